This is an optimization exercise on Yosys and OpenROAD, whose aim is small area, not a production implementation. At most, simulation tests tie the RTL to the original design; equivalence was not proved. Order is by start time. A run may have started before the one above it ended, and the first run may already hold edits. Some runs may be left out. An edit can pass the tests and still lose a function that they never use. No functional check of the RTL was part of runs 18 and 20 to 22. The flow treats the clock pin as an ideal source. Dropping or thinning the clock tree relies on that and would not hold on a real chip. Power and IR drop assume default switching activity.

==> design.v <==
`timescale 1ps/1ps
module full_adder (
    input A,
    input B,
    input c_in,
    output sum,
    output g,
    output p
);
    assign sum = A ^ B ^ c_in;
    assign g = A & B;
    assign p = A ^ B;
endmodule
`timescale 1ps/1ps
module cla_unit_4bit (
    input [3:0] g,
    input [3:0] p,
    input c_in,
    output [3:0] c_out
);
    assign c_out[0] = g[0] | (p[0] & c_in);  
    assign c_out[1] = g[1] | (p[1] & c_out[0]); 
    assign c_out[2] = g[2] | (p[2] & c_out[1]); 
    assign c_out[3] = g[3] | (p[3] & c_out[2]); 
endmodule
`timescale 1ps/1ps
module cla_4bit (
    input [3:0] A,
    input [3:0] B,
    input c_in,
    output [3:0] sum,
    output c_out
);
    wire [3:0] g;
    wire [3:0] p;
    wire [3:0] c;
    cla_unit_4bit CLA(.g(g), .p(p), .c_in(c_in), .c_out(c));
    full_adder f00(.A(A[0]), .B(B[0]), .c_in(c_in), .g(g[0]), .p(p[0]), .sum(sum[0]));
    full_adder f01(.A(A[1]), .B(B[1]), .c_in(c[0]), .g(g[1]), .p(p[1]), .sum(sum[1]));
    full_adder f02(.A(A[2]), .B(B[2]), .c_in(c[1]), .g(g[2]), .p(p[2]), .sum(sum[2]));
    full_adder f03(.A(A[3]), .B(B[3]), .c_in(c[2]), .g(g[3]), .p(p[3]), .sum(sum[3]));
    assign c_out = c[3];
endmodule
`timescale 1ps/1ps
module cla_8bit (
    input [7:0] A,
    input [7:0] B,
    input c_in,
    output [7:0] sum,
    output c_out
);
    wire c;  
    cla_4bit CLA00(.A(A[3:0]), .B(B[3:0]), .c_in(c_in), .sum(sum[3:0]), .c_out(c));
    cla_4bit CLA01(.A(A[7:4]), .B(B[7:4]), .c_in(c), .sum(sum[7:4]), .c_out(c_out));
endmodule
`timescale 1ps/1ps
module cla_16bit (
    input [15:0] A,
    input [15:0] B,
    input c_in,
    output [15:0] sum,
    output c_out
);
    wire c;  
    cla_8bit CLA00(.A(A[7:0]), .B(B[7:0]), .c_in(c_in), .sum(sum[7:0]), .c_out(c));
    cla_8bit CLA01(.A(A[15:8]), .B(B[15:8]), .c_in(c), .sum(sum[15:8]), .c_out(c_out));
endmodule
`timescale 1ps/1ps
module cla_32bit (
    input [31:0] A,
    input [31:0] B,
    input c_in,
    output [31:0] sum,
    output c_out
);
    wire c;  
    cla_16bit CLA00(.A(A[15:0]), .B(B[15:0]), .c_in(c_in), .sum(sum[15:0]), .c_out(c));
    cla_16bit CLA01(.A(A[31:16]), .B(B[31:16]), .c_in(c), .sum(sum[31:16]), .c_out(c_out));
endmodule
`timescale 1ns/1ps
module delay(
    clk,
    n_rst,
    din,
    dout
);
input clk, n_rst, din;
output dout;
parameter N = 2;
localparam S_ZERO  = 1'b0;
localparam S_ONE   = 1'b1;
reg state, next_state;
reg [N-1:0] cnt, next_cnt;
always @(posedge clk or negedge n_rst)
    if(!n_rst) begin
        state <= S_ZERO;
        cnt <= 1'b0;
    end
    else begin
        state <= next_state;
        cnt <= next_cnt;
    end
reg led_delay;
always @(state or din or cnt or next_cnt)
    case (state)
		S_ZERO : begin
			next_state = (din == 1'b1)? S_ONE : state;
			next_cnt = {N{1'b1}};
			led_delay = 1'b0;
		end
		S_ONE   : begin
			next_state = (next_cnt == {N{1'b0}})? S_ZERO : state;
			next_cnt   = cnt - {{(N-1){1'b0}},1'b1};
			led_delay = 1'b1;
		end
		default  : begin
			next_state = S_ZERO;
			next_cnt = cnt;
			led_delay = 1'b0;
		end
	endcase
assign dout = led_delay;
endmodule
`timescale 1ps/1ps
module divider_u (
    input clk,
    input n_rst,
    input [15:0] M,
    input [15:0] Q,
    input start,
    output [15:0] remain,
    output [15:0] quotient,
    output done
);
    localparam IDLE = 1'h0;
    localparam CHECK = 1'h1; 
    reg [16:0] A;
    reg [4:0] count;  
    reg [15:0] q;
    reg [15:0] result;
    wire [16:0] M_sign;
    assign M_sign = {1'b0,M};  
    wire [16:0] M_sign_not;
    assign M_sign_not = ~M_sign + 17'h01;  
    wire [16:0] A_shift;
    assign A_shift = {A[15:0],q[15]};
    wire [15:0] q_shift;
    assign q_shift = {q[14:0],1'b0};
    wire [16:0] A_a_M;
    assign A_a_M = A + M_sign;
    reg state, n_state;
    always @(posedge clk or negedge n_rst) begin
        if (!n_rst) begin
            state <= IDLE;
        end
        else begin
            state <= n_state;
        end
    end
    always @(*)
        case(state)
            IDLE : n_state = (start == 1'b1) ? CHECK : state;
            CHECK : n_state = (count == 5'h00) ? IDLE : state;  
            default : n_state = IDLE;
        endcase
    always @(posedge clk or negedge n_rst) begin
        if (!n_rst) begin
            A <= 17'h00000;
        end
        else begin
            if (state == IDLE) begin
                A <= 17'h00000;
            end
            else  begin
                A <= (A[16] == 1'b1) ? A_shift + M_sign : A_shift + M_sign_not;
            end
        end
    end
    always @(posedge clk or negedge n_rst) begin
        if (!n_rst) begin
            count <= 5'h10;
        end
        else begin
            if (state == IDLE) begin
                count <= 5'h10;
            end
            else begin
                count <= count - 5'h01;
            end
        end
    end
    always @(posedge clk or negedge n_rst) begin
        if (!n_rst) begin
            q <= 16'h0000;
        end
        else begin
            if ((state == IDLE) && (start == 1'b1)) begin
                q <= Q;
            end
            else if (state == CHECK) begin
                q <= (A[16] == 1'b0) ? {q_shift[15:1],1'b1} : {q_shift[15:1],1'b0};
            end
            else begin
                q <= q;
            end
        end
    end
    always @(posedge clk or negedge n_rst) begin
        if (!n_rst) begin
            result <= 16'h0000;
        end
        else begin
            if (state == CHECK) begin
                result <= ((count == 5'h00) && (A[16] == 1'b0)) ? {A[15:0]} : {A_a_M[15:0]};
            end
            else begin
                result <= result;
            end
        end
    end
    assign remain = result;
    assign quotient = q;
    wire done_sig;
    assign done_sig = (count == 5'h1f) ? 1'b1 : 1'b0;
    reg done_edge;
    always @(posedge clk or negedge n_rst) begin
        if (!n_rst) begin
            done_edge <= 1'b0;
        end
        else begin
            done_edge <= done_sig;
        end
    end
    assign done = ((done_sig == 1'b1) && (done_edge == 1'b0)) ? 1'b1 : 1'b0;
endmodule
`timescale 1ps/1ps
module divider_s (
    input clk,
    input n_rst,
    input [15:0] M,
    input [15:0] Q,
    input start,
    input different,
    output [15:0] remain,
    output [15:0] quotient,
    output done
);
    localparam IDLE = 1'h0;
    localparam CHECK = 1'h1; 
    reg [16:0] A;
    reg [4:0] count;  
    reg [15:0] q;
    reg [15:0] result;
    wire [16:0] M_sign;
    assign M_sign = {1'b0,M};  
    wire [16:0] M_sign_not;
    assign M_sign_not = ~M_sign + 17'h01;  
    wire [16:0] A_shift;
    assign A_shift = {A[15:0],q[15]};
    wire [15:0] q_shift;
    assign q_shift = {q[14:0],1'b0};
    wire [16:0] A_a_M;
    assign A_a_M = A + M_sign;
    reg state, n_state;
    always @(posedge clk or negedge n_rst) begin
        if (!n_rst) begin
            state <= IDLE;
        end
        else begin
            state <= n_state;
        end
    end
    always @(*)
        case(state)
            IDLE : n_state = (start == 1'b1) ? CHECK : state;
            CHECK : n_state = (count == 5'h00) ? IDLE : state;  
            default : n_state = IDLE;
        endcase
    always @(posedge clk or negedge n_rst) begin
        if (!n_rst) begin
            A <= 17'h00000;
        end
        else begin
            if (state == IDLE) begin
                A <= 17'h00000;
            end
            else  begin
                A <= (A[16] == 1'b1) ? A_shift + M_sign : A_shift + M_sign_not;
            end
        end
    end
    always @(posedge clk or negedge n_rst) begin
        if (!n_rst) begin
            count <= 5'h10;
        end
        else begin
            if (state == IDLE) begin
                count <= 5'h10;
            end
            else begin
                count <= count - 5'h01;
            end
        end
    end
    always @(posedge clk or negedge n_rst) begin
        if (!n_rst) begin
            q <= 16'h0000;
        end
        else begin
            if ((state == IDLE) && (start == 1'b1)) begin
                q <= Q;
            end
            else if (state == CHECK) begin
                q <= (A[16] == 1'b0) ? {q_shift[15:1],1'b1} : {q_shift[15:1],1'b0};
            end
            else begin
                q <= q;
            end
        end
    end
    always @(posedge clk or negedge n_rst) begin
        if (!n_rst) begin
            result <= 16'h0000;
        end
        else begin
            if (state == CHECK) begin
                result <= ((count == 5'h00) && (A[16] == 1'b0)) ? {A[15:0]} : {A_a_M[15:0]};
            end
            else begin
                result <= result;
            end
        end
    end
    assign remain = result;
    assign quotient = ((different == 1'b1) && (count == 5'h1f)) ? ~q + 16'h1 : q;  
    wire done_sig;
    assign done_sig = (count == 5'h1f) ? 1'b1 : 1'b0;
    reg done_edge;
    always @(posedge clk or negedge n_rst) begin
        if (!n_rst) begin
            done_edge <= 1'b0;
        end
        else begin
            done_edge <= done_sig;
        end
    end
    assign done = ((done_sig == 1'b1) && (done_edge == 1'b0)) ? 1'b1 : 1'b0;
endmodule
`timescale 1ps/1ps
module mul_s (
    input clk,
    input n_rst,
    input [15:0] M,
    input [15:0] Q,
    input start,
    input [3:0] dtype,
    output reg [31:0] result,
    output done
);
    localparam IDLE = 1'h0;
    localparam CHECK = 1'h1;  
    reg [16:0] A;  
    reg [4:0] count;  
    reg [15:0] q;
    reg q0;
    wire [16:0] A_m_not;
    wire [16:0] A_m;
    wire [16:0] m_not;
    assign A_m = A + {M[15],M};  
    assign A_m_not = A + m_not;  
    assign m_not = ~{M[15],M} + 17'h00001;  
    reg state, n_state;
    always @(posedge clk or negedge n_rst) begin
        if (!n_rst) begin
            state <= IDLE;
        end
        else begin
            state <= n_state;
        end
    end
    always @(*)
        case(state)
            IDLE : n_state = ((dtype == 4'h2) && (start == 1'b1)) ? CHECK : state;
            CHECK : n_state = (count == 5'h00) ? IDLE : state;
            default : n_state = IDLE;
        endcase
    always @(posedge clk or negedge n_rst) begin
        if (!n_rst) begin
            A <= 17'h00000;
        end
        else begin
            if (state == IDLE) begin
                A <= 17'h00000;
            end
            else  begin
                A <= (({q[0],q0}) == 2'b10) ? {A_m_not[16],A_m_not[16:1]} : 
                    (({q[0],q0}) == 2'b01) ? {A_m[16],A_m[16:1]} : {A[16],A[16:1]};
            end
        end
    end
    always @(posedge clk or negedge n_rst) begin
        if (!n_rst) begin
            count <= 5'h10;
        end
        else begin
            if (state == IDLE) begin
                count <= 5'h10;
            end
            else begin
                count <= count - 5'h01;
            end
        end
    end
    always @(posedge clk or negedge n_rst) begin
        if (!n_rst) begin
            q <= 16'h0000;
        end
        else begin
            if (state == IDLE) begin
                q <= Q;
            end
            else begin
                q <= (({q[0],q0}) == 2'b10) ? {A_m_not[0],q[15:1]} : 
                    (({q[0],q0}) == 2'b01) ? {A_m[0],q[15:1]} : {A[0],q[15:1]};
            end
        end
    end
    always @(posedge clk or negedge n_rst) begin
        if (!n_rst) begin
            q0 <= 1'b0;
        end
        else begin
            if (state == IDLE) begin
                q0 <= 1'b0;
            end
            else begin
                q0 <= q[0];
            end
        end
    end
    always @(posedge clk or negedge n_rst) begin
        if (!n_rst) begin
            result <= 32'h0000_0000;
        end
        else begin
            if (state == CHECK) begin
                result <= {A[15:0],q};
            end
            else begin
                result <= result;
            end
        end
    end
    wire done_sig;
    assign done_sig = (count == 5'h1f) ? 1'b1 : 1'b0;
    reg done_edge;
    always @(posedge clk or negedge n_rst) begin
        if (!n_rst) begin
            done_edge <= 1'b0;
        end
        else begin
            done_edge <= done_sig;
        end
    end
    assign done = ((done_sig == 1'b1) && (done_edge == 1'b0)) ? 1'b1 : 1'b0;
endmodule
`timescale 1ps/1ps
module mul_u (
    input clk,
    input n_rst,
    input [15:0] M,
    input [15:0] Q,
    input start,
    input [3:0] dtype,
    output reg [31:0] result,
    output done
);
    localparam IDLE = 1'h0;
    localparam CHECK = 1'h1;  
    reg [15:0] A;
    reg [4:0] count;  
    reg [15:0] q;
    wire [15:0] A_m;
    assign A_m = A + M;  
    wire [16:0] A_c_M;
    assign A_c_M = {1'b0,A} + {1'b0,M};
    wire c;
    assign c = A_c_M[16];
    reg state, n_state;
    always @(posedge clk or negedge n_rst) begin
        if (!n_rst) begin
            state <= IDLE;
        end
        else begin
            state <= n_state;
        end
    end
    always @(*)
        case(state)
            IDLE : n_state = ((dtype == 4'h1) && (start == 1'b1)) ? CHECK : state;
            CHECK : n_state = (count == 5'h00) ? IDLE : state;
            default : n_state = IDLE;
        endcase
    always @(posedge clk or negedge n_rst) begin
        if (!n_rst) begin
            A <= 16'h0000;
        end
        else begin
            if (state == IDLE) begin
                A <= 16'h0000;
            end
            else  begin
                A <= ((q[0]) ==1'b1) ? {c,A_m[15:1]} : {1'b0,A[15:1]};
            end
        end
    end
    always @(posedge clk or negedge n_rst) begin
        if (!n_rst) begin
            count <= 5'h10;
        end
        else begin
            if (state == IDLE) begin
                count <= 5'h10;
            end
            else begin
                count <= count - 5'h01;
            end
        end
    end
    always @(posedge clk or negedge n_rst) begin
        if (!n_rst) begin
            q <= 16'h0000;
        end
        else begin
            if (state == IDLE) begin
                q <= Q;
            end
            else begin
                q <= ((q[0]) ==1'b1) ? {A_m[0],q[15:1]} : {A[0],q[15:1]};
            end
        end
    end
    always @(posedge clk or negedge n_rst) begin
        if (!n_rst) begin
            result <= 32'h0000_0000;
        end
        else begin
            if (state == CHECK) begin
                result <= {A,q};
            end
            else begin
                result <= result;
            end
        end
    end
    wire done_sig;
    assign done_sig = (count == 5'h1f) ? 1'b1 : 1'b0;
    reg done_edge;
    always @(posedge clk or negedge n_rst) begin
        if (!n_rst) begin
            done_edge <= 1'b0;
        end
        else begin
            done_edge <= done_sig;
        end
    end
    assign done = ((done_sig == 1'b1) && (done_edge == 1'b0)) ? 1'b1 : 1'b0;
endmodule
`timescale 1ps/1ps
module alu (
    input clk,
    input n_rst,
    input [3:0] dtype,
    input [4:0] op,
    input [15:0] src1,
    input [15:0] src2,
    input start,
    output alu_done,
    output [31:0] result
);
    reg [3:0] dtype_s;  
    reg [4:0] op_s;  
    always @(posedge clk or negedge n_rst) begin
        if (!n_rst) begin
            dtype_s <= 4'h0;
            op_s <= 5'h00;
        end
        else if (start == 1'b1) begin
            dtype_s <= dtype;
            op_s <= op;
        end
        else begin
            dtype_s <= 4'h0;
            op_s <= 5'h00;
        end
    end
    wire div_start_u;
    wire div_start_s;
    assign div_start_u = ((op_s == 5'h08) && (dtype_s == 4'h1)) ? 1'b1 : 1'b0;
    assign div_start_s = ((op_s == 5'h08) && (dtype_s == 4'h2)) ? 1'b1 : 1'b0;
    wire mul_start_u;
    wire mul_start_s;
    assign mul_start_u = ((op_s == 5'h04) && (dtype_s == 4'h1)) ? 1'b1 : 1'b0;
    assign mul_start_s = ((op_s == 5'h04) && (dtype_s == 4'h2)) ? 1'b1 : 1'b0;
    wire different;  
    assign different = (src1[15] == src2[15]) ? 1'b0 : 1'b1;
    reg [31:0] result_d;
    wire [31:0] res_d_u;  
    wire [31:0] res_d_s;  
    wire [31:0] res_m_u;  
    wire [31:0] res_m_s;  
    wire [15:0] res_a_u;  
    wire a_u_carry;
    wire [31:0] res_a_s;  
    wire a_s_carry;
    wire [15:0] res_s_u;  
    wire s_u_carry;
    wire [31:0] res_s_s;  
    wire s_s_carry;
    wire done_d_u;
    wire done_m_u;
    wire done_m_s;
    wire done_d_s;
    divider_u dut_divider_u (
        .clk(clk),
        .n_rst(n_rst),
        .M(src2),
        .Q(src1),
        .start(div_start_u),  
        .remain(res_d_u[15:0]),
        .quotient(res_d_u[31:16]),
        .done(done_d_u)
    );
    wire [15:0] src1_division;
    wire [15:0] src2_division;
    assign src1_division = (src1[15] == 1'b1) ? ~src1 + 16'h1 : src1;
    assign src2_division = (src2[15] == 1'b1) ? ~src2 + 16'h1 : src2;
    divider_s dut_divider_s (
        .clk(clk),
        .n_rst(n_rst),
        .M(src2_division),
        .Q(src1_division),
        .start(div_start_s),  
        .different(different),
        .remain(res_d_s[15:0]),
        .quotient(res_d_s[31:16]),
        .done(done_d_s)
    );
    mul_s dut_mul_s (
        .clk(clk),
        .n_rst(n_rst),
        .M(src1),
        .Q(src2),
        .start(op_s[2]),
        .dtype(dtype_s),
        .result(res_m_s),
        .done(done_m_s)
    );
    mul_u dut_mul_u (
        .clk(clk),
        .n_rst(n_rst),
        .M(src1),
        .Q(src2),
        .start(op_s[2]),
        .dtype(dtype_s),
        .result(res_m_u),
        .done(done_m_u)
    );
    wire [15:0] src1_not;
    wire [15:0] src2_not;
    assign src1_not = ~src1 + 16'h1;
    assign src2_not = ~src2 + 16'h1;
    wire start_delay;  
    reg start_d;
    delay dut_delay(
        .clk(clk),
        .n_rst(n_rst),
        .din(start),
        .dout(start_delay)
    );
    always @(posedge clk or negedge n_rst) begin
        if (!n_rst) begin
            start_d <= 1'b0;
        end
        else begin
            start_d <= start_delay; 
        end
    end
    wire start_sig;
    assign start_sig = ((start_delay == 1'b0) && (start_d == 1'b1)) ? 1'b1 : 1'b0;
    cla_16bit dut_cla_16bit_a_u (
        .A(src1),
        .B(src2),
        .c_in(1'b0),
        .sum(res_a_u),
        .c_out(a_u_carry)
    );
    cla_16bit dut_cla_16bit_s_u (
        .A(src1),
        .B(src2_not),
        .c_in(1'b0),
        .sum(res_s_u),
        .c_out(s_u_carry)
    );
    wire [31:0] src1_signed;
    wire [31:0] src2_signed;
    assign src1_signed = (src1[15] == 1'b1) ? {16'hffff,src1} : {16'h0000,src1};
    assign src2_signed = (src2[15] == 1'b1) ? {16'hffff,src2} : {16'h0000,src2};
    wire [31:0] src2_signed_not;
    assign src2_signed_not = ~src2_signed + 32'h1;
    cla_32bit dut_cla_32bit_a_s (
        .A(src1_signed),
        .B(src2_signed),
        .c_in(1'b0),
        .sum(res_a_s),
        .c_out(a_s_carry)
    );
    cla_32bit dut_cla_32bit_s_s (
        .A(src1_signed),
        .B(src2_signed_not),
        .c_in(1'b0),
        .sum(res_s_s),
        .c_out(s_s_carry)
    );
    wire done_add_sub;
    assign done_add_sub = ((((op[0] == 1'b1) && (dtype == 4'h1)) && (start_sig == 1'b1)) ||
                        (((op[0] == 1'b1) && (dtype == 4'h2)) && (start_sig == 1'b1)) ||
                        (((op[1] == 1'b1) && (dtype == 4'h1)) && (start_sig == 1'b1)) ||
                        (((op[1] == 1'b1) && (dtype == 4'h2)) && (start_sig == 1'b1))) ? 1'b1 : 1'b0;
    always @(posedge clk or negedge n_rst) begin
        if (!n_rst) begin
            result_d <= 32'h0;
        end
        else begin
            if ((dtype == 4'h1) && (op == 5'h01)) begin
                result_d <= {15'h0000,a_u_carry,res_a_u};
            end
            else if ((dtype == 4'h1) && (op == 5'h02)) begin
                result_d <= (src1 >= src2) ? {16'h0000,res_s_u} : {16'hffff,res_s_u};
            end
            else if ((dtype == 4'h2) && (op == 5'h01)) begin
                result_d <= res_a_s;
            end
            else if ((dtype == 4'h2) && (op == 5'h02)) begin
                result_d <= res_s_s;
            end
            else if (done_m_u == 1'b1) begin
                result_d <= res_m_u;
            end
            else if (done_d_u == 1'b1) begin
                result_d <= res_d_u;
            end
            else if (done_m_s == 1'b1) begin
                result_d <= res_m_s;
            end
            else if (done_d_s == 1'b1) begin
                result_d <= res_d_s;
            end
            else begin
                result_d <= result_d;
            end
        end
    end
    reg alu_done_d;
    always @(posedge clk or negedge n_rst) begin
        if (!n_rst) begin
            alu_done_d <= 1'b0;
        end
        else begin
            alu_done_d <= ((done_d_u) | (done_d_s) | (done_m_s) | (done_m_u) | (done_add_sub)) ? 1'b1 : 1'b0;
        end
    end
    assign result = result_d;
    assign alu_done = alu_done_d;
endmodule
`timescale 1ps/1ps
module gen_en(
    input clk,
    input n_rst,
    output txen,
    output rxen
);
localparam MAX_9600 = 13'h1458;  
localparam MAX_19200 = 12'ha2c;  
localparam MAX_115200 = 9'h1b2;  
localparam HALF_9600 = 13'h0a2c;
localparam HALF_19200 = 12'h516;
localparam HALF_115200 = 9'h0d9;
localparam mix = 4'hf;
localparam mix_h = 4'h7;
reg [3:0] cnt;
always @(posedge clk or negedge n_rst)
    if(!n_rst) begin
        cnt <= 4'h0;
    end
    else begin
        cnt <= (cnt == mix) ? 4'h0 : cnt + 4'h1;
    end 
assign txen = (cnt == mix) ? 1'b1 : 1'b0;
assign rxen = (cnt == mix_h) ? 1'b1 : 1'b0;
endmodule
`timescale 1ps/1ps
module rx(
    input clk,
    input n_rst,
    input rxen,
    input rxd,
    output [7:0] rx_data,
    output valid
);
localparam IDLE = 2'h0; 
localparam DATA = 2'h1;
localparam STOP = 2'h2;
localparam CYCLE = 4'ha;
wire start_sig;  
reg [2:0] rx_state, rx_next_state;
reg [3:0] rx_cnt;  
reg [3:0] rx_n_cnt;
reg [7:0] fnd_rxd;
reg valid_sig;
always @(posedge clk or negedge n_rst)
	if(!n_rst) begin
		rx_state <= IDLE;
		rx_cnt <= 4'h0;
	end
	else begin
		rx_state <= rx_next_state;
		rx_cnt <= rx_n_cnt;
	end
assign start_sig = ((rx_state == IDLE) && (rxd == 1'b0) && (rxen == 1'b1)) ? 1'b1 : 1'b0;	
always @(*)
    case(rx_state)
        IDLE : rx_next_state = (start_sig == 1'b1) ? DATA : rx_state;
        DATA : rx_next_state = (rx_n_cnt == 4'h8) ? STOP : rx_state;
        STOP : rx_next_state = (rx_n_cnt == 4'h9) ? IDLE : rx_state;
        default : rx_next_state = IDLE;
    endcase
always @(*)
    case(rx_state)
        IDLE : rx_n_cnt = 4'h0;
        default : rx_n_cnt = (rxen == 1'b1) ? rx_cnt + 4'h1 : (rx_cnt == CYCLE) ? 4'h0 : rx_cnt;
    endcase
always @(posedge clk or negedge n_rst)
    if(!n_rst) begin
        fnd_rxd <= 8'h00;  
    end
    else if (rx_state == DATA && rxen == 1'b1) begin
        fnd_rxd <= {rxd,fnd_rxd[7:1]};
    end
    else if (rx_state == IDLE) begin
        fnd_rxd <= 8'h00;
    end
    else begin
        fnd_rxd <= fnd_rxd;
    end 
    reg valid_sig_d;
    always @(posedge clk or negedge n_rst) begin
        if (!n_rst) begin
            valid_sig <= 1'b0;
            valid_sig_d <= 1'b0;
        end
        else begin
            valid_sig <= (rx_state == STOP) ? 1'b1 : 1'b0;
            valid_sig_d <= valid_sig;
        end
    end
    wire valid_d_ff;
    assign valid_d_ff = ((valid_sig == 1'b1) && (valid_sig_d == 1'b0)) ? 1'b1 : 1'b0;
    assign rx_data = fnd_rxd;
    assign valid = valid_d_ff;
endmodule
`timescale 1ps/1ps
module tx(
    input clk,
    input n_rst,
    input txen,
    input [7:0] tx_data,
    input valid,
    output reg txd,
    output reg tx_done
);
localparam IDLE = 2'h0; 
localparam START = 2'h1;
localparam DATA = 2'h2;
localparam STOP = 2'h3;
localparam CYCLE = 4'hb;
reg [2:0] tx_state, tx_next_state;
reg [3:0] tx_cnt;  
reg [3:0] tx_n_cnt;
always @(posedge clk or negedge n_rst)
	if(!n_rst) begin
		tx_state <= IDLE;
		tx_cnt <= 4'h0;
	end
	else begin
		tx_state <= tx_next_state;
		tx_cnt <= tx_n_cnt;
	end
always @(*)
    case(tx_state)
        IDLE : tx_next_state = (valid == 1'b1) ? START : tx_state;
        START : tx_next_state = (tx_n_cnt == 4'h1) ? DATA : tx_state;
        DATA : tx_next_state = (tx_n_cnt == 4'ha) ? STOP : tx_state;
        STOP : tx_next_state = (tx_cnt == 4'ha) ? IDLE : tx_state;
        default : tx_next_state = IDLE;
    endcase
always @(*)
    case(tx_state)
        IDLE : tx_n_cnt = 4'h0;
        default : tx_n_cnt = (txen == 1'b1) ? tx_cnt + 4'h1 : (tx_cnt == CYCLE) ? 4'h1 : tx_cnt;
    endcase
reg [7:0] shift_data;
always @(posedge clk or negedge n_rst)
    if(!n_rst) begin
        txd <= 1'b1;
        shift_data <= 8'h00;
    end
    else begin
        if (tx_state == START && txen == 1'b1) begin
            shift_data <= tx_data;
            txd <= 1'b0;
        end
        if ((tx_state == DATA) && (txen == 1'b1)) begin
            txd <= shift_data[0];
            shift_data <= {1'b1,shift_data[7:1]};
        end
        if (tx_state == STOP) begin
            shift_data <= 8'h00;
            txd <= 1'b1;
        end
    end
always @(posedge clk or negedge n_rst) begin
    if (!n_rst) begin
        tx_done <= 1'b0;
    end
    else if (tx_state == STOP) begin
        tx_done <= 1'b1;
    end
    else begin
        tx_done <= 1'b0;
    end
end
endmodule
`timescale 1ps/1ps
module uart (
    input clk,
    input n_rst,
    input rxd,
    output [7:0] rx_data,
    output rx_valid,
    input [7:0] tx_data,
    output txd,
    input tx_valid,
    output tx_done
);
    wire txen;
    wire rxen;
    gen_en dut_gen_en (
        .clk(clk),
        .n_rst(n_rst),
        .txen(txen),
        .rxen(rxen)
    );
    rx dut_rx (
        .clk(clk),
        .n_rst(n_rst),
        .rxen(rxen),
        .rxd(rxd),
        .rx_data(rx_data),
        .valid(rx_valid)
    );
    tx dut_tx (
        .clk(clk),
        .n_rst(n_rst),
        .txen(txen),
        .tx_data(tx_data),
        .txd(txd),
        .valid(tx_valid),
        .tx_done(tx_done)
    );
endmodule
`timescale 1ps/1ps
module decorder (
    input clk,
    input n_rst,
    input [7:0] data,
    input valid,
    output [3:0] dtype,
    output [4:0] op,  
    output [15:0] src1,  
    output [15:0] src2,  
    output done
);
    localparam IDLE = 3'h0;
    localparam FORMAT = 3'h1;
    localparam TYPE = 3'h2;
    localparam DATA_1 = 3'h3;
    localparam OPERATION = 3'h4;
    localparam DATA_2 = 3'h5;
    localparam EQUAL = 3'h6;
    localparam END_DATA = 3'h7;
    reg [2:0] state, n_state;
    reg done_sig;
    reg [2:0] cnt_1, cnt_2;
    always @(posedge clk or negedge n_rst) begin
        if (!n_rst) begin
            state <= IDLE;
        end
        else begin
            state <= n_state;
        end
    end
    always @(*)
        case (state)
            IDLE : n_state = ((data == 8'h49) && (valid == 1'b1)) ? FORMAT : state;
            FORMAT : n_state = ((data == 8'h20) && (valid == 1'b1)) ? TYPE : state;
            TYPE : n_state = (((data == 8'h53) || (data == 8'h57)) && (valid == 1'b1)) ? DATA_1 : state;
            DATA_1 : n_state = (cnt_1 == 3'h0) ? OPERATION : state;
            OPERATION : n_state = (valid == 1'b1) ? DATA_2 : state;
            DATA_2 : n_state = (cnt_2 == 3'h0) ? EQUAL : state;
            EQUAL : n_state = ((data == 8'h3d) && (valid == 1'b1)) ? END_DATA : state;
            END_DATA : n_state = IDLE;
            default: n_state = IDLE;
        endcase
    always @(posedge clk or negedge n_rst) begin
        if (!n_rst) begin
            done_sig <= 1'b0;
        end
        else begin
            done_sig <= (state == END_DATA) ? 1'b1 : 1'b0;
        end
    end
    reg [15:0] src1_d, src2_d;
    always @(posedge clk or negedge n_rst) begin
        if (!n_rst) begin
            cnt_1 <= 3'h0;
        end
        else if (state == IDLE) begin
            cnt_1 <= 3'h5;
        end
        else if (state == DATA_1) begin
            cnt_1 <= (valid == 1'b1) ? cnt_1 - 3'h1 : cnt_1;
        end
        else begin
            cnt_1 <= cnt_1;
        end
    end
    always @(posedge clk or negedge n_rst) begin
        if (!n_rst) begin
            src1_d <= 16'h0000;
        end
        else if ((state == DATA_1) && (valid == 1'b1)) begin
            if (data == 8'h30) begin
                src1_d <= {src1_d[11:0],4'h0};
            end
            else if (data == 8'h31) begin
                src1_d <= {src1_d[11:0],4'h1};
            end
            else if (data == 8'h32) begin
                src1_d <= {src1_d[11:0],4'h2};
            end
            else if (data == 8'h33) begin
                src1_d <= {src1_d[11:0],4'h3};
            end
            else if (data == 8'h34) begin
                src1_d <= {src1_d[11:0],4'h4};
            end
            else if (data == 8'h35) begin
                src1_d <= {src1_d[11:0],4'h5};
            end
            else if (data == 8'h36) begin
                src1_d <= {src1_d[11:0],4'h6};
            end
            else if (data == 8'h37) begin
                src1_d <= {src1_d[11:0],4'h7};
            end
            else if (data == 8'h38) begin
                src1_d <= {src1_d[11:0],4'h8};
            end
            else if (data == 8'h39) begin
                src1_d <= {src1_d[11:0],4'h9};
            end
            else if (data == 8'h61) begin
                src1_d <= {src1_d[11:0],4'ha};
            end
            else if (data == 8'h62) begin
                src1_d <= {src1_d[11:0],4'hb};
            end
            else if (data == 8'h63) begin
                src1_d <= {src1_d[11:0],4'hc};
            end
            else if (data == 8'h64) begin
                src1_d <= {src1_d[11:0],4'hd};
            end
            else if (data == 8'h65) begin
                src1_d <= {src1_d[11:0],4'he};
            end
            else if (data == 8'h66) begin
                src1_d <= {src1_d[11:0],4'hf};
            end
            else begin
                src1_d <= src1_d;
            end
        end
        else begin
            src1_d <= src1_d;
        end
    end
    always @(posedge clk or negedge n_rst) begin
        if (!n_rst) begin
            cnt_2 <= 3'h0;
        end
        else if (state == IDLE) begin
            cnt_2 <= 3'h4;
        end
        else if (state == DATA_2) begin
            cnt_2 <= (valid == 1'b1) ? cnt_2 - 3'h1 : cnt_2;
        end
        else begin
            cnt_2 <= cnt_2;
        end
    end
    always @(posedge clk or negedge n_rst) begin
        if (!n_rst) begin
            src2_d <= 16'h0000;
        end
        else if ((state == DATA_2) && (valid == 1'b1)) begin
            if (data == 8'h30) begin
                src2_d <= {src2_d[11:0],4'h0};
            end
            else if (data == 8'h31) begin
                src2_d <= {src2_d[11:0],4'h1};
            end
            else if (data == 8'h32) begin
                src2_d <= {src2_d[11:0],4'h2};
            end
            else if (data == 8'h33) begin
                src2_d <= {src2_d[11:0],4'h3};
            end
            else if (data == 8'h34) begin
                src2_d <= {src2_d[11:0],4'h4};
            end
            else if (data == 8'h35) begin
                src2_d <= {src2_d[11:0],4'h5};
            end
            else if (data == 8'h36) begin
                src2_d <= {src2_d[11:0],4'h6};
            end
            else if (data == 8'h37) begin
                src2_d <= {src2_d[11:0],4'h7};
            end
            else if (data == 8'h38) begin
                src2_d <= {src2_d[11:0],4'h8};
            end
            else if (data == 8'h39) begin
                src2_d <= {src2_d[11:0],4'h9};
            end
            else if (data == 8'h61) begin
                src2_d <= {src2_d[11:0],4'ha};
            end
            else if (data == 8'h62) begin
                src2_d <= {src2_d[11:0],4'hb};
            end
            else if (data == 8'h63) begin
                src2_d <= {src2_d[11:0],4'hc};
            end
            else if (data == 8'h64) begin
                src2_d <= {src2_d[11:0],4'hd};
            end
            else if (data == 8'h65) begin
                src2_d <= {src2_d[11:0],4'he};
            end
            else if (data == 8'h66) begin
                src2_d <= {src2_d[11:0],4'hf};
            end
            else begin
                src2_d <= src2_d;
            end
        end
        else begin
            src2_d <= src2_d;
        end
    end
    reg [3:0] dtype_d;
    always @(posedge clk or negedge n_rst) begin
        if (!n_rst) begin
            dtype_d <= 4'h0;
        end
        else if (state == TYPE) begin
            dtype_d <= (data == 8'h57) ? 4'h1 : 4'h2;  
        end
        else begin
            dtype_d <= dtype_d;
        end
    end
    reg [4:0] op_d;
    always @(posedge clk or negedge n_rst) begin
        if (!n_rst) begin
            op_d <= 5'h00;
        end
        else if (state == OPERATION) begin
            op_d <= (data == 8'h2b) ? 5'h01 : 
                    (data == 8'h2d) ? 5'h02 :
                    (data == 8'h2a) ? 5'h04 :
                    (data == 8'h2f) ? 5'h08 : op_d;
        end
        else begin
            op_d <= op_d;
        end
    end
    assign src1 = src1_d;
    assign src2 = src2_d;
    assign dtype = dtype_d;
    assign op = op_d;
    assign done = done_sig;
endmodule
`timescale 1ps/1ps
module encorder (
    input clk,
    input n_rst,
    input alu_done,
    input [31:0] result,
    input tx_done,
    output [7:0] uart_out,
    output uart_valid
);
    wire txen;
    wire rxen;
    gen_en dut_gen_en (
        .clk(clk),
        .n_rst(n_rst),
        .txen(txen),
        .rxen(rxen)
    );
    localparam IDLE = 3'h0;
    localparam UART_SHIFT = 3'h1;
    localparam UART_DATA = 3'h2;
    localparam UART_END = 3'h3;
    localparam UART_VALID = 3'h4;
    reg [2:0] state, n_state;
    always @(posedge clk or negedge n_rst) begin
        if (!n_rst) begin
            state <= IDLE;
        end
        else begin
            state <= n_state;
        end
    end
    reg [3:0] cnt;
    reg [3:0] cnt_txen;
    always @(*)
        case(state)
            IDLE : n_state = (alu_done == 1'b1) ? UART_SHIFT : state;
            UART_SHIFT : n_state = UART_DATA;
            UART_DATA : n_state = UART_END;
            UART_END : n_state = (cnt == 4'h0) ? IDLE : UART_VALID;
            UART_VALID : n_state = (tx_done == 1'b1) ? UART_SHIFT : state;
            default : n_state = IDLE;
        endcase
    reg [31:0] shift_result;
    reg [3:0] data;
    reg [7:0] uart_out_d;  
    reg uart_valid_d;
    always @(posedge clk or negedge n_rst) begin
        if (!n_rst) begin
            data <= 4'h0;
            shift_result <= 32'h0000_0000;
        end
        else if (state == IDLE) begin
            shift_result <= result;
        end
        else if (state == UART_SHIFT) begin
            shift_result <= {shift_result[27:0],4'h0};
            data <= {shift_result[31:28]};
        end
        else begin
            data <= data;
            shift_result <= shift_result;
        end
    end
    always @(posedge clk or negedge n_rst) begin
        if (!n_rst) begin
            uart_out_d <= 8'h00;
        end
        else if (state == UART_DATA) begin
            if (data == 4'h0) begin
                uart_out_d <= 8'h30;
            end
            else if (data == 4'h1) begin
                uart_out_d <= 8'h31;
            end
            else if (data == 4'h2) begin
                uart_out_d <= 8'h32;
            end
            else if (data == 4'h3) begin
                uart_out_d <= 8'h33;
            end
            else if (data == 4'h4) begin
                uart_out_d <= 8'h34;
            end
            else if (data == 4'h5) begin
                uart_out_d <= 8'h35;
            end
            else if (data == 4'h6) begin
                uart_out_d <= 8'h36;
            end
            else if (data == 4'h7) begin
                uart_out_d <= 8'h37;
            end
            else if (data == 4'h8) begin
                uart_out_d <= 8'h38;
            end
            else if (data == 4'h9) begin
                uart_out_d <= 8'h39;
            end
            else if (data == 4'ha) begin
                uart_out_d <= 8'h61;
            end
            else if (data == 4'hb) begin
                uart_out_d <= 8'h62;
            end
            else if (data == 4'hc) begin
                uart_out_d <= 8'h63;
            end
            else if (data == 4'hd) begin
                uart_out_d <= 8'h64;
            end
            else if (data == 4'he) begin
                uart_out_d <= 8'h65;
            end
            else if (data == 4'hf) begin
                uart_out_d <= 8'h66;
            end
            else begin
                uart_out_d <= uart_out_d;
            end
        end
    end
    always @(posedge clk or negedge n_rst) begin
        if (!n_rst) begin
            cnt <= 4'h8;
        end
        else if (state == IDLE) begin
            cnt <= 4'h8;
        end
        else if (state == UART_END) begin
            cnt <= cnt - 4'h1;
        end
        else begin
            cnt <= cnt;
        end
    end
    reg uart_valid_dd;
    always @(posedge clk or negedge n_rst) begin
        if (!n_rst) begin
            uart_valid_d <= 1'b0;
            uart_valid_dd <= 1'b0;
        end
        else begin
            uart_valid_d <= ((state == UART_END) && (cnt != 4'h0)) ? 1'b1 : 1'b0;
            uart_valid_dd <= uart_valid_d;
        end
    end
    assign uart_out = uart_out_d;
    assign uart_valid = ((uart_valid_d == 1'b1) && (uart_valid_dd == 1'b0)) ? 1'b1 : 1'b0;
endmodule
`timescale 1ps/1ps
module top (
    input clk,
    input n_rst,
    input rxd,
    output txd
);
    wire [7:0] rx_data;
    wire rx_valid;
    wire [3:0] dtype;
    wire [4:0] op;
    wire [15:0] src1;
    wire [15:0] src2;
    wire done;
    wire alu_done;
    wire [31:0] result;
    wire [7:0] uart_out;
    wire uart_valid;
    wire tx_done;
    uart dut_uart (
        .clk(clk),
        .n_rst(n_rst),
        .rxd(rxd),
        .rx_data(rx_data),
        .rx_valid(rx_valid),
        .tx_data(uart_out),
        .txd(txd),
        .tx_valid(uart_valid),
        .tx_done(tx_done)
    );
    decorder dut_decorder (
        .clk(clk),
        .n_rst(n_rst),
        .data(rx_data),
        .valid(rx_valid),
        .dtype(dtype),
        .op(op),
        .src1(src1),
        .src2(src2),
        .done(done)
    );
    alu dut_alu (
        .clk(clk),
        .n_rst(n_rst),
        .dtype(dtype),
        .op(op),
        .src1(src1),
        .src2(src2),
        .start(done),
        .alu_done(alu_done),
        .result(result)
    );
    encorder dut_encorder (
        .clk(clk),
        .n_rst(n_rst),
        .alu_done(alu_done),
        .result(result),
        .uart_out(uart_out),
        .uart_valid(uart_valid),
        .tx_done(tx_done)
    );
endmodule
==> run.sh <==
#!/bin/bash
# synth_recipe.tcl (not shown) runs the flow's synth.tcl, then flattens the netlist and writes it again
# the make line also repeats each setting of config.mk as NAME=value (left out here)
make -C /OpenROAD-flow-scripts/flow DESIGN_CONFIG=/design/flow/config.mk WORK_HOME=/design/flow/orfs CLKGATE_MAP_FILE= SYNTH_SCRIPT=/design/flow/synth_recipe.tcl finish
==> config.mk <==
export PLATFORM = sky130hd
export DESIGN_NAME = top
export DESIGN_NICKNAME = top
export VERILOG_FILES = /design/flow/design.v
export SDC_FILE = /design/flow/constraint.sdc
export NUM_CORES = 4
export LEC_CHECK = 0
export CAP_MARGIN = 20
export CORE_MARGIN = 2
export CORE_UTILIZATION = 40
export PLACE_DENSITY = 0.6
export SLEW_MARGIN = 20
==> constraint.sdc <==
create_clock -name core_clock -period 14.0 [get_ports {clk}]
set_input_delay 2.8000 -clock core_clock [delete_from_list [all_inputs] [get_ports {clk}]]
set_output_delay 2.8000 -clock core_clock [all_outputs]
set_load 0.01 [all_outputs]
==> results.ini, run 1 <==
[grt]
pin_count_of_the_biggest_net_entering_global_routing=122
grt_pass1_vias=22400
grt_antenna_before_repair=0
grt_first_pass_wirelength_um=133000
grt_usage_pct=23.0
grt_overflow=0

[synth]
number_of_flops_mapped_to_enable_cells_by_yosys=0
synth-compound-area-share_pct=18.9
synth_top_area_share_pct=37.3
syn-cell-area_mm2=0.0288
yosys.cell_types.count=86
synth-xor-area-share_pct=4.07
synth_simple_gate_area_share_pct=16.3
total_of_flip_flops_plus_latches_after_synthesis=435
yosys-top-cells-area=dfrtp_1 37%, ha_1 8.5%, fa_1 5.8%, o21ai_0 5.5%, a21oi_1 4.2%
yosysWarnings=11
synth_top_family_by_area=compound AO/OA/AOI/OAI gates
synth_adder_area_share_pct=14.3
synthFlopType=dfrtp_1
synthesis.area_per_instance_um2=9.04
synth-async-reset-ratio_pct=100
syn-instance-count=3186
seq_area_frac_synth_pct=37.8
yosys-mux-area-fraction_pct=3.83
synth_largest_area_cell=dfrtp_1
mappedNetlistNets=3468

[clock_network]
cts_tree=yes
numClockSinks=435
cts_inserted_buffers=51
clock_tree.root_cell=clkbuf_16
cts_max_path_buffers=3
cts-hold-fix-buffers=0
post-cts-setup-buffer-count=0
clk_pin_slew_worst_paths_ns=0.06
cts-resized-gates=0
clock_insertion_delay_worst_skew_ns=0.62
htree_num_levels=2

[sta]
final.setup_skew_ns=0.0290
hold_viol_final=0
finalSetupViolations=0
finalSetupTns_ns=0
max_slew_margin_pct=25.5
timing_worst_slew_pin_value_ns=1.12
fmax_ghz=0.0785
rsz0062_at_grt=false
drv_slew=0
finalCritPeriodShare_pct=90.9
finalCriticalPeriod_ns=12.73

[routing]
avgRoutedWirePerCell_um=20.6
viasPerCell=5.59
ant_nets=0
route.met2.wl_um=39300
drt-pass1-iter-count=5
wirelength_um=84500
met1Wirelength_um=37600
uppermost_routed_layer=met4
wl_met3_um=4160
vias=22900
drt_iter0_markers=1871
drc=0

[outcome]
result_of_the_run=complete, no violations

[placed_design]
hpwl_um=62600
port_buffers=3
place.gp.congestion=0.997

[critical_path]
worst-path-max-fanout=10
critPathMaxStageDelay_ns=0.57
arrival_time_worst_endpoint_ns=13.21
timing.critical_path.to_type=flop
timing.critical_path.mode_cell=fa_1
crit_slowest_cell=dfrtp_1
cp.required_ns=14.48
criticalPathCategory=flop to flop
worst_setup_path_start_kind=flop

[floorplan]
floorplan.die_area_mm2=0.0742
core_ar_mm2=0.0714
height_of_the_die_um=272
dieWidth_um=272
io_pins=4
initial_utilization_pct=40.4
placement_rows=98

[finish]
multi_input_comb_area_mm2=0.0166
fraction_of_layout_instances_using_a_drive_strength_above_1_pct=6.98
fin_nets=3393
filler_cell_count=7027
areaGrowthSynthToFinish_pct=9.16
antenna_cells_inserted=0
final-seq-area_mm2=0.0109

[job]
drv_cap=0

[min_path]
hp-class=flop to flop

==> cell usage after synthesis (20+ instances only) <==
cell	count
a21oi_1	241
nand3_1	46
a211oi_1	41
a21o_1	27
o31ai_1	20
mux2i_1	55
a31oi_1	25
nor2_1	292
a221oi_1	20
xor2_1	33
nor3_1	53
nor2b_1	49
ha_1	195
o21ai_0	317
fa_1	84
or3_1	22
nand2_1	304
inv_1	202
dfrtp_1	429
nand2b_1	46
mux2_2	49
and2_1	52
clkbuf_1	149
xnor2_1	101
==> critical path, delay by kind of cell (launching register included) <==
kind | cells | cell delay, ns
AOI/OAI and AO/OA | 3 | 0.51
buffers and inverters | 2 | 0.18
DFF | 1 | 0.57
adders and majority gates | 30 | 11.33
==> layout by cell type (no fill, tap or decap), types with 20 or more instances in the layout <==
cell	count
xnor2_1	101
buf_4	30
a211oi_1	41
a31oi_1	25
a21o_1	27
mux2i_1	55
o31ai_1	20
nor3_1	53
ha_1	195
a21oi_1	241
xor2_1	33
fa_1	84
a221oi_1	20
nand2b_1	46
nor2_1	289
or3_1	22
o21ai_0	316
nand3_1	46
dfrtp_1	423
mux2_2	49
and2_1	52
nand2_1	303
clkbuf_16	51
inv_1	200
nor2b_1	48
==> worst paths after layout <==
check / slack, ns / depth (start not counted) / to / from
setup / recovery: 1.27 / 35 / dut_alu.result_d[29] / dut_decorder.src2_d[0]
hold / removal: 0.37 / 0 / dut_uart.dut_rx.valid_sig_d / dut_uart.dut_rx.valid_sig
min in group asynchronous: 2.21 / 1 / dut_uart.dut_tx.tx_state[0] / n_rst
setup reg to reg: 1.27 / 35 / dut_alu.result_d[29] / dut_decorder.src2_d[0]
hold reg to reg: 0.37 / 0 / dut_uart.dut_rx.valid_sig_d / dut_uart.dut_rx.valid_sig
max in group asynchronous: 10.15 / 2 / dut_alu.dut_divider_u.state / n_rst
==> layout make-up <==
cell class / instances / share of cell area [%]
Clock inverter: 26 / 1.09
Sequential cell: 435 / 34.7
Multi-Input combinational cell: 2386 / 52.7
Clock buffer: 68 / 4.52
Tap cell: 950 / 3.78
Inverter: 203 / 2.42
Timing Repair Buffer: 34 / 0.863
==> cells by family after synthesis <==
group,Yosys count
xor+xnor,134
fa+ha+maj,279
simple gates,980
compound gates,889
buf+inv,365
mux,104
flops,435
==> through the flow <==
stage | hold slack, ns | setup slack (ns) | std cells | instance area, um2 | util, %
2_1_floorplan | 0.347 | 2.04 | 3186 | 28800 | -
3_3_place_gp | 0.354 | 1.42 | 4007 | 29700 | 41.6
3_5_place_dp | 0.364 | 1.37 | 4007 | 29700 | 41.6
4_1_cts | 0.371 | 1.28 | 4101 | 31400 | 44.0
5_1_grt | 0.390 | 0.706 | 4102 | 31400 | 44.1
6_report | 0.369 | 1.27 | 4102 | 31400 | 44.1
==> metal layers <==
layer,vias to the layer above,track usage (%)
met3,159,2.73
met4,0,8.76
met5,-,0
li1,10900,-
met2,585,37.7
met1,11300,31.3
==> state kept, by name (all words and copies together) (netlist names), 7 cells and up <==
signal,cells
dut_alu.dut_divider_s.q,16
dut_alu.dut_divider_s.result,16
dut_uart.dut_rx.fnd_rxd,8
dut_alu.result_d,32
dut_alu.dut_divider_u.result,16
dut_alu.dut_mul_s.A,17
dut_alu.dut_divider_u.A,17
dut_alu.dut_mul_s.q,16
dut_encorder.shift_result,32
dut_alu.dut_divider_u.q,16
dut_uart.dut_tx.shift_data,8
dut_alu.dut_mul_s.result,32
dut_decorder.src2_d,16
dut_alu.dut_mul_u.q,16
dut_alu.dut_mul_u.A,16
dut_alu.dut_mul_u.result,32
dut_decorder.src1_d,16
dut_encorder.uart_out_d,7
dut_alu.dut_divider_s.A,17
Power of run 1 is not shown: the default activity estimate is doubtful for this run.
==> run 2, diff against run 1 <==
==> design.v (replaced) <==
`timescale 1ps/1ps
module top (
    input  clk,
    input  n_rst,
    input  rxd,
    output txd
);
    localparam PARSE = 2'd0, COMP = 2'd1, OUTP = 2'd2;
    reg  [4:0]  c;       
    reg  [1:0]  mode;
    reg  [3:0]  n;       
    reg  [4:0]  seq;     
    reg  [15:0] A, B;
    reg  [32:0] R;
    reg  [7:0]  SR;      
    reg         sgn;     
    reg         opl;     
    reg         opy;     
    reg         sa, sb;  
    reg         C;       
    reg         d;       
    wire parse = (mode == PARSE);
    wire comp  = (mode == COMP);
    wire outp  = (mode == OUTP);
    wire smp   = (c[3:0] == 4'hf);
    wire c0    = (c == 5'd0);
    wire c1    = (c == 5'd1);
    wire c16   = (c == 5'd16);
    wire c31   = (c == 5'd31);
    wire mul   = opl & ~opy;
    wire div   = opl & opy;
    wire sub   = ~opl & opy;
    wire rx_start = parse & (n == 4'd0) & smp & ~rxd;
    wire rx_bit   = parse & (n != 4'd0) & (n != 4'd9) & smp;
    wire win      = parse & (n == 4'd9);           
    wire win_end  = win & smp;
    wire digit    = SR[4] | SR[6];                  
    wire fieldA   = (seq >= 5'd3) & (seq <= 5'd7);
    wire fieldB   = (seq >= 5'd9) & (seq <= 5'd12);
    wire insA     = win & fieldA & digit;
    wire insB     = win & fieldB & digit;
    wire step  = comp & opl & (seq >= 5'd3) & (seq <= 5'd18);
    wire shl   = step | (comp & div & (seq == 5'd19) & ~c[4]);
    wire T     = shl ? R[32] : R[31];
    wire lastp = opl ? (seq == 5'd21) : (seq == 5'd2);
    wire load = outp & n[3] & (c[4:2] == {~seq[2] ^ div, ~seq[1], ~seq[0]});
    reg X, Ys, inv, init, cinv, act, wA, wB, wR, qinv, updd;
    always @(*) begin
        X = 1'b0; Ys = 1'b0; inv = 1'b0; init = 1'b0; cinv = 1'b0; act = 1'b0;
        wA = 1'b0; wB = 1'b0; wR = 1'b0; qinv = 1'b0; updd = 1'b0;
        if (parse) begin
            if (insA | insB) begin
                X = SR[0];
                Ys = SR[6] & ((c[3:0] == 4'd0) | (c[3:0] == 4'd3));
                init = (c[3:0] == 4'd0);
                act = 1'b1; wA = insA; wB = insB;
            end
        end else if (comp) begin
            if (~opl) begin
                if (seq == 5'd1) begin           
                    Ys = c[4] ? (sgn & sa) : A[15];
                    init = c0; act = 1'b1; wR = 1'b1;
                end else if (seq == 5'd2) begin  
                    X = T; Ys = c[4] ? (sgn & sb) : B[15];
                    inv = sub; init = c0; cinv = sub; act = 1'b1; wR = 1'b1;
                end
            end else if ((seq == 5'd1) | (seq == 5'd21)) begin
                Ys = c[4] ? B[15] : A[15];
                inv = 1'b1; init = c0 | c16; cinv = 1'b1; act = 1'b1;
                wA = ~c[4] & sgn & sa; wB = c[4] & sgn & sb;
            end else if (seq == 5'd2) begin
                Ys = mul ? (c[4] & B[15]) : (~c[4] & A[15]);
                init = c0; act = 1'b1; wR = 1'b1; updd = 1'b1;
            end else if (step) begin
                if (mul) begin                   
                    X = ~c0 & T;
                    Ys = ~c[4] & (c0 ? R[0] : d) & A[15];
                    init = c0; act = 1'b1; wR = 1'b1;
                end else if (c0 & (seq != 5'd3)) begin
                    X = T; inv = ~d; act = 1'b1; wR = 1'b1; qinv = 1'b1; updd = 1'b1;
                end else if (c[4]) begin         
                    X = T; Ys = B[15]; inv = ~d; init = c16; cinv = ~d;
                    act = 1'b1; wR = 1'b1;
                end
            end else if (seq == 5'd19) begin
                if (div) begin
                    if (c0) begin
                        X = T; inv = ~d; act = 1'b1; wR = 1'b1; qinv = 1'b1; updd = 1'b1;
                    end else if (c[4]) begin     
                        X = T; Ys = d & B[15]; init = c16; act = 1'b1; wR = 1'b1;
                    end
                end
            end else if (seq == 5'd20) begin
                if (sgn & (sa ^ sb) & (mul | ~c[4])) begin
                    Ys = T; inv = 1'b1; init = c0; cinv = 1'b1; act = 1'b1; wR = 1'b1;
                end
            end
        end
    end
    wire Y   = Ys ^ inv;
    wire Ce  = init ? cinv : C;
    wire sum = X ^ Y ^ Ce;
    wire Cn  = (X & Y) | (X & Ce) | (Y & Ce);
    always @(posedge clk or negedge n_rst)
        if (!n_rst) c <= 5'd0;
        else c <= c + 5'd1;
    always @(posedge clk or negedge n_rst)
        if (!n_rst) begin
            A <= 16'h0000;
            B <= 16'h0000;
        end else begin
            A <= {A[14:0], wA ? sum : A[15]};
            B <= {B[14:0], wB ? sum : B[15]};
        end
    always @(posedge clk)
        R <= {R[31:0], wR ? (sum ^ qinv) : T};
    always @(posedge clk) begin
        if (act) C <= Cn;
        if (updd) d <= sum & ~(comp & (seq == 5'd2));
        else if (step & mul & c0) d <= R[0];
    end
    always @(posedge clk) begin
        if (rx_bit) SR <= {rxd, SR[7:1]};
        else if (insA | insB | load)
            SR[3:0] <= {load ? R[31] : insA ? A[15] : B[15], SR[3:1]};
        if (win_end & (seq == 5'd2)) sgn <= ~SR[2];
        if (win_end & (seq == 5'd8)) begin
            opl <= ~SR[0] | (SR[1] & SR[2]);
            opy <= SR[2];
        end
        if (parse & smp) begin
            sa <= A[15];
            sb <= B[15];
        end
    end
    always @(posedge clk or negedge n_rst)
        if (!n_rst) begin
            mode <= PARSE;
            n <= 4'd0;
            seq <= 5'd0;
        end else begin
            case (mode)
                PARSE: begin
                    if (rx_start) n <= 4'd1;
                    else if (smp & (n != 4'd0)) n <= (n == 4'd9) ? 4'd0 : n + 4'd1;
                    if (win_end) begin
                        if (seq == 5'd0) seq <= (SR == 8'h49) ? 5'd1 : 5'd0;
                        else if (seq == 5'd13) begin
                            mode <= COMP;
                            seq <= 5'd0;
                        end else seq <= seq + 5'd1;
                    end
                end
                COMP: begin
                    if (c31) begin
                        if (lastp) begin
                            mode <= OUTP;
                            seq <= 5'd0;
                            n <= 4'd8;
                        end else seq <= seq + 5'd1;
                    end
                end
                default: begin
                    if (smp) begin
                        if (n == 4'd9) begin
                            n <= 4'd0;
                            if (seq == 5'd8) begin
                                mode <= PARSE;
                                seq <= 5'd0;
                            end else seq <= seq + 5'd1;
                        end else n <= n + 4'd1;
                    end
                end
            endcase
        end
    wire [3:0] dg = SR[3:0];
    wire       L  = dg[3] & (dg[2] | dg[1]);
    wire [3:0] e  = dg + {1'b0, L, L, L};
    reg tx;
    always @(*) begin
        if (~outp | (seq == 5'd0)) tx = 1'b1;
        else case (n)
            4'd0: tx = 1'b0;
            4'd1: tx = e[0];
            4'd2: tx = e[1];
            4'd3: tx = e[2];
            4'd4: tx = e[3];
            4'd5: tx = ~L;
            4'd6: tx = 1'b1;
            4'd7: tx = L;
            4'd8: tx = 1'b0;
            default: tx = 1'b1;
        endcase
    end
    assign txd = tx;
endmodule
==> results.ini, run 2 <==
[grt]
grt_pass1_vias=2882
grt_antenna_before_repair=0
pin_count_of_the_biggest_net_entering_global_routing=49
grt_first_pass_wirelength_um=15300
grt_usage_pct=17.1
global_route.usage.met3_pct=4.10
grt_overflow=0
grt_busiest_layer=met1
gr-usage-met1_pct=24.8
globalRouteMet2Util_pct=24.6

[critical_path]
worst_setup_path_start_kind=flop
cp.required_ns=11.20
arrival_time_worst_endpoint_ns=3.18
worst-r2r-setup-slack_ns=10.44
worst-r2r-cell-count=9
worst-path-max-fanout=6
criticalPathCategory=flop to primary output
critical_path.startpoint=SR[1]
critical_path.endpoint=txd
timing.critical_path.to_type=primary output
reg2reg_to=B[0]
crit-reg2reg-launch=seq[0]

[floorplan]
initial_utilization_pct=41.6
dieWidth_um=108
core_ar_mm2=0.0104
floorplan.die_area_mm2=0.0117
io_pins=4
height_of_the_die_um=108
placement_rows=37

[synth]
number_of_flops_mapped_to_enable_cells_by_yosys=15
total_of_flip_flops_plus_latches_after_synthesis=96
yosysWarnings=1
synthesis.area_per_instance_um2=11.2
seq_area_frac_synth_pct=53.4
synth-async-reset-ratio_pct=50.0
yosys.cell_types.count=79
yosysMostFrequentCell=dfrtp_1
mappedNetlistNets=403
netlist_top_cells_count=48 x dfrtp_1, 33 x dfxtp_1, 26 x nand2_1, 25 x nor2_1, 17 x inv_1
syn-instance-count=388
synth_largest_area_cell=dfrtp_1
syn-cell-area_mm2=0.00433
synthFlopType=dfrtp_1
yosys-top-cells-area=dfrtp_1 28%, dfxtp_1 15%, edfxtp_1 10%, ha_1 2.9%, nand2_1 2.3%
synth_top_area_share_pct=27.7

[finish]
antenna_cells_inserted=0
layout.core_utilization_pct=44.4
layoutNonFillerInstCount=520
areaGrowthSynthToFinish_pct=6.79
top_library_cells_by_usage_in_the_layout_fill_and_taps_aside=48 x dfrtp_1, 33 x dfxtp_1, 26 x nand2_1, 25 x nor2_1, 17 x inv_1
filler_cell_count=976
fin_nets=394
top_regs=R: 33 flops, A: 16 flops, B: 16 flops
fraction_of_layout_instances_using_a_drive_strength_above_1_pct=10.9
most_flops_register=R
largest_register_ff_count=33
final_common_cell=dfrtp_1

[sta]
worst_slack_ns=8.02
drv_slew=0
finalSetupViolations=0
finalCritPeriodShare_pct=42.7
finalSetupTns_ns=0
timing_worst_slew_pin_value_ns=0.990
hold_viol_final=0
finalCriticalPeriod_ns=5.98
fmax_ghz=0.167
rsz0062_at_grt=false
final.setup_skew_ns=0.0111
max_slew_margin_pct=33.5

[clock_network]
cts_inserted_buffers=9
htree_num_levels=3
clock_tree.root_cell=clkbuf_8
numClockSinks=96
cts_tree=yes
clock_insertion_delay_worst_skew_ns=0.36
cts-resized-gates=0
post-cts-setup-buffer-count=0
cts_max_path_buffers=2
clk_pin_slew_worst_paths_ns=0.10
cts-hold-fix-buffers=0

[min_path]
hp-class=flop to flop

[pwr]
cellLeakagePower_nw=1.89
pwr_density_cell_mw_per_mm2=104
highest_ir_drop_seen_on_vdd_mv=0.100

[placed_design]
hpwl_um=6250
dp.cells=504
place.gp.congestion=0.893
port_buffers=3
worst_setup_slack_post_dpl_ns=8.42

[routing]
vias=2933
ant_nets=0
viasPerCell=5.64
avgRoutedWirePerCell_um=17.0
drt_iter0_markers=282
drt-pass1-iter-count=6
wirelength_um=8860
drc=0

[outcome]
result_of_the_run=complete, no violations

[job]
drv_cap=0

==> run 2: cell types whose count changed in the layout (fill, tap and decap cells not counted), sizes merged, moves of 45 or more <==
cell,before,now
nor2,293,26
clkbuf,68,10
dfrtp,429,48
mux2i,55,7
nor3,55,9
xnor2,101,8
ha,195,10
fa,84,2
nand2,304,26
mux2,49,4
inv,203,19
o21ai,318,23
and2,53,4
a21oi,243,14
==> run 2: layout make-up <==
class	instances	area, um2	area share, %
timing repair buffer	4	35.0	0.758
multi-input combinational	251	1820	39.4
clock buffer	10	149	3.22
clock inverter	6	72.6	1.57
tap	136	170	3.68
inverter	17	63.8	1.38
sequential	96	2310	50.0
==> run 2: worst min path at each step <==
stage | start | to | slack (ns) | cells after the start
after global routing | R[13] | R[14] | 0.33 | 0
after detailed placement | R[15] | R[16] | 0.31 | 0
after CTS | R[5] | R[6] | 0.33 | 0
final | R[13] | R[14] | 0.33 | 0
after floorplan | R[9] | R[10] | 0.31 | 0
after global placement | R[18] | R[19] | 0.31 | 0
==> run 2: power by group <==
group	switching [W]	total (W)	leakage, nW	internal (W)
clock network	0.000105	0.000186	0.111	0.0000814
logic	0.00000500	0.00000857	0.728	0.00000358
registers	0.00000367	0.000286	1.05	0.000282
==> run 2: kinds of logic (layout without fill, tap and decap cells) <==
kind of cell / count (synthesis) / after routing / synth area share (%)
AOI/OAI and AO/OA: 92 / 92 / 16.6
and+or+nand+nor: 122 / 122 / 15.9
xor gates and xnor gates: 14 / 14 / 3.01
buffers and inverters: 41 / 37 / 4.54
DFF: 96 / 96 / 53.4
adders and majority gates: 12 / 12 / 3.82
muxes: 11 / 11 / 2.75
==> run 2: through the flow <==
| stage | hold slack (ns) | cell area, um2 | power, W |
|---|---|---|---|
| 2_1_floorplan | 0.310 | 4330 | 0.000296 |
| 5_1_grt | 0.333 | 4620 | 0.000500 |
| 3_3_place_gp | 0.312 | 4400 | 0.000300 |
| 4_1_cts | 0.330 | 4620 | 0.000487 |
| 6_report | 0.328 | 4620 | 0.000480 |
| 3_5_place_dp | 0.312 | 4400 | 0.000300 |
==> run 2: per-layer routing <==
metal  routed length [um]  vias up
li1                     -     1399
met1                 4210     1435
met5                    0        -
met4                  196        0
met2                 3970       80
met3                  482       19
==> run 2: worst max-delay path, stage by stage, from the launching register on <==
cell and delay, ns:
edfxtp_1 0.51, o21ai_0 0.34, inv_1 0.17, ha_1 0.25
fa_1 0.40, xnor2_1 0.16, nor2_1 0.05, nand2_1 0.07
o21ai_0 0.08, o21ai_0 0.16, o2111ai_1 0.12, clkdlybuf4s50_1 0.50
==> run 3, diff against run 2 <==
--- a/design.v
+++ b/design.v
@@ -30,8 +30,9 @@
     wire mul   = opl & ~opy;
     wire div   = opl & opy;
     wire sub   = ~opl & opy;
-    wire rx_start = parse & (n == 4'd0) & smp & ~rxd;
-    wire rx_bit   = parse & (n != 4'd0) & (n != 4'd9) & smp;
+    wire zfill    = n[3] & n[1];                   
+    wire rx_start = parse & ((n == 4'd0) | zfill) & smp & ~rxd;
+    wire rx_bit   = parse & (n != 4'd0) & (n != 4'd9) & ~zfill & smp;
     wire win      = parse & (n == 4'd9);           
     wire win_end  = win & smp;
     wire digit    = SR[4] | SR[6];                  
@@ -39,10 +40,10 @@
     wire fieldB   = (seq >= 5'd9) & (seq <= 5'd12);
     wire insA     = win & fieldA & digit;
     wire insB     = win & fieldB & digit;
-    wire step  = comp & opl & (seq >= 5'd3) & (seq <= 5'd18);
-    wire shl   = step | (comp & div & (seq == 5'd19) & ~c[4]);
+    wire step  = comp & opl & seq[4];
+    wire shl   = step | (comp & div & (seq == 5'd0) & ~c[4]);
     wire T     = shl ? R[32] : R[31];
-    wire lastp = opl ? (seq == 5'd21) : (seq == 5'd2);
+    wire lastp = opl ? (seq == 5'd2) : (seq == 5'd15);
     wire load = outp & n[3] & (c[4:2] == {~seq[2] ^ div, ~seq[1], ~seq[0]});
     reg X, Ys, inv, init, cinv, act, wA, wB, wR, qinv, updd;
     always @(*) begin
@@ -57,18 +58,18 @@
             end
         end else if (comp) begin
             if (~opl) begin
-                if (seq == 5'd1) begin           
+                if (seq == 5'd14) begin          
                     Ys = c[4] ? (sgn & sa) : A[15];
                     init = c0; act = 1'b1; wR = 1'b1;
-                end else if (seq == 5'd2) begin  
+                end else if (seq == 5'd15) begin  
                     X = T; Ys = c[4] ? (sgn & sb) : B[15];
                     inv = sub; init = c0; cinv = sub; act = 1'b1; wR = 1'b1;
                 end
-            end else if ((seq == 5'd1) | (seq == 5'd21)) begin
+            end else if ((seq == 5'd14) | (seq == 5'd2)) begin
                 Ys = c[4] ? B[15] : A[15];
                 inv = 1'b1; init = c0 | c16; cinv = 1'b1; act = 1'b1;
                 wA = ~c[4] & sgn & sa; wB = c[4] & sgn & sb;
-            end else if (seq == 5'd2) begin
+            end else if (seq == 5'd15) begin
                 Ys = mul ? (c[4] & B[15]) : (~c[4] & A[15]);
                 init = c0; act = 1'b1; wR = 1'b1; updd = 1'b1;
             end else if (step) begin
@@ -76,13 +77,13 @@
                     X = ~c0 & T;
                     Ys = ~c[4] & (c0 ? R[0] : d) & A[15];
                     init = c0; act = 1'b1; wR = 1'b1;
-                end else if (c0 & (seq != 5'd3)) begin
+                end else if (c0 & (seq != 5'd16)) begin
                     X = T; inv = ~d; act = 1'b1; wR = 1'b1; qinv = 1'b1; updd = 1'b1;
                 end else if (c[4]) begin         
                     X = T; Ys = B[15]; inv = ~d; init = c16; cinv = ~d;
                     act = 1'b1; wR = 1'b1;
                 end
-            end else if (seq == 5'd19) begin
+            end else if (seq == 5'd0) begin
                 if (div) begin
                     if (c0) begin
                         X = T; inv = ~d; act = 1'b1; wR = 1'b1; qinv = 1'b1; updd = 1'b1;
@@ -90,7 +91,7 @@
                         X = T; Ys = d & B[15]; init = c16; act = 1'b1; wR = 1'b1;
                     end
                 end
-            end else if (seq == 5'd20) begin
+            end else if (seq == 5'd1) begin
                 if (sgn & (sa ^ sb) & (mul | ~c[4])) begin
                     Ys = T; inv = 1'b1; init = c0; cinv = 1'b1; act = 1'b1; wR = 1'b1;
                 end
@@ -104,19 +105,15 @@
     always @(posedge clk or negedge n_rst)
         if (!n_rst) c <= 5'd0;
         else c <= c + 5'd1;
-    always @(posedge clk or negedge n_rst)
-        if (!n_rst) begin
-            A <= 16'h0000;
-            B <= 16'h0000;
-        end else begin
-            A <= {A[14:0], wA ? sum : A[15]};
-            B <= {B[14:0], wB ? sum : B[15]};
-        end
+    always @(posedge clk) begin
+        A <= {A[14:0], ~zfill & (wA ? sum : A[15])};
+        B <= {B[14:0], ~zfill & (wB ? sum : B[15])};
+    end
     always @(posedge clk)
         R <= {R[31:0], wR ? (sum ^ qinv) : T};
     always @(posedge clk) begin
         if (act) C <= Cn;
-        if (updd) d <= sum & ~(comp & (seq == 5'd2));
+        if (updd) d <= sum & ~(comp & (seq == 5'd15));
         else if (step & mul & c0) d <= R[0];
     end
     always @(posedge clk) begin
@@ -136,18 +133,17 @@
     always @(posedge clk or negedge n_rst)
         if (!n_rst) begin
             mode <= PARSE;
-            n <= 4'd0;
+            n <= 4'd10;
             seq <= 5'd0;
         end else begin
             case (mode)
                 PARSE: begin
                     if (rx_start) n <= 4'd1;
-                    else if (smp & (n != 4'd0)) n <= (n == 4'd9) ? 4'd0 : n + 4'd1;
+                    else if (smp & (n != 4'd0)) n <= ((n == 4'd9) | zfill) ? 4'd0 : n + 4'd1;
                     if (win_end) begin
                         if (seq == 5'd0) seq <= (SR == 8'h49) ? 5'd1 : 5'd0;
                         else if (seq == 5'd13) begin
                             mode <= COMP;
-                            seq <= 5'd0;
                         end else seq <= seq + 5'd1;
                     end
                 end
==> results.ini, run 3 <==
[grt]
pin_count_of_the_biggest_net_entering_global_routing=24
grt_pass1_vias=2695
grt_overflow=0
grt_first_pass_wirelength_um=13300
grt_antenna_before_repair=0
grt_usage_pct=16.2

[clock_network]
htree_num_levels=3
clock_tree.root_cell=clkbuf_8
clk_pin_slew_worst_paths_ns=0.11
cts-resized-gates=0
clock_insertion_delay_worst_skew_ns=0.36
cts_inserted_buffers=9
cts_tree=yes
cts-hold-fix-buffers=0
post-cts-setup-buffer-count=0
cts_max_path_buffers=2
numClockSinks=96

[floorplan]
dieWidth_um=103
initial_utilization_pct=40.8
height_of_the_die_um=103
core_ar_mm2=0.00968
placement_rows=36
io_pins=4
floorplan.die_area_mm2=0.0107

[finish]
areaGrowthSynthToFinish_pct=8.02
antenna_cells_inserted=0
fraction_of_layout_instances_using_a_drive_strength_above_1_pct=6.72
fin_nets=387
most_flops_register=R
top_regs=R: 33 flops, A: 16 flops, B: 16 flops
largest_register_ff_count=33
top_library_cells_by_usage_in_the_layout_fill_and_taps_aside=65 x dfxtp_1, 23 x o21ai_0, 22 x nand2_1
final_common_cell=dfxtp_1

[outcome]
result_of_the_run=complete, no violations

[synth]
synth-async-reset-ratio_pct=16.7
synth_top_area_share_pct=33.0
yosysWarnings=1
syn-instance-count=371
yosysMostFrequentCell=dfxtp_1
mappedNetlistNets=391
yosys-top-cells-area=dfxtp_1 33%, edfxtp_1 11%, dfrtp_1 8.9%, ha_1 4.8%, o21ai_0 2.9%
synthesis.area_per_instance_um2=10.6
number_of_flops_mapped_to_enable_cells_by_yosys=15
seq_area_frac_synth_pct=54.6
synthFlopType=dfxtp_1
syn-cell-area_mm2=0.00395
yosys.cell_types.count=59
total_of_flip_flops_plus_latches_after_synthesis=96
netlist_top_cells_count=65 x dfxtp_1, 23 x o21ai_0, 22 x nand2_1
synth_largest_area_cell=dfxtp_1

[sta]
fmax_ghz=0.173
max_slew_margin_pct=39.0
final.setup_skew_ns=0.00828
hold_viol_final=0
finalSetupViolations=0
finalCriticalPeriod_ns=5.78
worst_slack_ns=8.22
timing_worst_slew_pin_value_ns=0.913
drv_slew=0
rsz0062_at_grt=false
finalSetupTns_ns=0
finalCritPeriodShare_pct=41.3

[placed_design]
port_buffers=3
worst_setup_slack_post_dpl_ns=8.63
hpwl_um=5610
place.gp.congestion=0.900

[critical_path]
cp_top_family=adder cells
criticalPathCategory=flop to primary output
crit_slowest_cell=clkdlybuf4s50_1
worst_setup_path_start_kind=flop
cp_num_cells=10
worst-r2r-cell-count=11
worst-path-max-fanout=5
critPathMaxStageDelay_ns=0.57
timing.critical_path.mode_cell=nor2_1
timing.critical_path.to_type=primary output
worst-r2r-setup-slack_ns=10.09
cells_along_the_critical_path=nor2_1 -> nor2b_1 -> ha_1 -> fa_1 -> xor2_1 -> a22oi_1 -> nor2_1 -> a31oi_1 -> o2111ai_1 -> clkdlybuf4s50_1
worstPathBufferInverterCount=1
cp.required_ns=11.20
arrival_time_worst_endpoint_ns=2.98
crit-reg2reg-launch=seq[0]
reg2reg_to=d

[job]
drv_cap=0

[routing]
ant_nets=0
wirelength_um=7890
drc=0
drt-pass1-iter-count=5
drt_iter0_markers=176
avgRoutedWirePerCell_um=15.6
viasPerCell=5.36
vias=2709

[min_path]
hold_path.startpoint=R[16]
min_path_cells=0
whs_endpoint=R[17]
hp-class=flop to flop

## run 3: changes by cell type in the layout (fill, tap and decap cells not counted), moves of 4 or more
cell      change
o21ai_1       -5
nor2_1        -7
nand2_1       -4
and3_1        -4
ha_1          +5
nand3b_1      +5
o21ai_0       +7
nand3_1       +4
a21oi_1       +5
dfrtp_1      -34
dfxtp_1      +32
## run 3: cells by family (layout without fill, tap and decap cells)
group                    Yosys count  in the layout  synth area share, %
multiplexers                      12             12                 3.26
AO/OA/AOI/OAI                     89             89                 14.9
buffers and inverters             36             37                 3.64
XOR/XNOR                          12             12                 2.66
AND/OR/NAND/NOR                  109            109                 15.2
adder cells (fa/ha/maj)           17             17                 5.77
flip-flops                        96             96                 54.6
## run 3: worst max-delay path by stage
stage,startpoint,to,slack [ns]
6_report,SR[1],txd,8.22
2_1_floorplan,SR[1],txd,9.21
3_5_place_dp,SR[1],txd,8.63
3_3_place_gp,SR[1],txd,8.68
5_1_grt,SR[1],txd,7.92
4_1_cts,SR[1],txd,8.21
## run 3: layer usage
metal | GRT usage, % | vias to the layer above | share of wire, %
met4 | 8.20 | 0 | 2.5
met2 | 23.7 | 68 | 45
met1 | 22.9 | 1299 | 49
li1 | - | 1328 | -
met5 | 0 | - | 0
met3 | 3.23 | 14 | 3.4
## run 3: cell type report
class	instances	area, um2
Sequential cell	96	2150
Clock buffer	9	124
Clock inverter	7	72.6
Timing Repair Buffer	3	30.0
Fill cell	926	5420
Multi-Input combinational cell	239	1650
Inverter	18	67.6
Tap cell	133	166
## run 3: through the flow
step | util, % | instances | cell area (um2) | hold slack [ns]
floorplan | - | 371 | 3950 | 0.310
global placement | 42.0 | 489 | 4070 | 0.310
detailed placement | 42.0 | 489 | 4070 | 0.312
CTS | 44.0 | 505 | 4260 | 0.327
global route | 44.0 | 505 | 4260 | 0.336
finish | 44.0 | 505 | 4260 | 0.327
Power of run 3 is not shown: the default activity estimate is doubtful for this run.
==> run 4, diff against run 3 <==
--- a/config.mk
+++ b/config.mk
@@ -8,5 +8,6 @@
 export CAP_MARGIN = 20
 export CORE_MARGIN = 2
 export CORE_UTILIZATION = 40
+export CTS_BUF_LIST = sky130_fd_sc_hd__clkbuf_2 sky130_fd_sc_hd__clkbuf_4 sky130_fd_sc_hd__clkbuf_8
 export PLACE_DENSITY = 0.6
 export SLEW_MARGIN = 20
==> results.ini, run 4 <==
[floorplan]
placement_rows=36
core_ar_mm2=0.00968
initial_utilization_pct=40.8
io_pins=4
floorplan.die_area_mm2=0.0107
height_of_the_die_um=103
dieWidth_um=103

[clock_network]
cts_inserted_buffers=9
clk_pin_slew_worst_paths_ns=0.11
post-cts-setup-buffer-count=0
numClockSinks=96
cts-hold-fix-buffers=0
cts_tree=yes
cts_max_path_buffers=2
clock_tree.root_cell=clkbuf_8
clock_insertion_delay_worst_skew_ns=0.36
cts-resized-gates=0
htree_num_levels=3

[sta]
fmax_ghz=0.173
finalSetupViolations=0
finalCritPeriodShare_pct=41.3
timing_worst_slew_pin_value_ns=0.913
hold_viol_final=0
finalCriticalPeriod_ns=5.78
finalSetupTns_ns=0
rsz0062_at_grt=false
max_slew_margin_pct=39.0
final.setup_skew_ns=0.00828
drv_slew=0

[critical_path]
worst-r2r-cell-count=11
worst_setup_path_start_kind=flop
arrival_time_worst_endpoint_ns=2.98
criticalPathCategory=flop to primary output
cp_top_family=adder cells
crit_slowest_cell=clkdlybuf4s50_1
cp.required_ns=11.20
timing.critical_path.to_type=primary output
worstPathBufferInverterCount=1
critPathMaxStageDelay_ns=0.57
timing.critical_path.mode_cell=nor2_1
worst-path-max-fanout=5
cp_num_cells=10
cells_along_the_critical_path=nor2_1 -> nor2b_1 -> ha_1 -> fa_1 -> xor2_1 -> a22oi_1 -> nor2_1 -> a31oi_1 -> o2111ai_1 -> clkdlybuf4s50_1

[finish]
top_regs=R: 33 flops, A: 16 flops, B: 16 flops
fin_nets=387
fraction_of_layout_instances_using_a_drive_strength_above_1_pct=6.72
antenna_cells_inserted=0
top_library_cells_by_usage_in_the_layout_fill_and_taps_aside=65 x dfxtp_1, 23 x o21ai_0, 22 x nand2_1
layout.core_utilization_pct=44.0
final_common_cell=dfxtp_1
areaGrowthSynthToFinish_pct=8.02
filler_cell_count=926
largest_register_ff_count=33
layoutNonFillerInstCount=505
most_flops_register=R

[routing]
avgRoutedWirePerCell_um=15.6
ant_nets=0
wirelength_um=7890
vias=2709
drt-pass1-iter-count=5
viasPerCell=5.36
drc=0
drt_iter0_markers=176

[synth]
number_of_flops_mapped_to_enable_cells_by_yosys=15
syn-instance-count=371
synth-async-reset-ratio_pct=16.7
synthFlopType=dfxtp_1
netlist_top_cells_count=65 x dfxtp_1, 23 x o21ai_0, 22 x nand2_1
total_of_flip_flops_plus_latches_after_synthesis=96
synthesis.area_per_instance_um2=10.6
seq_area_frac_synth_pct=54.6
yosysMostFrequentCell=dfxtp_1
mappedNetlistNets=391
yosysWarnings=1
yosys-top-cells-area=dfxtp_1 33%, edfxtp_1 11%, dfrtp_1 8.9%, ha_1 4.8%, o21ai_0 2.9%
syn-cell-area_mm2=0.00395
synth_top_area_share_pct=33.0
yosys.cell_types.count=59
synth_largest_area_cell=dfxtp_1

[placed_design]
hpwl_um=5610
place.gp.congestion=0.900
dp.cells=489
port_buffers=3

[grt]
grt_first_pass_wirelength_um=13300
grt_pass1_vias=2695
pin_count_of_the_biggest_net_entering_global_routing=24
grt_usage_pct=16.2
grt_antenna_before_repair=0
grt_overflow=0

[min_path]
hp-class=flop to flop
min_path_cells=0

[outcome]
result_of_the_run=complete, no violations

[job]
drv_cap=0

## run 4: worst register-to-register path, stage by stage (launching register included)
cell	delay (ns)
dfrtp_1	0.51
inv_1	0.15
ha_1	0.25
or3b_1	0.48
or2_2	0.38
mux2_2	0.28
a221oi_1	0.28
o21ai_1	0.11
mux2_1	0.37
fa_1	0.63
a41oi_1	0.14
o21ai_0	0.18
## run 4: cell type report
class                           count  area (um2)  share of cell area [%]
Sequential cell                    96        2150                    50.5
Multi-Input combinational cell    239        1650                    38.7
Tap cell                          133         166                    3.90
Clock buffer                        9         124                    2.90
Clock inverter                      7        72.6                    1.70
Inverter                           18        67.6                    1.58
Timing Repair Buffer                3        30.0                   0.704
## run 4: layer usage
layer | track usage, % | routed length (um)
met5 | 0 | 0
met4 | 8.20 | 194
met3 | 3.23 | 267
met2 | 23.7 | 3570
met1 | 22.9 | 3850
## run 4: worst paths after layout
kind / startpoint / end / slack [ns]
worst min register to register: R[16] / R[17] / 0.33
worst min-delay path: R[16] / R[17] / 0.33
max in group asynchronous: n_rst / seq[4] / 10.65
min in group asynchronous: n_rst / c[1] / 2.88
worst max-delay path: SR[1] / txd / 8.22
worst max register to register: seq[0] / d / 10.09
## run 4: stage by stage
step | area (um2) | hold slack, ns | worst slack, ns
finish | 4260 | 0.327 | 8.22
global route | 4260 | 0.336 | 7.92
CTS | 4260 | 0.327 | 8.21
detailed placement | 4070 | 0.312 | 8.63
global placement | 4070 | 0.310 | 8.68
floorplan | 3950 | 0.310 | 9.21
## run 4: kinds of logic after synthesis
family / share of synthesized area, %
buf+inv: 3.64
fa+ha+maj: 5.77
compound gates: 14.9
flops: 54.6
simple gates: 15.2
mux: 3.26
xor+xnor: 2.66
Power of run 4 is not shown: the default activity estimate is doubtful for this run.
==> run 5, diff against run 4 <==
==> flow/run.sh (new file) <==
#!/bin/bash
bash standard.sh > standard.log 2>&1
==> standard.sh (new file) <==
#!/bin/bash
# synth_recipe.tcl (not shown) runs the flow's synth.tcl, then flattens the netlist and writes it again
# the make line also repeats each setting of config.mk as NAME=value (left out here)
make -C /OpenROAD-flow-scripts/flow DESIGN_CONFIG=/design/flow/config.mk WORK_HOME=/design/flow/orfs CLKGATE_MAP_FILE= SYNTH_SCRIPT=/design/flow/synth_recipe.tcl "${@:-finish}"
--- a/config.mk
+++ b/config.mk
@@ -8,6 +8,5 @@
 export CAP_MARGIN = 20
 export CORE_MARGIN = 2
 export CORE_UTILIZATION = 40
-export CTS_BUF_LIST = sky130_fd_sc_hd__clkbuf_2 sky130_fd_sc_hd__clkbuf_4 sky130_fd_sc_hd__clkbuf_8
 export PLACE_DENSITY = 0.6
 export SLEW_MARGIN = 20
removed: run.sh
==> results.ini, run 5 <==
[clock_network]
clk_pin_slew_worst_paths_ns=0.11
post-cts-setup-buffer-count=0
cts-hold-fix-buffers=0
cts_inserted_buffers=9
htree_num_levels=3
cts_max_path_buffers=2
cts-resized-gates=0
cts_tree=yes
clock_tree.root_cell=clkbuf_8
clock_insertion_delay_worst_skew_ns=0.36
numClockSinks=96

[sta]
hold_viol_final=0
finalCritPeriodShare_pct=41.3
max_slew_margin_pct=39.0
fmax_ghz=0.173
rsz0062_at_grt=false
finalSetupViolations=0
finalSetupTns_ns=0
final.setup_skew_ns=0.00828
finalCriticalPeriod_ns=5.78
drv_slew=0
timing_worst_slew_pin_value_ns=0.913
hold_ws_ns=0.327

[synth]
total_of_flip_flops_plus_latches_after_synthesis=96
yosys-top-cells-area=dfxtp_1 33%, edfxtp_1 11%, dfrtp_1 8.9%, ha_1 4.8%, o21ai_0 2.9%
yosys.cell_types.count=59
number_of_flops_mapped_to_enable_cells_by_yosys=15
syn-cell-area_mm2=0.00395
synthesis.area_per_instance_um2=10.6
synth_largest_area_cell=dfxtp_1
synth-async-reset-ratio_pct=16.7
syn-instance-count=371
mappedNetlistNets=391
synthFlopType=dfxtp_1
yosysMostFrequentCell=dfxtp_1
netlist_top_cells_count=65 x dfxtp_1, 23 x o21ai_0, 22 x nand2_1
seq_area_frac_synth_pct=54.6
synth_top_area_share_pct=33.0
yosysWarnings=1

[finish]
layoutNonFillerInstCount=505
final_common_cell=dfxtp_1
layout.core_utilization_pct=44.0
most_flops_register=R
top_library_cells_by_usage_in_the_layout_fill_and_taps_aside=65 x dfxtp_1, 23 x o21ai_0, 22 x nand2_1
antenna_cells_inserted=0
top_regs=R: 33 flops, A: 16 flops, B: 16 flops
fin_nets=387
fraction_of_layout_instances_using_a_drive_strength_above_1_pct=6.72
areaGrowthSynthToFinish_pct=8.02
largest_register_ff_count=33

[routing]
wirelength_um=7890
drt-pass1-iter-count=5
vias=2709
viasPerCell=5.36
avgRoutedWirePerCell_um=15.6
drt_iter0_markers=176
ant_nets=0
drc=0

[grt]
grt_antenna_before_repair=0
grt_overflow=0
grt_usage_pct=16.2
pin_count_of_the_biggest_net_entering_global_routing=24
grt_pass1_vias=2695
grt_first_pass_wirelength_um=13300

[floorplan]
floorplan.die_area_mm2=0.0107
placement_rows=36
initial_utilization_pct=40.8
dieWidth_um=103
io_pins=4
core_ar_mm2=0.00968
height_of_the_die_um=103

[critical_path]
criticalPathCategory=flop to primary output
arrival_time_worst_endpoint_ns=2.98
timing.critical_path.to_type=primary output
worst_setup_path_start_kind=flop
cp.required_ns=11.20
worst-path-max-fanout=5

[placed_design]
hpwl_um=5610
dp.cells=489
place.gp.congestion=0.900
port_buffers=3

[job]
drv_cap=0

[outcome]
result_of_the_run=complete, no violations

[min_path]
hp-class=flop to flop

## run 5: area by class of cell
cell class / count / area [um2]
Sequential cell: 96 / 2150
Clock buffer: 9 / 124
Tap cell: 133 / 166
Clock inverter: 7 / 72.6
Multi-Input combinational cell: 239 / 1650
Inverter: 18 / 67.6
Timing Repair Buffer: 3 / 30.0
Fill cell: 926 / 5420
## run 5: cell families after synthesis
| family | after synthesis | share of synthesized area [%] |
|---|---|---|
| and+or+nand+nor | 109 | 15.2 |
| DFF | 96 | 54.6 |
| adders and majority gates | 17 | 5.77 |
| buffers and inverters | 36 | 3.64 |
| AOI/OAI and AO/OA | 89 | 14.9 |
| xor gates and xnor gates | 12 | 2.66 |
| muxes | 12 | 3.26 |
## run 5: routing by layer
layer,vias to the layer above,part of all wire [%],wire length (um),global-route usage (%)
met2,68,45,3570,23.7
met4,0,2.5,194,8.20
met1,1299,49,3850,22.9
met3,14,3.4,267,3.23
met5,-,0,0,0
li1,1328,-,-,-
## run 5: final timing paths
kind,start,endpoint,slack [ns],depth (start not counted)
worst max-delay path,SR[1],txd,8.22,10
worst min-delay path,R[16],R[17],0.33,0
worst max register to register,seq[0],d,10.09,11
worst min register to register,R[16],R[17],0.33,0
max in group asynchronous,n_rst,seq[4],10.65,1
min in group asynchronous,n_rst,c[1],2.88,1
## run 5: through the flow
step	area, um2	setup WS, ns
4_1_cts	4260	8.21
6_report	4260	8.22
2_1_floorplan	3950	9.21
3_3_place_gp	4070	8.68
3_5_place_dp	4070	8.63
5_1_grt	4260	7.92
## run 5: worst max-delay path, cell delays in order, from the launching register on
cell	delay [ns]
edfxtp_1	0.49
nor2_1	0.25
nor2b_1	0.15
ha_1	0.23
fa_1	0.38
xor2_1	0.16
a22oi_1	0.09
nor2_1	0.09
a31oi_1	0.05
o2111ai_1	0.18
clkdlybuf4s50_1	0.57
Power of run 5 is not shown: the default activity estimate is doubtful for this run.
==> run 6, diff against run 5 <==
==> flow/run.sh (replaced) <==
#!/bin/bash
# Layout flow: the standard flow, except that synthesis maps the logic
# with yosys's default abc script (no full-adder extraction), and CTS uses
# the arguments in flow/cts_args.txt.  Registers are the standard ones.
set -euo pipefail
W=$(pwd)
CTS="$(cat $W/flow/cts_args.txt 2>/dev/null || true)"
# synthesis with our script
sed -e "s|SYNTH_SCRIPT=[^ ]*|SYNTH_SCRIPT=$W/flow/synth.tcl ADDER_MAP_FILE=|" standard.sh > my_synth.sh
bash my_synth.sh synth > synth.log 2>&1
# the rest of the standard flow
if [[ -n "$CTS" ]]; then
  sed -e "s|SYNTH_SCRIPT=[^ ]*|& CTS_ARGS='$CTS'|" standard.sh > my_std.sh
else
  cp standard.sh my_std.sh
fi
bash my_std.sh > layout.log 2>&1
==> flow/synth.tcl (new file) <==
proc synth {args} { yosys synth -nofsm -noshare {*}$args }
set f [open $::env(SCRIPTS_DIR)/synth.tcl]; set s [read $f]; close $f
set n 0
set s [string map [list {log_cmd abc {*}$abc_args} {log_cmd abc {*}$::my_abc_args}] $s]
source $::env(SCRIPTS_DIR)/synth_preamble.tcl
set ::my_abc_args [list {*}$lib_args {*}$lib_dont_use_args]
if {[info exists ::env(MY_ABC)] && $::env(MY_ABC) ne ""} { set ::my_abc_args [list {*}$::env(MY_ABC) {*}$lib_args {*}$lib_dont_use_args] }
eval $s
# left out here: clear keep_hierarchy, flatten, clean up, hide names made inside functions, write 1_2_yosys.v
==> results.ini, run 6 <==
[outcome]
result_of_the_run=complete, no violations

[pwr]
sw_frac_of_total_pct=24.0
design_power_total_w=0.000466
p_int_w=0.000355
share_seq_of_total_power_pct=61.0
pwr_density_cell_mw_per_mm2=122
cellLeakagePower_nw=1.42
combPwrFrac_pct=1.4
switchingPower_w=0.000112
power.clock.fraction_pct=37.6
highest_ir_drop_seen_on_vdd_mv=0.0468

[finish]
final_common_cell=dfxtp_1
filler_cell_count=796
top_library_cells_by_usage_in_the_layout_fill_and_taps_aside=65 x dfxtp_1, 36 x o21ai_0, 34 x nor2_1, 30 x nand2_1, 28 x a21oi_1
fin_nets=351
fraction_of_layout_instances_using_a_drive_strength_above_1_pct=5.10
most_flops_register=R
antenna_cells_inserted=0
top_regs=R: 33 flops, A: 16 flops, B: 16 flops
final_cell_area_mm2=0.00383
areaGrowthSynthToFinish_pct=10.3
largest_register_ff_count=33

[sta]
final.setup_skew_ns=0.00864
timing_worst_slew_pin_value_ns=0.699
finalSetupTns_ns=0
hold_viol_final=0
rsz0062_at_grt=false
fmax_ghz=0.194
finalCritPeriodShare_pct=36.8
finalSetupViolations=0
max_slew_margin_pct=53.3
drv_slew=0
finalCriticalPeriod_ns=5.15

[grt]
grt_usage_pct=16.0
grt_first_pass_wirelength_um=11800
grt_antenna_before_repair=0
pin_count_of_the_biggest_net_entering_global_routing=20
grt_overflow=0
grt_pass1_vias=2322

[synth]
seq_area_frac_synth_pct=62.1
synth-compound-area-share_pct=16.5
yosysWarnings=1
syn-cell-area_mm2=0.00347
synth_top_family_by_area=compound AO/OA/AOI/OAI gates
synthesis.area_per_instance_um2=10.4
netlist_top_cells_count=65 x dfxtp_1, 36 x o21ai_0, 34 x nor2_1, 30 x nand2_1, 28 x a21oi_1
syn-instance-count=334
synth_simple_gate_area_share_pct=16.2
synthFlopType=dfxtp_1
yosys-top-cells-area=dfxtp_1 38%, edfxtp_1 13%, dfrtp_1 10%, o21ai_0 5.2%, a21oi_1 4.0%
mappedNetlistNets=337
yosysMostFrequentCell=dfxtp_1
synth-async-reset-ratio_pct=16.7
synth_top_area_share_pct=37.5
yosys.cell_types.count=44
synth-xor-area-share_pct=3.17
yosys-mux-area-fraction_pct=0.902
synth_adder_area_share_pct=0
number_of_flops_mapped_to_enable_cells_by_yosys=15
synth_largest_area_cell=dfxtp_1
total_of_flip_flops_plus_latches_after_synthesis=96

[placed_design]
port_buffers=3
place.gp.congestion=0.912
hpwl_um=5010
place_area_mm2=0.00363

[clock_network]
htree_num_levels=3
clk_pin_slew_worst_paths_ns=0.10
clock_insertion_delay_worst_skew_ns=0.37
numClockSinks=96
cts_inserted_buffers=9
post-cts-setup-buffer-count=0
cts-resized-gates=0
cts-hold-fix-buffers=0
cts_tree=yes
cts_max_path_buffers=2
clock_tree.root_cell=clkbuf_8

[floorplan]
height_of_the_die_um=97.1
io_pins=4
floorplan.die_area_mm2=0.00944
core_ar_mm2=0.00830
initial_utilization_pct=41.8
dieWidth_um=97.1
placement_rows=33

[critical_path]
worst-path-max-fanout=11
cp_top_family=simple AND/OR/NAND/NOR gates
arrival_time_worst_endpoint_ns=2.35
reg2reg_to=d
worst-r2r-cell-count=12
worst_setup_path_start_kind=flop
criticalPathCategory=flop to primary output
cp.required_ns=11.20
cells_along_the_critical_path=nor3_1 -> nand2_1 -> o211ai_1 -> clkdlybuf4s50_1
timing.critical_path.to_type=primary output
worstPathBufferInverterCount=1
critPathMaxStageDelay_ns=0.58
crit-reg2reg-launch=seq[1]
worst-r2r-setup-slack_ns=10.21
crit_slowest_cell=nor3_1

[min_path]
min_path_cells=0
hp-class=flop to flop
whs_endpoint=R[2]
hold_path.startpoint=R[1]

[routing]
drc=0
ant_nets=0
wirelength_um=7000
drt-pass1-iter-count=5
drt_iter0_markers=213
viasPerCell=5.50
vias=2519
avgRoutedWirePerCell_um=15.3

[job]
drv_cap=0

-- run 6: layout make-up --
type	count	area, um2	area share, %
clock buffers	9	124	3.24
clock inverters	7	71.3	1.86
inverters	10	37.5	0.981
multi-input cells	228	1280	33.4
flip-flops and latches	96	2150	56.3
well taps	105	131	3.43
repair buffers	3	30.0	0.785
-- run 6: kinds of logic after synthesis --
| logic type | count (synthesis) |
|---|---|
| AND/OR/NAND/NOR | 116 |
| AO/OA/AOI/OAI | 98 |
| flip-flops | 96 |
| XOR/XNOR | 11 |
| buffers and inverters | 10 |
| multiplexers | 3 |
-- run 6: how the worst max path moves through the flow --
stage / startpoint / to / slack, ns / depth (start not counted)
2_1_floorplan: SR[0] / txd / 9.91 / 6
3_3_place_gp: seq[1] / txd / 9.34 / 4
3_5_place_dp: seq[0] / txd / 9.28 / 4
4_1_cts: seq[1] / txd / 8.85 / 4
5_1_grt: seq[1] / txd / 8.68 / 4
6_report: seq[1] / txd / 8.85 / 4
-- run 6: routing by layer --
layer | up-vias | wire [um] | track usage [%] | share of wire [%]
li1 | 1247 | - | - | -
met1 | 1169 | 3390 | 22.2 | 48
met3 | 14 | 462 | 4.96 | 6.6
met4 | 0 | 155 | 6.28 | 2.2
met2 | 89 | 3000 | 23.3 | 43
met5 | - | 0 | 0 | 0
-- run 6: through the flow --
stage / util, % / hold slack (ns) / instances / setup WS (ns)
after detailed placement: 43.8 / 0.312 / 442 / 9.28
final: 46.1 / 0.331 / 458 / 8.85
after floorplan: - / 0.310 / 334 / 9.91
after CTS: 46.1 / 0.333 / 458 / 8.85
after global routing: 46.1 / 0.338 / 458 / 8.68
after global placement: 43.8 / 0.310 / 442 / 9.34
-- run 6: worst register-to-register path, cell delays in order, from the launching register on --
cell       delay, ns
dfrtp_1         0.50
nor3_1          0.58
nand4_1         0.26
o31ai_1         0.30
mux2_1          0.42
a21oi_1         0.14
o21ai_0         0.10
a21oi_1         0.16
o2bb2ai_1       0.11
xor2_1          0.26
xnor3_1         0.47
a21oi_1         0.18
a21oi_1         0.05
-- run 6: power groups by stage --
stage            logic, W  clock network (W)  registers, W
6_report       0.00000657           0.000176      0.000284
5_1_grt        0.00000779           0.000195      0.000285
4_1_cts        0.00000672           0.000182      0.000284
3_5_place_dp   0.00000669                  0      0.000290
3_3_place_gp   0.00000656                  0      0.000290
2_1_floorplan  0.00000449                  0      0.000290
==> run 7, diff against run 6 <==
==> flow/cts_args.txt (new file) <==
-sink_clustering_enable -repair_clock_nets -dont_use_dummy_load -buf_list sky130_fd_sc_hd__clkbuf_8
==> results.ini, run 7 <==
[finish]
final-seq-area_mm2=0.00215
most_flops_register=R
top_regs=R: 33 flops, A: 16 flops, B: 16 flops
fraction_of_layout_instances_using_a_drive_strength_above_1_pct=3.18
areaGrowthSynthToFinish_pct=8.22
top_library_cells_by_usage_in_the_layout_fill_and_taps_aside=65 x dfxtp_1, 36 x o21ai_0, 34 x nor2_1, 30 x nand2_1, 28 x a21oi_1
antenna_cells_inserted=0
largest_register_ff_count=33
filler_cell_count=801
multi_input_comb_area_mm2=0.00128
final_common_cell=dfxtp_1
fin_nets=351
layout.core_utilization_pct=45.2
final_cell_area_mm2=0.00375

[critical_path]
timing.critical_path.to_type=primary output
arrival_time_worst_endpoint_ns=2.31
worst_setup_path_start_kind=flop
worst-r2r-cell-count=12
criticalPathCategory=flop to primary output
cp.required_ns=11.20
worst-path-max-fanout=11
reg2reg_to=d
worst-r2r-setup-slack_ns=10.23
crit-reg2reg-launch=seq[1]

[floorplan]
initial_utilization_pct=41.8
io_pins=4
floorplan.die_area_mm2=0.00944
core_ar_mm2=0.00830
placement_rows=33
height_of_the_die_um=97.1
dieWidth_um=97.1

[routing]
avgRoutedWirePerCell_um=15.4
drc=0
wirelength_um=6940
vias=2499
drt_iter0_markers=274
ant_nets=0
drt-pass1-iter-count=5
viasPerCell=5.54

[clock_network]
cts_tree=yes
clk_pin_slew_worst_paths_ns=0.10
cts_inserted_buffers=9
cts-hold-fix-buffers=0
clock_insertion_delay_worst_skew_ns=0.36
cts_max_path_buffers=2
clock_tree.root_cell=clkbuf_8
post-cts-setup-buffer-count=0
cts-resized-gates=0
numClockSinks=96
htree_num_levels=3

[synth]
synth-async-reset-ratio_pct=16.7
number_of_flops_mapped_to_enable_cells_by_yosys=15
synthesis.area_per_instance_um2=10.4
synthFlopType=dfxtp_1
netlist_top_cells_count=65 x dfxtp_1, 36 x o21ai_0, 34 x nor2_1, 30 x nand2_1, 28 x a21oi_1
seq_area_frac_synth_pct=62.1
yosys.cell_types.count=44
synth_largest_area_cell=dfxtp_1
syn-instance-count=334
yosys-top-cells-area=dfxtp_1 38%, edfxtp_1 13%, dfrtp_1 10%, o21ai_0 5.2%, a21oi_1 4.0%
yosysMostFrequentCell=dfxtp_1
total_of_flip_flops_plus_latches_after_synthesis=96
mappedNetlistNets=337
yosysWarnings=1
synth_top_area_share_pct=37.5
syn-cell-area_mm2=0.00347

[pwr]
pwr_density_cell_mw_per_mm2=113
highest_ir_drop_seen_on_vdd_mv=0.0410
cellLeakagePower_nw=1.38

[placed_design]
hpwl_um=5010
place_area_mm2=0.00363
place.gp.congestion=0.912
worst_setup_slack_post_dpl_ns=9.28
port_buffers=3

[sta]
max_slew_margin_pct=53.6
rsz0062_at_grt=false
finalCritPeriodShare_pct=36.5
hold_ws_ns=0.310
timing_worst_slew_pin_value_ns=0.694
final.setup_skew_ns=0.0304
finalSetupViolations=0
fmax_ghz=0.196
drv_slew=0
finalCriticalPeriod_ns=5.11
finalSetupTns_ns=0
hold_viol_final=0
worst_slack_ns=8.89

[grt]
grt_pass1_vias=2302
pin_count_of_the_biggest_net_entering_global_routing=20
grt_first_pass_wirelength_um=11700
grt_usage_pct=15.7
grt_overflow=0
grt_antenna_before_repair=0

[min_path]
min_path_cells=0
hold_path.startpoint=R[10]
whs_endpoint=R[11]
hp-class=flop to flop

[job]
drv_cap=0

[outcome]
result_of_the_run=complete, no violations

==> run 7: cell counts after synthesis <==
Identical to the previous run, type by type.
==> run 7: how the worst max path moves through the flow <==
| stage | startpoint | endpoint | slack [ns] | cells after the start |
|---|---|---|---|---|
| final | seq[1] | txd | 8.89 | 4 |
| after global routing | seq[1] | txd | 8.72 | 4 |
| after CTS | seq[1] | txd | 8.89 | 4 |
| after detailed placement | seq[0] | txd | 9.28 | 4 |
| after global placement | seq[1] | txd | 9.34 | 4 |
| after floorplan | SR[0] | txd | 9.91 | 6 |
==> run 7: worst max-delay path: stages (launching register included) <==
cell and delay (ns):
dfrtp_1 0.49, nor3_1 0.58, nand2_1 0.22, o211ai_1 0.12, clkdlybuf4s50_1 0.56
==> run 7: cell families (layout without fill, tap and decap cells) <==
group / count (synthesis) / in the layout / synth area share [%]
flip-flops: 96 / 96 / 62.1
buffers and inverters: 10 / 22 / 1.08
AO/OA/AOI/OAI: 98 / 98 / 16.5
XOR/XNOR: 11 / 11 / 3.17
multiplexers: 3 / 3 / 0.902
AND/OR/NAND/NOR: 116 / 116 / 16.2
==> run 7: routing by layer <==
layer | GRT usage (%) | wire length [um] | up-vias
met5 | 0 | 0 | -
met1 | 22.0 | 3430 | 1187
met4 | 5.96 | 142 | 0
met2 | 23.0 | 3010 | 60
li1 | - | - | 1240
met3 | 4.60 | 360 | 12
==> run 7: stage by stage <==
| stage | std cells | power, W |
|---|---|---|
| after floorplan | 334 | 0.000294 |
| after global placement | 442 | 0.000297 |
| after detailed placement | 442 | 0.000297 |
| after CTS | 451 | 0.000434 |
| after global routing | 451 | 0.000447 |
| final | 451 | 0.000425 |
==> run 7: area by class of cell <==
type	instances	area share (%)
clock buffer	9	3.30
inverter	10	1.00
multi-input combinational	228	34.0
sequential	96	57.4
tap	105	3.50
timing repair buffer	3	0.800
==> run 7: report_power, final <==
group          switching, W  internal [W]
Sequential       0.00000341      0.000281
Combinational    0.00000330    0.00000327
Clock             0.0000768     0.0000576
Total             0.0000835      0.000342
==> run 8, diff against run 7 <==
==> flow/cts_args.txt (replaced) <==
-dont_use_dummy_load -buf_list sky130_fd_sc_hd__clkbuf_16 -repair_clock_nets
==> results.ini, run 8 <==
[min_path]
hp-class=flop to flop
hold_path.startpoint=R[1]

[clock_network]
htree_num_levels=3
cts_max_path_buffers=2
clock_tree.root_cell=clkbuf_16
cts_tree=yes
post-cts-setup-buffer-count=0
clock_insertion_delay_worst_skew_ns=0.34
cts-resized-gates=0
clk_pin_slew_worst_paths_ns=0.07
cts-hold-fix-buffers=0
cts_inserted_buffers=9
numClockSinks=96

[synth]
synth-async-reset-ratio_pct=16.7
syn-cell-area_mm2=0.00347
number_of_flops_mapped_to_enable_cells_by_yosys=15
syn-instance-count=334
synthFlopType=dfxtp_1
yosys-top-cells-area=dfxtp_1 38%, edfxtp_1 13%, dfrtp_1 10%, o21ai_0 5.2%, a21oi_1 4.0%
total_of_flip_flops_plus_latches_after_synthesis=96
synth_largest_area_cell=dfxtp_1
yosysWarnings=1
netlist_top_cells_count=65 x dfxtp_1, 36 x o21ai_0, 34 x nor2_1, 30 x nand2_1, 28 x a21oi_1
yosys.cell_types.count=44
yosysMostFrequentCell=dfxtp_1
synthesis.area_per_instance_um2=10.4
seq_area_frac_synth_pct=62.1
mappedNetlistNets=337
synth_top_area_share_pct=37.5

[sta]
hold_ws_ns=0.313
finalCriticalPeriod_ns=5.08
drv_slew=0
hold_viol_final=0
finalCritPeriodShare_pct=36.3
worst_slack_ns=8.92
finalSetupTns_ns=0
final.setup_skew_ns=0.0177
finalSetupViolations=0
fmax_ghz=0.197
timing_worst_slew_pin_value_ns=0.700
rsz0062_at_grt=false
max_slew_margin_pct=53.2

[routing]
avgRoutedWirePerCell_um=15.6
vias=2508
ant_nets=0
drt-pass1-iter-count=5
drc=0
viasPerCell=5.56
drt_iter0_markers=250
wirelength_um=7030

[critical_path]
crit-reg2reg-launch=seq[1]
cp.required_ns=11.20
worst-r2r-cell-count=12
arrival_time_worst_endpoint_ns=2.28
criticalPathCategory=flop to primary output
worst-path-max-fanout=11
reg2reg_to=d
critical_path.endpoint=txd
worst_setup_path_start_kind=flop
timing.critical_path.to_type=primary output
critical_path.startpoint=seq[1]
worst-r2r-setup-slack_ns=10.22

[floorplan]
height_of_the_die_um=97.1
core_ar_mm2=0.00830
initial_utilization_pct=41.8
io_pins=4
placement_rows=33
dieWidth_um=97.1
floorplan.die_area_mm2=0.00944

[grt]
grt_usage_pct=15.8
grt_antenna_before_repair=0
grt_overflow=0
pin_count_of_the_biggest_net_entering_global_routing=20
grt_first_pass_wirelength_um=11700
grt_pass1_vias=2318

[placed_design]
place_area_mm2=0.00363
port_buffers=3
hpwl_um=5010
worst_setup_slack_post_dpl_ns=9.28
place.gp.congestion=0.912

[finish]
largest_register_ff_count=33
fin_nets=351
layout.core_utilization_pct=46.5
fraction_of_layout_instances_using_a_drive_strength_above_1_pct=3.18
filler_cell_count=793
multi_input_comb_area_mm2=0.00128
most_flops_register=R
top_library_cells_by_usage_in_the_layout_fill_and_taps_aside=65 x dfxtp_1, 36 x o21ai_0, 34 x nor2_1, 30 x nand2_1, 28 x a21oi_1
final-seq-area_mm2=0.00215
final_cell_area_mm2=0.00386
final_common_cell=dfxtp_1
areaGrowthSynthToFinish_pct=11.1
antenna_cells_inserted=0
top_regs=R: 33 flops, A: 16 flops, B: 16 flops

[job]
drv_cap=0

[outcome]
result_of_the_run=complete, no violations

[pwr]
cellLeakagePower_nw=1.43
pwr_density_cell_mw_per_mm2=127
highest_ir_drop_seen_on_vdd_mv=0.0483

[run 8: worst min path at each step]
stage	to	slack [ns]	cells after the start
floorplan	A[10]	0.31	0
global placement	A[10]	0.31	0
detailed placement	B[15]	0.31	0
CTS	A[13]	0.32	0
global route	A[13]	0.32	0
finish	R[2]	0.31	0
[run 8: cell families (layout without fill, tap and decap cells)]
family / count (synthesis) / after routing / synth area share [%]
flip-flops: 96 / 96 / 62.1
XOR/XNOR: 11 / 11 / 3.17
buffers and inverters: 10 / 22 / 1.08
AND/OR/NAND/NOR: 116 / 116 / 16.2
AO/OA/AOI/OAI: 98 / 98 / 16.5
multiplexers: 3 / 3 / 0.902
[run 8: metal layers]
layer | vias to the layer above | part of all wire, % | GRT usage, %
li1 | 1233 | - | -
met1 | 1177 | 48 | 22.0
met2 | 87 | 44 | 23.2
met5 | - | 0 | 0
met3 | 11 | 6.1 | 4.96
met4 | 0 | 1.8 | 5.74
[run 8: layout make-up]
| class | instances | share of cell area (%) |
|---|---|---|
| inverter | 10 | 0.973 |
| timing repair buffer | 3 | 0.779 |
| tap | 105 | 3.41 |
| multi-input combinational | 228 | 33.1 |
| sequential | 96 | 55.9 |
| clock buffer | 9 | 5.84 |
[run 8: worst max-delay path, cell delays in order (launching register included)]
cell             delay, ns
dfrtp_1               0.49
nor3_1                0.57
nand2_1               0.21
o211ai_1              0.12
clkdlybuf4s50_1       0.56
[run 8: power by group]
part | internal, W | leakage (nW) | total [W] | switching (W)
Clock | 0.000113 | 0.111 | 0.000200 | 0.0000869
Combinational | 0.00000327 | 0.468 | 0.00000656 | 0.00000329
Sequential | 0.000281 | 0.852 | 0.000285 | 0.00000337
Total | 0.000398 | 1.43 | 0.000491 | 0.0000936
[run 8: through the flow]
stage          power [W]  std cells
2_1_floorplan   0.000294        334
3_3_place_gp    0.000297        442
3_5_place_dp    0.000297        442
4_1_cts         0.000497        451
5_1_grt         0.000512        451
6_report        0.000491        451
==> run 9, diff against run 8 <==
==> flow/cts_args.txt (replaced) <==
-sink_clustering_enable -sink_clustering_size 50 -sink_clustering_max_diameter 300 -dont_use_dummy_load -buf_list sky130_fd_sc_hd__clkbuf_8 -repair_clock_nets
==> results.ini, run 9 <==
[sta]
final.setup_skew_ns=0.0304
fmax_ghz=0.196
timing_worst_slew_pin_value_ns=0.694
drv_slew=0
finalCritPeriodShare_pct=36.5
rsz0062_at_grt=false
hold_ws_ns=0.310
max_slew_margin_pct=53.6
finalSetupViolations=0
finalSetupTns_ns=0
hold_viol_final=0
finalCriticalPeriod_ns=5.11

[grt]
grt_overflow=0
grt_usage_pct=15.7
grt_antenna_before_repair=0
grt_pass1_vias=2302
pin_count_of_the_biggest_net_entering_global_routing=20
grt_first_pass_wirelength_um=11700

[pwr]
cellLeakagePower_nw=1.38
combPwrFrac_pct=1.5
highest_ir_drop_seen_on_vdd_mv=0.0410
switchingPower_w=0.0000835
pwr_density_cell_mw_per_mm2=113
power.clock.fraction_pct=31.6
share_seq_of_total_power_pct=66.9
p_int_w=0.000342
sw_frac_of_total_pct=19.6

[clock_network]
numClockSinks=96
clock_insertion_delay_worst_skew_ns=0.36
post-cts-setup-buffer-count=0
cts-hold-fix-buffers=0
htree_num_levels=3
cts-resized-gates=0
cts_inserted_buffers=9
clk_pin_slew_worst_paths_ns=0.10
clock_tree.root_cell=clkbuf_8
cts_max_path_buffers=2
cts_tree=yes

[floorplan]
dieWidth_um=97.1
initial_utilization_pct=41.8
core_ar_mm2=0.00830
height_of_the_die_um=97.1
io_pins=4
placement_rows=33
floorplan.die_area_mm2=0.00944

[synth]
yosys.cell_types.count=44
synthFlopType=dfxtp_1
syn-cell-area_mm2=0.00347
yosys-top-cells-area=dfxtp_1 38%, edfxtp_1 13%, dfrtp_1 10%, o21ai_0 5.2%, a21oi_1 4.0%
yosysMostFrequentCell=dfxtp_1
mappedNetlistNets=337
synth-async-reset-ratio_pct=16.7
synth_largest_area_cell=dfxtp_1
synth_top_area_share_pct=37.5
yosysWarnings=1
number_of_flops_mapped_to_enable_cells_by_yosys=15
synthesis.area_per_instance_um2=10.4
syn-instance-count=334
seq_area_frac_synth_pct=62.1
netlist_top_cells_count=65 x dfxtp_1, 36 x o21ai_0, 34 x nor2_1, 30 x nand2_1, 28 x a21oi_1
total_of_flip_flops_plus_latches_after_synthesis=96

[routing]
wirelength_um=6940
drt_iter0_markers=274
viasPerCell=5.54
drt-pass1-iter-count=5
avgRoutedWirePerCell_um=15.4
ant_nets=0
vias=2499
drc=0

[finish]
top_library_cells_by_usage_in_the_layout_fill_and_taps_aside=65 x dfxtp_1, 36 x o21ai_0, 34 x nor2_1, 30 x nand2_1, 28 x a21oi_1
fraction_of_layout_instances_using_a_drive_strength_above_1_pct=3.18
layout.core_utilization_pct=45.2
largest_register_ff_count=33
most_flops_register=R
areaGrowthSynthToFinish_pct=8.22
final_common_cell=dfxtp_1
antenna_cells_inserted=0
top_regs=R: 33 flops, A: 16 flops, B: 16 flops
fin_nets=351
filler_cell_count=801

[critical_path]
crit_slowest_cell=nor3_1
timing.critical_path.to_type=primary output
critPathMaxStageDelay_ns=0.58
cp.required_ns=11.20
worst_setup_path_start_kind=flop
worstPathBufferInverterCount=1
arrival_time_worst_endpoint_ns=2.31
worst-r2r-setup-slack_ns=10.23
cells_along_the_critical_path=nor3_1 -> nand2_1 -> o211ai_1 -> clkdlybuf4s50_1
worst-path-max-fanout=11
cp_top_family=simple AND/OR/NAND/NOR gates
criticalPathCategory=flop to primary output

[placed_design]
hpwl_um=5010
port_buffers=3
place.gp.congestion=0.912

[min_path]
hp-class=flop to flop

[outcome]
result_of_the_run=complete, no violations

[job]
drv_cap=0

## run 9: cell counts after synthesis
No cell type changed its count.
## run 9: area by class of cell
| type | instances | area (um2) | share of cell area, % |
|---|---|---|---|
| clock buffer | 9 | 124 | 3.30 |
| inverter | 10 | 37.5 | 1.00 |
| multi-input combinational | 228 | 1280 | 34.0 |
| sequential | 96 | 2150 | 57.4 |
| tap | 105 | 131 | 3.50 |
| timing repair buffer | 3 | 30.0 | 0.800 |
## run 9: kinds of logic (layout without fill, tap and decap cells)
family	count (synthesis)	after routing	synth area share [%]
compound gates	98	98	16.5
xor+xnor	11	11	3.17
buf+inv	10	22	1.08
flops	96	96	62.1
mux	3	3	0.902
simple gates	116	116	16.2
## run 9: worst paths after layout
check | endpoint | cells after the start | startpoint
min reg2reg | R[11] | 0 | R[10]
max | txd | 4 | seq[1]
min in group asynchronous | seq[4] | 1 | n_rst
min | R[11] | 0 | R[10]
max reg2reg | d | 12 | seq[1]
max in group asynchronous | seq[2] | 1 | n_rst
## run 9: power groups by stage
stage | combinational (W) | clock (W) | sequential [W]
after global placement | 0.00000656 | 0 | 0.000290
after global routing | 0.00000779 | 0.000154 | 0.000285
final | 0.00000657 | 0.000134 | 0.000284
after CTS | 0.00000672 | 0.000143 | 0.000284
after detailed placement | 0.00000669 | 0 | 0.000290
after floorplan | 0.00000449 | 0 | 0.000290
## run 9: routing by layer
layer | share of wire, % | routed length [um] | up-vias | GRT usage [%]
met5 | 0 | 0 | - | 0
met1 | 49 | 3430 | 1187 | 22.0
met3 | 5.2 | 360 | 12 | 4.60
li1 | - | - | 1240 | -
met4 | 2.0 | 142 | 0 | 5.96
met2 | 43 | 3010 | 60 | 23.0
## run 9: stage by stage
step / setup WS [ns] / std cells / power [W] / area (um2)
6_report: 8.89 / 451 / 0.000425 / 3750
5_1_grt: 8.72 / 451 / 0.000447 / 3750
4_1_cts: 8.89 / 451 / 0.000434 / 3750
3_5_place_dp: 9.28 / 442 / 0.000297 / 3630
3_3_place_gp: 9.34 / 442 / 0.000297 / 3630
2_1_floorplan: 9.91 / 334 / 0.000294 / 3470
==> run 10, diff against run 9 <==
==> flow/cts_args.txt (replaced) <==
-sink_clustering_enable -dont_use_dummy_load -root_buf sky130_fd_sc_hd__clkbuf_16 -buf_list sky130_fd_sc_hd__clkbuf_4 -repair_clock_nets
==> flow/synth.tcl (replaced) <==
proc synth {args} { yosys synth -nofsm -noshare {*}$args }
set f [open $::env(SCRIPTS_DIR)/synth.tcl]; set s [read $f]; close $f
set s [string map [list {log_cmd abc {*}$abc_args} {log_cmd abc {*}$::my_abc_args}] $s]
source $::env(SCRIPTS_DIR)/synth_preamble.tcl
# area-oriented mapping: two rounds of choice computation and area mapping
set ::my_abc_args [list -script "+strash;ifraig;scorr;dc2;strash;&get,-n;&dch,-f;&nf,-R,1000;&put;strash;&get,-n;&dch,-f;&nf,-R,1000;&put" {*}$lib_args {*}$lib_dont_use_args]
eval $s
# left out here: clear keep_hierarchy, flatten, clean up, hide names made inside functions, write 1_2_yosys.v
==> results.ini, run 10 <==
[critical_path]
arrival_time_worst_endpoint_ns=2.20
cp.required_ns=11.20
critPathMaxStageDelay_ns=0.54
worst-path-max-fanout=6
criticalPathCategory=flop to primary output
timing.critical_path.to_type=primary output
crit_slowest_cell=clkdlybuf4s50_1
cells_along_the_critical_path=clkinv_1 -> nand3_1 -> nor4b_1 -> nor4_1 -> o32ai_1 -> nand4_1 -> clkdlybuf4s50_1
worst_setup_path_start_kind=flop
cp_top_family=simple AND/OR/NAND/NOR gates
worstPathBufferInverterCount=2

[synth]
synthFlopType=dfxtp_1
number_of_flops_mapped_to_enable_cells_by_yosys=15
yosysMostFrequentCell=dfxtp_1
yosys-top-cells-area=dfxtp_1 38%, edfxtp_1 13%, dfrtp_1 10%, nand2_1 4.9%, a21oi_1 4.8%
netlist_top_cells_count=65 x dfxtp_1, 45 x nand2_1, 33 x a21oi_1, 29 x nor2_1, 29 x o21ai_0
synth-xor-area-share_pct=2.82
synthesis.area_per_instance_um2=10.2
seq_area_frac_synth_pct=63.0
synth-async-reset-ratio_pct=16.7
yosys.cell_types.count=40
synth_largest_area_cell=dfxtp_1
synth_top_area_share_pct=38.0
synth-compound-area-share_pct=15.4
total_of_flip_flops_plus_latches_after_synthesis=96
yosys-mux-area-fraction_pct=0.585
synth_adder_area_share_pct=0
syn-cell-area_mm2=0.00342
synth_simple_gate_area_share_pct=17.4
yosysWarnings=1
syn-instance-count=334
synth_top_family_by_area=simple AND/OR/NAND/NOR gates
mappedNetlistNets=337

[sta]
finalSetupTns_ns=0
drv_slew=0
max_slew_margin_pct=42.6
finalCritPeriodShare_pct=35.7
rsz0062_at_grt=false
final.setup_skew_ns=0.0207
finalCriticalPeriod_ns=5.00
hold_ws_ns=0.300
hold_viol_final=0
fmax_ghz=0.200
timing_worst_slew_pin_value_ns=0.853
finalSetupViolations=0

[job]
drv_cap=0

[finish]
top_library_cells_by_usage_in_the_layout_fill_and_taps_aside=65 x dfxtp_1, 45 x nand2_1, 33 x a21oi_1, 29 x nor2_1, 29 x o21ai_0
most_flops_register=R
antenna_cells_inserted=0
fraction_of_layout_instances_using_a_drive_strength_above_1_pct=3.18
top_regs=R: 33 flops, A: 16 flops, B: 16 flops
layout.core_utilization_pct=46.1
areaGrowthSynthToFinish_pct=11.3
fin_nets=351
largest_register_ff_count=33
final_common_cell=dfxtp_1

[placed_design]
place.gp.congestion=0.913
port_buffers=3
hpwl_um=4750

[grt]
grt_usage_pct=15.9
grt_overflow=0
grt_pass1_vias=2212
grt_antenna_before_repair=0
grt_first_pass_wirelength_um=11100
pin_count_of_the_biggest_net_entering_global_routing=19

[floorplan]
io_pins=4
dieWidth_um=96.5
core_ar_mm2=0.00826
height_of_the_die_um=96.5
floorplan.die_area_mm2=0.00931
initial_utilization_pct=41.4
placement_rows=33

[routing]
drc=0
drt-pass1-iter-count=5
wirelength_um=6770
vias=2542
drt_iter0_markers=352
viasPerCell=5.64
avgRoutedWirePerCell_um=15.0
ant_nets=0

[clock_network]
cts_max_path_buffers=2
cts_tree=yes
numClockSinks=96
clk_pin_slew_worst_paths_ns=0.06
cts_inserted_buffers=9
htree_num_levels=3
cts-resized-gates=0
post-cts-setup-buffer-count=0
cts-hold-fix-buffers=0
clock_insertion_delay_worst_skew_ns=0.33
clock_tree.root_cell=clkbuf_16

[min_path]
hp-class=flop to flop

[outcome]
result_of_the_run=complete, no violations

## run 10: changes by cell type after synthesis, moves of 3 or more
cell,previous run,this run
a21oi_1,28,33
and3_1,5,2
a21o_1,3,0
nor2_1,34,29
o32ai_1,0,3
o21ai_0,36,29
nand2_1,30,45
## run 10: final timing paths
path | from | endpoint | slack, ns | cells past startpoint
setup / recovery | SR[0] | txd | 9.00 | 7
hold / removal | A[14] | A[15] | 0.30 | 0
setup reg to reg | seq[1] | d | 9.68 | 13
hold reg to reg | A[14] | A[15] | 0.30 | 0
max in group asynchronous | n_rst | seq[4] | 10.62 | 1
min in group asynchronous | n_rst | n[0] | 2.91 | 1
## run 10: logic make-up (layout without fill, tap and decap cells)
family | Yosys count | after routing
AND/OR/NAND/NOR | 126 | 126
flip-flops | 96 | 96
AO/OA/AOI/OAI | 91 | 91
XOR/XNOR | 11 | 11
buffers and inverters | 8 | 20
multiplexers | 2 | 2
## run 10: routing by layer
metal / GRT usage, % / vias up / part of all wire (%)
li1: - / 1227 / -
met3: 3.80 / 11 / 5.6
met2: 24.2 / 91 / 45
met4: 4.93 / 0 / 1.6
met5: 0 / - / 0
met1: 22.6 / 1213 / 48
## run 10: worst register-to-register path: cells and delay by family (launching register included)
family / cells / cell delay, ns
flip-flops: 1 / 0.51
XOR/XNOR: 3 / 0.86
AO/OA/AOI/OAI: 6 / 0.94
AND/OR/NAND/NOR: 3 / 1.34
multiplexers: 1 / 0.42
## run 10: per-stage QoR
step	cells	setup WS [ns]	cell area (um2)
floorplan	334	9.98	3420
global placement	442	9.36	3580
detailed placement	442	9.36	3580
CTS	451	8.99	3810
global route	451	8.84	3810
finish	451	9.00	3810
## run 10: cell type report
cell class	count	area (um2)
fill	787	4450
timing repair buffer	3	30.0
sequential	96	2150
multi-input combinational	230	1240
inverter	8	30.0
clock buffer	9	225
tap	105	131
Power of run 10 is not shown: the default activity estimate is doubtful for this run.
==> run 11, diff against run 10 <==
==> flow/cts_args.txt (replaced) <==
-sink_clustering_enable -dont_use_dummy_load -root_buf sky130_fd_sc_hd__clkbuf_8 -buf_list sky130_fd_sc_hd__clkbuf_4 -repair_clock_nets
==> results.ini, run 11 <==
[sta]
hold_viol_final=0
finalCritPeriodShare_pct=35.9
fmax_ghz=0.199
final.setup_skew_ns=0.0345
finalCriticalPeriod_ns=5.02
finalSetupViolations=0
timing_worst_slew_pin_value_ns=0.863
finalSetupTns_ns=0
drv_slew=0
max_slew_margin_pct=41.9
rsz0062_at_grt=false

[grt]
grt_first_pass_wirelength_um=11200
grt_pass1_vias=2214
grt_usage_pct=16.0
pin_count_of_the_biggest_net_entering_global_routing=19
grt_overflow=0
grt_antenna_before_repair=0

[clock_network]
numClockSinks=96
clock_insertion_delay_worst_skew_ns=0.35
htree_num_levels=3
post-cts-setup-buffer-count=0
clk_pin_slew_worst_paths_ns=0.09
cts-resized-gates=0
cts-hold-fix-buffers=0
cts_tree=yes
cts_inserted_buffers=9
cts_max_path_buffers=2
clock_tree.root_cell=clkbuf_8

[routing]
avgRoutedWirePerCell_um=15.2
drt-pass1-iter-count=6
vias=2531
ant_nets=0
wirelength_um=6850
drc=0
viasPerCell=5.61
drt_iter0_markers=330

[floorplan]
height_of_the_die_um=96.5
dieWidth_um=96.5
core_ar_mm2=0.00826
io_pins=4
initial_utilization_pct=41.4
floorplan.die_area_mm2=0.00931
placement_rows=33

[critical_path]
worst_setup_path_start_kind=flop
crit-reg2reg-launch=seq[1]
worst-r2r-setup-slack_ns=9.65
worst-path-max-fanout=6
reg2reg_to=d
arrival_time_worst_endpoint_ns=2.22
timing.critical_path.to_type=primary output
worst-r2r-cell-count=13
critical_path.startpoint=SR[0]
critical_path.endpoint=txd
cp.required_ns=11.20
criticalPathCategory=flop to primary output

[synth]
seq_area_frac_synth_pct=63.0
yosysWarnings=1
synthesis.area_per_instance_um2=10.2
number_of_flops_mapped_to_enable_cells_by_yosys=15
syn-instance-count=334
synthFlopType=dfxtp_1
yosys.cell_types.count=40
total_of_flip_flops_plus_latches_after_synthesis=96
yosysMostFrequentCell=dfxtp_1
synth_top_area_share_pct=38.0
synth_largest_area_cell=dfxtp_1
yosys-top-cells-area=dfxtp_1 38%, edfxtp_1 13%, dfrtp_1 10%, nand2_1 4.9%, a21oi_1 4.8%
syn-cell-area_mm2=0.00342
netlist_top_cells_count=65 x dfxtp_1, 45 x nand2_1, 33 x a21oi_1, 29 x nor2_1, 29 x o21ai_0
mappedNetlistNets=337
synth-async-reset-ratio_pct=16.7

[finish]
largest_register_ff_count=33
layout.core_utilization_pct=44.9
final_common_cell=dfxtp_1
multi_input_comb_area_mm2=0.00124
fraction_of_layout_instances_using_a_drive_strength_above_1_pct=3.18
top_regs=R: 33 flops, A: 16 flops, B: 16 flops
fin_nets=351
most_flops_register=R
top_library_cells_by_usage_in_the_layout_fill_and_taps_aside=65 x dfxtp_1, 45 x nand2_1, 33 x a21oi_1, 29 x nor2_1, 29 x o21ai_0
antenna_cells_inserted=0
filler_cell_count=806
final-seq-area_mm2=0.00215
areaGrowthSynthToFinish_pct=8.34

[placed_design]
port_buffers=3
place.gp.congestion=0.913
hpwl_um=4750

[outcome]
result_of_the_run=complete, no violations

[min_path]
hp-class=flop to flop

[job]
drv_cap=0

## run 11: cell counts after synthesis
No cell type changed its count.
## run 11: final cells by class
cell class	count	area share, %
clock buffer	9	3.34
inverter	8	0.810
multi-input combinational	230	33.4
sequential	96	58.1
tap	105	3.54
timing repair buffer	3	0.810
## run 11: worst min path at each step
stage                from  slack (ns)  cells after the start    end
floorplan            A[9]        0.31                      0  A[10]
global placement    A[10]        0.31                      0  A[11]
detailed placement  R[13]        0.31                      0  R[14]
CTS                 A[14]        0.29                      0  A[15]
global route        A[14]        0.30                      0  A[15]
finish              A[14]        0.29                      0  A[15]
## run 11: kinds of logic (layout without fill, tap and decap cells)
| group | after synthesis | after routing | share of synthesized area [%] |
|---|---|---|---|
| AO/OA/AOI/OAI | 91 | 91 | 15.4 |
| XOR/XNOR | 11 | 11 | 2.82 |
| buffers and inverters | 8 | 20 | 0.878 |
| flip-flops | 96 | 96 | 63.0 |
| multiplexers | 2 | 2 | 0.585 |
| AND/OR/NAND/NOR | 126 | 126 | 17.4 |
## run 11: stage by stage
stage               instance area [um2]  hold slack (ns)  instances  setup slack [ns]
global route                       3710            0.299        451              8.80
global placement                   3580            0.310        442              9.36
floorplan                          3420            0.310        334              9.98
detailed placement                 3580            0.312        442              9.36
CTS                                3710            0.290        451              8.95
finish                             3710            0.286        451              8.98
## run 11: worst max-delay path: stages (launching register included)
cell and delay, ns:
edfxtp_1 0.46, clkinv_1 0.11, nand3_1 0.10, nor4b_1 0.17
nor4_1 0.27, o32ai_1 0.12, nand4_1 0.11, clkdlybuf4s50_1 0.54
## run 11: metal layers
layer	wire (um)	vias to the layer above	track usage [%]
li1	-	1224	-
met1	3190	1180	22.5
met2	3040	109	24.4
met3	484	18	4.03
met4	128	0	4.93
met5	0	-	0
Power of run 11 is not shown: the default activity estimate is doubtful for this run.
==> run 12, diff against run 11 <==
--- a/design.v
+++ b/design.v
@@ -45,55 +45,55 @@
     wire T     = shl ? R[32] : R[31];
     wire lastp = opl ? (seq == 5'd2) : (seq == 5'd15);
     wire load = outp & n[3] & (c[4:2] == {~seq[2] ^ div, ~seq[1], ~seq[0]});
-    reg X, Ys, inv, init, cinv, act, wA, wB, wR, qinv, updd;
+    reg X, Ys, inv, init, cinv, wA, wB, wR, qinv, updd;
     always @(*) begin
-        X = 1'b0; Ys = 1'b0; inv = 1'b0; init = 1'b0; cinv = 1'b0; act = 1'b0;
+        X = 1'b0; Ys = 1'b0; inv = 1'b0; init = 1'b0; cinv = 1'b0;
         wA = 1'b0; wB = 1'b0; wR = 1'b0; qinv = 1'b0; updd = 1'b0;
         if (parse) begin
             if (insA | insB) begin
                 X = SR[0];
                 Ys = SR[6] & ((c[3:0] == 4'd0) | (c[3:0] == 4'd3));
                 init = (c[3:0] == 4'd0);
-                act = 1'b1; wA = insA; wB = insB;
+                wA = insA; wB = insB;
             end
         end else if (comp) begin
             if (~opl) begin
                 if (seq == 5'd14) begin          
                     Ys = c[4] ? (sgn & sa) : A[15];
-                    init = c0; act = 1'b1; wR = 1'b1;
+                    init = c0; wR = 1'b1;
                 end else if (seq == 5'd15) begin  
                     X = T; Ys = c[4] ? (sgn & sb) : B[15];
-                    inv = sub; init = c0; cinv = sub; act = 1'b1; wR = 1'b1;
+                    inv = sub; init = c0; cinv = sub; wR = 1'b1;
                 end
             end else if ((seq == 5'd14) | (seq == 5'd2)) begin
                 Ys = c[4] ? B[15] : A[15];
-                inv = 1'b1; init = c0 | c16; cinv = 1'b1; act = 1'b1;
+                inv = 1'b1; init = c0 | c16; cinv = 1'b1;
                 wA = ~c[4] & sgn & sa; wB = c[4] & sgn & sb;
             end else if (seq == 5'd15) begin
                 Ys = mul ? (c[4] & B[15]) : (~c[4] & A[15]);
-                init = c0; act = 1'b1; wR = 1'b1; updd = 1'b1;
+                init = c0; wR = 1'b1; updd = 1'b1;
             end else if (step) begin
                 if (mul) begin                   
                     X = ~c0 & T;
                     Ys = ~c[4] & (c0 ? R[0] : d) & A[15];
-                    init = c0; act = 1'b1; wR = 1'b1;
+                    init = c0; wR = 1'b1;
                 end else if (c0 & (seq != 5'd16)) begin
-                    X = T; inv = ~d; act = 1'b1; wR = 1'b1; qinv = 1'b1; updd = 1'b1;
+                    X = T; inv = ~d; wR = 1'b1; qinv = 1'b1; updd = 1'b1;
                 end else if (c[4]) begin         
                     X = T; Ys = B[15]; inv = ~d; init = c16; cinv = ~d;
-                    act = 1'b1; wR = 1'b1;
+                    wR = 1'b1;
                 end
             end else if (seq == 5'd0) begin
                 if (div) begin
                     if (c0) begin
-                        X = T; inv = ~d; act = 1'b1; wR = 1'b1; qinv = 1'b1; updd = 1'b1;
+                        X = T; inv = ~d; wR = 1'b1; qinv = 1'b1; updd = 1'b1;
                     end else if (c[4]) begin     
-                        X = T; Ys = d & B[15]; init = c16; act = 1'b1; wR = 1'b1;
+                        X = T; Ys = d & B[15]; init = c16; wR = 1'b1;
                     end
                 end
             end else if (seq == 5'd1) begin
                 if (sgn & (sa ^ sb) & (mul | ~c[4])) begin
-                    Ys = T; inv = 1'b1; init = c0; cinv = 1'b1; act = 1'b1; wR = 1'b1;
+                    Ys = T; inv = 1'b1; init = c0; cinv = 1'b1; wR = 1'b1;
                 end
             end
         end
@@ -112,7 +112,7 @@
     always @(posedge clk)
         R <= {R[31:0], wR ? (sum ^ qinv) : T};
     always @(posedge clk) begin
-        if (act) C <= Cn;
+        C <= Cn;
         if (updd) d <= sum & ~(comp & (seq == 5'd15));
         else if (step & mul & c0) d <= R[0];
     end
==> flow/cts_args.txt (replaced) <==
-sink_clustering_enable -dont_use_dummy_load -buf_list sky130_fd_sc_hd__clkbuf_16 -sink_buffer_max_cap_derate 1.0 -repair_clock_nets
==> results.ini, run 12 <==
[outcome]
result_of_the_run=complete, no violations

[grt]
grt_pass1_vias=2273
grt_antenna_before_repair=0
grt_first_pass_wirelength_um=11900
pin_count_of_the_biggest_net_entering_global_routing=19
grt_usage_pct=17.3
grt_overflow=0

[finish]
areaGrowthSynthToFinish_pct=11.3
top_regs=R: 33 flops, A: 16 flops, B: 16 flops
fin_nets=345
antenna_cells_inserted=0
top_library_cells_by_usage_in_the_layout_fill_and_taps_aside=66 x dfxtp_1, 34 x nor2_1, 30 x nand2_1, 27 x o21ai_0, 25 x a21oi_1
fraction_of_layout_instances_using_a_drive_strength_above_1_pct=3.24
final_common_cell=dfxtp_1
largest_register_ff_count=33
most_flops_register=R
filler_cell_count=809

[critical_path]
timing.critical_path.to_type=primary output
cp.required_ns=11.20
worst-r2r-setup-slack_ns=10.19
worst_setup_path_start_kind=flop
criticalPathCategory=flop to primary output
arrival_time_worst_endpoint_ns=2.44
worst-path-max-fanout=6

[synth]
synthesis.area_per_instance_um2=10.4
synth-async-reset-ratio_pct=16.7
yosysMostFrequentCell=dfxtp_1
syn-instance-count=328
synthFlopType=dfxtp_1
number_of_flops_mapped_to_enable_cells_by_yosys=14
mappedNetlistNets=331
yosys.cell_types.count=41
syn-cell-area_mm2=0.00342
synth_largest_area_cell=dfxtp_1
total_of_flip_flops_plus_latches_after_synthesis=96
yosysWarnings=1
seq_area_frac_synth_pct=62.7
yosys-top-cells-area=dfxtp_1 39%, edfxtp_1 12%, dfrtp_1 10%, o21ai_0 4.0%, nor2_1 3.7%
netlist_top_cells_count=66 x dfxtp_1, 34 x nor2_1, 30 x nand2_1, 27 x o21ai_0, 25 x a21oi_1
synth_top_area_share_pct=38.7

[sta]
finalCritPeriodShare_pct=37.5
max_slew_margin_pct=43.3
fmax_ghz=0.191
finalSetupTns_ns=0
drv_slew=0
rsz0062_at_grt=false
hold_viol_final=0
timing_worst_slew_pin_value_ns=0.849
finalCriticalPeriod_ns=5.24
final.setup_skew_ns=0.0105
finalSetupViolations=0

[routing]
wirelength_um=7330
viasPerCell=5.73
vias=2551
drt_iter0_markers=252
ant_nets=0
drt-pass1-iter-count=5
avgRoutedWirePerCell_um=16.5
drc=0

[clock_network]
cts-hold-fix-buffers=0
htree_num_levels=3
numClockSinks=96
clock_insertion_delay_worst_skew_ns=0.34
cts_tree=yes
cts-resized-gates=0
post-cts-setup-buffer-count=0
cts_inserted_buffers=9
cts_max_path_buffers=2
clk_pin_slew_worst_paths_ns=0.07
clock_tree.root_cell=clkbuf_16

[job]
drv_cap=0

[floorplan]
floorplan.die_area_mm2=0.00930
height_of_the_die_um=96.4
dieWidth_um=96.4
initial_utilization_pct=41.4
core_ar_mm2=0.00826
placement_rows=33
io_pins=4

[pwr]
pwr_density_cell_mw_per_mm2=130
highest_ir_drop_seen_on_vdd_mv=0.0793
design_power_total_w=0.000494
cellLeakagePower_nw=1.38

[placed_design]
hpwl_um=5020
place.gp.congestion=0.940
port_buffers=3

[min_path]
hp-class=flop to flop

## run 12: cell types whose count changed after synthesis, sizes merged, moves of 4 or more
cell,before,now
nand2,45,30
a21oi,33,25
nand3,5,12
nor2,29,34
nand2b,3,7
nand4,4,8
o31ai,3,7
## run 12: where the power goes
group / internal, W / total (W) / switching (W)
registers: 0.000281 / 0.000284 / 0.00000302
logic: 0.00000338 / 0.00000725 / 0.00000387
clock network: 0.000113 / 0.000203 / 0.0000895
total: 0.000397 / 0.000494 / 0.0000964
## run 12: path summary, 6_finish.rpt
kind	start	end	cells past startpoint
hold reg to reg	R[6]	R[7]	0
hold / removal	R[6]	R[7]	0
min in group asynchronous	n_rst	c[2]	1
setup reg to reg	seq[1]	R[0]	13
max in group asynchronous	n_rst	n[2]	1
setup / recovery	SR[0]	txd	7
## run 12: per-stage QoR
stage	util (%)	worst slack, ns	hold WS [ns]	std cells	instance area [um2]
2_1_floorplan	-	9.65	0.310	328	3420
5_1_grt	46.1	8.57	0.325	445	3810
4_1_cts	46.1	8.76	0.318	445	3800
6_report	46.1	8.76	0.317	445	3810
3_3_place_gp	43.3	9.15	0.311	436	3580
3_5_place_dp	43.3	9.12	0.312	436	3580
## run 12: critical path, cell delays in order, from the launching register on
cell and delay (ns):
edfxtp_1 0.48, or3_1 0.40, a21oi_1 0.16, o21bai_1 0.07, a31oi_1 0.13, nor2_1 0.05
or3b_1 0.34, clkdlybuf4s50_1 0.48
## run 12: routing by layer
metal,track usage (%),vias up,wire length [um]
li1,-,1224,-
met1,25.3,1224,3550
met2,23.8,88,3150
met3,5.74,15,486
met4,6.10,0,146
met5,0,-,0
## run 12: layout make-up
cell class                      instances  area [um2]  share of cell area [%]
Timing Repair Buffer                    3        30.0                   0.789
Sequential cell                        96        2140                    56.3
Clock buffer                            9         225                    5.92
Multi-Input combinational cell        226        1250                    32.9
Inverter                                6        22.5                   0.592
Tap cell                              105         131                    3.45
## run 12: kinds of logic (layout without fill, tap and decap cells)
group | count (synthesis) | count (layout) | synth area share, %
xor+xnor | 12 | 12 | 3.07
mux | 2 | 2 | 0.622
simple gates | 127 | 127 | 17.9
compound gates | 84 | 84 | 14.7
fa+ha+maj | 1 | 1 | 0.293
flops | 96 | 96 | 62.7
buf+inv | 6 | 18 | 0.659
==> run 13, diff against run 12 <==
==> flow/cts_args.txt (replaced) <==
-sink_clustering_enable -dont_use_dummy_load -buf_list sky130_fd_sc_hd__clkbuf_8 -sink_buffer_max_cap_derate 0.5 -repair_clock_nets
==> results.ini, run 13 <==
[synth]
yosys-top-cells-area=dfxtp_1 39%, edfxtp_1 12%, dfrtp_1 10%, o21ai_0 4.0%, nor2_1 3.7%
number_of_flops_mapped_to_enable_cells_by_yosys=14
synth-xor-area-share_pct=3.07
synth_adder_area_share_pct=0.293
synthFlopType=dfxtp_1
synth_largest_area_cell=dfxtp_1
syn-cell-area_mm2=0.00342
yosysMostFrequentCell=dfxtp_1
synth_top_family_by_area=simple AND/OR/NAND/NOR gates
mappedNetlistNets=331
synth-async-reset-ratio_pct=16.7
yosys.cell_types.count=41
synthesis.area_per_instance_um2=10.4
syn-instance-count=328
yosys-mux-area-fraction_pct=0.622
synth_top_area_share_pct=38.7
total_of_flip_flops_plus_latches_after_synthesis=96
synth-compound-area-share_pct=14.7
yosysWarnings=1
synth_simple_gate_area_share_pct=17.9
seq_area_frac_synth_pct=62.7
netlist_top_cells_count=66 x dfxtp_1, 34 x nor2_1, 30 x nand2_1, 27 x o21ai_0, 25 x a21oi_1

[sta]
finalSetupViolations=0
hold_ws_ns=0.316
drv_slew=0
rsz0062_at_grt=false
hold_viol_final=0
fmax_ghz=0.190
max_slew_margin_pct=32.3
timing_worst_slew_pin_value_ns=0.990
finalCriticalPeriod_ns=5.25
final.setup_skew_ns=0.0148
finalSetupTns_ns=0
finalCritPeriodShare_pct=37.5

[routing]
drt-pass1-iter-count=5
drt_iter0_markers=290
ant_nets=0
avgRoutedWirePerCell_um=16.1
viasPerCell=5.59
wirelength_um=7180
drc=0
vias=2487

[floorplan]
dieWidth_um=96.4
initial_utilization_pct=41.4
core_ar_mm2=0.00826
placement_rows=33
io_pins=4
floorplan.die_area_mm2=0.00930
height_of_the_die_um=96.4

[outcome]
result_of_the_run=complete, no violations

[critical_path]
worst-r2r-cell-count=13
worst-r2r-setup-slack_ns=10.25
cp.required_ns=11.20
reg2reg_to=R[0]
crit-reg2reg-launch=seq[1]
timing.critical_path.to_type=primary output
worst_setup_path_start_kind=flop
worst-path-max-fanout=6
arrival_time_worst_endpoint_ns=2.45
criticalPathCategory=flop to primary output

[min_path]
whs_endpoint=R[22]
min_path_cells=0
hp-class=flop to flop
hold_path.startpoint=R[21]

[finish]
antenna_cells_inserted=0
layoutNonFillerInstCount=445
fraction_of_layout_instances_using_a_drive_strength_above_1_pct=3.24
fin_nets=345
filler_cell_count=820
layout.core_utilization_pct=44.8
final-seq-area_mm2=0.00214
top_library_cells_by_usage_in_the_layout_fill_and_taps_aside=66 x dfxtp_1, 34 x nor2_1, 30 x nand2_1, 27 x o21ai_0, 25 x a21oi_1
areaGrowthSynthToFinish_pct=8.35
multi_input_comb_area_mm2=0.00125
largest_register_ff_count=33
most_flops_register=R
final_common_cell=dfxtp_1
top_regs=R: 33 flops, A: 16 flops, B: 16 flops

[grt]
grt_first_pass_wirelength_um=11800
grt_antenna_before_repair=0
pin_count_of_the_biggest_net_entering_global_routing=19
grt_pass1_vias=2259
grt_overflow=0
grt_usage_pct=16.8

[pwr]
highest_ir_drop_seen_on_vdd_mv=0.0834
design_power_total_w=0.000429
cellLeakagePower_nw=1.34
pwr_density_cell_mw_per_mm2=116

[clock_network]
numClockSinks=96
cts_max_path_buffers=2
htree_num_levels=3
cts-hold-fix-buffers=0
clock_insertion_delay_worst_skew_ns=0.35
post-cts-setup-buffer-count=0
cts-resized-gates=0
clk_pin_slew_worst_paths_ns=0.08
cts_inserted_buffers=9
clock_tree.root_cell=clkbuf_8
cts_tree=yes

[placed_design]
hpwl_um=5020
place.gp.congestion=0.940
dp.cells=436
port_buffers=3

[job]
drv_cap=0

==> run 13: metal layers <==
| layer | GRT usage, % | up-vias | part of all wire (%) | wire [um] |
|---|---|---|---|---|
| met5 | 0 | - | 0 | 0 |
| met4 | 7.63 | 0 | 2.1 | 148 |
| met3 | 3.72 | 16 | 6.2 | 442 |
| met2 | 23.2 | 82 | 43 | 3070 |
| met1 | 25.0 | 1170 | 49 | 3520 |
| li1 | - | 1219 | - | - |
==> run 13: worst max-delay path by stage <==
stage / startpoint / endpoint / slack (ns) / depth (start not counted)
6_report: SR[3] / txd / 8.75 / 8
5_1_grt: SR[3] / txd / 8.54 / 8
4_1_cts: SR[0] / txd / 8.73 / 7
3_5_place_dp: SR[3] / txd / 9.12 / 8
3_3_place_gp: SR[0] / txd / 9.15 / 7
2_1_floorplan: SR[1] / txd / 9.65 / 6
==> run 13: worst max-delay path, stage by stage (launching register included) <==
cell and delay, ns:
edfxtp_1 0.44, clkinv_1 0.11, or3_1 0.32, a21oi_1 0.16, o21bai_1 0.07, a31oi_1 0.13, nor2_1 0.05, or3b_1 0.34
clkdlybuf4s50_1 0.48
==> run 13: cell type report <==
cell class,count,area share (%)
Tap cell,105,3.55
Inverter,6,0.608
Sequential cell,96,57.9
Clock buffer,9,3.34
Timing Repair Buffer,3,0.811
Multi-Input combinational cell,226,33.8
==> run 13: logic make-up after synthesis <==
group / Yosys count
flops: 96
buf+inv: 6
mux: 2
fa+ha+maj: 1
xor+xnor: 12
simple gates: 127
compound gates: 84
==> run 13: power by group <==
part / total, W / switching (W) / leakage [nW] / internal, W
Combinational: 0.00000726 / 0.00000387 / 0.416 / 0.00000338
Clock: 0.000138 / 0.0000801 / 0.0647 / 0.0000577
Sequential: 0.000284 / 0.00000298 / 0.855 / 0.000281
Total: 0.000429 / 0.0000869 / 1.34 / 0.000342
==> run 13: through the flow <==
| stage | setup WS [ns] | area [um2] |
|---|---|---|
| after global routing | 8.54 | 3700 |
| after floorplan | 9.65 | 3420 |
| after detailed placement | 9.12 | 3580 |
| after CTS | 8.73 | 3700 |
| final | 8.75 | 3700 |
| after global placement | 9.15 | 3580 |
==> run 14, diff against run 13 <==
==> flow/cts_args.txt (replaced) <==
-sink_clustering_enable -dont_use_dummy_load -root_buf sky130_fd_sc_hd__clkbuf_8 -buf_list sky130_fd_sc_hd__clkbuf_4 -repair_clock_nets
==> results.ini, run 14 <==
[synth]
synth_largest_area_cell=dfxtp_1
synth_top_area_share_pct=38.7
number_of_flops_mapped_to_enable_cells_by_yosys=14
yosysMostFrequentCell=dfxtp_1
syn-cell-area_mm2=0.00342
mappedNetlistNets=331
total_of_flip_flops_plus_latches_after_synthesis=96
synth-async-reset-ratio_pct=16.7
yosys.cell_types.count=41
seq_area_frac_synth_pct=62.7
yosys-top-cells-area=dfxtp_1 39%, edfxtp_1 12%, dfrtp_1 10%, o21ai_0 4.0%, nor2_1 3.7%
netlist_top_cells_count=66 x dfxtp_1, 34 x nor2_1, 30 x nand2_1, 27 x o21ai_0, 25 x a21oi_1
synthFlopType=dfxtp_1
yosysWarnings=1
synthesis.area_per_instance_um2=10.4
syn-instance-count=328

[pwr]
highest_ir_drop_seen_on_vdd_mv=0.0834
p_int_w=0.000342
share_seq_of_total_power_pct=66.2
combPwrFrac_pct=1.7
sw_frac_of_total_pct=20.3
design_power_total_w=0.000429
switchingPower_w=0.0000869
cellLeakagePower_nw=1.34
power.clock.fraction_pct=32.2
pwr_density_cell_mw_per_mm2=116

[finish]
fin_nets=345
final_common_cell=dfxtp_1
filler_cell_count=820
top_regs=R: 33 flops, A: 16 flops, B: 16 flops
fraction_of_layout_instances_using_a_drive_strength_above_1_pct=3.24
areaGrowthSynthToFinish_pct=8.35
antenna_cells_inserted=0
layoutNonFillerInstCount=445
top_library_cells_by_usage_in_the_layout_fill_and_taps_aside=66 x dfxtp_1, 34 x nor2_1, 30 x nand2_1, 27 x o21ai_0, 25 x a21oi_1
layout.core_utilization_pct=44.8
most_flops_register=R
largest_register_ff_count=33

[critical_path]
timing.critical_path.to_type=primary output
crit-reg2reg-launch=seq[1]
criticalPathCategory=flop to primary output
worst_setup_path_start_kind=flop
worst-r2r-cell-count=13
cp.required_ns=11.20
arrival_time_worst_endpoint_ns=2.45
reg2reg_to=R[0]
worst-r2r-setup-slack_ns=10.25
worst-path-max-fanout=6

[placed_design]
dp.cells=436
hpwl_um=5020
place.gp.congestion=0.940
port_buffers=3

[floorplan]
initial_utilization_pct=41.4
floorplan.die_area_mm2=0.00930
height_of_the_die_um=96.4
core_ar_mm2=0.00826
placement_rows=33
io_pins=4
dieWidth_um=96.4

[sta]
max_slew_margin_pct=32.3
finalSetupTns_ns=0
finalSetupViolations=0
final.setup_skew_ns=0.0148
hold_viol_final=0
finalCriticalPeriod_ns=5.25
rsz0062_at_grt=false
timing_worst_slew_pin_value_ns=0.990
fmax_ghz=0.190
finalCritPeriodShare_pct=37.5
drv_slew=0

[clock_network]
cts-resized-gates=0
cts_tree=yes
cts_max_path_buffers=2
numClockSinks=96
clk_pin_slew_worst_paths_ns=0.08
clock_insertion_delay_worst_skew_ns=0.35
htree_num_levels=3
clock_tree.root_cell=clkbuf_8
cts_inserted_buffers=9
cts-hold-fix-buffers=0
post-cts-setup-buffer-count=0

[routing]
avgRoutedWirePerCell_um=16.1
viasPerCell=5.59
drt_iter0_markers=290
vias=2487
drt-pass1-iter-count=5
wirelength_um=7180
drc=0
ant_nets=0

[grt]
grt_overflow=0
grt_first_pass_wirelength_um=11800
grt_antenna_before_repair=0
pin_count_of_the_biggest_net_entering_global_routing=19
grt_usage_pct=16.8
grt_pass1_vias=2259

[min_path]
hold_path.startpoint=R[21]
hp-class=flop to flop
min_path_cells=0
whs_endpoint=R[22]

[outcome]
result_of_the_run=complete, no violations

[job]
drv_cap=0

-- run 14: how the worst max path moves through the flow --
| stage | from | endpoint | slack (ns) | cells past startpoint |
|---|---|---|---|---|
| 4_1_cts | SR[0] | txd | 8.73 | 7 |
| 6_report | SR[3] | txd | 8.75 | 8 |
| 2_1_floorplan | SR[1] | txd | 9.65 | 6 |
| 5_1_grt | SR[3] | txd | 8.54 | 8 |
| 3_3_place_gp | SR[0] | txd | 9.15 | 7 |
| 3_5_place_dp | SR[3] | txd | 9.12 | 8 |
-- run 14: power groups by stage --
stage	Clock (W)	Sequential (W)	Combinational (W)
finish	0.000138	0.000284	0.00000726
global route	0.000154	0.000284	0.00000850
global placement	0	0.000289	0.00000720
floorplan	0	0.000289	0.00000497
detailed placement	0	0.000290	0.00000734
CTS	0.000145	0.000283	0.00000739
-- run 14: critical path, stage by stage (launching register included) --
cell and delay [ns]:
edfxtp_1 0.44, clkinv_1 0.11, or3_1 0.32, a21oi_1 0.16
o21bai_1 0.07, a31oi_1 0.13, nor2_1 0.05, or3b_1 0.34
clkdlybuf4s50_1 0.48
-- run 14: metrics by stage --
stage          hold WS (ns)  setup slack, ns  area [um2]
4_1_cts               0.315             8.73        3700
3_3_place_gp          0.311             9.15        3580
2_1_floorplan         0.310             9.65        3420
5_1_grt               0.327             8.54        3700
6_report              0.316             8.75        3700
3_5_place_dp          0.312             9.12        3580
-- run 14: kinds of logic after synthesis --
family	synth area share [%]
AOI/OAI and AO/OA	14.7
xor gates and xnor gates	3.07
adders and majority gates	0.293
buffers and inverters	0.659
DFF	62.7
muxes	0.622
and+or+nand+nor	17.9
-- run 14: layer usage --
metal	global-route usage, %	up-vias	routed length (um)	part of all wire (%)
met5	0	-	0	0
met4	7.63	0	148	2.1
met3	3.72	16	442	6.2
met2	23.2	82	3070	43
met1	25.0	1170	3520	49
li1	-	1219	-	-
-- run 14: area by class of cell --
class	instances	area (um2)	area share [%]
Clock buffer	9	124	3.34
Inverter	6	22.5	0.608
Multi-Input combinational cell	226	1250	33.8
Sequential cell	96	2140	57.9
Tap cell	105	131	3.55
Timing Repair Buffer	3	30.0	0.811
==> run 15, diff against run 14 <==
--- a/design.v
+++ b/design.v
@@ -5,7 +5,7 @@
     input  rxd,
     output txd
 );
-    localparam PARSE = 2'd0, COMP = 2'd1, OUTP = 2'd2;
+    localparam PARSE = 2'd0, COMP = 2'd1, OUTP = 2'd2, ZF = 2'd3;
     reg  [4:0]  c;       
     reg  [1:0]  mode;
     reg  [3:0]  n;       
@@ -30,9 +30,9 @@
     wire mul   = opl & ~opy;
     wire div   = opl & opy;
     wire sub   = ~opl & opy;
-    wire zfill    = n[3] & n[1];                   
-    wire rx_start = parse & ((n == 4'd0) | zfill) & smp & ~rxd;
-    wire rx_bit   = parse & (n != 4'd0) & (n != 4'd9) & ~zfill & smp;
+    wire zfill    = (mode == ZF);                  
+    wire rxp      = parse | zfill;
+    wire rx_bit   = parse & (n != 4'd0) & (n != 4'd9) & smp;
     wire win      = parse & (n == 4'd9);           
     wire win_end  = win & smp;
     wire digit    = SR[4] | SR[6];                  
@@ -43,7 +43,6 @@
     wire step  = comp & opl & seq[4];
     wire shl   = step | (comp & div & (seq == 5'd0) & ~c[4]);
     wire T     = shl ? R[32] : R[31];
-    wire lastp = opl ? (seq == 5'd2) : (seq == 5'd15);
     wire load = outp & n[3] & (c[4:2] == {~seq[2] ^ div, ~seq[1], ~seq[0]});
     reg X, Ys, inv, init, cinv, wA, wB, wR, qinv, updd;
     always @(*) begin
@@ -132,14 +131,17 @@
     end
     always @(posedge clk or negedge n_rst)
         if (!n_rst) begin
-            mode <= PARSE;
-            n <= 4'd10;
+            mode <= ZF;
+            n <= 4'd0;
             seq <= 5'd0;
         end else begin
+            if (smp) begin
+                if (n == 4'd9) n <= 4'd0;
+                else if ((n != 4'd0) | ~rxp | ~rxd) n <= n + 4'd1;
+            end
             case (mode)
+                ZF: if (smp) mode <= PARSE;
                 PARSE: begin
-                    if (rx_start) n <= 4'd1;
-                    else if (smp & (n != 4'd0)) n <= ((n == 4'd9) | zfill) ? 4'd0 : n + 4'd1;
                     if (win_end) begin
                         if (seq == 5'd0) seq <= (SR == 8'h49) ? 5'd1 : 5'd0;
                         else if (seq == 5'd13) begin
@@ -149,22 +151,19 @@
                 end
                 COMP: begin
                     if (c31) begin
-                        if (lastp) begin
+                        if (seq != 5'd3) seq <= seq + 5'd1;
+                        else if (n[3:1] == 3'b011) begin
                             mode <= OUTP;
                             seq <= 5'd0;
-                            n <= 4'd8;
-                        end else seq <= seq + 5'd1;
+                        end
                     end
                 end
                 default: begin
-                    if (smp) begin
-                        if (n == 4'd9) begin
-                            n <= 4'd0;
-                            if (seq == 5'd8) begin
-                                mode <= PARSE;
-                                seq <= 5'd0;
-                            end else seq <= seq + 5'd1;
-                        end else n <= n + 4'd1;
+                    if (smp & (n == 4'd9)) begin
+                        if (seq == 5'd8) begin
+                            mode <= PARSE;
+                            seq <= 5'd0;
+                        end else seq <= seq + 5'd1;
                     end
                 end
             endcase
==> results.ini, run 15 <==
[outcome]
result_of_the_run=complete, no violations

[sta]
max_slew_margin_pct=38.3
finalCriticalPeriod_ns=5.45
rsz0062_at_grt=false
finalSetupViolations=0
hold_viol_final=0
finalCritPeriodShare_pct=38.9
timing_worst_slew_pin_value_ns=0.917
finalSetupTns_ns=0
hold_ws_ns=0.313
final.setup_skew_ns=0.0179
drv_slew=0
fmax_ghz=0.183

[finish]
largest_register_ff_count=33
areaGrowthSynthToFinish_pct=8.63
most_flops_register=R
antenna_cells_inserted=0
fin_nets=332
final-seq-area_mm2=0.00214
layoutNonFillerInstCount=432
top_library_cells_by_usage_in_the_layout_fill_and_taps_aside=66 x dfxtp_1, 39 x nand2_1, 28 x nor2_1, 22 x o21ai_0
fraction_of_layout_instances_using_a_drive_strength_above_1_pct=3.67
filler_cell_count=791
final_common_cell=dfxtp_1
top_regs=R: 33 flops, A: 16 flops, B: 16 flops
multi_input_comb_area_mm2=0.00122

[placed_design]
hpwl_um=4800
port_buffers=3
place.gp.congestion=0.937
dp.cells=423

[critical_path]
worst-r2r-setup-slack_ns=9.75
crit_slowest_cell=or4_1
timing.critical_path.mode_cell=a31oi_1
critPathMaxStageDelay_ns=0.51
reg2reg_to=A[0]
criticalPathCategory=flop to primary output
worst-path-max-fanout=8
cells_along_the_critical_path=o21ai_0 -> xnor2_1 -> nand2_1 -> a31oi_1 -> a31oi_1 -> nor2_1 -> or4_1 -> clkdlybuf4s50_1
worst-r2r-cell-count=14
arrival_time_worst_endpoint_ns=2.65
cp.required_ns=11.20
crit-reg2reg-launch=seq[2]
worst_setup_path_start_kind=flop
timing.critical_path.to_type=primary output

[grt]
pin_count_of_the_biggest_net_entering_global_routing=19
grt_first_pass_wirelength_um=11200
grt_usage_pct=16.3
grt_overflow=0
grt_pass1_vias=2181
grt_antenna_before_repair=0

[floorplan]
dieWidth_um=95.9
placement_rows=33
floorplan.die_area_mm2=0.00920
core_ar_mm2=0.00822
io_pins=4
initial_utilization_pct=41.1
height_of_the_die_um=95.9

[clock_network]
cts_tree=yes
clock_tree.root_cell=clkbuf_8
clk_pin_slew_worst_paths_ns=0.09
numClockSinks=96
post-cts-setup-buffer-count=0
cts-hold-fix-buffers=0
cts_max_path_buffers=2
htree_num_levels=3
cts_inserted_buffers=9
cts-resized-gates=0
clock_insertion_delay_worst_skew_ns=0.36

[synth]
netlist_top_cells_count=66 x dfxtp_1, 39 x nand2_1, 28 x nor2_1, 22 x o21ai_0
yosysMostFrequentCell=dfxtp_1
seq_area_frac_synth_pct=63.5
synth_top_area_share_pct=39.1
yosys-top-cells-area=dfxtp_1 39%, edfxtp_1 12%, dfrtp_1 10%, nand2_1 4.3%, o21ai_0 3.3%
synth-async-reset-ratio_pct=16.7
syn-instance-count=315
yosysWarnings=1
syn-cell-area_mm2=0.00338
synth_largest_area_cell=dfxtp_1
mappedNetlistNets=318
number_of_flops_mapped_to_enable_cells_by_yosys=14
total_of_flip_flops_plus_latches_after_synthesis=96
yosys.cell_types.count=42
synthesis.area_per_instance_um2=10.7
synthFlopType=dfxtp_1

[min_path]
min_path_cells=0
hold_path.startpoint=R[12]
whs_endpoint=R[13]
hp-class=flop to flop

[job]
drv_cap=0

[routing]
vias=2366
viasPerCell=5.48
drt-pass1-iter-count=5
drt_iter0_markers=265
ant_nets=0
wirelength_um=6770
drc=0
avgRoutedWirePerCell_um=15.7

## run 15: cell types whose count changed after synthesis, sizes merged, moves of 5 or more
| cell | change |
|---|---|
| a21oi | -15 |
| nand2 | +9 |
| nor2 | -6 |
| nor2b | +5 |
| o21ai | -5 |
| o31ai | -5 |
## run 15: kinds of logic (layout without fill, tap and decap cells)
logic type                 count (synthesis)  after routing  share of synthesized area, %
and+or+nand+nor                          128            128                          18.2
DFF                                       96             96                          63.5
AOI/OAI and AO/OA                         64             64                          12.0
xor gates and xnor gates                  16             16                          4.15
buffers and inverters                      6             18                         0.667
muxes                                      4              4                          1.26
adders and majority gates                  1              1                         0.296
## run 15: area by class of cell
class / instances / share of cell area [%]
sequential: 96 / 58.4
multi-input combinational: 213 / 33.2
tap: 105 / 3.58
clock buffer: 9 / 3.38
timing repair buffer: 3 / 0.818
inverter: 6 / 0.614
## run 15: worst max-delay path by stage
stage | start | to | slack, ns | depth (start not counted)
after floorplan | SR[1] | txd | 9.48 | 6
after global placement | SR[2] | txd | 9.00 | 8
after detailed placement | SR[2] | txd | 8.93 | 8
after CTS | SR[2] | txd | 8.54 | 8
after global routing | SR[2] | txd | 8.39 | 8
final | SR[2] | txd | 8.55 | 8
## run 15: stage by stage
step / cell area, um2 / setup WS [ns] / util, %
2_1_floorplan: 3380 / 9.48 / -
3_3_place_gp: 3540 / 9.00 / 43.1
3_5_place_dp: 3540 / 8.93 / 43.1
4_1_cts: 3660 / 8.54 / 44.6
5_1_grt: 3670 / 8.39 / 44.7
6_report: 3670 / 8.55 / 44.7
## run 15: metal layers
metal | vias to the layer above | GRT usage [%] | share of wire [%]
met5 | - | 0 | 0
met4 | 0 | 6.55 | 1.8
met3 | 11 | 5.32 | 8.2
met2 | 93 | 23.0 | 44
met1 | 1112 | 23.1 | 46
li1 | 1150 | - | -
## run 15: worst max-delay path, delay by kind of cell (launching register included)
kind,cells,cell delay [ns]
buf+inv,1,0.49
xor+xnor,1,0.12
compound gates,3,0.57
simple gates,3,0.63
flops,1,0.49
Power of run 15 is not shown: the default activity estimate is doubtful for this run.
==> run 16, diff against run 15 <==
==> flow/run.sh (replaced) <==
#!/bin/bash
# Layout flow: the standard flow, except that synthesis maps the logic
# with yosys's default abc script (no full-adder extraction), and CTS uses
# the arguments in flow/cts_args.txt, after which flow/post_cts.tcl
# merges the leaf clusters in pairs (4 clkbuf_16 leaves, no root).  Registers are the standard ones.
set -euo pipefail
W=$(pwd)
CTS="$(cat $W/flow/cts_args.txt 2>/dev/null || true)"
# synthesis with our script
sed -e "s|SYNTH_SCRIPT=[^ ]*|SYNTH_SCRIPT=$W/flow/synth.tcl ADDER_MAP_FILE=|" standard.sh > my_synth.sh
bash my_synth.sh synth > synth.log 2>&1
# the rest of the standard flow
if [[ -n "$CTS" ]]; then
  sed -e "s|SYNTH_SCRIPT=[^ ]*|& CTS_ARGS='$CTS' POST_CTS_TCL=$W/flow/post_cts.tcl|" standard.sh > my_std.sh
else
  cp standard.sh my_std.sh
fi
bash my_std.sh > layout.log 2>&1
==> flow/post_cts.tcl (new file) <==
# After CTS: merge the clock tree's leaf clusters in pairs, drive each pair
# by one clkbuf_16 placed at the centre of its flip-flops and fed straight
# from the clock port (4 leaf buffers, so the port drives 4 pins), and drop
# the root buffer.  Every flip-flop still sees one buffer between the clock
# port and its clock pin.
set block [ord::get_db_block]
set root [$block findInst clkbuf_0_clk]
if {$root eq "NULL"} { puts "post_cts: no root buffer, tree left as is"; return }
set clknet [[$root findITerm A] getNet]
set rootnet [[$root findITerm X] getNet]
set leaves {}
foreach it [$rootnet getITerms] { if {[$it getInst] ne $root} { lappend leaves [$it getInst] } }
set leaves [lsort -command {apply {{a b} {string compare [$a getName] [$b getName]}}} $leaves]
if {[llength $leaves] != 8} { puts "post_cts: [llength $leaves] leaves, tree left as is"; return }
set keep {}
for {set i 0} {$i < 8} {incr i 2} {
  set k [lindex $leaves $i]
  set o [lindex $leaves [expr {$i + 1}]]
  set knet [[$k findITerm X] getNet]
  set onet [[$o findITerm X] getNet]
  foreach it [$onet getITerms] { if {[$it getInst] ne $o} { $it disconnect; $it connect $knet } }
  odb::dbInst_destroy $o
  odb::dbNet_destroy $onet
  [$k findITerm A] disconnect
  [$k findITerm A] connect $clknet
  # move the buffer to the centre of its sinks
  set sx 0; set sy 0; set ns 0
  foreach it [$knet getITerms] {
    set in [$it getInst]
    if {$in eq $k} continue
    set b [$in getBBox]
    set sx [expr {$sx + ([$b xMin] + [$b xMax]) / 2}]
    set sy [expr {$sy + ([$b yMin] + [$b yMax]) / 2}]
    incr ns
  }
  if {$ns > 0} { $k setLocation [expr {$sx / $ns}] [expr {$sy / $ns}] }
  lappend keep [$k getName]
}
odb::dbInst_destroy $root
odb::dbNet_destroy $rootnet
foreach k $keep { replace_cell [get_cells $k] sky130_fd_sc_hd__clkbuf_16 }
puts "post_cts: 4 leaf buffers: $keep"
detailed_placement
check_placement -verbose
estimate_parasitics -placement
report_clock_skew
==> results.ini, run 16 <==
[floorplan]
placement_rows=33
dieWidth_um=95.9
initial_utilization_pct=41.1
height_of_the_die_um=95.9
floorplan.die_area_mm2=0.00920
io_pins=4
core_ar_mm2=0.00822

[finish]
areaGrowthSynthToFinish_pct=7.93
fin_nets=327
most_flops_register=R
antenna_cells_inserted=0
top_regs=R: 33 flops, A: 16 flops, B: 16 flops
final_common_cell=dfxtp_1
filler_cell_count=793
fraction_of_layout_instances_using_a_drive_strength_above_1_pct=2.17
top_library_cells_by_usage_in_the_layout_fill_and_taps_aside=66 x dfxtp_1, 39 x nand2_1, 28 x nor2_1, 22 x o21ai_0
largest_register_ff_count=33

[sta]
finalSetupTns_ns=0
final.setup_skew_ns=0.0142
drv_slew=0
rsz0062_at_grt=false
hold_viol_final=0
fmax_ghz=0.191
finalCriticalPeriod_ns=5.25
finalCritPeriodShare_pct=37.5
timing_worst_slew_pin_value_ns=0.870
max_slew_margin_pct=41.5
finalSetupViolations=0

[min_path]
hp-class=flop to flop
hold_path.startpoint=A[11]
min_path_cells=0
whs_endpoint=A[12]

[critical_path]
arrival_time_worst_endpoint_ns=2.45
reg2reg_to=A[0]
worst_setup_path_start_kind=flop
timing.critical_path.mode_cell=a31oi_1
cp.required_ns=11.20
cells_along_the_critical_path=o21ai_0 -> xnor2_1 -> nand2_1 -> a31oi_1 -> a31oi_1 -> nor2_1 -> or4_1 -> clkdlybuf4s50_1
timing.critical_path.to_type=primary output
worst-r2r-cell-count=14
crit-reg2reg-launch=seq[2]
worst-r2r-setup-slack_ns=9.77
critPathMaxStageDelay_ns=0.51
crit_slowest_cell=or4_1
worst-path-max-fanout=8
criticalPathCategory=flop to primary output
critical_path.startpoint=SR[2]

[synth]
total_of_flip_flops_plus_latches_after_synthesis=96
yosysMostFrequentCell=dfxtp_1
yosys-top-cells-area=dfxtp_1 39%, edfxtp_1 12%, dfrtp_1 10%, nand2_1 4.3%, o21ai_0 3.3%
synthFlopType=dfxtp_1
number_of_flops_mapped_to_enable_cells_by_yosys=14
netlist_top_cells_count=66 x dfxtp_1, 39 x nand2_1, 28 x nor2_1, 22 x o21ai_0
synthesis.area_per_instance_um2=10.7
syn-instance-count=315
syn-cell-area_mm2=0.00338
synth-async-reset-ratio_pct=16.7
seq_area_frac_synth_pct=63.5
yosysWarnings=1
mappedNetlistNets=318
yosys.cell_types.count=42
synth_top_area_share_pct=39.1
synth_largest_area_cell=dfxtp_1

[placed_design]
hpwl_um=4800
port_buffers=3
place.gp.congestion=0.937

[grt]
grt_usage_pct=15.7
grt_pass1_vias=2125
grt_antenna_before_repair=0
grt_first_pass_wirelength_um=11000
grt_overflow=0
pin_count_of_the_biggest_net_entering_global_routing=31

[routing]
drt-pass1-iter-count=5
drt_iter0_markers=228
wirelength_um=6680
avgRoutedWirePerCell_um=15.6
ant_nets=0
drc=0
vias=2320
viasPerCell=5.43

[clock_network]
numClockSinks=96
clock_insertion_delay_worst_skew_ns=0.16
clk_pin_slew_worst_paths_ns=0.10

[outcome]
result_of_the_run=complete, no violations

[job]
drv_cap=0

-- run 16: how the worst max path moves through the flow --
stage / to / slack [ns] / cells past startpoint
after global routing: txd / 8.61 / 8
after global placement: txd / 9.00 / 8
final: txd / 8.75 / 8
after floorplan: txd / 9.48 / 6
after detailed placement: txd / 8.93 / 8
-- run 16: metal layers --
metal | wire [um] | vias to the layer above | GRT usage, %
li1 | - | 1138 | -
met1 | 3190 | 1079 | 23.0
met2 | 2850 | 92 | 22.6
met3 | 516 | 11 | 3.37
met4 | 127 | 0 | 5.83
met5 | 0 | - | 0
-- run 16: per-stage QoR --
step / utilization [%] / worst slack [ns] / cell area (um2) / cells / hold WS [ns]
final: 44.4 / 8.75 / 3650 / 427 / 0.324
after detailed placement: 43.1 / 8.93 / 3540 / 423 / 0.312
after floorplan: - / 9.48 / 3380 / 315 / 0.310
after global placement: 43.1 / 9.00 / 3540 / 423 / 0.310
after global routing: 44.4 / 8.61 / 3650 / 427 / 0.333
-- run 16: final cells by class --
type                            instances  area [um2]  share of cell area (%)
Inverter                                6        22.5                   0.618
Timing Repair Buffer                    3        30.0                   0.824
Clock buffer                            4         100                    2.75
Multi-Input combinational cell        213        1220                    33.4
Tap cell                              105         131                    3.60
Sequential cell                        96        2140                    58.8
-- run 16: critical path, delay by kind of cell, from the launching register on --
kind | cells | cell delay (ns)
XOR/XNOR | 1 | 0.12
buffers and inverters | 1 | 0.49
flip-flops | 1 | 0.49
AND/OR/NAND/NOR | 3 | 0.64
AO/OA/AOI/OAI | 3 | 0.57
-- run 16: logic make-up (layout without fill, tap and decap cells) --
group | after synthesis | count (layout) | synth area share (%)
multiplexers | 4 | 4 | 1.26
AO/OA/AOI/OAI | 64 | 64 | 12.0
adder cells (fa/ha/maj) | 1 | 1 | 0.296
buffers and inverters | 6 | 13 | 0.667
flip-flops | 96 | 96 | 63.5
XOR/XNOR | 16 | 16 | 4.15
AND/OR/NAND/NOR | 128 | 128 | 18.2
Power of run 16 is not shown: the default activity estimate is doubtful for this run.
==> run 17, diff against run 16 <==
--- a/flow/run.sh
+++ b/flow/run.sh
@@ -11,7 +11,7 @@
 bash my_synth.sh synth > synth.log 2>&1
 # the rest of the standard flow
 if [[ -n "$CTS" ]]; then
-  sed -e "s|SYNTH_SCRIPT=[^ ]*|& CTS_ARGS='$CTS' POST_CTS_TCL=$W/flow/post_cts.tcl|" standard.sh > my_std.sh
+  sed -e "s|SYNTH_SCRIPT=[^ ]*|& CTS_ARGS='$CTS' POST_CTS_TCL=$W/flow/post_cts.tcl CTS_ARGS='$CTS' POST_CTS_TCL=$W/flow/post_cts.tcl BUFFER_PORTS_ARGS='-buffer_cell sky130_fd_sc_hd__buf_1'|" standard.sh > my_std.sh
 else
   cp standard.sh my_std.sh
 fi
==> results.ini, run 17 <==
[outcome]
result_of_the_run=complete, no violations

[synth]
mappedNetlistNets=318
synthFlopType=dfxtp_1
synth_top_area_share_pct=39.1
synth-compound-area-share_pct=12.0
netlist_top_cells_count=66 x dfxtp_1, 39 x nand2_1, 28 x nor2_1, 22 x o21ai_0
yosys.cell_types.count=42
number_of_flops_mapped_to_enable_cells_by_yosys=14
total_of_flip_flops_plus_latches_after_synthesis=96
synth_largest_area_cell=dfxtp_1
yosysMostFrequentCell=dfxtp_1
syn-instance-count=315
yosysWarnings=1
yosys-top-cells-area=dfxtp_1 39%, edfxtp_1 12%, dfrtp_1 10%, nand2_1 4.3%, o21ai_0 3.3%
yosys-mux-area-fraction_pct=1.26
synth-async-reset-ratio_pct=16.7
seq_area_frac_synth_pct=63.5
synth_adder_area_share_pct=0.296
syn-cell-area_mm2=0.00338
synth-xor-area-share_pct=4.15
synth_top_family_by_area=simple AND/OR/NAND/NOR gates
synth_simple_gate_area_share_pct=18.2
synthesis.area_per_instance_um2=10.7

[sta]
max_slew_margin_pct=34.3
timing_worst_slew_pin_value_ns=0.977
rsz0062_at_grt=false
finalCriticalPeriod_ns=4.91
finalSetupTns_ns=0
finalCritPeriodShare_pct=35.1
final.setup_skew_ns=0.0116
drv_slew=0
finalSetupViolations=0
hold_viol_final=0
fmax_ghz=0.203

[routing]
viasPerCell=5.44
drc=0
met1Wirelength_um=3460
wirelength_um=6800
drt-pass1-iter-count=5
drt_iter0_markers=171
uppermost_routed_layer=met4
ant_nets=0
avgRoutedWirePerCell_um=15.9
wl_met3_um=308
route.met2.wl_um=2940
vias=2322

[finish]
most_flops_register=R
fin_nets=327
fraction_of_layout_instances_using_a_drive_strength_above_1_pct=2.17
largest_register_ff_count=33
antenna_cells_inserted=0
top_regs=R: 33 flops, A: 16 flops, B: 16 flops
final_common_cell=dfxtp_1
areaGrowthSynthToFinish_pct=7.37
top_library_cells_by_usage_in_the_layout_fill_and_taps_aside=66 x dfxtp_1, 39 x nand2_1, 28 x nor2_1, 22 x o21ai_0

[floorplan]
height_of_the_die_um=95.9
io_pins=4
dieWidth_um=95.9
placement_rows=33
floorplan.die_area_mm2=0.00920
initial_utilization_pct=41.1
core_ar_mm2=0.00822

[grt]
grt_first_pass_wirelength_um=11000
pin_count_of_the_biggest_net_entering_global_routing=29
grt_overflow=0
grt_pass1_vias=2057
grt_antenna_before_repair=0
grt_usage_pct=15.9

[critical_path]
worst-path-max-fanout=8
worst_setup_path_start_kind=flop
worst-r2r-setup-slack_ns=9.68
criticalPathCategory=flop to primary output
arrival_time_worst_endpoint_ns=2.11
timing.critical_path.to_type=primary output
cp.required_ns=11.20

[placed_design]
place.gp.congestion=0.897
hpwl_um=4820
port_buffers=3

[clock_network]
clock_insertion_delay_worst_skew_ns=0.16
clk_pin_slew_worst_paths_ns=0.09
numClockSinks=96

[min_path]
hp-class=flop to flop

[job]
drv_cap=0

-- run 17: cell counts after synthesis --
Identical to the previous run, type by type.
-- run 17: cells by family after synthesis --
kind of cell,Yosys count
buffers and inverters,6
and+or+nand+nor,128
AOI/OAI and AO/OA,64
adders and majority gates,1
xor gates and xnor gates,16
muxes,4
DFF,96
-- run 17: metrics by stage --
step	cells	hold slack, ns	setup WS (ns)	cell area [um2]	util [%]
floorplan	315	0.310	9.48	3380	-
global placement	423	0.310	9.35	3520	42.9
detailed placement	423	0.312	9.27	3520	42.9
global route	427	0.338	8.90	3630	44.1
finish	427	0.330	9.09	3630	44.1
-- run 17: cell type report --
cell class	count	area (um2)
multi-input combinational	213	1220
fill	790	4590
timing repair buffer	3	11.3
clock buffer	4	100
tap	105	131
inverter	6	22.5
sequential	96	2140
-- run 17: critical path, stage by stage, from the launching register on --
cell      delay, ns
edfxtp_1       0.51
o21ai_0        0.37
xnor2_1        0.11
nand2_1        0.08
a31oi_1        0.06
a31oi_1        0.14
nor2_1         0.05
or4_1          0.49
buf_1          0.15
-- run 17: worst paths after layout --
check	start	cells past startpoint	to
setup reg to reg	seq[2]	14	A[0]
setup / recovery	SR[2]	8	txd
min in group asynchronous	n_rst	1	seq[3]
hold / removal	B[7]	0	B[8]
max in group asynchronous	n_rst	1	seq[2]
hold reg to reg	B[7]	0	B[8]
-- run 17: routing by layer --
| layer | global-route usage [%] | up-vias |
|---|---|---|
| met5 | 0 | - |
| met4 | 4.76 | 0 |
| met3 | 2.74 | 8 |
| met2 | 22.8 | 61 |
| met1 | 24.3 | 1109 |
| li1 | - | 1144 |
Power of run 17 is not shown: the default activity estimate is doubtful for this run.
==> run 18, diff against run 17 <==
--- a/design.v
+++ b/design.v
@@ -10,7 +10,7 @@
     reg  [1:0]  mode;
     reg  [3:0]  n;       
     reg  [4:0]  seq;     
-    reg  [15:0] A, B;
+    reg  [31:0] AB;
     reg  [32:0] R;
     reg  [7:0]  SR;      
     reg         sgn;     
@@ -32,62 +32,62 @@
     wire sub   = ~opl & opy;
     wire zfill    = (mode == ZF);                  
     wire rxp      = parse | zfill;
-    wire rx_bit   = parse & (n != 4'd0) & (n != 4'd9) & smp;
+    wire rx_bit   = rxp & (n != 4'd0) & (n != 4'd9) & smp;
     wire win      = parse & (n == 4'd9);           
-    wire win_end  = win & smp;
+    wire win_end  = win & smp & ~stay;
     wire digit    = SR[4] | SR[6];                  
     wire fieldA   = (seq >= 5'd3) & (seq <= 5'd7);
     wire fieldB   = (seq >= 5'd9) & (seq <= 5'd12);
-    wire insA     = win & fieldA & digit;
-    wire insB     = win & fieldB & digit;
+    wire ins      = win & digit & ((fieldA & ~c[4]) | (fieldB & c[4]));
+    wire stay     = win & digit & ((fieldA & c[4]) | (fieldB & ~c[4]));
     wire step  = comp & opl & seq[4];
     wire shl   = step | (comp & div & (seq == 5'd0) & ~c[4]);
     wire T     = shl ? R[32] : R[31];
     wire load = outp & n[3] & (c[4:2] == {~seq[2] ^ div, ~seq[1], ~seq[0]});
-    reg X, Ys, inv, init, cinv, wA, wB, wR, qinv, updd;
+    reg X, Ys, inv, init, cinv, wAB, wR, qinv;
     always @(*) begin
         X = 1'b0; Ys = 1'b0; inv = 1'b0; init = 1'b0; cinv = 1'b0;
-        wA = 1'b0; wB = 1'b0; wR = 1'b0; qinv = 1'b0; updd = 1'b0;
+        wAB = 1'b0; wR = 1'b0; qinv = 1'b0;
         if (parse) begin
-            if (insA | insB) begin
+            if (ins) begin
                 X = SR[0];
                 Ys = SR[6] & ((c[3:0] == 4'd0) | (c[3:0] == 4'd3));
                 init = (c[3:0] == 4'd0);
-                wA = insA; wB = insB;
+                wAB = 1'b1;
             end
         end else if (comp) begin
             if (~opl) begin
                 if (seq == 5'd14) begin          
-                    Ys = c[4] ? (sgn & sa) : A[15];
+                    Ys = c[4] ? (sgn & sa) : AB[31];
                     init = c0; wR = 1'b1;
                 end else if (seq == 5'd15) begin  
-                    X = T; Ys = c[4] ? (sgn & sb) : B[15];
+                    X = T; Ys = c[4] ? (sgn & sb) : AB[15];
                     inv = sub; init = c0; cinv = sub; wR = 1'b1;
                 end
             end else if ((seq == 5'd14) | (seq == 5'd2)) begin
-                Ys = c[4] ? B[15] : A[15];
+                Ys = AB[31];
                 inv = 1'b1; init = c0 | c16; cinv = 1'b1;
-                wA = ~c[4] & sgn & sa; wB = c[4] & sgn & sb;
+                wAB = sgn & (c[4] ? sb : sa);
             end else if (seq == 5'd15) begin
-                Ys = mul ? (c[4] & B[15]) : (~c[4] & A[15]);
-                init = c0; wR = 1'b1; updd = 1'b1;
+                Ys = AB[31] & (mul ? c[4] : ~c[4]);
+                init = c0; wR = 1'b1;
             end else if (step) begin
                 if (mul) begin                   
                     X = ~c0 & T;
-                    Ys = ~c[4] & (c0 ? R[0] : d) & A[15];
+                    Ys = ~c[4] & (c0 ? R[0] : d) & AB[31];
                     init = c0; wR = 1'b1;
                 end else if (c0 & (seq != 5'd16)) begin
-                    X = T; inv = ~d; wR = 1'b1; qinv = 1'b1; updd = 1'b1;
+                    X = T; inv = ~d; wR = 1'b1; qinv = 1'b1;
                 end else if (c[4]) begin         
-                    X = T; Ys = B[15]; inv = ~d; init = c16; cinv = ~d;
+                    X = T; Ys = AB[31]; inv = ~d; init = c16; cinv = ~d;
                     wR = 1'b1;
                 end
             end else if (seq == 5'd0) begin
                 if (div) begin
                     if (c0) begin
-                        X = T; inv = ~d; wR = 1'b1; qinv = 1'b1; updd = 1'b1;
+                        X = T; inv = ~d; wR = 1'b1; qinv = 1'b1;
                     end else if (c[4]) begin     
-                        X = T; Ys = d & B[15]; init = c16; wR = 1'b1;
+                        X = T; Ys = d & AB[31]; init = c16; wR = 1'b1;
                     end
                 end
             end else if (seq == 5'd1) begin
@@ -105,28 +105,28 @@
         if (!n_rst) c <= 5'd0;
         else c <= c + 5'd1;
     always @(posedge clk) begin
-        A <= {A[14:0], ~zfill & (wA ? sum : A[15])};
-        B <= {B[14:0], ~zfill & (wB ? sum : B[15])};
+        AB <= {AB[30:0], ~zfill & (wAB ? sum : AB[31])};
     end
     always @(posedge clk)
         R <= {R[31:0], wR ? (sum ^ qinv) : T};
     always @(posedge clk) begin
         C <= Cn;
-        if (updd) d <= sum & ~(comp & (seq == 5'd15));
-        else if (step & mul & c0) d <= R[0];
+        if (comp & (seq == 5'd15)) d <= 1'b0;
+        else if (step & c0) d <= mul ? R[0] : (seq == 5'd16) ? 1'b0 : T ^ ~d ^ C;
+        else if (comp & (seq == 5'd0) & c0) d <= T ^ ~d ^ C;
     end
     always @(posedge clk) begin
         if (rx_bit) SR <= {rxd, SR[7:1]};
-        else if (insA | insB | load)
-            SR[3:0] <= {load ? R[31] : insA ? A[15] : B[15], SR[3:1]};
+        else if (ins | load)
+            SR[3:0] <= {load ? R[31] : AB[31], SR[3:1]};
         if (win_end & (seq == 5'd2)) sgn <= ~SR[2];
         if (win_end & (seq == 5'd8)) begin
             opl <= ~SR[0] | (SR[1] & SR[2]);
             opy <= SR[2];
         end
         if (parse & smp) begin
-            sa <= A[15];
-            sb <= B[15];
+            if (c[4]) sb <= AB[31];
+            else sa <= AB[31];
         end
     end
     always @(posedge clk or negedge n_rst)
@@ -136,11 +136,13 @@
             seq <= 5'd0;
         end else begin
             if (smp) begin
-                if (n == 4'd9) n <= 4'd0;
+                if (n == 4'd9) begin
+                    if (~stay) n <= {3'd0, rxp & ~rxd};
+                end
                 else if ((n != 4'd0) | ~rxp | ~rxd) n <= n + 4'd1;
             end
             case (mode)
-                ZF: if (smp) mode <= PARSE;
+                ZF: if (c31) mode <= PARSE;
                 PARSE: begin
                     if (win_end) begin
                         if (seq == 5'd0) seq <= (SR == 8'h49) ? 5'd1 : 5'd0;
==> flow/run.sh (replaced) <==
#!/bin/bash
# Layout flow: the standard flow, except that synthesis maps the logic
# with yosys's default abc script (no full-adder extraction), and CTS uses
# the arguments in flow/cts_args.txt, after which flow/post_cts.tcl
# merges the leaf clusters in pairs (4 clkbuf_16 leaves, no root), and
# the port buffers are buf_1.  Registers are the standard ones.
set -euo pipefail
W=$(pwd)
CTS="$(cat $W/flow/cts_args.txt 2>/dev/null || true)"
# synthesis with our script
sed -e "s|SYNTH_SCRIPT=[^ ]*|SYNTH_SCRIPT=$W/flow/synth.tcl ADDER_MAP_FILE=|" standard.sh > my_synth.sh
bash my_synth.sh synth > synth.log 2>&1
# the rest of the standard flow
if [[ -n "$CTS" ]]; then
  sed -e "s|SYNTH_SCRIPT=[^ ]*|& CTS_ARGS='$CTS' POST_CTS_TCL=$W/flow/post_cts.tcl BUFFER_PORTS_ARGS='-buffer_cell sky130_fd_sc_hd__buf_1'|" standard.sh > my_std.sh
else
  cp standard.sh my_std.sh
fi
bash my_std.sh > layout.log 2>&1
==> results.ini, run 18 <==
[finish]
final-seq-area_mm2=0.00213
fin_nets=337
filler_cell_count=765
top_library_cells_by_usage_in_the_layout_fill_and_taps_aside=67 x dfxtp_1, 37 x nand2_1, 33 x nor2_1, 26 x a21oi_1, 22 x o21ai_0
fraction_of_layout_instances_using_a_drive_strength_above_1_pct=2.11
antenna_cells_inserted=0
top_regs=R: 33 flops, AB: 32 flops, SR: 8 flops
areaGrowthSynthToFinish_pct=7.41
multi_input_comb_area_mm2=0.00122
layoutNonFillerInstCount=437
most_flops_register=R
largest_register_ff_count=33
final_cell_area_mm2=0.00363
final_common_cell=dfxtp_1

[synth]
number_of_flops_mapped_to_enable_cells_by_yosys=13
yosysWarnings=1
total_of_flip_flops_plus_latches_after_synthesis=96
synthesis.area_per_instance_um2=10.4
syn-cell-area_mm2=0.00338
netlist_top_cells_count=67 x dfxtp_1, 37 x nand2_1, 33 x nor2_1, 26 x a21oi_1, 22 x o21ai_0
yosysMostFrequentCell=dfxtp_1
syn-instance-count=324
yosys.cell_types.count=40
mappedNetlistNets=327
seq_area_frac_synth_pct=63.2
synth_largest_area_cell=dfxtp_1
synth_top_area_share_pct=39.7
synth-async-reset-ratio_pct=16.7
synthFlopType=dfxtp_1
yosys-top-cells-area=dfxtp_1 40%, edfxtp_1 12%, dfrtp_1 10%, nand2_1 4.1%, a21oi_1 3.9%

[critical_path]
timing.critical_path.mode_cell=nand3_1
worst_setup_path_start_kind=flop
cp_num_cells=7
cp_top_family=simple AND/OR/NAND/NOR gates
cells_along_the_critical_path=or3_1 -> nand3_1 -> o21ai_0 -> a211oi_1 -> o32ai_1 -> nand3_1 -> buf_1
critical_path.startpoint=SR[0]
worst-path-max-fanout=7
timing.critical_path.to_type=primary output
critPathMaxStageDelay_ns=0.48
critical_path.endpoint=txd
reg2reg_to=AB[0]
worst-r2r-setup-slack_ns=10.02
crit-reg2reg-launch=mode[0]
cp.required_ns=11.20
criticalPathCategory=flop to primary output
worst-r2r-cell-count=15
worstPathBufferInverterCount=1
arrival_time_worst_endpoint_ns=1.84
crit_slowest_cell=edfxtp_1

[grt]
grt_pass1_vias=2263
pin_count_of_the_biggest_net_entering_global_routing=35
grt_first_pass_wirelength_um=11100
grt_antenna_before_repair=0
grt_overflow=0
grt_usage_pct=15.9

[sta]
rsz0062_at_grt=false
final.setup_skew_ns=0.0318
finalCritPeriodShare_pct=33.1
finalSetupTns_ns=0
finalCriticalPeriod_ns=4.64
hold_viol_final=0
max_slew_margin_pct=42.0
fmax_ghz=0.216
drv_slew=0
timing_worst_slew_pin_value_ns=0.870
finalSetupViolations=0

[floorplan]
io_pins=4
height_of_the_die_um=95.9
floorplan.die_area_mm2=0.00919
placement_rows=33
core_ar_mm2=0.00822
initial_utilization_pct=41.1
dieWidth_um=95.9

[placed_design]
place.gp.congestion=0.959
port_buffers=3
dp.cells=433
place_area_mm2=0.00353
hpwl_um=4650

[routing]
drt-pass1-iter-count=5
viasPerCell=5.53
vias=2417
ant_nets=0
drt_iter0_markers=452
avgRoutedWirePerCell_um=15.1
drc=0
wirelength_um=6600

[clock_network]
clk_pin_slew_worst_paths_ns=0.11
clock_insertion_delay_worst_skew_ns=0.17
numClockSinks=96

[outcome]
result_of_the_run=complete, no violations

[min_path]
hp-class=flop to flop

[job]
drv_cap=0

## run 18: cell types whose count changed after synthesis, moves of 3 or more
cell,change
nor2b_1,-5
a21oi_1,+16
nor4_1,-5
nor2_1,+5
a22oi_1,-3
## run 18: layout make-up
cell class / instances / share of cell area [%]
flip-flops and latches: 96 / 58.9
multi-input cells: 222 / 33.6
well taps: 105 / 3.62
clock buffers: 4 / 2.76
inverters: 6 / 0.621
repair buffers: 4 / 0.518
## run 18: kinds of logic (layout without fill, tap and decap cells)
family	Yosys count	count (layout)	synth area share, %
muxes	3	3	0.890
buffers and inverters	6	14	0.667
AOI/OAI and AO/OA	79	79	14.1
DFF	96	96	63.2
and+or+nand+nor	126	126	17.5
xor gates and xnor gates	14	14	3.63
## run 18: per-layer routing
| layer | share of wire (%) | GRT usage (%) | vias up |
|---|---|---|---|
| met5 | 0 | 0 | - |
| met4 | 1.7 | 5.00 | 0 |
| met3 | 7.7 | 4.93 | 10 |
| met2 | 42 | 22.3 | 111 |
| met1 | 48 | 23.4 | 1122 |
| li1 | - | - | 1174 |
## run 18: worst min-delay path by stage
stage | from | endpoint | slack [ns] | depth (start not counted)
after global routing | R[23] | R[24] | 0.31 | 0
after floorplan | AB[9] | AB[10] | 0.31 | 0
after detailed placement | AB[12] | AB[13] | 0.31 | 0
final | AB[21] | AB[22] | 0.31 | 0
after global placement | AB[17] | AB[18] | 0.31 | 0
## run 18: metrics by stage
stage | hold WS [ns] | util [%] | setup slack, ns
6_report | 0.309 | 44.1 | 9.36
5_1_grt | 0.310 | 44.1 | 9.15
3_5_place_dp | 0.312 | 42.9 | 9.56
3_3_place_gp | 0.312 | 42.9 | 9.59
2_1_floorplan | 0.310 | - | 9.80
## run 18: worst register-to-register path, stage by stage (launching register included)
cell and delay, ns:
dfstp_2 0.63, nor2b_1 0.53, and2_0 0.32, nand2_1 0.17
o31ai_1 0.13, mux2i_1 0.48, o21ai_0 0.16, a21oi_1 0.14
nand3_1 0.08, o311ai_0 0.11, o21ai_0 0.17, xor2_1 0.27
xnor2_1 0.17, xor2_1 0.26, nor2_1 0.07, a221oi_1 0.22
Power of run 18 is not shown: the default activity estimate is doubtful for this run.
==> run 19, diff against run 18 <==
--- a/design.v
+++ b/design.v
@@ -10,15 +10,16 @@
     reg  [1:0]  mode;
     reg  [3:0]  n;       
     reg  [4:0]  seq;     
-    reg  [31:0] AB;
+    reg  [15:0] A, B;
     reg  [32:0] R;
     reg  [7:0]  SR;      
     reg         sgn;     
     reg         opl;     
     reg         opy;     
-    reg         sa, sb;  
     reg         C;       
     reg         d;       
+    wire sa = SR[7];
+    wire sb = SR[6];
     wire parse = (mode == PARSE);
     wire comp  = (mode == COMP);
     wire outp  = (mode == OUTP);
@@ -32,62 +33,62 @@
     wire sub   = ~opl & opy;
     wire zfill    = (mode == ZF);                  
     wire rxp      = parse | zfill;
-    wire rx_bit   = rxp & (n != 4'd0) & (n != 4'd9) & smp;
+    wire rx_bit   = parse & (n != 4'd0) & (n != 4'd9) & smp;
     wire win      = parse & (n == 4'd9);           
-    wire win_end  = win & smp & ~stay;
+    wire win_end  = win & smp;
     wire digit    = SR[4] | SR[6];                  
     wire fieldA   = (seq >= 5'd3) & (seq <= 5'd7);
     wire fieldB   = (seq >= 5'd9) & (seq <= 5'd12);
-    wire ins      = win & digit & ((fieldA & ~c[4]) | (fieldB & c[4]));
-    wire stay     = win & digit & ((fieldA & c[4]) | (fieldB & ~c[4]));
+    wire insA     = win & fieldA & digit;
+    wire insB     = win & fieldB & digit;
     wire step  = comp & opl & seq[4];
     wire shl   = step | (comp & div & (seq == 5'd0) & ~c[4]);
     wire T     = shl ? R[32] : R[31];
     wire load = outp & n[3] & (c[4:2] == {~seq[2] ^ div, ~seq[1], ~seq[0]});
-    reg X, Ys, inv, init, cinv, wAB, wR, qinv;
+    reg X, Ys, inv, init, cinv, wA, wB, wR, qinv, updd;
     always @(*) begin
         X = 1'b0; Ys = 1'b0; inv = 1'b0; init = 1'b0; cinv = 1'b0;
-        wAB = 1'b0; wR = 1'b0; qinv = 1'b0;
+        wA = 1'b0; wB = 1'b0; wR = 1'b0; qinv = 1'b0; updd = 1'b0;
         if (parse) begin
-            if (ins) begin
+            if (insA | insB) begin
                 X = SR[0];
                 Ys = SR[6] & ((c[3:0] == 4'd0) | (c[3:0] == 4'd3));
                 init = (c[3:0] == 4'd0);
-                wAB = 1'b1;
+                wA = insA; wB = insB;
             end
         end else if (comp) begin
             if (~opl) begin
                 if (seq == 5'd14) begin          
-                    Ys = c[4] ? (sgn & sa) : AB[31];
+                    Ys = c[4] ? (sgn & sa) : A[15];
                     init = c0; wR = 1'b1;
                 end else if (seq == 5'd15) begin  
-                    X = T; Ys = c[4] ? (sgn & sb) : AB[15];
+                    X = T; Ys = c[4] ? (sgn & sb) : B[15];
                     inv = sub; init = c0; cinv = sub; wR = 1'b1;
                 end
             end else if ((seq == 5'd14) | (seq == 5'd2)) begin
-                Ys = AB[31];
+                Ys = c[4] ? B[15] : A[15];
                 inv = 1'b1; init = c0 | c16; cinv = 1'b1;
-                wAB = sgn & (c[4] ? sb : sa);
+                wA = ~c[4] & sgn & sa; wB = c[4] & sgn & sb;
             end else if (seq == 5'd15) begin
-                Ys = AB[31] & (mul ? c[4] : ~c[4]);
-                init = c0; wR = 1'b1;
+                Ys = mul ? (c[4] & B[15]) : (~c[4] & A[15]);
+                init = c0; wR = 1'b1; updd = 1'b1;
             end else if (step) begin
                 if (mul) begin                   
                     X = ~c0 & T;
-                    Ys = ~c[4] & (c0 ? R[0] : d) & AB[31];
+                    Ys = ~c[4] & (c0 ? R[0] : d) & A[15];
                     init = c0; wR = 1'b1;
                 end else if (c0 & (seq != 5'd16)) begin
-                    X = T; inv = ~d; wR = 1'b1; qinv = 1'b1;
+                    X = T; inv = ~d; wR = 1'b1; qinv = 1'b1; updd = 1'b1;
                 end else if (c[4]) begin         
-                    X = T; Ys = AB[31]; inv = ~d; init = c16; cinv = ~d;
+                    X = T; Ys = B[15]; inv = ~d; init = c16; cinv = ~d;
                     wR = 1'b1;
                 end
             end else if (seq == 5'd0) begin
                 if (div) begin
                     if (c0) begin
-                        X = T; inv = ~d; wR = 1'b1; qinv = 1'b1;
+                        X = T; inv = ~d; wR = 1'b1; qinv = 1'b1; updd = 1'b1;
                     end else if (c[4]) begin     
-                        X = T; Ys = d & AB[31]; init = c16; wR = 1'b1;
+                        X = T; Ys = d & B[15]; init = c16; wR = 1'b1;
                     end
                 end
             end else if (seq == 5'd1) begin
@@ -105,28 +106,28 @@
         if (!n_rst) c <= 5'd0;
         else c <= c + 5'd1;
     always @(posedge clk) begin
-        AB <= {AB[30:0], ~zfill & (wAB ? sum : AB[31])};
+        A <= {A[14:0], ~zfill & (wA ? sum : A[15])};
+        B <= {B[14:0], ~zfill & (wB ? sum : B[15])};
     end
     always @(posedge clk)
         R <= {R[31:0], wR ? (sum ^ qinv) : T};
     always @(posedge clk) begin
         C <= Cn;
-        if (comp & (seq == 5'd15)) d <= 1'b0;
-        else if (step & c0) d <= mul ? R[0] : (seq == 5'd16) ? 1'b0 : T ^ ~d ^ C;
-        else if (comp & (seq == 5'd0) & c0) d <= T ^ ~d ^ C;
+        if (updd) d <= sum & ~(comp & (seq == 5'd15));
+        else if (step & mul & c0) d <= R[0];
     end
     always @(posedge clk) begin
         if (rx_bit) SR <= {rxd, SR[7:1]};
-        else if (ins | load)
-            SR[3:0] <= {load ? R[31] : AB[31], SR[3:1]};
+        else if (insA | insB | load)
+            SR[3:0] <= {load ? R[31] : insA ? A[15] : B[15], SR[3:1]};
         if (win_end & (seq == 5'd2)) sgn <= ~SR[2];
         if (win_end & (seq == 5'd8)) begin
             opl <= ~SR[0] | (SR[1] & SR[2]);
             opy <= SR[2];
         end
-        if (parse & smp) begin
-            if (c[4]) sb <= AB[31];
-            else sa <= AB[31];
+        if (comp & (seq == 5'd13) & smp) begin
+            SR[7] <= A[15];
+            SR[6] <= B[15];
         end
     end
     always @(posedge clk or negedge n_rst)
@@ -136,13 +137,11 @@
             seq <= 5'd0;
         end else begin
             if (smp) begin
-                if (n == 4'd9) begin
-                    if (~stay) n <= {3'd0, rxp & ~rxd};
-                end
+                if (n == 4'd9) n <= 4'd0;
                 else if ((n != 4'd0) | ~rxp | ~rxd) n <= n + 4'd1;
             end
             case (mode)
-                ZF: if (c31) mode <= PARSE;
+                ZF: if (smp) mode <= PARSE;
                 PARSE: begin
                     if (win_end) begin
                         if (seq == 5'd0) seq <= (SR == 8'h49) ? 5'd1 : 5'd0;
==> results.ini, run 19 <==
[outcome]
result_of_the_run=complete, no violations

[sta]
final.setup_skew_ns=0.0223
rsz0062_at_grt=false
finalSetupTns_ns=0
drv_slew=0
max_slew_margin_pct=42.3
finalCritPeriodShare_pct=33.3
hold_viol_final=0
finalCriticalPeriod_ns=4.66
timing_worst_slew_pin_value_ns=0.865
fmax_ghz=0.215
hold_ws_ns=0.317
finalSetupViolations=0

[synth]
synth_largest_area_cell=dfxtp_1
synth_simple_gate_area_share_pct=17.6
synth-compound-area-share_pct=14.5
seq_area_frac_synth_pct=62.9
syn-cell-area_mm2=0.00332
synthFlopType=dfxtp_1
yosysMostFrequentCell=dfxtp_1
synth_adder_area_share_pct=0.302
number_of_flops_mapped_to_enable_cells_by_yosys=12
yosys.cell_types.count=44
synth-async-reset-ratio_pct=17.0
synth_top_area_share_pct=39.8
yosys-mux-area-fraction_pct=0.642
synth-xor-area-share_pct=3.17
yosys-top-cells-area=dfxtp_1 40%, edfxtp_1 11%, dfrtp_1 11%, o21ai_0 4.5%, nand2_1 4.2%
netlist_top_cells_count=66 x dfxtp_1, 37 x nand2_1, 32 x nor2_1, 30 x o21ai_0, 17 x a21oi_1
synth_top_family_by_area=simple AND/OR/NAND/NOR gates
yosysWarnings=1
syn-instance-count=319
mappedNetlistNets=322
total_of_flip_flops_plus_latches_after_synthesis=94
synthesis.area_per_instance_um2=10.4

[finish]
antenna_cells_inserted=0
areaGrowthSynthToFinish_pct=7.51
layoutNonFillerInstCount=431
fraction_of_layout_instances_using_a_drive_strength_above_1_pct=2.15
top_library_cells_by_usage_in_the_layout_fill_and_taps_aside=66 x dfxtp_1, 37 x nand2_1, 32 x nor2_1, 30 x o21ai_0, 17 x a21oi_1
fin_nets=331
top_regs=R: 33 flops, A: 16 flops, B: 16 flops
final_common_cell=dfxtp_1
layout.core_utilization_pct=43.8
largest_register_ff_count=33
most_flops_register=R

[floorplan]
height_of_the_die_um=95.0
placement_rows=33
floorplan.die_area_mm2=0.00903
io_pins=4
dieWidth_um=95.0
core_ar_mm2=0.00813
initial_utilization_pct=40.8

[grt]
grt_pass1_vias=2146
grt_antenna_before_repair=0
grt_usage_pct=15.3
grt_first_pass_wirelength_um=10800
grt_overflow=0
pin_count_of_the_biggest_net_entering_global_routing=34

[placed_design]
hpwl_um=4520
dp.cells=427
port_buffers=3
place.gp.congestion=0.896

[routing]
vias=2299
drt-pass1-iter-count=5
drt_iter0_markers=186
viasPerCell=5.33
avgRoutedWirePerCell_um=14.8
wirelength_um=6370
ant_nets=0
drc=0

[critical_path]
worst_setup_path_start_kind=flop
crit-reg2reg-launch=mode[0]
worst-r2r-cell-count=16
worst-path-max-fanout=11
critical_path.startpoint=seq[2]
arrival_time_worst_endpoint_ns=1.86
cp.required_ns=11.20
timing.critical_path.to_type=primary output
criticalPathCategory=flop to primary output

[min_path]
min_path_cells=0
hp-class=flop to flop
hold_path.startpoint=B[1]

[clock_network]
clock_insertion_delay_worst_skew_ns=0.17
clk_pin_slew_worst_paths_ns=0.11
numClockSinks=94

[job]
drv_cap=0

-- run 19: cell types whose count changed in the layout (fill, tap and decap cells not counted), sizes merged, moves of 3 or more --
cell / before / now
nand3: 12 / 7
a21oi: 26 / 17
a31oi: 7 / 11
o211ai: 3 / 0
o21ai: 22 / 30
xor2: 6 / 3
-- run 19: worst paths after layout --
check / slack [ns] / end
worst min-delay path: 0.32 / B[2]
worst max register to register: 9.66 / d
max in group asynchronous: 10.72 / n[2]
worst min register to register: 0.32 / B[2]
worst max-delay path: 9.34 / txd
min in group asynchronous: 2.73 / c[3]
-- run 19: per-stage QoR --
stage / setup WS [ns] / cell area (um2)
floorplan: 9.85 / 3320
global placement: 9.64 / 3460
detailed placement: 9.58 / 3460
global route: 9.20 / 3560
finish: 9.34 / 3560
-- run 19: logic make-up (layout without fill, tap and decap cells) --
| logic type | Yosys count | in the layout |
|---|---|---|
| AOI/OAI and AO/OA | 80 | 80 |
| muxes | 2 | 2 |
| adders and majority gates | 1 | 1 |
| xor gates and xnor gates | 12 | 12 |
| buffers and inverters | 8 | 15 |
| and+or+nand+nor | 122 | 122 |
| DFF | 94 | 94 |
-- run 19: critical path: stages (launching register included) --
cell	delay, ns
dfrtp_1	0.51
nor3_1	0.57
nand2_1	0.30
nand3_1	0.17
buf_1	0.16
-- run 19: area by class of cell --
cell class	count	area [um2]
fillers	784	4570
flip-flops and latches	94	2080
multi-input cells	217	1210
well taps	105	131
clock buffers	4	100
inverters	8	30.0
repair buffers	3	11.3
-- run 19: per-layer routing --
metal  track usage (%)  up-vias  share of wire (%)
met5                 0        -                  0
met4              3.86        0                1.3
met3              4.35        7                4.9
met2              21.9       52                 43
met1              22.8     1085                 51
li1                  -     1155                  -
Power of run 19 is not shown: the default activity estimate is doubtful for this run.
==> run 20, diff against run 19 <==
--- a/design.v
+++ b/design.v
@@ -16,10 +16,9 @@
     reg         sgn;     
     reg         opl;     
     reg         opy;     
+    reg         sa, sb;  
     reg         C;       
     reg         d;       
-    wire sa = SR[7];
-    wire sb = SR[6];
     wire parse = (mode == PARSE);
     wire comp  = (mode == COMP);
     wire outp  = (mode == OUTP);
@@ -44,7 +43,7 @@
     wire step  = comp & opl & seq[4];
     wire shl   = step | (comp & div & (seq == 5'd0) & ~c[4]);
     wire T     = shl ? R[32] : R[31];
-    wire load = outp & n[3] & (c[4:2] == {~seq[2] ^ div, ~seq[1], ~seq[0]});
+    wire load = outp & ((n == 4'd9) | (n == 4'd0)) & (c[4:2] == {~seq[2] ^ div, ~seq[1], ~seq[0]});
     reg X, Ys, inv, init, cinv, wA, wB, wR, qinv, updd;
     always @(*) begin
         X = 1'b0; Ys = 1'b0; inv = 1'b0; init = 1'b0; cinv = 1'b0;
@@ -125,9 +124,9 @@
             opl <= ~SR[0] | (SR[1] & SR[2]);
             opy <= SR[2];
         end
-        if (comp & (seq == 5'd13) & smp) begin
-            SR[7] <= A[15];
-            SR[6] <= B[15];
+        if (parse & smp) begin
+            sa <= A[15];
+            sb <= B[15];
         end
     end
     always @(posedge clk or negedge n_rst)
@@ -151,20 +150,16 @@
                     end
                 end
                 COMP: begin
-                    if (c31) begin
-                        if (seq != 5'd3) seq <= seq + 5'd1;
-                        else if (n[3:1] == 3'b011) begin
-                            mode <= OUTP;
-                            seq <= 5'd0;
-                        end
-                    end
+                    if ((seq == 5'd3) & smp & (n == 4'd8)) begin
+                        mode <= OUTP;
+                        seq <= 5'd0;
+                    end else if (c31 & (seq != 5'd3)) seq <= seq + 5'd1;
                 end
                 default: begin
-                    if (smp & (n == 4'd9)) begin
-                        if (seq == 5'd8) begin
-                            mode <= PARSE;
-                            seq <= 5'd0;
-                        end else seq <= seq + 5'd1;
+                    if (smp & (n == 4'd8)) seq <= seq + 5'd1;
+                    if (smp & (n == 4'd9) & (seq == 5'd8)) begin
+                        mode <= PARSE;
+                        seq <= 5'd0;
                     end
                 end
             endcase
@@ -174,7 +169,7 @@
     wire [3:0] e  = dg + {1'b0, L, L, L};
     reg tx;
     always @(*) begin
-        if (~outp | (seq == 5'd0)) tx = 1'b1;
+        if (~outp) tx = 1'b1;
         else case (n)
             4'd0: tx = 1'b0;
             4'd1: tx = e[0];
==> results.ini, run 20 <==
[finish]
antenna_cells_inserted=0
areaGrowthSynthToFinish_pct=7.39
filler_cell_count=784
fraction_of_layout_instances_using_a_drive_strength_above_1_pct=2.09
multi_input_comb_area_mm2=0.00122
final_cell_area_mm2=0.00363
final_common_cell=dfxtp_1
final-seq-area_mm2=0.00214
top_regs=R: 33 flops, A: 16 flops, B: 16 flops
largest_register_ff_count=33
top_library_cells_by_usage_in_the_layout_fill_and_taps_aside=66 x dfxtp_1, 40 x nand2_1, 32 x nor2_1, 24 x o21ai_0, 19 x a21oi_1
fin_nets=340
most_flops_register=R

[placed_design]
place_area_mm2=0.00353
hpwl_um=4580
place.gp.congestion=0.856
worst_setup_slack_post_dpl_ns=9.45
port_buffers=3

[sta]
final.setup_skew_ns=0.0139
finalCriticalPeriod_ns=4.75
worst_slack_ns=9.25
rsz0062_at_grt=false
finalCritPeriodShare_pct=33.9
timing_worst_slew_pin_value_ns=0.885
hold_viol_final=0
finalSetupTns_ns=0
fmax_ghz=0.210
max_slew_margin_pct=40.5
drv_slew=0
finalSetupViolations=0
hold_ws_ns=0.315

[synth]
netlist_top_cells_count=66 x dfxtp_1, 40 x nand2_1, 32 x nor2_1, 24 x o21ai_0, 19 x a21oi_1
synth-async-reset-ratio_pct=16.7
seq_area_frac_synth_pct=63.4
total_of_flip_flops_plus_latches_after_synthesis=96
yosysMostFrequentCell=dfxtp_1
yosysWarnings=1
synth_largest_area_cell=dfxtp_1
synthFlopType=dfxtp_1
yosys.cell_types.count=36
syn-instance-count=327
synth_top_area_share_pct=39.0
syn-cell-area_mm2=0.00338
synthesis.area_per_instance_um2=10.4
number_of_flops_mapped_to_enable_cells_by_yosys=14
mappedNetlistNets=330
yosys-top-cells-area=dfxtp_1 39%, edfxtp_1 12%, dfrtp_1 10%, nand2_1 4.4%, o21ai_0 3.5%

[routing]
drt_iter0_markers=111
vias=2308
wirelength_um=6280
drc=0
ant_nets=0
avgRoutedWirePerCell_um=14.3
viasPerCell=5.25
drt-pass1-iter-count=4

[grt]
grt_usage_pct=15.0
grt_pass1_vias=2160
pin_count_of_the_biggest_net_entering_global_routing=29
grt_overflow=0
grt_antenna_before_repair=0
grt_first_pass_wirelength_um=10600

[critical_path]
cells_along_the_critical_path=o21ai_0 -> o21ai_0 -> nand2_1 -> a21oi_1 -> or3_1 -> nand4_1 -> buf_1
crit_slowest_cell=edfxtp_1
cp_top_family=compound AO/OA/AOI/OAI gates
worst_setup_path_start_kind=flop
arrival_time_worst_endpoint_ns=1.95
cp.required_ns=11.20
worst-path-max-fanout=8
timing.critical_path.to_type=primary output
worstPathBufferInverterCount=1
timing.critical_path.mode_cell=o21ai_0
criticalPathCategory=flop to primary output
critPathMaxStageDelay_ns=0.51

[outcome]
result_of_the_run=complete, no violations

[floorplan]
core_ar_mm2=0.00822
floorplan.die_area_mm2=0.00921
dieWidth_um=96.0
io_pins=4
placement_rows=33
initial_utilization_pct=41.2
height_of_the_die_um=96.0

[job]
drv_cap=0

[min_path]
hp-class=flop to flop

[clock_network]
clk_pin_slew_worst_paths_ns=0.09
clock_insertion_delay_worst_skew_ns=0.16
numClockSinks=96

[run 20: cells by family (layout without fill, tap and decap cells)]
family / Yosys count / count (layout) / synth area share, %
AND/OR/NAND/NOR: 141 / 141 / 20.1
flip-flops: 96 / 96 / 63.4
XOR/XNOR: 13 / 13 / 3.36
AO/OA/AOI/OAI: 68 / 68 / 11.6
buffers and inverters: 6 / 14 / 0.665
multiplexers: 3 / 3 / 0.887
[run 20: final timing paths]
| kind | to | depth (start not counted) | slack (ns) | start |
|---|---|---|---|---|
| worst max-delay path | txd | 7 | 9.25 | SR[2] |
| worst min-delay path | R[21] | 0 | 0.32 | R[20] |
| worst max register to register | R[0] | 15 | 9.96 | seq[2] |
| worst min register to register | R[21] | 0 | 0.32 | R[20] |
| max in group asynchronous | c[4] | 1 | 10.74 | n_rst |
| min in group asynchronous | seq[1] | 1 | 2.73 | n_rst |
[run 20: final cells by class]
type,count,area share [%]
Multi-Input combinational cell,225,33.5
Sequential cell,96,59.0
Clock buffer,4,2.75
Tap cell,105,3.61
Timing Repair Buffer,4,0.516
Inverter,6,0.620
[run 20: metal layers]
layer	wire length (um)	global-route usage [%]	vias up
met3	212	2.51	6
met1	3090	21.3	1083
li1	-	-	1189
met5	0	0	-
met4	91	5.12	0
met2	2890	23.2	30
[run 20: worst register-to-register path, stage by stage (launching register included)]
cell and delay (ns):
dfrtp_1 0.48, or3_1 0.46, nor4_1 0.75, a31oi_1 0.23, mux2i_1 0.33, o21ai_0 0.15
o21ai_0 0.10, a21oi_1 0.12, a31oi_1 0.18, xor2_1 0.19, nor2_1 0.08, nor2_1 0.13
xor2_1 0.43, xor2_1 0.12, nand2_1 0.08, o21ai_0 0.07
[run 20: through the flow]
| step | cells | util (%) |
|---|---|---|
| finish | 440 | 44.2 |
| global route | 440 | 44.2 |
| detailed placement | 436 | 43.0 |
| global placement | 436 | 43.0 |
| floorplan | 327 | - |
Power of run 20 is not shown: the default activity estimate is doubtful for this run.
==> run 21, diff against run 20 <==
--- a/design.v
+++ b/design.v
@@ -16,9 +16,10 @@
     reg         sgn;     
     reg         opl;     
     reg         opy;     
-    reg         sa, sb;  
     reg         C;       
     reg         d;       
+    wire sa = SR[7];
+    wire sb = SR[6];
     wire parse = (mode == PARSE);
     wire comp  = (mode == COMP);
     wire outp  = (mode == OUTP);
@@ -43,11 +44,11 @@
     wire step  = comp & opl & seq[4];
     wire shl   = step | (comp & div & (seq == 5'd0) & ~c[4]);
     wire T     = shl ? R[32] : R[31];
-    wire load = outp & ((n == 4'd9) | (n == 4'd0)) & (c[4:2] == {~seq[2] ^ div, ~seq[1], ~seq[0]});
-    reg X, Ys, inv, init, cinv, wA, wB, wR, qinv, updd;
+    wire load = outp & n[3] & (c[4:2] == {~seq[2] ^ div, ~seq[1], ~seq[0]});
+    reg X, Ys, inv, init, cinv, wA, wB, wR, qinv;
     always @(*) begin
         X = 1'b0; Ys = 1'b0; inv = 1'b0; init = 1'b0; cinv = 1'b0;
-        wA = 1'b0; wB = 1'b0; wR = 1'b0; qinv = 1'b0; updd = 1'b0;
+        wA = 1'b0; wB = 1'b0; wR = 1'b0; qinv = 1'b0;
         if (parse) begin
             if (insA | insB) begin
                 X = SR[0];
@@ -70,14 +71,14 @@
                 wA = ~c[4] & sgn & sa; wB = c[4] & sgn & sb;
             end else if (seq == 5'd15) begin
                 Ys = mul ? (c[4] & B[15]) : (~c[4] & A[15]);
-                init = c0; wR = 1'b1; updd = 1'b1;
+                init = c0; wR = 1'b1;
             end else if (step) begin
                 if (mul) begin                   
                     X = ~c0 & T;
                     Ys = ~c[4] & (c0 ? R[0] : d) & A[15];
                     init = c0; wR = 1'b1;
                 end else if (c0 & (seq != 5'd16)) begin
-                    X = T; inv = ~d; wR = 1'b1; qinv = 1'b1; updd = 1'b1;
+                    X = T; inv = ~d; wR = 1'b1; qinv = 1'b1;
                 end else if (c[4]) begin         
                     X = T; Ys = B[15]; inv = ~d; init = c16; cinv = ~d;
                     wR = 1'b1;
@@ -85,7 +86,7 @@
             end else if (seq == 5'd0) begin
                 if (div) begin
                     if (c0) begin
-                        X = T; inv = ~d; wR = 1'b1; qinv = 1'b1; updd = 1'b1;
+                        X = T; inv = ~d; wR = 1'b1; qinv = 1'b1;
                     end else if (c[4]) begin     
                         X = T; Ys = d & B[15]; init = c16; wR = 1'b1;
                     end
@@ -112,8 +113,9 @@
         R <= {R[31:0], wR ? (sum ^ qinv) : T};
     always @(posedge clk) begin
         C <= Cn;
-        if (updd) d <= sum & ~(comp & (seq == 5'd15));
-        else if (step & mul & c0) d <= R[0];
+        if (comp & (seq == 5'd15)) d <= 1'b0;
+        else if (step & c0) d <= mul ? R[0] : (seq == 5'd16) ? 1'b0 : T ^ ~d ^ C;
+        else if (comp & (seq == 5'd0) & c0) d <= T ^ ~d ^ C;
     end
     always @(posedge clk) begin
         if (rx_bit) SR <= {rxd, SR[7:1]};
@@ -124,9 +126,9 @@
             opl <= ~SR[0] | (SR[1] & SR[2]);
             opy <= SR[2];
         end
-        if (parse & smp) begin
-            sa <= A[15];
-            sb <= B[15];
+        if (comp & (seq == 5'd13) & smp) begin
+            SR[7] <= A[15];
+            SR[6] <= B[15];
         end
     end
     always @(posedge clk or negedge n_rst)
@@ -150,16 +152,20 @@
                     end
                 end
                 COMP: begin
-                    if ((seq == 5'd3) & smp & (n == 4'd8)) begin
-                        mode <= OUTP;
-                        seq <= 5'd0;
-                    end else if (c31 & (seq != 5'd3)) seq <= seq + 5'd1;
+                    if (c31) begin
+                        if (seq != 5'd3) seq <= seq + 5'd1;
+                        else if (n[3:1] == 3'b011) begin
+                            mode <= OUTP;
+                            seq <= 5'd0;
+                        end
+                    end
                 end
                 default: begin
-                    if (smp & (n == 4'd8)) seq <= seq + 5'd1;
-                    if (smp & (n == 4'd9) & (seq == 5'd8)) begin
-                        mode <= PARSE;
-                        seq <= 5'd0;
+                    if (smp & (n == 4'd9)) begin
+                        if (seq == 5'd8) begin
+                            mode <= PARSE;
+                            seq <= 5'd0;
+                        end else seq <= seq + 5'd1;
                     end
                 end
             endcase
@@ -169,7 +175,7 @@
     wire [3:0] e  = dg + {1'b0, L, L, L};
     reg tx;
     always @(*) begin
-        if (~outp) tx = 1'b1;
+        if (~outp | (seq == 5'd0)) tx = 1'b1;
         else case (n)
             4'd0: tx = 1'b0;
             4'd1: tx = e[0];
==> results.ini, run 21 <==
[outcome]
result_of_the_run=complete, no violations

[placed_design]
hpwl_um=4870
port_buffers=3
dp.cells=438
place.gp.congestion=0.913
place_area_mm2=0.00350

[synth]
synthesis.area_per_instance_um2=10.2
total_of_flip_flops_plus_latches_after_synthesis=94
yosys-top-cells-area=dfxtp_1 40%, dfrtp_1 10%, edfxtp_1 9.8%, nand2_1 4.6%, o21ai_0 4.3%
yosysWarnings=1
synth_top_area_share_pct=40.0
yosys.cell_types.count=43
seq_area_frac_synth_pct=61.8
netlist_top_cells_count=67 x dfxtp_1, 41 x nand2_1, 30 x nor2_1, 29 x o21ai_0, 21 x a21oi_1
synthFlopType=dfxtp_1
number_of_flops_mapped_to_enable_cells_by_yosys=11
synth-async-reset-ratio_pct=17.0
mappedNetlistNets=333
yosysMostFrequentCell=dfxtp_1
syn-cell-area_mm2=0.00335
synth_largest_area_cell=dfxtp_1
syn-instance-count=330

[routing]
drc=0
wirelength_um=6800
vias=2358
viasPerCell=5.33
ant_nets=0
avgRoutedWirePerCell_um=15.4
drt_iter0_markers=300
uppermost_routed_layer=met4
met1Wirelength_um=3390
wl_met3_um=375
route.met2.wl_um=2920
drt-pass1-iter-count=4

[sta]
drv_slew=0
finalSetupViolations=0
fmax_ghz=0.212
finalCritPeriodShare_pct=33.7
finalCriticalPeriod_ns=4.71
hold_viol_final=0
max_slew_margin_pct=39.7
rsz0062_at_grt=false
final.setup_skew_ns=0.0270
finalSetupTns_ns=0
timing_worst_slew_pin_value_ns=0.904

[finish]
top_library_cells_by_usage_in_the_layout_fill_and_taps_aside=67 x dfxtp_1, 41 x nand2_1, 30 x nor2_1, 29 x o21ai_0, 21 x a21oi_1
final-seq-area_mm2=0.00207
multi_input_comb_area_mm2=0.00125
fraction_of_layout_instances_using_a_drive_strength_above_1_pct=1.78
areaGrowthSynthToFinish_pct=7.24
final_common_cell=dfxtp_1
fin_nets=342
final_cell_area_mm2=0.00360
layout.core_utilization_pct=44.0
most_flops_register=R
antenna_cells_inserted=0
layoutNonFillerInstCount=442
largest_register_ff_count=33
filler_cell_count=782
top_regs=R: 33 flops, A: 16 flops, B: 16 flops

[critical_path]
cp_top_family=simple AND/OR/NAND/NOR gates
worstPathBufferInverterCount=1
criticalPathCategory=flop to primary output
cells_along_the_critical_path=or3_1 -> nor3_1 -> nand3b_1 -> buf_1
worst_setup_path_start_kind=flop
timing.critical_path.to_type=primary output
critPathMaxStageDelay_ns=0.49
worst-path-max-fanout=11
cp.required_ns=11.20
crit_slowest_cell=dfrtp_1
arrival_time_worst_endpoint_ns=1.91

[floorplan]
dieWidth_um=95.6
floorplan.die_area_mm2=0.00913
core_ar_mm2=0.00818
height_of_the_die_um=95.6
placement_rows=33
io_pins=4
initial_utilization_pct=41.0

[grt]
grt_pass1_vias=2184
grt_antenna_before_repair=0
grt_first_pass_wirelength_um=11300
pin_count_of_the_biggest_net_entering_global_routing=34
grt_overflow=0
grt_usage_pct=16.4

[clock_network]
clk_pin_slew_worst_paths_ns=0.11
numClockSinks=94
clock_insertion_delay_worst_skew_ns=0.17

[min_path]
hp-class=flop to flop

[job]
drv_cap=0

[run 21: cell types whose count changed after synthesis, moves of 3 or more]
cell / delta
o21ai_0: +5
a31oi_1: -4
and2_0: -4
edfxtp_1: -3
nor4_1: -3
o31ai_1: +3
[run 21: final timing paths]
| check | from | to | slack (ns) | depth (start not counted) |
|---|---|---|---|---|
| max | seq[2] | txd | 9.29 | 4 |
| min | R[21] | R[22] | 0.32 | 0 |
| max reg2reg | mode[0] | R[0] | 10.04 | 15 |
| min reg2reg | R[21] | R[22] | 0.32 | 0 |
| max in group asynchronous | n_rst | c[0] | 10.69 | 1 |
| min in group asynchronous | n_rst | n[0] | 2.75 | 1 |
[run 21: logic make-up after synthesis]
group	share of synthesized area, %
AND/OR/NAND/NOR	18.8
flip-flops	61.8
AO/OA/AOI/OAI	13.6
XOR/XNOR	3.66
buffers and inverters	0.895
multiplexers	0.932
adder cells (fa/ha/maj)	0.298
[run 21: worst reg2reg max path, stage by stage, from the launching register on]
cell and delay [ns]:
dfstp_2 0.62, nor2b_1 0.56, and3_1 0.41, a31oi_1 0.11
mux2i_1 0.42, o21ai_0 0.17, a21oi_1 0.17, o221ai_1 0.13
o21ai_0 0.12, o21ai_0 0.17, xor2_1 0.20, xnor2_1 0.16
xnor2_1 0.37, a21oi_1 0.08, nor2_1 0.10, a22oi_1 0.07
[run 21: final cells by class]
class                   count  area share [%]
clock buffers               4            2.78
inverters                   8           0.835
multi-input cells         228            34.7
flip-flops and latches     94            57.7
well taps                 105            3.65
repair buffers              3           0.313
[run 21: metrics by stage]
step	setup slack, ns	hold WS [ns]
final	9.29	0.319
after global routing	9.13	0.330
after detailed placement	9.49	0.312
after global placement	9.55	0.312
after floorplan	9.78	0.310
[run 21: metal layers]
| layer | vias up | global-route usage [%] |
|---|---|---|
| li1 | 1188 | - |
| met1 | 1101 | 24.3 |
| met2 | 58 | 23.8 |
| met3 | 11 | 3.00 |
| met4 | 0 | 5.60 |
| met5 | - | 0 |
Power of run 21 is not shown: the default activity estimate is doubtful for this run.
==> run 22, diff against run 21 <==
--- a/design.v
+++ b/design.v
@@ -44,11 +44,11 @@
     wire step  = comp & opl & seq[4];
     wire shl   = step | (comp & div & (seq == 5'd0) & ~c[4]);
     wire T     = shl ? R[32] : R[31];
-    wire load = outp & n[3] & (c[4:2] == {~seq[2] ^ div, ~seq[1], ~seq[0]});
-    reg X, Ys, inv, init, cinv, wA, wB, wR, qinv;
+    wire load = outp & ((n == 4'd9) | (n == 4'd0)) & (c[4:2] == {~seq[2] ^ div, ~seq[1], ~seq[0]});
+    reg X, Ys, inv, init, cinv, wA, wB, wR, qinv, updd;
     always @(*) begin
         X = 1'b0; Ys = 1'b0; inv = 1'b0; init = 1'b0; cinv = 1'b0;
-        wA = 1'b0; wB = 1'b0; wR = 1'b0; qinv = 1'b0;
+        wA = 1'b0; wB = 1'b0; wR = 1'b0; qinv = 1'b0; updd = 1'b0;
         if (parse) begin
             if (insA | insB) begin
                 X = SR[0];
@@ -71,14 +71,14 @@
                 wA = ~c[4] & sgn & sa; wB = c[4] & sgn & sb;
             end else if (seq == 5'd15) begin
                 Ys = mul ? (c[4] & B[15]) : (~c[4] & A[15]);
-                init = c0; wR = 1'b1;
+                init = c0; wR = 1'b1; updd = 1'b1;
             end else if (step) begin
                 if (mul) begin                   
                     X = ~c0 & T;
                     Ys = ~c[4] & (c0 ? R[0] : d) & A[15];
                     init = c0; wR = 1'b1;
                 end else if (c0 & (seq != 5'd16)) begin
-                    X = T; inv = ~d; wR = 1'b1; qinv = 1'b1;
+                    X = T; inv = ~d; wR = 1'b1; qinv = 1'b1; updd = 1'b1;
                 end else if (c[4]) begin         
                     X = T; Ys = B[15]; inv = ~d; init = c16; cinv = ~d;
                     wR = 1'b1;
@@ -86,7 +86,7 @@
             end else if (seq == 5'd0) begin
                 if (div) begin
                     if (c0) begin
-                        X = T; inv = ~d; wR = 1'b1; qinv = 1'b1;
+                        X = T; inv = ~d; wR = 1'b1; qinv = 1'b1; updd = 1'b1;
                     end else if (c[4]) begin     
                         X = T; Ys = d & B[15]; init = c16; wR = 1'b1;
                     end
@@ -113,9 +113,8 @@
         R <= {R[31:0], wR ? (sum ^ qinv) : T};
     always @(posedge clk) begin
         C <= Cn;
-        if (comp & (seq == 5'd15)) d <= 1'b0;
-        else if (step & c0) d <= mul ? R[0] : (seq == 5'd16) ? 1'b0 : T ^ ~d ^ C;
-        else if (comp & (seq == 5'd0) & c0) d <= T ^ ~d ^ C;
+        if (updd) d <= sum & ~(comp & (seq == 5'd15));
+        else if (step & mul & c0) d <= R[0];
     end
     always @(posedge clk) begin
         if (rx_bit) SR <= {rxd, SR[7:1]};
@@ -152,20 +151,16 @@
                     end
                 end
                 COMP: begin
-                    if (c31) begin
-                        if (seq != 5'd3) seq <= seq + 5'd1;
-                        else if (n[3:1] == 3'b011) begin
-                            mode <= OUTP;
-                            seq <= 5'd0;
-                        end
-                    end
+                    if ((seq == 5'd3) & smp & (n == 4'd8)) begin
+                        mode <= OUTP;
+                        seq <= 5'd0;
+                    end else if (c31 & (seq != 5'd3)) seq <= seq + 5'd1;
                 end
                 default: begin
-                    if (smp & (n == 4'd9)) begin
-                        if (seq == 5'd8) begin
-                            mode <= PARSE;
-                            seq <= 5'd0;
-                        end else seq <= seq + 5'd1;
+                    if (smp & (n == 4'd8)) seq <= seq + 5'd1;
+                    if (smp & (n == 4'd9) & (seq == 5'd8)) begin
+                        mode <= PARSE;
+                        seq <= 5'd0;
                     end
                 end
             endcase
@@ -175,7 +170,7 @@
     wire [3:0] e  = dg + {1'b0, L, L, L};
     reg tx;
     always @(*) begin
-        if (~outp | (seq == 5'd0)) tx = 1'b1;
+        if (~outp) tx = 1'b1;
         else case (n)
             4'd0: tx = 1'b0;
             4'd1: tx = e[0];
==> results.ini, run 22 <==
[outcome]
result_of_the_run=complete, no violations

[floorplan]
core_ar_mm2=0.00818
placement_rows=33
floorplan.die_area_mm2=0.00914
height_of_the_die_um=95.6
dieWidth_um=95.6
io_pins=4
initial_utilization_pct=41.1

[critical_path]
cells_along_the_critical_path=o21ai_0 -> a31oi_1 -> a311o_1 -> nand4_1 -> buf_1
worst-path-max-fanout=8
worst_setup_path_start_kind=flop
cp.required_ns=11.20
crit_slowest_cell=edfxtp_1
criticalPathCategory=flop to primary output
arrival_time_worst_endpoint_ns=1.72
critPathMaxStageDelay_ns=0.50
timing.critical_path.to_type=primary output

[finish]
top_library_cells_by_usage_in_the_layout_fill_and_taps_aside=66 x dfxtp_1, 34 x nor2_1, 29 x nand2_1, 23 x a21oi_1, 15 x a31oi_1
filler_cell_count=820
layout.core_utilization_pct=44.1
final-seq-area_mm2=0.00208
layoutNonFillerInstCount=435
largest_register_ff_count=33
most_flops_register=R
fraction_of_layout_instances_using_a_drive_strength_above_1_pct=2.12
final_common_cell=dfxtp_1
top_regs=R: 33 flops, A: 16 flops, B: 16 flops
fin_nets=335
antenna_cells_inserted=0
areaGrowthSynthToFinish_pct=7.45
multi_input_comb_area_mm2=0.00124

[routing]
avgRoutedWirePerCell_um=14.8
drt-pass1-iter-count=5
vias=2411
ant_nets=0
drc=0
viasPerCell=5.54
wirelength_um=6450
drt_iter0_markers=126

[placed_design]
place.gp.congestion=0.909
hpwl_um=4670
dp.cells=431
port_buffers=3

[sta]
hold_viol_final=0
rsz0062_at_grt=false
drv_slew=0
fmax_ghz=0.221
finalSetupTns_ns=0
final.setup_skew_ns=0.0206
timing_worst_slew_pin_value_ns=0.824
finalCriticalPeriod_ns=4.52
finalCritPeriodShare_pct=32.3
max_slew_margin_pct=45.0
finalSetupViolations=0

[grt]
grt_usage_pct=15.3
grt_antenna_before_repair=0
grt_first_pass_wirelength_um=10800
pin_count_of_the_biggest_net_entering_global_routing=31
grt_pass1_vias=2115
grt_overflow=0

[synth]
synth-async-reset-ratio_pct=17.0
synth_largest_area_cell=dfxtp_1
seq_area_frac_synth_pct=62.1
total_of_flip_flops_plus_latches_after_synthesis=94
mappedNetlistNets=325
synthFlopType=dfxtp_1
yosys.cell_types.count=44
yosysMostFrequentCell=dfxtp_1
syn-instance-count=322
netlist_top_cells_count=66 x dfxtp_1, 34 x nor2_1, 29 x nand2_1, 23 x a21oi_1, 15 x a31oi_1
syn-cell-area_mm2=0.00336
synth_top_area_share_pct=39.4
yosys-top-cells-area=dfxtp_1 39%, edfxtp_1 11%, dfrtp_1 10%, nor2_1 3.8%, a21oi_1 3.4%
synthesis.area_per_instance_um2=10.4
number_of_flops_mapped_to_enable_cells_by_yosys=12
yosysWarnings=1

[clock_network]
numClockSinks=94
clk_pin_slew_worst_paths_ns=0.10
clock_insertion_delay_worst_skew_ns=0.16

[min_path]
hp-class=flop to flop

[job]
drv_cap=0

-- run 22: area by class of cell --
type / count / share of cell area (%)
sequential: 94 / 57.8
timing repair buffer: 4 / 0.520
clock buffer: 4 / 2.77
inverter: 9 / 0.937
multi-input combinational: 219 / 34.3
tap: 105 / 3.64
-- run 22: stage by stage --
step	hold slack, ns	instance area (um2)	setup slack, ns
after global placement	0.310	3510	9.76
final	0.314	3610	9.48
after detailed placement	0.312	3510	9.67
after global routing	0.317	3610	9.40
after floorplan	0.310	3360	9.93
-- run 22: cells by family (layout without fill, tap and decap cells) --
| family | after synthesis | count (layout) | share of synthesized area [%] |
|---|---|---|---|
| flops | 94 | 94 | 62.1 |
| compound gates | 74 | 74 | 13.6 |
| xor+xnor | 13 | 13 | 3.39 |
| simple gates | 128 | 128 | 18.7 |
| mux | 4 | 4 | 1.23 |
| buf+inv | 9 | 17 | 1.01 |
-- run 22: path summary, 6_finish.rpt --
kind	from	endpoint	slack (ns)	cells after the start
setup / recovery	SR[2]	txd	9.48	5
hold / removal	A[12]	A[13]	0.31	0
setup reg to reg	mode[0]	A[0]	9.92	15
hold reg to reg	A[12]	A[13]	0.31	0
max in group asynchronous	n_rst	seq[3]	10.78	1
min in group asynchronous	n_rst	seq[0]	2.72	1
-- run 22: worst max-delay path: cells and delay by family (launching register included) --
kind / cells / cell delay [ns]
and+or+nand+nor: 1 / 0.08
DFF: 1 / 0.50
buffers and inverters: 1 / 0.15
AOI/OAI and AO/OA: 3 / 0.85
-- run 22: per-layer routing --
layer / share of wire, % / GRT usage, %
met3: 7.1 / 3.95
met4: 1.1 / 2.86
met2: 45 / 22.7
met1: 47 / 22.7
met5: 0 / 0
Power of run 22 is not shown: the default activity estimate is doubtful for this run.
==> run 23, diff against run 22 <==
--- a/design.v
+++ b/design.v
@@ -17,9 +17,9 @@
     reg         opl;     
     reg         opy;     
     reg         C;       
-    reg         d;       
     wire sa = SR[7];
     wire sb = SR[6];
+    wire d  = SR[5];     
     wire parse = (mode == PARSE);
     wire comp  = (mode == COMP);
     wire outp  = (mode == OUTP);
@@ -44,7 +44,7 @@
     wire step  = comp & opl & seq[4];
     wire shl   = step | (comp & div & (seq == 5'd0) & ~c[4]);
     wire T     = shl ? R[32] : R[31];
-    wire load = outp & ((n == 4'd9) | (n == 4'd0)) & (c[4:2] == {~seq[2] ^ div, ~seq[1], ~seq[0]});
+    wire load = outp & n[3] & (c[4:2] == {~seq[2] ^ div, ~seq[1], ~seq[0]});
     reg X, Ys, inv, init, cinv, wA, wB, wR, qinv, updd;
     always @(*) begin
         X = 1'b0; Ys = 1'b0; inv = 1'b0; init = 1'b0; cinv = 1'b0;
@@ -113,8 +113,6 @@
         R <= {R[31:0], wR ? (sum ^ qinv) : T};
     always @(posedge clk) begin
         C <= Cn;
-        if (updd) d <= sum & ~(comp & (seq == 5'd15));
-        else if (step & mul & c0) d <= R[0];
     end
     always @(posedge clk) begin
         if (rx_bit) SR <= {rxd, SR[7:1]};
@@ -125,6 +123,8 @@
             opl <= ~SR[0] | (SR[1] & SR[2]);
             opy <= SR[2];
         end
+        if (updd) SR[5] <= sum & ~(comp & (seq == 5'd15));
+        else if (step & mul & c0) SR[5] <= R[0];
         if (comp & (seq == 5'd13) & smp) begin
             SR[7] <= A[15];
             SR[6] <= B[15];
@@ -151,16 +151,20 @@
                     end
                 end
                 COMP: begin
-                    if ((seq == 5'd3) & smp & (n == 4'd8)) begin
-                        mode <= OUTP;
-                        seq <= 5'd0;
-                    end else if (c31 & (seq != 5'd3)) seq <= seq + 5'd1;
+                    if (c31) begin
+                        if (seq != 5'd3) seq <= seq + 5'd1;
+                        else if (n[3:1] == 3'b011) begin
+                            mode <= OUTP;
+                            seq <= 5'd0;
+                        end
+                    end
                 end
                 default: begin
-                    if (smp & (n == 4'd8)) seq <= seq + 5'd1;
-                    if (smp & (n == 4'd9) & (seq == 5'd8)) begin
-                        mode <= PARSE;
-                        seq <= 5'd0;
+                    if (smp & (n == 4'd9)) begin
+                        if (seq == 5'd8) begin
+                            mode <= PARSE;
+                            seq <= 5'd0;
+                        end else seq <= seq + 5'd1;
                     end
                 end
             endcase
@@ -170,7 +174,7 @@
     wire [3:0] e  = dg + {1'b0, L, L, L};
     reg tx;
     always @(*) begin
-        if (~outp) tx = 1'b1;
+        if (~outp | (seq == 5'd0)) tx = 1'b1;
         else case (n)
             4'd0: tx = 1'b0;
             4'd1: tx = e[0];
==> results.ini, run 23 <==
[sta]
drv_slew=0
finalCriticalPeriod_ns=4.60
finalCritPeriodShare_pct=32.9
hold_viol_final=0
finalSetupTns_ns=0
rsz0062_at_grt=false
timing_worst_slew_pin_value_ns=1.07
finalSetupViolations=0
max_slew_margin_pct=27.7
final.setup_skew_ns=0.0208
fmax_ghz=0.217

[synth]
syn-instance-count=323
seq_area_frac_synth_pct=62.2
synth-async-reset-ratio_pct=17.2
netlist_top_cells_count=66 x dfxtp_1, 37 x nand2_1, 30 x nor2_1, 30 x o21ai_0, 18 x a21oi_1
synth_top_area_share_pct=40.0
yosys.cell_types.count=40
synthFlopType=dfxtp_1
synth_largest_area_cell=dfxtp_1
syn-cell-area_mm2=0.00330
total_of_flip_flops_plus_latches_after_synthesis=93
yosysMostFrequentCell=dfxtp_1
mappedNetlistNets=326
yosysWarnings=1
number_of_flops_mapped_to_enable_cells_by_yosys=11
synthesis.area_per_instance_um2=10.2
yosys-top-cells-area=dfxtp_1 40%, dfrtp_1 11%, edfxtp_1 10%, o21ai_0 4.5%, nand2_1 4.2%

[routing]
ant_nets=0
drt_iter0_markers=225
viasPerCell=5.58
wirelength_um=6670
avgRoutedWirePerCell_um=15.3
vias=2427
drt-pass1-iter-count=5
drc=0

[critical_path]
worst_setup_path_start_kind=flop
crit_slowest_cell=edfxtp_1
timing.critical_path.to_type=primary output
critPathMaxStageDelay_ns=0.45
worst-path-max-fanout=6
cells_along_the_critical_path=clkinv_1 -> or3_1 -> a221oi_1 -> a211oi_1 -> o32ai_1 -> nand2_1 -> buf_1
arrival_time_worst_endpoint_ns=1.80
cp.required_ns=11.20
criticalPathCategory=flop to primary output

[floorplan]
floorplan.die_area_mm2=0.00900
initial_utilization_pct=40.8
placement_rows=33
core_ar_mm2=0.00809
dieWidth_um=94.9
height_of_the_die_um=94.9
io_pins=4

[finish]
areaGrowthSynthToFinish_pct=7.35
fin_nets=335
top_regs=R: 33 flops, A: 16 flops, B: 16 flops
final_common_cell=dfxtp_1
largest_register_ff_count=33
layoutNonFillerInstCount=435
antenna_cells_inserted=0
fraction_of_layout_instances_using_a_drive_strength_above_1_pct=1.82
top_library_cells_by_usage_in_the_layout_fill_and_taps_aside=66 x dfxtp_1, 37 x nand2_1, 30 x nor2_1, 30 x o21ai_0, 18 x a21oi_1
filler_cell_count=815
most_flops_register=R

[clock_network]
clk_pin_slew_worst_paths_ns=0.09
clock_insertion_delay_worst_skew_ns=0.16
numClockSinks=93

[pwr]
highest_ir_drop_seen_on_vdd_mv=0.0574
pwr_density_cell_mw_per_mm2=110
cellLeakagePower_nw=1.26

[grt]
pin_count_of_the_biggest_net_entering_global_routing=31
grt_pass1_vias=2178
grt_usage_pct=16.3
grt_overflow=0
grt_first_pass_wirelength_um=11300
grt_antenna_before_repair=0

[job]
drv_cap=0

[min_path]
hp-class=flop to flop

[outcome]
result_of_the_run=complete, no violations

[placed_design]
hpwl_um=4700
port_buffers=3
place.gp.congestion=0.898
dp.cells=431

run 23: changes by cell type after synthesis, sizes merged, moves of 5 or more:
cell,change
a31oi,-7
o21ai,+16
o31ai,+5
nand2,+8
a21oi,-5
run 23: cells by family after synthesis:
group | synth area share, %
simple gates | 17.4
compound gates | 13.9
mux | 1.59
flops | 62.2
xor+xnor | 3.18
fa+ha+maj | 0.303
buf+inv | 1.36
run 23: area by class of cell:
class / count / area [um2] / area share [%]
Clock buffer: 4 / 100 / 2.82
Timing Repair Buffer: 3 / 11.3 / 0.318
Inverter: 12 / 45.0 / 1.27
Tap cell: 105 / 131 / 3.71
Sequential cell: 93 / 2050 / 57.9
Multi-Input combinational cell: 218 / 1200 / 33.9
run 23: power by group:
| group | internal [W] | switching, W | leakage, nW |
|---|---|---|---|
| registers | 0.000270 | 0.00000164 | 0.831 |
| logic | 0.00000138 | 0.00000256 | 0.383 |
| clock network | 0.0000522 | 0.0000629 | 0.0493 |
run 23: worst paths after layout:
| check | start | endpoint | slack, ns | cells after the start |
|---|---|---|---|---|
| worst max register to register | mode[0] | SR[5] | 10.60 | 14 |
| worst min-delay path | A[9] | A[10] | 0.32 | 0 |
| worst min register to register | A[9] | A[10] | 0.32 | 0 |
| worst max-delay path | SR[3] | txd | 9.40 | 7 |
| min in group asynchronous | n_rst | n[1] | 2.73 | 1 |
| max in group asynchronous | n_rst | seq[3] | 10.73 | 1 |
run 23: per-stage QoR:
step	instance area (um2)	util (%)	total power [W]	setup slack [ns]	hold slack, ns
2_1_floorplan	3300	-	0.000279	9.86	0.310
3_3_place_gp	3450	42.6	0.000281	9.71	0.311
3_5_place_dp	3450	42.6	0.000282	9.60	0.312
5_1_grt	3550	43.8	0.000406	9.27	0.326
6_report	3550	43.8	0.000391	9.40	0.324
run 23: layer usage:
metal | up-vias | GRT usage (%) | share of wire, %
met5 | - | 0 | 0
met4 | 0 | 4.95 | 1.5
met3 | 10 | 3.03 | 6.4
met2 | 101 | 23.9 | 43
met1 | 1147 | 24.4 | 49
li1 | 1169 | - | -
run 23: worst max-delay path: cells and delay by family, from the launching register on:
family / cells / cell delay (ns)
DFF: 1 / 0.45
buffers and inverters: 2 / 0.24
and+or+nand+nor: 2 / 0.41
AOI/OAI and AO/OA: 3 / 0.54
==> run 24, diff against run 23 <==
--- a/flow/run.sh
+++ b/flow/run.sh
@@ -1,6 +1,6 @@
 #!/bin/bash
 # Layout flow: the standard flow, except that synthesis maps the logic
-# with yosys's default abc script (no full-adder extraction), and CTS uses
+# with the best of several abc scripts (no full-adder extraction), and CTS uses
 # the arguments in flow/cts_args.txt, after which flow/post_cts.tcl
 # merges the leaf clusters in pairs (4 clkbuf_16 leaves, no root), and
 # the port buffers are buf_1.  Registers are the standard ones.
==> flow/synth.tcl (replaced) <==
# The standard flow's synthesis (synth_recipe.tcl) with one change: the logic is mapped
# by abc with several area-oriented scripts in turn, and the smallest
# result is kept.  Flip-flops are mapped before abc and are not touched.
proc synth {args} { yosys synth -nofsm -noshare {*}$args }
set f [open $::env(SCRIPTS_DIR)/synth.tcl]; set s [read $f]; close $f
set s [string map [list {log_cmd abc {*}$abc_args} {best_abc}] $s]
source $::env(SCRIPTS_DIR)/synth_preamble.tcl
set ::my_lib_args [list {*}$lib_args {*}$lib_dont_use_args]
set ::my_stat_args $lib_args
proc best_abc {} {
  set scripts [list \
    "+strash;ifraig;scorr;dc2;strash;&get,-n;&dch,-f;&nf,-R,1000;&put;strash;&get,-n;&dch,-f;&nf,-R,1000;&put" \
    "+strash;dc2;strash;&get,-n;&synch2;&nf,-R,1000;&put;strash;&get,-n;&dch,-f;&nf,-R,1000;&put" \
    "+strash;ifraig;scorr;dc2;strash;&get,-n;&dch,-f;&nf,-R,1000;&put" \
    "+strash;ifraig;scorr;dc2;strash;&get,-n;&dch,-f;&nf,-R,1000;&put;strash;&get,-n;&dch,-f;&nf,-R,1000;&put;strash;&get,-n;&dch,-f;&nf,-R,1000;&put" ]
  yosys design -save pre_abc
  set best ""; set best_area 1e30
  foreach sc $scripts {
    yosys design -load pre_abc
    yosys abc -script $sc {*}$::my_lib_args
    set st [yosys tee -q -s result.string stat {*}$::my_stat_args]
    if {[regexp {Chip area for module[^:]*: ([0-9.]+)} $st -> a]} {
      puts "best_abc: $a for $sc"
      if {$a < $best_area} { set best_area $a; set best $sc }
    }
  }
  puts "best_abc: keeping $best_area with $best"
  yosys design -load pre_abc
  yosys abc -script $best {*}$::my_lib_args
}
eval $s
# left out here: clear keep_hierarchy, flatten, clean up, hide names made inside functions, write 1_2_yosys.v
==> results.ini, run 24 <==
[outcome]
result_of_the_run=complete, no violations

[synth]
yosysWarnings=1
synth_top_area_share_pct=40.0
synth-async-reset-ratio_pct=17.2
yosys.cell_types.count=45
syn-instance-count=309
netlist_top_cells_count=66 x dfxtp_1, 30 x nand2_1, 25 x nor2_1, 24 x o21ai_0, 19 x a21oi_1
yosys-top-cells-area=dfxtp_1 40%, dfrtp_1 11%, edfxtp_1 10%, o21ai_0 3.6%, nand2_1 3.4%
synthFlopType=dfxtp_1
seq_area_frac_synth_pct=62.2
total_of_flip_flops_plus_latches_after_synthesis=93
synth_largest_area_cell=dfxtp_1
mappedNetlistNets=312
syn-cell-area_mm2=0.00330
yosysMostFrequentCell=dfxtp_1
number_of_flops_mapped_to_enable_cells_by_yosys=11
synthesis.area_per_instance_um2=10.7

[clock_network]
numClockSinks=93
clk_pin_slew_worst_paths_ns=0.10
clock_insertion_delay_worst_skew_ns=0.16

[floorplan]
core_ar_mm2=0.00809
height_of_the_die_um=94.8
io_pins=4
placement_rows=33
floorplan.die_area_mm2=0.00899
initial_utilization_pct=40.8
dieWidth_um=94.8

[grt]
grt_busiest_layer=met1
grt_pass1_vias=2130
pin_count_of_the_biggest_net_entering_global_routing=30
grt_overflow=0
global_route.usage.met3_pct=2.23
gr-usage-met1_pct=23.2
grt_usage_pct=15.6
globalRouteMet2Util_pct=23.1
grt_first_pass_wirelength_um=10900
grt_antenna_before_repair=0

[critical_path]
criticalPathCategory=flop to primary output
reg2reg_to=R[0]
critical_path.startpoint=seq[0]
arrival_time_worst_endpoint_ns=1.89
critPathMaxStageDelay_ns=0.72
cp_top_family=simple AND/OR/NAND/NOR gates
worstPathBufferInverterCount=1
worst-path-max-fanout=12
timing.critical_path.to_type=primary output
crit_slowest_cell=nor3_1
worst-r2r-setup-slack_ns=10.14
crit-reg2reg-launch=seq[0]
cells_along_the_critical_path=nor3_1 -> a21oi_1 -> o21ai_0 -> buf_1
cp.required_ns=11.20
worst_setup_path_start_kind=flop
worst-r2r-cell-count=12

[finish]
largest_register_ff_count=33
final_cell_area_mm2=0.00354
top_regs=R: 33 flops, A: 16 flops, B: 16 flops
most_flops_register=R
areaGrowthSynthToFinish_pct=7.35
final_common_cell=dfxtp_1
fraction_of_layout_instances_using_a_drive_strength_above_1_pct=1.90
fin_nets=321
top_library_cells_by_usage_in_the_layout_fill_and_taps_aside=66 x dfxtp_1, 30 x nand2_1, 25 x nor2_1, 24 x o21ai_0, 19 x a21oi_1
layoutNonFillerInstCount=421
antenna_cells_inserted=0

[placed_design]
place_area_mm2=0.00344
port_buffers=3
worst_setup_slack_post_dpl_ns=9.58
dp.cells=417
place.gp.congestion=0.927
hpwl_um=4620

[min_path]
hold_path.startpoint=A[12]
min_path_cells=0
hp-class=flop to flop
whs_endpoint=A[13]

[routing]
drc=0
wirelength_um=6600
avgRoutedWirePerCell_um=15.7
ant_nets=0
vias=2355
drt_iter0_markers=314
viasPerCell=5.59
drt-pass1-iter-count=5

[sta]
drv_slew=0
finalSetupTns_ns=0
worst_slack_ns=9.31
fmax_ghz=0.213
final.setup_skew_ns=0.0199
finalCritPeriodShare_pct=33.5
finalCriticalPeriod_ns=4.69
rsz0062_at_grt=false
hold_viol_final=0
max_slew_margin_pct=33.2
timing_worst_slew_pin_value_ns=0.993
finalSetupViolations=0

[pwr]
switchingPower_w=0.0000668
combPwrFrac_pct=0.9
highest_ir_drop_seen_on_vdd_mv=0.0802
cellLeakagePower_nw=1.26
power.clock.fraction_pct=29.5
design_power_total_w=0.000390
p_int_w=0.000324
sw_frac_of_total_pct=17.1
pwr_density_cell_mw_per_mm2=110
share_seq_of_total_power_pct=69.6

[job]
drv_cap=0

run 24: logic make-up after synthesis:
group | Yosys count | share of synthesized area [%]
AO/OA/AOI/OAI | 78 | 14.4
adder cells (fa/ha/maj) | 1 | 0.303
XOR/XNOR | 13 | 3.45
buffers and inverters | 5 | 0.569
multiplexers | 6 | 1.90
flip-flops | 93 | 62.2
AND/OR/NAND/NOR | 113 | 17.1
run 24: layer usage:
| metal | share of wire (%) | routed length (um) | vias up |
|---|---|---|---|
| li1 | - | - | 1145 |
| met5 | 0 | 0 | - |
| met3 | 4.7 | 312 | 11 |
| met4 | 2.3 | 155 | 0 |
| met2 | 43 | 2830 | 69 |
| met1 | 50 | 3300 | 1130 |
run 24: metrics by stage:
stage	utilization, %	hold slack, ns
final	43.8	0.311
after global routing	43.8	0.329
after detailed placement	42.5	0.312
after global placement	42.5	0.311
after floorplan	-	0.310
run 24: layout make-up:
class	count	area, um2
inverters	5	18.8
repair buffers	3	11.3
flip-flops and latches	93	2050
multi-input cells	211	1230
clock buffers	4	100
fillers	781	4550
well taps	105	131
run 24: worst reg2reg max path, delay by kind of cell, from the launching register on:
family	cells	cell delay (ns)
DFF	1	0.50
xor gates and xnor gates	4	1.05
AOI/OAI and AO/OA	4	0.73
muxes	1	0.10
and+or+nand+nor	3	1.37
run 24: worst max path at each step:
stage / cells after the start / to / slack, ns
3_5_place_dp: 7 / txd / 9.58
2_1_floorplan: 4 / txd / 9.77
3_3_place_gp: 4 / txd / 9.57
6_report: 4 / txd / 9.31
5_1_grt: 4 / txd / 9.18
run 24: power groups by stage:
stage          Clock, W  Sequential [W]  Combinational [W]
6_report       0.000115        0.000272         0.00000357
2_1_floorplan         0        0.000277         0.00000202
5_1_grt        0.000129        0.000272         0.00000409
3_3_place_gp          0        0.000277         0.00000347
3_5_place_dp          0        0.000278         0.00000356

==> static timing again, ports no longer ideal <==
The results above use ideal ports. As a check the final layouts listed here were re-extracted and re-timed, cells and wires unchanged. Step 1, drivers: a clkbuf_16 drives clk and a buf_2 each remaining input, both assumed. Step 2 moves the port delays by t, midway between the first and last clock arrival at a register: inputs arrive t later, outputs are due t later. That takes back most of the time a late clock gives input paths. Three values: ideal, step 1, step 2; two values: the first two.
run | t, ns | slack for setup (ns) | hold WS [ns] | latest minus earliest clock arrival (ns) | worst slew at a driven data input, ns
run 1 | 0.669 | 1.268 / 1.268 / 1.268 | 0.369 / 0.369 / 0.369 | 0.031 / 0.031 | 0.05
run 2 | 0.395 | 8.022 / 7.986 / 8.381 | 0.328 / 0.328 / 0.328 | 0.013 / 0.013 | 0.03
run 3 | 0.382 | 8.223 / 8.193 / 8.575 | 0.327 / 0.327 / 0.327 | 0.010 / 0.010 | 0.03
run 4 | 0.382 | 8.223 / 8.193 / 8.575 | 0.327 / 0.327 / 0.327 | 0.010 / 0.010 | 0.03
run 5 | 0.382 | 8.223 / 8.193 / 8.575 | 0.327 / 0.327 / 0.327 | 0.010 / 0.010 | 0.03
run 6 | 0.400 | 8.849 / 8.817 / 9.217 | 0.331 / 0.331 / 0.331 | 0.010 / 0.010 | 0.03
run 7 | 0.381 | 8.889 / 8.857 / 9.238 | 0.310 / 0.310 / 0.310 | 0.031 / 0.031 | 0.03
run 8 | 0.368 | 8.917 / 8.880 / 9.248 | 0.313 / 0.313 / 0.313 | 0.019 / 0.018 | 0.03
run 9 | 0.381 | 8.889 / 8.857 / 9.238 | 0.310 / 0.310 / 0.310 | 0.031 / 0.031 | 0.03
run 10 | 0.351 | 9.005 / 8.971 / 9.322 | 0.300 / 0.300 / 0.300 | 0.022 / 0.022 | 0.03
run 11 | 0.361 | 8.977 / 8.947 / 9.309 | 0.286 / 0.286 / 0.286 | 0.036 / 0.035 | 0.03
run 12 | 0.371 | 8.755 / 8.717 / 9.088 | 0.317 / 0.317 / 0.317 | 0.014 / 0.014 | 0.03
run 13 | 0.376 | 8.750 / 8.717 / 9.092 | 0.316 / 0.316 / 0.316 | 0.021 / 0.021 | 0.03
run 14 | 0.376 | 8.750 / 8.717 / 9.092 | 0.316 / 0.316 / 0.316 | 0.021 / 0.021 | 0.03
run 15 | 0.377 | 8.549 / 8.517 / 8.894 | 0.313 / 0.313 / 0.313 | 0.022 / 0.022 | 0.03
run 16 | 0.227 | 8.754 / 8.679 / 8.906 | 0.324 / 0.324 / 0.324 | 0.017 / 0.016 | 0.03
run 17 | 0.228 | 9.085 / 9.007 / 9.235 | 0.330 / 0.330 / 0.330 | 0.012 / 0.012 | 0.03
run 18 | 0.230 | 9.361 / 9.282 / 9.513 | 0.309 / 0.309 / 0.309 | 0.035 / 0.035 | 0.03
run 19 | 0.225 | 9.340 / 9.266 / 9.492 | 0.317 / 0.317 / 0.317 | 0.031 / 0.031 | 0.03
run 20 | 0.222 | 9.248 / 9.174 / 9.396 | 0.315 / 0.315 / 0.315 | 0.015 / 0.015 | 0.03
run 21 | 0.231 | 9.285 / 9.208 / 9.439 | 0.319 / 0.319 / 0.319 | 0.027 / 0.028 | 0.03
run 22 | 0.224 | 9.476 / 9.402 / 9.626 | 0.314 / 0.314 / 0.314 | 0.022 / 0.022 | 0.03
run 23 | 0.227 | 9.399 / 9.323 / 9.550 | 0.324 / 0.324 / 0.324 | 0.025 / 0.025 | 0.04
run 24 | 0.220 | 9.312 / 9.243 / 9.463 | 0.311 / 0.311 / 0.311 | 0.019 / 0.020 | 0.03
After both steps setup and hold are still met in every run listed.
